Background: an optimization exercise with open tools, aiming at small area. Do not read the settings as production practice. RTL that was checked went through simulation tests only; none was proved equivalent to the original. Runs are listed by start time; runs that overlapped did not see each other's results, and the first one shown may already differ from the original design. Not every run is shown, and edits may drop behaviour that the tests do not exercise. Function not checked in runs 1 and 3 to 8: the RTL went through the layout flow alone. The clock cells of runs 11 to 15 and 18 to 20 come from the design's own scripts or RTL, not from TritonCTS. The clock input has no modelled driver; a real chip could not lean on it and would need a root buffer or a full tree. Power and IR drop assume default switching activity.

==> flow/run.sh <==
#!/bin/bash
# synth_recipe.tcl (not shown) runs the flow's synth.tcl, then flattens the netlist and writes it again
# the make line also repeats each setting of config.mk as NAME=value (left out here)
make -C /OpenROAD-flow-scripts/flow DESIGN_CONFIG=/design/flow/config.mk WORK_HOME=/design/flow/orfs CLKGATE_MAP_FILE= SYNTH_SCRIPT=/design/flow/synth_recipe.tcl finish
==> flow/config.mk <==
export PLATFORM = sky130hd
export DESIGN_NAME = i2c_slave
export DESIGN_NICKNAME = i2c_slave
export VERILOG_FILES = /design/flow/design.v
export SDC_FILE = /design/flow/constraint.sdc
export NUM_CORES = 4
export LEC_CHECK = 0
export CAP_MARGIN = 20
export CORE_MARGIN = 2
export CORE_UTILIZATION = 40
export PLACE_DENSITY = 0.6
export SLEW_MARGIN = 20
==> flow/constraint.sdc <==
create_clock -name core_clock -period 6.0 [get_ports {i_sclk}]
set_input_delay 1.2000 -clock core_clock [delete_from_list [all_inputs] [get_ports {i_sclk}]]
set_output_delay 1.2000 -clock core_clock [all_outputs]
set_load 0.01 [all_outputs]
==> flow/design.v <==
module i2c_slave(
 input			       i_sclk
,input  		       i_rst_n
,input         [7:0]   i_device_addr
,output reg 	       o_wr_de
,output        [7:0]   o_wr_addr
,output        [7:0]   o_wr_data
,output reg            o_wr_done
,output reg    [8:0]   o_wr_length
,output        [7:0]   o_rd_addr
,input         [7:0]   i_rd_data
,output reg            o_rd_de
,input			       i_scl
,input			       i_sda
,output			       o_sda
);
localparam   S_IDLE         = 'h0;
localparam   S_START        = 'h1;
localparam   S_DEV_ADDR     = 'h2;
localparam   S_DEV_ACK      = 'h3;
localparam   S_REG_ADDR     = 'h4;
localparam   S_REG_ACK      = 'h5;
localparam   S_WR_DATA      = 'h6;
localparam   S_WR_DATA_ACK  = 'h7;
localparam   S_RD_DATA      = 'h8;
localparam   S_RD_DATA_ACK  = 'h9;
localparam   S_STOP         = 'ha;
reg  [4:0]   r_cs                ;
reg  [4:0]   r_ns                ;
reg  [3:0]   r_scl            ;
reg  [3:0]   r_sda            ;
reg          ro_sda           ;
wire         w_sda_pos        ;
wire         w_sda_neg        ;
wire         w_scl_pos        ;
wire         w_scl_neg        ;
reg  [5:0]   r_scl_pos        ;
reg  [5:0]   r_scl_neg        ;
wire         w_bus_start      ;
wire         w_bus_stop       ;
reg  [7:0]   r_device_addr    ;
reg  [7:0]   r_bit_cnt        ;
reg  [7:0]	r_wr_data_shift   ;
reg  [7:0]	r_wr_data		  ;
reg  [7:0]	r_wr_addr		  ;
reg  [7:0]	r_start_wr_addr   ;
reg  [8:0]	r_wr_length       ;
reg         r_rd_de           ;
reg  [7:0]  r_rd_addr         ;
reg  [7:0]  r_rd_data         ;
reg         r_check_ack       ;
reg         r_bus_wr_rd       ;
reg  [19:0] r_scl_low_freq_cnt;
reg  [19:0] r_scl_low_freq    ;
reg  [19:0] ro_sda_en_cnt     ;
reg         ro_sda_en         ;
reg  [19:0] r_scl_hight_freq_cnt;
reg  [19:0] r_scl_hight_freq    ;
reg  [29:0] r_scl_idle_cnt      ;
reg         r_scl_idle_en       ;
assign o_sda       = ro_sda     ;
assign o_rd_addr   = r_rd_addr  ;
assign o_wr_data   = r_wr_data  ;
assign o_wr_addr   = r_wr_addr  ;
assign w_sda_pos   = ~r_sda[3] & r_sda[2];
assign w_sda_neg   = r_sda[3] & ~r_sda[2];
assign w_scl_pos   = ~r_scl[3] & r_scl[2];
assign w_scl_neg   = r_scl[3] & ~r_scl[2];
assign w_bus_start = w_sda_neg & r_scl[3];
assign w_bus_stop  = w_sda_pos & r_scl[3];
always @(posedge i_sclk or negedge i_rst_n) begin	
	if(~i_rst_n) begin
		r_sda <= 'd0;
		r_scl <= 'd0;
	end
	else begin
		r_sda <= {r_sda[2:0],i_sda};
		r_scl <= {r_scl[2:0],i_scl};
	end
end
always @(posedge i_sclk or negedge i_rst_n) begin	
	if(~i_rst_n) begin
		r_scl_pos <= 'd0;
		r_scl_neg <= 'd0;
	end
	else begin
		r_scl_pos <= {r_scl_pos[4:0], w_scl_pos};
		r_scl_neg <= {r_scl_neg[4:0], w_scl_neg};
	end
end
always @(posedge i_sclk or negedge i_rst_n) begin	
	if(~i_rst_n)
		r_device_addr <= 'd0;
	else if(w_bus_start)
		r_device_addr <= i_device_addr;
	else ;
end
always @(posedge i_sclk or negedge i_rst_n) begin	
	if(~i_rst_n)
		r_bit_cnt <= 'd0;
	else case(r_ns)
		S_DEV_ADDR,S_REG_ADDR,S_WR_DATA,S_RD_DATA:
			if(w_scl_pos)
				r_bit_cnt <= r_bit_cnt + 'd1;
			else ;
		default:r_bit_cnt <= 'd0;
	endcase
end
always @(posedge i_sclk or negedge i_rst_n) begin	
	if(~i_rst_n)
		o_rd_de <= 'd0;
	else if((r_ns==S_DEV_ACK) && w_scl_pos && r_bus_wr_rd)
		o_rd_de <= 'd1;
	else if((r_ns==S_RD_DATA_ACK) && w_scl_pos && r_bus_wr_rd)
		o_rd_de <= 'd1;
	else
		o_rd_de <= 'd0;
end
always @(posedge i_sclk or negedge i_rst_n) begin	
	if(~i_rst_n)
		r_rd_de <= 'd0;
	else
		r_rd_de <= o_rd_de;
end
always @(posedge i_sclk or negedge i_rst_n) begin	
	if(~i_rst_n)
		o_wr_de <= 'd0;
	else if(r_cs==S_WR_DATA && r_bit_cnt=='d8 && w_scl_neg)
		o_wr_de <= 'd1;
	else
		o_wr_de <= 'd0;
end
always @(posedge i_sclk or negedge i_rst_n) begin
	if(~i_rst_n)
		r_bus_wr_rd <= 1'b0;
	else if(r_ns==S_DEV_ADDR && r_bit_cnt=='d7 && w_scl_pos)
		r_bus_wr_rd <= r_sda[3];
	else ;
end
always @(posedge i_sclk or negedge i_rst_n) begin
	if(~i_rst_n)
		r_wr_addr <= 1'b0;
	else if(r_cs==S_REG_ADDR && r_bit_cnt=='d8 && w_scl_neg)
		r_wr_addr <= r_wr_data_shift;
	else if(r_cs==S_WR_DATA_ACK && w_scl_pos)
		r_wr_addr <= r_wr_addr + 1;
	else ;
end
always @(posedge i_sclk or negedge i_rst_n) begin
	if(~i_rst_n)
		r_start_wr_addr <= 1'b0;
	else if(r_cs==S_REG_ADDR && r_bit_cnt=='d8 && w_scl_neg)
		r_start_wr_addr <= r_wr_data_shift;
	else ;
end
always @(posedge i_sclk or negedge i_rst_n) begin
	if(~i_rst_n)
		r_rd_addr <= 1'b0;
	else if(r_cs==S_REG_ADDR && r_bit_cnt=='d8 && w_scl_neg)
		r_rd_addr <= r_wr_data_shift;
	else if(r_cs==S_RD_DATA_ACK && w_scl_pos)
		r_rd_addr <= r_rd_addr + 1;
	else ;
end
always @(posedge i_sclk or negedge i_rst_n) begin
	if(~i_rst_n)
		r_wr_data <= 1'b0;
	else if(r_cs==S_WR_DATA && r_bit_cnt=='d8 && w_scl_neg)
		r_wr_data <= r_wr_data_shift;
	else ;
end
always @(posedge i_sclk or negedge i_rst_n) begin
	if(~i_rst_n)
		r_wr_length <= 'd0;
	else if(r_cs==S_WR_DATA_ACK && ~r_bus_wr_rd && w_scl_pos)
		r_wr_length <= 1 + r_wr_addr - r_start_wr_addr;
	else ;
end
always @(posedge i_sclk or negedge i_rst_n) begin
	if(~i_rst_n) begin
		o_wr_done   <= 'd0;
		o_wr_length <= 'd0;
	end
	else if(~r_bus_wr_rd && w_bus_stop) begin
		o_wr_done   <= 'd1;
		o_wr_length <= r_wr_length;
	end
	else begin
		o_wr_done   <= 'd0;
		o_wr_length <= 'd0;
	end
end
always @(posedge i_sclk or negedge i_rst_n) begin	
	if(~i_rst_n)
		r_wr_data_shift <= 'd0;
	else if(w_scl_pos)
		r_wr_data_shift <= {r_wr_data_shift[6:0],r_sda[3]};
	else;
end
always @(posedge i_sclk or negedge i_rst_n) begin	
	if(~i_rst_n)
		r_rd_data <= 'd0;
	else if(r_rd_de)
		r_rd_data <= i_rd_data;
	else if(r_ns == S_RD_DATA && w_scl_pos)
		r_rd_data <= {r_rd_data[6:0],1'b0};
	else ;
end
always @(posedge i_sclk or negedge i_rst_n) begin	
	if(~i_rst_n)
		r_check_ack <= 'd0;
	else if(r_cs == S_RD_DATA_ACK && w_scl_pos)
		if(~r_sda[3])
			r_check_ack <= 1'b1;
		else
			r_check_ack <= 1'b0;
	else if(r_cs == S_RD_DATA_ACK && w_scl_neg)
		r_check_ack <= 1'b0;
	else ;
end
always @(posedge i_sclk or negedge i_rst_n) begin	
	if(~i_rst_n)
		ro_sda <= 1'b1;
	else if(r_ns == S_IDLE)
		ro_sda <= 1'b1;
	else if(r_scl_idle_en)
		ro_sda <= 1'b1;
	else if(r_ns == S_DEV_ACK)
		if(ro_sda_en)
			ro_sda <= 1'b0;
		else
			ro_sda <= ro_sda;
	else if(r_ns == S_REG_ACK)
		if(ro_sda_en)
			ro_sda <= 1'b0;
		else
			ro_sda <= ro_sda;	
	else if(r_ns == S_RD_DATA)
		if(ro_sda_en)
			ro_sda <= r_rd_data[7];
		else
			ro_sda <= ro_sda;
	else if(r_ns == S_WR_DATA_ACK)
		if(ro_sda_en)
			ro_sda <= 1'b0;
		else
			ro_sda <= ro_sda;
	else
		if(ro_sda_en) 
			ro_sda <= 1'b1;
		else
			ro_sda <= ro_sda;
end
always @(posedge i_sclk or negedge i_rst_n) begin	
	if(~i_rst_n)
		r_scl_low_freq_cnt <= 'd0;
	else if(r_ns==S_DEV_ADDR && r_bit_cnt=='d1 && w_scl_neg)
		r_scl_low_freq_cnt <= 'd0;
	else
		r_scl_low_freq_cnt <= r_scl_low_freq_cnt + 1'd1;
end
always @(posedge i_sclk or negedge i_rst_n) begin	
	if(~i_rst_n)
		r_scl_low_freq <= 'd0;
	else if(r_ns==S_DEV_ADDR && r_bit_cnt=='d1 && w_scl_pos)
		r_scl_low_freq <= r_scl_low_freq_cnt;
	else ;
end
always @(posedge i_sclk or negedge i_rst_n) begin	
	if(~i_rst_n)
		ro_sda_en_cnt <= 'd0;
	else if(r_ns != S_IDLE && r_scl_low_freq > 0)
		if(ro_sda_en_cnt == r_scl_low_freq)
			ro_sda_en_cnt <= 0;
		else if(r_scl[3])
			ro_sda_en_cnt <= 0;
		else
			ro_sda_en_cnt <= ro_sda_en_cnt + 1'b1;
	else
		ro_sda_en_cnt <= 0;
end
always @(posedge i_sclk or negedge i_rst_n) begin	
	if(~i_rst_n)
		ro_sda_en <= 0;
	else if(|r_scl_low_freq)
		if(ro_sda_en_cnt == r_scl_low_freq[19:1])
			ro_sda_en <= 1;
		else
			ro_sda_en <= 0;
	else
		ro_sda_en <= 0;
end
always @(posedge i_sclk or negedge i_rst_n) begin	
	if(~i_rst_n)
		r_scl_hight_freq_cnt <= 'd0;
	else if(r_ns==S_DEV_ADDR && r_bit_cnt=='d1 && w_scl_pos)
		r_scl_hight_freq_cnt <= 'd0;
	else if(w_scl_pos || w_scl_neg)
		r_scl_hight_freq_cnt <= 'd0;
	else
		r_scl_hight_freq_cnt <= r_scl_hight_freq_cnt + 1'd1;
end
always @(posedge i_sclk or negedge i_rst_n) begin	
	if(~i_rst_n)
		r_scl_hight_freq <= 'd0;
	else if(r_ns == S_IDLE)
		r_scl_hight_freq <= 'd0;
	else if(r_ns==S_DEV_ADDR && r_bit_cnt=='d2 && w_scl_neg)
		r_scl_hight_freq <= r_scl_hight_freq_cnt;
	else ;
end
always @(posedge i_sclk or negedge i_rst_n) begin	
	if(~i_rst_n)
		r_scl_idle_cnt <= 'd0;
	else if(r_ns != S_IDLE && r_scl_hight_freq > 0)
		if(r_scl_idle_cnt > r_scl_hight_freq + r_scl_hight_freq[19:1]) 
			r_scl_idle_cnt <= 0;
		else if(~r_scl[3])
			r_scl_idle_cnt <= 0;
		else
			r_scl_idle_cnt <= r_scl_idle_cnt + 1'b1;
	else
		r_scl_idle_cnt <= 0;
end
always @(posedge i_sclk or negedge i_rst_n) begin	
	if(~i_rst_n)
		r_scl_idle_en <= 0;
	else if(r_scl_idle_cnt > r_scl_hight_freq + r_scl_hight_freq[19:2])
		r_scl_idle_en <= 1;
	else
		r_scl_idle_en <= 0;
end
always @(posedge i_sclk or negedge i_rst_n) begin
	if(~i_rst_n)
		r_cs <= S_IDLE;
	else if(r_scl_idle_en)
		r_cs <= S_IDLE;
	else
		r_cs <= r_ns;
end
always @(*) begin
	if(~i_rst_n)
		r_ns = S_IDLE;
	else case(r_cs)
		S_IDLE:
			if(w_bus_start)
				r_ns = S_START;
			else
				r_ns = S_IDLE;
		S_START:
			if(w_bus_start)
				r_ns = S_START;
			else if(w_bus_stop)
				r_ns = S_IDLE;
			else if(w_scl_neg)
				r_ns = S_DEV_ADDR;
			else
				r_ns = S_START;
		S_DEV_ADDR:
			if(w_bus_start)
				r_ns = S_START;
			else if(w_bus_stop)
				r_ns = S_IDLE;
			else if(r_bit_cnt == 'd8 && w_scl_neg)
				if(r_wr_data_shift[7:1] == r_device_addr[7:1])
					r_ns = S_DEV_ACK;
				else
					r_ns = S_IDLE;
			else
				r_ns = S_DEV_ADDR;
		S_DEV_ACK:
			if(w_bus_start)
				r_ns = S_START;
			else if(w_bus_stop)
				r_ns = S_IDLE;
			else if(r_bus_wr_rd && w_scl_neg)
				r_ns = S_RD_DATA;
			else if(~r_bus_wr_rd && w_scl_neg)
				r_ns = S_REG_ADDR;
			else
				r_ns = S_DEV_ACK;
		S_REG_ADDR:
			if(w_bus_start)
				r_ns = S_START;
			else if(w_bus_stop)
				r_ns = S_IDLE;
			else if(r_bit_cnt=='d8 && w_scl_neg)
				r_ns = S_REG_ACK;
			else
				r_ns = S_REG_ADDR;
		S_REG_ACK:
			if(w_bus_start)
				r_ns = S_START;
			else if(w_bus_stop)
				r_ns = S_IDLE;
			else if(w_scl_neg)
				r_ns = S_WR_DATA;
			else
				r_ns = S_REG_ACK;
		S_WR_DATA:
			if(w_bus_start)
				r_ns = S_START;
			else if(w_bus_stop)
				r_ns = S_IDLE;
			else if(r_bit_cnt=='d8 && w_scl_neg)
				r_ns = S_WR_DATA_ACK;
			else
				r_ns = S_WR_DATA;
		S_WR_DATA_ACK:
			if(w_bus_start)
				r_ns = S_START;
			else if(w_bus_stop)
				r_ns = S_IDLE;
			else if(w_scl_neg)
				r_ns = S_WR_DATA;
			else
				r_ns = S_WR_DATA_ACK;
		S_RD_DATA:
			if(w_bus_start)
				r_ns = S_START;
			else if(w_bus_stop)
				r_ns = S_IDLE;
			else if(~r_bus_wr_rd && w_scl_neg)
				r_ns = S_IDLE;
			else if(r_bit_cnt=='d8 && w_scl_neg)
				r_ns = S_RD_DATA_ACK;
			else
				r_ns = S_RD_DATA;
		S_RD_DATA_ACK:
			if(w_bus_start)
				r_ns = S_START;
			else if(w_bus_stop)
				r_ns = S_IDLE;
			else if(w_scl_neg)
				if(r_check_ack)
					r_ns = S_RD_DATA;
				else
					r_ns = S_STOP;
			else
				r_ns = S_RD_DATA_ACK;
		S_STOP:
			if(w_bus_start)
				r_ns = S_START;
			else if(w_bus_stop)
				r_ns = S_IDLE;
			else
				r_ns = S_STOP;
		default:
			if(w_bus_start)
				r_ns = S_START;
			else if(w_bus_stop)
				r_ns = S_IDLE;
			else
				r_ns = S_IDLE;
	endcase
end
endmodule
==> flow_summary.json, run 1 <==
{
  "synth_adder_area_share_pct": 11.1,
  "htreeDepth": 1,
  "power_frac_comb_pct": 4.1,
  "synth_compound_area_share_pct": 10.2,
  "globalplace.congestion": 0.826,
  "overflow": 0,
  "cp_max_fo": 5,
  "dp.cells": 1913,
  "min_path_type": "reg -> reg",
  "final_nets": 1627,
  "fin_crit_ns": 4.58,
  "grt_pass1_wl_mm": 49.5,
  "synth.largest_area_cell": "dfrtp_1",
  "finalPower_mw": 3.38,
  "netlist_instances": 1423,
  "fillers": 3310,
  "cts-resized-gates": 0,
  "outcome": "complete, no violations",
  "synth_cell_types": 73,
  "initial_core_util_pct": 40.4,
  "routed_wl_mm": 29.6,
  "fin_setup_tns_ns": 0,
  "fin_util_pct": 46.0,
  "post_layout_nonfiller_instances": 1961,
  "maxSlewViolCount": 0,
  "synth_top_family_by_area": "simple AND/OR/NAND/NOR gates",
  "drc": 0,
  "finClkSkew_ns": 0.0126,
  "cts_sinks": 232,
  "grt_usage_pct": 16.4,
  "cpMaxStageDelayCell": "dfrtp_1",
  "cts_buffer_depth": 3,
  "post-route-period-util_pct": 76.4,
  "synth_edf_count": 0,
  "pwr-share-seq_pct": 49.2,
  "slowest_delay_ns": 0.44,
  "endpoint": "r_scl_idle_en$_DFF_PN0_",
  "setup.worst_path.start": "r_scl_hight_freq[2]$_DFFE_PN0P_",
  "fp.dieArea_um2": 36200,
  "antenna_found_initial": 0,
  "drv_cap": 0,
  "postPlaceCellArea_um2": 15000,
  "io_pins": 57,
  "areaGrowthSynthToFinish_pct": 14.0,
  "r2r_slack_ns": 1.42,
  "worst_slack_ns": 1.42,
  "syn_area_um2": 13900,
  "cts_buffers": 26,
  "cp.required_ns": 6.44,
  "cp.depth": 17,
  "yosys.area_share.simple_pct": 18.6,
  "synth_mux_area_share_pct": 4.63,
  "seq_area_frac_synth_pct": 41.8,
  "firstDrtPassIters": 5,
  "synth_ff_type": "dfrtp_1",
  "hold_ws_ns": 0.349,
  "finalHoldViolCount": 0,
  "r2r_cells": 17,
  "critical_path_arrival_ns": 5.02,
  "cts-root-buf": "clkbuf_16",
  "tightest_slew_ns": 1.00,
  "r2r_start": "r_scl_hight_freq[2]$_DFFE_PN0P_",
  "first_global_vias": 10100,
  "synth_xor_xnor_area_share_pct": 10.7,
  "portBuffers": 55,
  "p_clk_share_pct": 46.6,
  "leakage_nw": 7.47,
  "diodes": 0,
  "die_x_um": 190,
  "viasPerCell": 5.17,
  "dp_hpwl_mm": 21.4,
  "timing.rr.end": "r_scl_idle_en$_DFF_PN0_",
  "vias": 10100,
  "intPower_mw": 2.58,
  "hold_buffers": 0,
  "swShare_pct": 23.7,
  "wl_per_cell_um": 15.1,
  "yosys_register_bits": 232,
  "crit_chain": "ha_1, fa_1, a211oi_1, o21ai_0, a31oi_1, a2111oi_0, a211o_1, nor2_1, xor2_1, ha_1, a21o_1, a21o_1, a21o_1, a21o_1, a211oi_1, o21ai_0, a21o_1",
  "clkLatencyLatePin_ns": 0.55,
  "synth_async_sr_flop_share_pct": 100,
  "drt_iter0_drc": 367,
  "synth_warnings": 1,
  "end_kind": "register",
  "core-area_um2": 34400,
  "cp-start-kind": "register",
  "clock.fmax_mhz": 218,
  "drive_gt1_share_pct": 7.57,
  "p_sw_uw": 802,
  "stdcell_area_um2": 15800,
  "postCtsSetupRepairBufs": 0,
  "antenna_left": 0,
  "syn_area_per_cell_um2": 9.75,
  "cp_top_family": "compound AO/OA/AOI/OAI gates",
  "grt_max_degree": 96,
  "power_density_nw_per_um2": 213,
  "ir_worst_vdd_uv": 222,
  "crit_buf_inv": 0,
  "relSlewSlack_pct": 32.4,
  "final-setup-viol-count": 0,
  "rows": 68,
  "cp_common_cell": "a21o_1",
  "rsz0062_at_grt": "false",
  "die_y_um": 190,
  "worstSetupPathType": "reg -> reg",
  "dp_slack_ns": 1.42,
  "tritoncts": "built",
  "clkTransAtPathRegs_ns": 0.06,
  "synth_top_area_share_pct": 41.7,
  "synth_area_leaders": "dfrtp_1 42%, ha_1 11%, xor2_1 6.3%"
}
## Yosys cell counts (17+ instances only)
library cell,instances
inv_1,59
mux2_2,17
a21oi_1,50
o21ai_0,53
nand2_1,132
xor2_1,100
nand3_1,80
ha_1,118
nor3_1,45
xnor2_1,69
mux2_4,20
dfrtp_1,231
nor4_1,20
nand4_1,24
nor2_1,131
clkbuf_1,29
and3_1,31
nor2b_1,19
a21o_1,26
## power groups by stage
stage               Clock (mW)  Combinational, mW  Sequential [mW]
global route              1.69              0.157             1.67
finish                    1.57              0.139             1.66
CTS                       1.62              0.144             1.66
floorplan                    0             0.0824             1.67
detailed placement           0              0.143             1.69
global placement             0              0.141             1.69
## sequential cells by signal, summed over array words and instances (netlist names), 9 cells and up
register	flops
r_wr_length	9
o_wr_length	9
r_scl_idle_cnt	30
ro_sda_en_cnt	20
r_scl_low_freq	20
r_scl_hight_freq_cnt	20
r_scl_hight_freq	20
r_scl_low_freq_cnt	20
## layer usage
layer  vias to the layer above  global-route usage (%)  wire, um
met5                         -                       0         0
met4                         0                    3.76       661
met3                        46                    1.95       882
met2                       115                    26.8     13500
met1                      4891                    23.3     14600
li1                       5094                       -         -
## worst min path at each step
stage                                  start                  to  slack, ns  cells after the start
final                     r_sda[0]$_DFF_PN0_  r_sda[1]$_DFF_PN0_       0.35                      0
after global routing      r_sda[0]$_DFF_PN0_  r_sda[1]$_DFF_PN0_       0.35                      0
after CTS                 r_sda[0]$_DFF_PN0_  r_sda[1]$_DFF_PN0_       0.35                      0
after detailed placement  r_sda[0]$_DFF_PN0_  r_sda[1]$_DFF_PN0_       0.34                      0
after global placement    r_sda[1]$_DFF_PN0_  r_sda[2]$_DFF_PN0_       0.33                      0
after floorplan           r_scl[0]$_DFF_PN0_  r_scl[1]$_DFF_PN0_       0.33                      0
## logic make-up after synthesis
family          after synthesis
buf+inv                      99
simple gates                535
flops                       232
other cells                   1
compound gates              214
fa+ha+maj                   121
mux                          52
xor+xnor                    169
## placed cells by master (no fill, tap or decap), types with 31 or more instances in the layout
cell,count
dfrtp_1,231
nand2_1,132
nor2_1,131
ha_1,118
xor2_1,100
nand3_1,80
xnor2_1,69
inv_1,59
clkdlybuf4s50_1,54
o21ai_0,53
a21oi_1,50
nor3_1,45
and3_1,31
## layout make-up
type | instances | area [um^2] | share of cell area, %
Multi-Input combinational cell | 1099 | 7720 | 48.8
Inverter | 60 | 225 | 1.42
Timing Repair Buffer | 67 | 646 | 4.08
Tap cell | 455 | 569 | 3.60
Clock inverter | 14 | 155 | 0.981
Sequential cell | 232 | 5810 | 36.7
Clock buffer | 34 | 691 | 4.37
==> inputs of run 2 (changes only) <==
==> flow/design.v (replaced) <==
module i2c_slave(
 input                 i_sclk
,input                 i_rst_n
,input         [7:0]   i_device_addr
,output reg            o_wr_de
,output        [7:0]   o_wr_addr
,output        [7:0]   o_wr_data
,output reg            o_wr_done
,output        [8:0]   o_wr_length
,output        [7:0]   o_rd_addr
,input         [7:0]   i_rd_data
,output reg            o_rd_de
,input                 i_scl
,input                 i_sda
,output                o_sda
);
localparam   S_IDLE         = 4'h0;
localparam   S_START        = 4'h1;
localparam   S_DEV_ADDR     = 4'h2;
localparam   S_DEV_ACK      = 4'h3;
localparam   S_REG_ADDR     = 4'h4;
localparam   S_REG_ACK      = 4'h5;
localparam   S_WR_DATA      = 4'h6;
localparam   S_WR_DATA_ACK  = 4'h7;
localparam   S_RD_DATA      = 4'h8;
localparam   S_RD_DATA_ACK  = 4'h9;
localparam   S_STOP         = 4'ha;
reg  [3:0]   r_cs;
reg  [3:0]   r_ns;
reg  [3:0]   r_scl;
reg  [3:0]   r_sda;
reg          ro_sda;
wire w_sda_pos   = ~r_sda[3] &  r_sda[2];
wire w_sda_neg   =  r_sda[3] & ~r_sda[2];
wire w_scl_pos   = ~r_scl[3] &  r_scl[2];
wire w_scl_neg   =  r_scl[3] & ~r_scl[2];
wire w_bus_start = w_sda_neg & r_scl[3];
wire w_bus_stop  = w_sda_pos & r_scl[3];
reg  [3:0]   r_bit_cnt;
reg  [7:0]   r_shift;
reg  [7:0]   r_rd_data;
reg  [7:0]   r_rd_addr;
reg  [8:0]   r_wr_length;
reg          r_wr_first;
reg          r_rd_de;
reg          r_bus_wr_rd;
reg  [10:0]  r_ph_cnt;
reg  [9:0]   r_scl_low;
reg  [9:0]   r_scl_high;
reg  [9:0]   r_sda_en_cnt;
reg          r_sda_en;
reg          r_idle_en;
assign o_sda       = ro_sda;
assign o_rd_addr   = r_rd_addr;
assign o_wr_data   = r_shift;
assign o_wr_length = r_wr_length;
wire [7:0] w_wr_ofs = r_wr_first ? 8'd0 : r_wr_length[7:0];
wire [8:0] w_wr_sum = {1'b0, r_rd_addr} + {1'b0, w_wr_ofs};
assign o_wr_addr = w_wr_sum[7:0];
wire w_ns_idle  = (r_ns == S_IDLE);
wire w_ns_dev   = (r_ns == S_DEV_ADDR);
wire w_cs_acked = (r_cs == S_REG_ADDR) && (r_bit_cnt == 4'd8) && w_scl_neg;
always @(posedge i_sclk or negedge i_rst_n) begin
	if(~i_rst_n) begin
		r_sda <= 4'd0;
		r_scl <= 4'd0;
	end
	else begin
		r_sda <= {r_sda[2:0], i_sda};
		r_scl <= {r_scl[2:0], i_scl};
	end
end
always @(posedge i_sclk or negedge i_rst_n) begin
	if(~i_rst_n)
		r_bit_cnt <= 4'd0;
	else if(r_ns == S_DEV_ADDR || r_ns == S_REG_ADDR || r_ns == S_WR_DATA || r_ns == S_RD_DATA) begin
		if(w_scl_pos)
			r_bit_cnt <= r_bit_cnt + 4'd1;
	end
	else
		r_bit_cnt <= 4'd0;
end
always @(posedge i_sclk or negedge i_rst_n) begin
	if(~i_rst_n)
		o_rd_de <= 1'b0;
	else
		o_rd_de <= w_scl_pos && ((r_cs == S_DEV_ACK && r_bus_wr_rd) || r_cs == S_RD_DATA_ACK);
end
always @(posedge i_sclk or negedge i_rst_n) begin
	if(~i_rst_n)
		r_rd_de <= 1'b0;
	else
		r_rd_de <= o_rd_de;
end
always @(posedge i_sclk or negedge i_rst_n) begin
	if(~i_rst_n)
		o_wr_de <= 1'b0;
	else
		o_wr_de <= (r_cs == S_WR_DATA) && (r_bit_cnt == 4'd8) && w_scl_neg;
end
always @(posedge i_sclk or negedge i_rst_n) begin
	if(~i_rst_n)
		r_bus_wr_rd <= 1'b0;
	else if(r_cs == S_DEV_ADDR && r_bit_cnt == 4'd7 && w_scl_pos)
		r_bus_wr_rd <= r_sda[3];
end
always @(posedge i_sclk) begin
	if(w_cs_acked)
		r_wr_first <= 1'b1;
	else if(r_cs == S_WR_DATA_ACK && w_scl_pos)
		r_wr_first <= 1'b0;
end
always @(posedge i_sclk or negedge i_rst_n) begin
	if(~i_rst_n)
		r_rd_addr <= 8'd0;
	else if(w_cs_acked)
		r_rd_addr <= r_shift;
	else if(r_cs == S_RD_DATA_ACK && w_scl_pos)
		r_rd_addr <= r_rd_addr + 8'd1;
end
always @(posedge i_sclk or negedge i_rst_n) begin
	if(~i_rst_n)
		r_wr_length <= 9'd0;
	else if(r_cs == S_WR_DATA_ACK && w_scl_pos)
		r_wr_length <= ({1'b0, w_wr_ofs} + 9'd1) ^ {w_wr_sum[8], 8'd0};
end
always @(posedge i_sclk or negedge i_rst_n) begin
	if(~i_rst_n)
		o_wr_done <= 1'b0;
	else
		o_wr_done <= ~r_bus_wr_rd & w_bus_stop;
end
always @(posedge i_sclk) begin
	if(w_scl_pos)
		r_shift <= {r_shift[6:0], r_sda[3]};
end
always @(posedge i_sclk) begin
	if(r_rd_de)
		r_rd_data <= i_rd_data;
	else if(r_ns == S_RD_DATA && w_scl_pos)
		r_rd_data <= {r_rd_data[6:0], 1'b0};
end
always @(posedge i_sclk or negedge i_rst_n) begin
	if(~i_rst_n)
		ro_sda <= 1'b1;
	else if(w_ns_idle || r_idle_en)
		ro_sda <= 1'b1;
	else if(r_sda_en)
		case(r_ns)
			S_DEV_ACK, S_REG_ACK, S_WR_DATA_ACK: ro_sda <= 1'b0;
			S_RD_DATA:                           ro_sda <= r_rd_data[7];
			default:                             ro_sda <= 1'b1;
		endcase
end
always @(posedge i_sclk) begin
	if(w_scl_pos || w_scl_neg)
		r_ph_cnt <= 11'd0;
	else
		r_ph_cnt <= r_ph_cnt + 11'd1;
end
always @(posedge i_sclk or negedge i_rst_n) begin
	if(~i_rst_n)
		r_scl_low <= 10'd0;
	else if(w_ns_dev && r_bit_cnt == 4'd1 && w_scl_pos)
		r_scl_low <= r_ph_cnt[9:0];
end
always @(posedge i_sclk) begin
	if(~w_ns_idle && r_scl_low != 10'd0 && r_sda_en_cnt != r_scl_low && ~r_scl[3])
		r_sda_en_cnt <= r_sda_en_cnt + 10'd1;
	else
		r_sda_en_cnt <= 10'd0;
end
always @(posedge i_sclk or negedge i_rst_n) begin
	if(~i_rst_n)
		r_sda_en <= 1'b0;
	else
		r_sda_en <= (r_scl_low != 10'd0) && (r_sda_en_cnt == r_scl_low[9:1]);
end
always @(posedge i_sclk or negedge i_rst_n) begin
	if(~i_rst_n)
		r_scl_high <= 10'd0;
	else if(w_ns_idle)
		r_scl_high <= 10'd0;
	else if(w_ns_dev && r_bit_cnt == 4'd2 && w_scl_neg)
		r_scl_high <= r_ph_cnt[9:0];
end
always @(posedge i_sclk or negedge i_rst_n) begin
	if(~i_rst_n)
		r_idle_en <= 1'b0;
	else
		r_idle_en <= r_scl[3] && (r_scl_high != 10'd0) &&
		             (r_ph_cnt > {1'b0, r_scl_high} + {3'b0, r_scl_high[9:2]});
end
always @(posedge i_sclk or negedge i_rst_n) begin
	if(~i_rst_n)
		r_cs <= S_IDLE;
	else if(r_idle_en)
		r_cs <= S_IDLE;
	else
		r_cs <= r_ns;
end
always @(*) begin
	if(w_bus_start)
		r_ns = S_START;
	else if(w_bus_stop)
		r_ns = S_IDLE;
	else case(r_cs)
		S_START:
			r_ns = w_scl_neg ? S_DEV_ADDR : S_START;
		S_DEV_ADDR:
			if(r_bit_cnt == 4'd8 && w_scl_neg)
				r_ns = (r_shift[7:1] == i_device_addr[7:1]) ? S_DEV_ACK : S_IDLE;
			else
				r_ns = S_DEV_ADDR;
		S_DEV_ACK:
			if(w_scl_neg)
				r_ns = r_bus_wr_rd ? S_RD_DATA : S_REG_ADDR;
			else
				r_ns = S_DEV_ACK;
		S_REG_ADDR:
			r_ns = (r_bit_cnt == 4'd8 && w_scl_neg) ? S_REG_ACK : S_REG_ADDR;
		S_REG_ACK:
			r_ns = w_scl_neg ? S_WR_DATA : S_REG_ACK;
		S_WR_DATA:
			r_ns = (r_bit_cnt == 4'd8 && w_scl_neg) ? S_WR_DATA_ACK : S_WR_DATA;
		S_WR_DATA_ACK:
			r_ns = w_scl_neg ? S_WR_DATA : S_WR_DATA_ACK;
		S_RD_DATA:
			r_ns = (r_bit_cnt == 4'd8 && w_scl_neg) ? S_RD_DATA_ACK : S_RD_DATA;
		S_RD_DATA_ACK:
			if(w_scl_neg)
				r_ns = r_shift[0] ? S_STOP : S_RD_DATA;
			else
				r_ns = S_RD_DATA_ACK;
		S_STOP:
			r_ns = S_STOP;
		default:
			r_ns = S_IDLE;
	endcase
end
endmodule
==> run 2 against run 1 <==
Effect of this change: worst hold slack got worse by 0.00089 ns; still clean on timing, DRC and antenna; core utilization rose by 2.1 points; largest power group unchanged; first-iteration DRC count fell by 28%; clock power fell by 65%; critical endpoint is now o_wr_addr[7]; highest routed layer unchanged; worst setup slack improved by 0.17 ns; clock skew fell by 0.0066 ns.
==> flow_summary.json, run 2 <==
{
  "portBuffers": 55,
  "finClkSkew_ns": 0.00596,
  "finalPower_mw": 1.33,
  "grt_usage_pct": 17.1,
  "final_common_cell": "dfrtp_1",
  "globalplace.congestion": 0.841,
  "synth_top_area_share_pct": 26.6,
  "relSlewSlack_pct": 47.1,
  "setup.worst_path.start": "r_wr_first$_SDFFE_PP1P_",
  "seqCellArea_um2": 2450,
  "netlist_instances": 549,
  "routed_wl_mm": 12.2,
  "synth_edf_count": 16,
  "min_to": "r_sda[2]$_DFF_PN0_",
  "areaGrowthSynthToFinish_pct": 17.7,
  "cts-resized-gates": 0,
  "fillers": 1279,
  "largest_reg_flops": 11,
  "cp_max_fo": 16,
  "min_from": "r_sda[1]$_DFF_PN0_",
  "grt_pass1_wl_mm": 20.2,
  "r2r_cells": 12,
  "critical_path_arrival_ns": 3.21,
  "timing.rr.end": "r_idle_en$_DFF_PN0_",
  "min_path_type": "reg -> reg",
  "tritoncts": "built",
  "r2r_start": "r_scl_high[2]$_DFFE_PN0P_",
  "final_nets": 659,
  "fin_setup_tns_ns": 0,
  "grt_max_degree": 62,
  "power_density_nw_per_um2": 200,
  "cts_buffers": 9,
  "min_path_cells": 0,
  "core-area_um2": 13800,
  "dp_hpwl_mm": 8.97,
  "drive_gt1_share_pct": 7.93,
  "fp.dieArea_um2": 15100,
  "yosysMostFrequentCell": "dfrtp_1",
  "viasPerCell": 5.43,
  "syn_area_per_cell_um2": 10.3,
  "crit_buf_inv": 2,
  "clkLatencyLatePin_ns": 0.34,
  "seq_area_frac_synth_pct": 43.3,
  "antenna_found_initial": 0,
  "syn_area_um2": 5650,
  "fin_crit_ns": 4.41,
  "clock.fmax_mhz": 227,
  "crit_chain": "nand2b_1, inv_1, ha_1, a21o_1, a21oi_1, nor2b_1, o21a_1, o41a_1, xor2_1, clkdlybuf4s50_1",
  "worstSetupPathType": "reg -> out",
  "cpMaxStageDelayCell": "dfxtp_1",
  "drc": 0,
  "wl_per_cell_um": 15.6,
  "first_global_vias": 4076,
  "multi_input_area_um2": 3070,
  "outcome": "complete, no violations",
  "synth_area_leaders": "dfrtp_1 27%, edfxtp_1 8.5%, ha_1 8.2%",
  "cp-start-kind": "register",
  "overflow": 0,
  "clkTransAtPathRegs_ns": 0.07,
  "initial_core_util_pct": 40.9,
  "synth_common_cells": "60 x dfrtp_1, 42 x xor2_1, 37 x ha_1, 37 x nor2_1, 34 x nand2_1",
  "hold_buffers": 0,
  "end_kind": "output pin",
  "r2r_slack_ns": 2.59,
  "drt_iter0_drc": 265,
  "io_pins": 57,
  "antenna_left": 0,
  "firstDrtPassIters": 4,
  "maxSlewViolCount": 0,
  "die_x_um": 123,
  "yosys_register_bits": 99,
  "htreeDepth": 3,
  "rows": 43,
  "diodes": 0,
  "synth.largest_area_cell": "dfrtp_1",
  "final-setup-viol-count": 0,
  "drv_cap": 0,
  "synth_async_sr_flop_share_pct": 61.6,
  "cts-root-buf": "clkbuf_16",
  "cts_buffer_depth": 2,
  "rsz0062_at_grt": "false",
  "layout_common_cells": "60 x dfrtp_1, 54 x clkdlybuf4s50_1, 42 x xor2_1, 37 x nor2_1, 37 x ha_1",
  "synth_cell_types": 66,
  "vias": 4262,
  "cp_top_family": "compound AO/OA/AOI/OAI gates",
  "post-route-period-util_pct": 73.5,
  "postCtsSetupRepairBufs": 0,
  "cts_sinks": 99,
  "tightest_slew_ns": 0.793,
  "leakage_nw": 2.89,
  "ir_worst_vdd_uv": 138,
  "synth_ff_type": "dfrtp_1",
  "finalHoldViolCount": 0,
  "synth_warnings": 1,
  "die_y_um": 123,
  "fin_util_pct": 48.1,
  "cp.required_ns": 4.80,
  "largest_register": "r_ph_cnt",
  "slowest_delay_ns": 0.63
}
run 2: cell type report:
| cell class | instances | area share, % |
|---|---|---|
| Tap cell | 180 | 3.39 |
| Clock inverter | 3 | 0.339 |
| Clock buffer | 13 | 3.93 |
| Inverter | 17 | 0.960 |
| Timing Repair Buffer | 57 | 8.43 |
| Sequential cell | 99 | 36.8 |
| Multi-Input combinational cell | 416 | 46.1 |
run 2: layer usage:
metal	share of wire [%]	GRT usage, %	vias up	wire, um
met5	0	0	-	0
met4	0.93	4.96	0	114
met3	3.4	3.95	9	417
met2	49	28.9	66	6020
met1	46	21.8	2089	5670
li1	-	-	2098	-
run 2: through the flow:
stage | setup WS, ns | hold WS (ns) | cell area (um^2) | instances
6_report | 1.59 | 0.348 | 6650 | 785
5_1_grt | 1.40 | 0.351 | 6650 | 785
4_1_cts | 1.55 | 0.349 | 6650 | 785
3_5_place_dp | 1.94 | 0.336 | 6360 | 769
3_3_place_gp | 1.95 | 0.339 | 6360 | 769
2_1_floorplan | 2.80 | 0.331 | 5650 | 549
run 2: how the worst max path moves through the flow:
stage,slack (ns),endpoint,cells past startpoint
after global placement,1.95,o_wr_addr[7],10
after detailed placement,1.94,o_wr_addr[7],10
after global routing,1.40,o_wr_addr[7],10
after floorplan,2.80,o_wr_addr[7],9
final,1.59,o_wr_addr[7],10
after CTS,1.55,o_wr_addr[7],10
run 2: cell families (layout without fill, tap and decap cells):
group	count (synthesis)	after routing	share of synthesized area [%]
AOI/OAI and AO/OA	94	94	12.2
buffers and inverters	34	90	2.37
adders and majority gates	39	39	8.90
xor gates and xnor gates	64	64	9.92
and+or+nand+nor	197	197	18.9
DFF	99	99	43.3
muxes	22	22	4.32
run 2: worst reg2reg max path, cell delays in order, from the launching register on:
cell and delay (ns):
dfrtp_1 0.41, ha_1 0.23, fa_1 0.40, a21o_1 0.17, a21oi_1 0.21, nor2b_1 0.08
o21a_1 0.19, o41a_1 0.36, xnor2_1 0.15, ha_1 0.29, and3_1 0.18, a2111oi_0 0.46
a21oi_1 0.15
run 2: where the power goes:
group	total (mW)	leakage, nW	switching, mW	internal, mW
Clock	0.548	0.139	0.241	0.308
Sequential	0.706	1.13	0.0153	0.691
Combinational	0.0744	1.62	0.0364	0.0380
==> inputs of run 3 (changes only) <==
--- a/flow/design.v
+++ b/flow/design.v
@@ -38,15 +38,14 @@
 wire w_bus_stop  = w_sda_pos & r_scl[3];
 reg  [3:0]   r_bit_cnt;
 reg  [7:0]   r_shift;
-reg  [7:0]   r_rd_data;
 reg  [7:0]   r_rd_addr;
 reg  [8:0]   r_wr_length;
 reg          r_wr_first;
-reg          r_rd_de;
 reg          r_bus_wr_rd;
 reg  [10:0]  r_ph_cnt;
 reg  [9:0]   r_scl_low;
 reg  [9:0]   r_scl_high;
+reg          r_scl_high_vld;
 reg  [9:0]   r_sda_en_cnt;
 reg          r_sda_en;
 reg          r_idle_en;
@@ -58,8 +57,9 @@
 wire [8:0] w_wr_sum = {1'b0, r_rd_addr} + {1'b0, w_wr_ofs};
 assign o_wr_addr = w_wr_sum[7:0];
 wire w_ns_idle  = (r_ns == S_IDLE);
+wire w_rd_bit   = ~r_bit_cnt[3] & i_rd_data[~r_bit_cnt[2:0]];
 wire w_ns_dev   = (r_ns == S_DEV_ADDR);
-wire w_cs_acked = (r_cs == S_REG_ADDR) && (r_bit_cnt == 4'd8) && w_scl_neg;
+wire w_cs_acked = (r_cs == S_REG_ADDR) && (r_bit_cnt[3]) && w_scl_neg;
 always @(posedge i_sclk or negedge i_rst_n) begin
 	if(~i_rst_n) begin
 		r_sda <= 4'd0;
@@ -70,10 +70,8 @@
 		r_scl <= {r_scl[2:0], i_scl};
 	end
 end
-always @(posedge i_sclk or negedge i_rst_n) begin
-	if(~i_rst_n)
-		r_bit_cnt <= 4'd0;
-	else if(r_ns == S_DEV_ADDR || r_ns == S_REG_ADDR || r_ns == S_WR_DATA || r_ns == S_RD_DATA) begin
+always @(posedge i_sclk) begin
+	if(r_ns == S_DEV_ADDR || r_ns == S_REG_ADDR || r_ns == S_WR_DATA || r_ns == S_RD_DATA) begin
 		if(w_scl_pos)
 			r_bit_cnt <= r_bit_cnt + 4'd1;
 	end
@@ -88,20 +86,14 @@
 end
 always @(posedge i_sclk or negedge i_rst_n) begin
 	if(~i_rst_n)
-		r_rd_de <= 1'b0;
-	else
-		r_rd_de <= o_rd_de;
-end
-always @(posedge i_sclk or negedge i_rst_n) begin
-	if(~i_rst_n)
 		o_wr_de <= 1'b0;
 	else
-		o_wr_de <= (r_cs == S_WR_DATA) && (r_bit_cnt == 4'd8) && w_scl_neg;
+		o_wr_de <= (r_cs == S_WR_DATA) && (r_bit_cnt[3]) && w_scl_neg;
 end
 always @(posedge i_sclk or negedge i_rst_n) begin
 	if(~i_rst_n)
 		r_bus_wr_rd <= 1'b0;
-	else if(r_cs == S_DEV_ADDR && r_bit_cnt == 4'd7 && w_scl_pos)
+	else if(r_cs == S_DEV_ADDR && r_bit_cnt[2:0] == 3'd7 && w_scl_pos)
 		r_bus_wr_rd <= r_sda[3];
 end
 always @(posedge i_sclk) begin
@@ -133,12 +125,6 @@
 always @(posedge i_sclk) begin
 	if(w_scl_pos)
 		r_shift <= {r_shift[6:0], r_sda[3]};
-end
-always @(posedge i_sclk) begin
-	if(r_rd_de)
-		r_rd_data <= i_rd_data;
-	else if(r_ns == S_RD_DATA && w_scl_pos)
-		r_rd_data <= {r_rd_data[6:0], 1'b0};
 end
 always @(posedge i_sclk or negedge i_rst_n) begin
 	if(~i_rst_n)
@@ -148,7 +134,7 @@
 	else if(r_sda_en)
 		case(r_ns)
 			S_DEV_ACK, S_REG_ACK, S_WR_DATA_ACK: ro_sda <= 1'b0;
-			S_RD_DATA:                           ro_sda <= r_rd_data[7];
+			S_RD_DATA:                           ro_sda <= w_rd_bit;
 			default:                             ro_sda <= 1'b1;
 		endcase
 end
@@ -158,37 +144,31 @@
 	else
 		r_ph_cnt <= r_ph_cnt + 11'd1;
 end
-always @(posedge i_sclk or negedge i_rst_n) begin
-	if(~i_rst_n)
-		r_scl_low <= 10'd0;
-	else if(w_ns_dev && r_bit_cnt == 4'd1 && w_scl_pos)
+always @(posedge i_sclk) begin
+	if(r_cs == S_DEV_ADDR && r_bit_cnt[2:0] == 3'd1 && w_scl_pos)
 		r_scl_low <= r_ph_cnt[9:0];
 end
 always @(posedge i_sclk) begin
-	if(~w_ns_idle && r_scl_low != 10'd0 && r_sda_en_cnt != r_scl_low && ~r_scl[3])
+	if(~w_ns_idle && r_sda_en_cnt != r_scl_low && ~r_scl[3])
 		r_sda_en_cnt <= r_sda_en_cnt + 10'd1;
 	else
 		r_sda_en_cnt <= 10'd0;
 end
-always @(posedge i_sclk or negedge i_rst_n) begin
-	if(~i_rst_n)
-		r_sda_en <= 1'b0;
-	else
-		r_sda_en <= (r_scl_low != 10'd0) && (r_sda_en_cnt == r_scl_low[9:1]);
-end
-always @(posedge i_sclk or negedge i_rst_n) begin
-	if(~i_rst_n)
-		r_scl_high <= 10'd0;
-	else if(w_ns_idle)
-		r_scl_high <= 10'd0;
-	else if(w_ns_dev && r_bit_cnt == 4'd2 && w_scl_neg)
+always @(posedge i_sclk) begin
+	r_sda_en <= (r_sda_en_cnt == r_scl_low[9:1]);
+end
+always @(posedge i_sclk) begin
+	if(w_ns_dev && r_bit_cnt[2:0] == 3'd2 && w_scl_neg)
 		r_scl_high <= r_ph_cnt[9:0];
 end
-always @(posedge i_sclk or negedge i_rst_n) begin
-	if(~i_rst_n)
-		r_idle_en <= 1'b0;
-	else
-		r_idle_en <= r_scl[3] && (r_scl_high != 10'd0) &&
+always @(posedge i_sclk) begin
+	if(w_ns_idle)
+		r_scl_high_vld <= 1'b0;
+	else if(w_ns_dev && r_bit_cnt[2:0] == 3'd2 && w_scl_neg)
+		r_scl_high_vld <= 1'b1;
+end
+always @(posedge i_sclk) begin
+	r_idle_en <= r_scl[3] && r_scl_high_vld &&
 		             (r_ph_cnt > {1'b0, r_scl_high} + {3'b0, r_scl_high[9:2]});
 end
 always @(posedge i_sclk or negedge i_rst_n) begin
@@ -208,7 +188,7 @@
 		S_START:
 			r_ns = w_scl_neg ? S_DEV_ADDR : S_START;
 		S_DEV_ADDR:
-			if(r_bit_cnt == 4'd8 && w_scl_neg)
+			if(r_bit_cnt[3] && w_scl_neg)
 				r_ns = (r_shift[7:1] == i_device_addr[7:1]) ? S_DEV_ACK : S_IDLE;
 			else
 				r_ns = S_DEV_ADDR;
@@ -218,15 +198,15 @@
 			else
 				r_ns = S_DEV_ACK;
 		S_REG_ADDR:
-			r_ns = (r_bit_cnt == 4'd8 && w_scl_neg) ? S_REG_ACK : S_REG_ADDR;
+			r_ns = (r_bit_cnt[3] && w_scl_neg) ? S_REG_ACK : S_REG_ADDR;
 		S_REG_ACK:
 			r_ns = w_scl_neg ? S_WR_DATA : S_REG_ACK;
 		S_WR_DATA:
-			r_ns = (r_bit_cnt == 4'd8 && w_scl_neg) ? S_WR_DATA_ACK : S_WR_DATA;
+			r_ns = (r_bit_cnt[3] && w_scl_neg) ? S_WR_DATA_ACK : S_WR_DATA;
 		S_WR_DATA_ACK:
 			r_ns = w_scl_neg ? S_WR_DATA : S_WR_DATA_ACK;
 		S_RD_DATA:
-			r_ns = (r_bit_cnt == 4'd8 && w_scl_neg) ? S_RD_DATA_ACK : S_RD_DATA;
+			r_ns = (r_bit_cnt[3] && w_scl_neg) ? S_RD_DATA_ACK : S_RD_DATA;
 		S_RD_DATA_ACK:
 			if(w_scl_neg)
 				r_ns = r_shift[0] ? S_STOP : S_RD_DATA;
--- a/flow/config.mk
+++ b/flow/config.mk
@@ -5,6 +5,7 @@
 export SDC_FILE = /design/flow/constraint.sdc
 export NUM_CORES = 4
 export LEC_CHECK = 0
+export ABC_AREA = 1
 export CAP_MARGIN = 20
 export CORE_MARGIN = 2
 export CORE_UTILIZATION = 40
==> run 3 against run 2 <==
Effect of this change: synthesized cell count rose by 12%; sequential power down 5.8%; maximum frequency rose by 6.7%; first-iteration DRC count up 23%; sequential share of layout area decreased by 0.46 points; clock skew up 0.0011 ns; largest power group unchanged.
==> flow_summary.json, run 3 <==
{
  "yosysMostFrequentCell": "nand2_1",
  "fin_crit_ns": 4.13,
  "routed_wl_mm": 11.6,
  "largest_reg_flops": 11,
  "wl_per_cell_um": 13.5,
  "cp_max_fo": 8,
  "synth_top_area_share_pct": 16.3,
  "worstSetupPathType": "reg -> out",
  "die_y_um": 118,
  "clkLatencyLatePin_ns": 0.35,
  "drt_iter0_drc": 325,
  "post_layout_nonfiller_instances": 856,
  "synth_cell_types": 43,
  "layout_common_cells": "126 x nand2_1, 85 x inv_1, 64 x nor2_1, 54 x clkdlybuf4s50_1, 38 x ha_1",
  "cp-start-kind": "register",
  "clock.fmax_mhz": 242,
  "cts_buffer_depth": 2,
  "die_x_um": 118,
  "core-area_um2": 12600,
  "synth_warnings": 1,
  "grt_pass1_wl_mm": 19.7,
  "yosys_register_bits": 91,
  "final_common_cell": "nand2_1",
  "fp.dieArea_um2": 13900,
  "seq_area_frac_synth_pct": 44.0,
  "end_kind": "output pin",
  "synth_edf_count": 28,
  "critical_path_arrival_ns": 2.93,
  "synth_area_leaders": "edfxtp_1 16%, dfrtp_1 16%, dfxtp_1 11%",
  "cts_sinks": 91,
  "grt_usage_pct": 17.5,
  "antenna_found_initial": 0,
  "syn_area_um2": 5170,
  "fin_setup_tns_ns": 0,
  "grt_max_degree": 35,
  "globalplace.congestion": 0.944,
  "vias": 4258,
  "viasPerCell": 4.97,
  "postCtsSetupRepairBufs": 0,
  "dp_hpwl_mm": 8.94,
  "first_global_vias": 4140,
  "firstDrtPassIters": 5,
  "portBuffers": 55,
  "maxSlewViolCount": 0,
  "diodes": 0,
  "synth_async_sr_flop_share_pct": 37.4,
  "drive_gt1_share_pct": 6.14,
  "finClkSkew_ns": 0.00709,
  "clkTransAtPathRegs_ns": 0.07,
  "overflow": 0,
  "outcome": "complete, no violations",
  "antenna_left": 0,
  "tritoncts": "built",
  "largest_register": "r_ph_cnt",
  "min_path_type": "reg -> reg",
  "r2r_cells": 18,
  "r2r_slack_ns": 3.05,
  "tightest_slew_ns": 0.832,
  "finalHoldViolCount": 0,
  "leakage_nw": 2.68,
  "drv_cap": 0,
  "post-route-period-util_pct": 68.9,
  "rsz0062_at_grt": "false",
  "initial_core_util_pct": 41.0,
  "synth.largest_area_cell": "edfxtp_1",
  "synth_ff_type": "dfrtp_1",
  "final_nets": 739,
  "final-setup-viol-count": 0,
  "power_density_nw_per_um2": 211,
  "drc": 0,
  "ir_worst_vdd_uv": 124,
  "dp.cells": 840,
  "cts-root-buf": "clkbuf_16",
  "htreeDepth": 3,
  "rows": 41,
  "cts-resized-gates": 0,
  "hold_buffers": 0,
  "netlist_instances": 613,
  "syn_area_per_cell_um2": 8.44,
  "min_path_cells": 0,
  "areaGrowthSynthToFinish_pct": 20.9,
  "io_pins": 57,
  "relSlewSlack_pct": 44.5,
  "cts_buffers": 9,
  "cp.required_ns": 4.80,
  "synth_common_cells": "126 x nand2_1, 85 x inv_1, 64 x nor2_1"
}
==> run 3: changes by cell type after synthesis, moves of 12 or more <==
cell and delta:
nor2_1 +27, xor2_1 -20, inv_1 +68, and2_1 -14, nor2b_1 -16, dfrtp_1 -27
nand2_1 +92, mux2_2 -19, edfxtp_1 +12, a21oi_1 +15
==> run 3: area by class of cell <==
class,count,area [um^2]
timing repair buffer,56,553
clock inverter,3,25.0
multi-input combinational,432,2570
clock buffer,13,283
fill,1226,6370
sequential,91,2270
inverter,89,334
tap,172,215
==> run 3: final timing paths <==
kind,startpoint,endpoint
max,r_wr_first$_SDFFE_PP1P_,o_wr_addr[7]
min,r_sda[0]$_DFF_PN0_,r_sda[1]$_DFF_PN0_
max reg2reg,r_scl_high[2]$_DFFE_PP_,r_idle_en$_DFF_P_
min reg2reg,r_sda[0]$_DFF_PN0_,r_sda[1]$_DFF_PN0_
max in group asynchronous,i_rst_n,r_wr_length[3]$_DFFE_PN0P_
min in group asynchronous,i_rst_n,r_rd_addr[7]$_DFFE_PN0P_
==> run 3: stage by stage <==
| stage | utilization, % | power (mW) | instance area [um^2] | hold slack (ns) | worst slack (ns) |
|---|---|---|---|---|---|
| finish | 49.5 | 1.32 | 6250 | 0.355 | 1.87 |
| global route | 49.5 | 1.37 | 6250 | 0.361 | 1.65 |
| CTS | 49.5 | 1.34 | 6250 | 0.357 | 1.85 |
| detailed placement | 47.1 | 0.761 | 5940 | 0.338 | 2.24 |
| global placement | 47.1 | 0.759 | 5940 | 0.335 | 2.28 |
| floorplan | - | 0.718 | 5170 | 0.331 | 2.86 |
==> run 3: cell families after synthesis <==
| group | share of synthesized area, % |
|---|---|
| XOR/XNOR | 6.10 |
| flip-flops | 44.0 |
| AND/OR/NAND/NOR | 22.9 |
| AO/OA/AOI/OAI | 10.5 |
| buffers and inverters | 6.53 |
| adder cells (fa/ha/maj) | 9.97 |
==> run 3: worst max-delay path, cell delays in order (launching register included) <==
cell	delay [ns]
dfxtp_1	0.48
inv_1	0.13
nand2_1	0.13
inv_1	0.09
ha_1	0.35
a21oi_1	0.17
nand2_1	0.10
nand2_1	0.07
nand2_1	0.05
nand2_1	0.06
nand2_1	0.07
a21oi_1	0.13
o21bai_1	0.09
xor2_1	0.13
clkdlybuf4s50_1	0.55
==> run 3: report_power, final <==
group | internal (mW) | total, mW | switching, mW
clock | 0.334 | 0.575 | 0.241
sequential | 0.650 | 0.665 | 0.0155
combinational | 0.0357 | 0.0811 | 0.0454
total | 1.02 | 1.32 | 0.302
==> run 3: routing by layer <==
metal	global-route usage, %	share of wire [%]	up-vias
li1	-	-	2169
met1	22.2	46	1925
met4	8.21	3.2	0
met2	29.0	47	130
met3	3.05	4.7	34
met5	0	0	-
==> inputs of run 4 (changes only) <==
--- a/flow/config.mk
+++ b/flow/config.mk
@@ -5,7 +5,6 @@
 export SDC_FILE = /design/flow/constraint.sdc
 export NUM_CORES = 4
 export LEC_CHECK = 0
-export ABC_AREA = 1
 export CAP_MARGIN = 20
 export CORE_MARGIN = 2
 export CORE_UTILIZATION = 40
==> run 4 against run 3 <==
Effect of this change: first-iteration DRC count shrank 3.7%; register-to-register slack lost 0.55 ns; critical path type unchanged; sequential share of layout area grew 0.39 points; total power shrank 1.1%; still clean on timing, DRC and antenna; area after synthesis grew 0.68%; maximum frequency shrank 4.5%; clock power shrank 1%; highest routed layer unchanged; synthesized cell count shrank 18%; routed wire length shrank 4.8%; flip-flop and latch count is the same; clock-buffer cell count shrank 1; core utilization shrank 0.72 points.
==> flow_summary.json, run 4 <==
{
  "outcome": "complete, no violations",
  "core-area_um2": 12700,
  "tightest_slew_ns": 1.02,
  "p_clk_share_pct": 43.5,
  "cp-start-kind": "register",
  "clock.fmax_mhz": 231,
  "antenna_left": 0,
  "timing.rr.end": "r_idle_en$_DFF_P_",
  "clkTransAtPathRegs_ns": 0.06,
  "r2r_cells": 13,
  "globalplace.congestion": 0.853,
  "leakage_nw": 2.46,
  "fin_setup_tns_ns": 0,
  "synth_area_leaders": "edfxtp_1 16%, dfrtp_1 16%, dfxtp_1 11%",
  "cts_buffers": 9,
  "rows": 41,
  "finalHoldViolCount": 0,
  "cp.required_ns": 4.80,
  "swShare_pct": 21.9,
  "fin_util_pct": 48.8,
  "power_frac_comb_pct": 5.5,
  "initial_core_util_pct": 41.1,
  "vias": 3859,
  "intPower_mw": 1.02,
  "fin_crit_ns": 4.33,
  "drt_iter0_drc": 313,
  "setup.worst_path.start": "r_wr_first$_SDFFE_PP1P_",
  "diodes": 0,
  "r2r_slack_ns": 2.50,
  "synth_cell_types": 70,
  "min_from": "r_scl[0]$_DFF_PN0_",
  "layout_common_cells": "54 x clkdlybuf4s50_1, 38 x ha_1, 37 x nand2_1, 35 x xor2_1, 33 x dfrtp_1",
  "relSlewSlack_pct": 31.3,
  "io_pins": 57,
  "syn_area_per_cell_um2": 10.4,
  "areaGrowthSynthToFinish_pct": 18.8,
  "end_kind": "output pin",
  "largest_reg_flops": 11,
  "power_density_nw_per_um2": 211,
  "final-setup-viol-count": 0,
  "yosys_register_bits": 91,
  "fp.dieArea_um2": 13900,
  "finClkSkew_ns": 0.00586,
  "cts_buffer_depth": 2,
  "largest_register": "r_ph_cnt",
  "clkLatencyLatePin_ns": 0.34,
  "drv_cap": 0,
  "synth_ff_type": "dfrtp_1",
  "min_to": "r_scl[1]$_DFF_PN0_",
  "drive_gt1_share_pct": 6.95,
  "critical_path_arrival_ns": 3.13,
  "maxSlewViolCount": 0,
  "cts-root-buf": "clkbuf_16",
  "synth_async_sr_flop_share_pct": 37.4,
  "final_common_cell": "clkdlybuf4s50_1",
  "hold_buffers": 0,
  "cp_max_fo": 16,
  "first_global_vias": 3818,
  "grt_max_degree": 35,
  "postCtsSetupRepairBufs": 0,
  "antenna_found_initial": 0,
  "netlist_instances": 502,
  "synth_top_area_share_pct": 16.1,
  "portBuffers": 55,
  "die_x_um": 118,
  "rsz0062_at_grt": "false",
  "grt_pass1_wl_mm": 18.9,
  "die_y_um": 118,
  "synth_edf_count": 28,
  "p_sw_uw": 286,
  "syn_area_um2": 5210,
  "viasPerCell": 5.26,
  "synth_warnings": 1,
  "final_nets": 616,
  "yosysMostFrequentCell": "ha_1",
  "seq_area_frac_synth_pct": 43.7,
  "ir_worst_vdd_uv": 147,
  "min_path_cells": 0,
  "fillers": 1178,
  "cts_sinks": 91,
  "synth_common_cells": "38 x ha_1, 37 x nand2_1, 35 x xor2_1",
  "synth.largest_area_cell": "edfxtp_1",
  "cts-resized-gates": 0,
  "htreeDepth": 3,
  "min_path_type": "reg -> reg",
  "tritoncts": "built",
  "dp_hpwl_mm": 8.20,
  "wl_per_cell_um": 15.0,
  "overflow": 0,
  "post-route-period-util_pct": 72.1,
  "pwr-share-seq_pct": 51.0,
  "grt_usage_pct": 16.8,
  "drc": 0,
  "routed_wl_mm": 11.0,
  "r2r_start": "r_scl_high[2]$_DFFE_PP_",
  "firstDrtPassIters": 4,
  "worstSetupPathType": "reg -> out"
}
run 4: cell count changes after synthesis, moves of 7 or more:
cell,delta
a21o_1,+7
a21oi_1,-13
inv_1,-70
nand2_1,-89
nand3_1,-9
nor2_1,-32
nor2b_1,+12
or3_1,+11
xnor2_1,+11
xor2_1,+13
run 4: worst max-delay path by stage:
stage | to | slack, ns | cells past startpoint
2_1_floorplan | r_scl_high[0]$_DFFE_PP_ | 2.83 | 6
3_3_place_gp | o_wr_addr[7] | 2.07 | 10
3_5_place_dp | o_wr_addr[7] | 2.03 | 10
4_1_cts | o_wr_addr[7] | 1.65 | 10
5_1_grt | o_wr_addr[7] | 1.40 | 10
6_report | o_wr_addr[7] | 1.67 | 10
run 4: power groups by stage:
stage / combinational (mW) / sequential, mW / clock, mW
after CTS: 0.0727 / 0.667 / 0.584
after floorplan: 0.0405 / 0.675 / 0
after global placement: 0.0705 / 0.680 / 0
final: 0.0715 / 0.667 / 0.569
after detailed placement: 0.0724 / 0.680 / 0
after global routing: 0.0789 / 0.670 / 0.615
run 4: final cells by class:
type	instances	area (um^2)	area share (%)
clock buffers	12	246	3.99
clock inverters	4	50.0	0.809
inverters	15	56.3	0.910
repair buffers	57	561	9.06
well taps	172	215	3.48
multi-input cells	382	2780	45.0
flip-flops and latches	91	2270	36.8
run 4: kinds of logic (layout without fill, tap and decap cells):
family                   count (synthesis)  count (layout)  share of synthesized area, %
buffers and inverters                   29              88                          3.03
multiplexers                            10              10                          2.55
AND/OR/NAND/NOR                        179             179                          18.5
adder cells (fa/ha/maj)                 40              40                          9.90
XOR/XNOR                                60              60                          10.1
flip-flops                              91              91                          43.7
AO/OA/AOI/OAI                           93              93                          12.3
run 4: worst max-delay path, stage by stage (launching register included):
cell,delay (ns)
dfxtp_1,0.63
nand2b_1,0.23
inv_1,0.09
ha_1,0.27
a21o_1,0.18
a21oi_1,0.20
nand2b_1,0.14
a21boi_0,0.13
o211ai_1,0.23
xnor2_1,0.14
clkdlybuf4s50_1,0.55
run 4: routing by layer:
| layer | vias to the layer above | track usage [%] | share of wire (%) |
|---|---|---|---|
| met5 | - | 0 | 0 |
| met4 | 0 | 4.59 | 0.83 |
| met3 | 6 | 4.99 | 3.6 |
| met2 | 72 | 27.1 | 48 |
| met1 | 1856 | 21.9 | 48 |
| li1 | 1925 | - | - |
run 4: metrics by stage:
step	area, um^2	cells	power (mW)	setup slack, ns	hold WS, ns
2_1_floorplan	5210	502	0.715	2.83	0.331
3_3_place_gp	5890	717	0.750	2.07	0.341
3_5_place_dp	5890	717	0.753	2.03	0.340
4_1_cts	6180	733	1.32	1.65	0.347
5_1_grt	6180	733	1.36	1.40	0.348
6_report	6180	733	1.31	1.67	0.348
==> inputs of run 5 (changes only) <==
--- a/flow/config.mk
+++ b/flow/config.mk
@@ -7,6 +7,9 @@
 export LEC_CHECK = 0
 export CAP_MARGIN = 20
 export CORE_MARGIN = 2
-export CORE_UTILIZATION = 40
-export PLACE_DENSITY = 0.6
+export CORE_UTILIZATION = 60
+export CTS_BUF_LIST = sky130_fd_sc_hd__clkbuf_8
+export CTS_CLUSTER_DIAMETER = 200
+export CTS_CLUSTER_SIZE = 50
+export PLACE_DENSITY = 0.8
 export SLEW_MARGIN = 20
==> run 5 against run 4 <==
Effect of this change: maximum frequency is 1.5% lower; flip-flop and latch count is the same; final area fell by 3.1%; via count grew 0.41%; routed wire length is 0.48% higher; clock-buffer cell count shrank 3; largest cell class unchanged; area after synthesis unchanged; largest power group unchanged; still clean on timing, DRC and antenna; sequential share of layout area grew 1.2 points.
==> flow_summary.json, run 5 <==
{
  "cts_buffers": 9,
  "hold_buffers": 0,
  "min_path_type": "reg -> reg",
  "stdcell_area_um2": 5990,
  "drv_cap": 0,
  "largest_register": "r_ph_cnt",
  "synth.largest_area_cell": "edfxtp_1",
  "vias": 3875,
  "seq_area_frac_synth_pct": 43.7,
  "cts-resized-gates": 0,
  "synth_ff_type": "dfrtp_1",
  "core-area_um2": 8300,
  "largest_reg_flops": 11,
  "finalHoldViolCount": 0,
  "finClkSkew_ns": 0.0122,
  "grt_usage_pct": 24.1,
  "grt_max_degree": 35,
  "antenna_left": 0,
  "power_density_nw_per_um2": 186,
  "synth_async_sr_flop_share_pct": 37.4,
  "htreeDepth": 3,
  "critical_path_arrival_ns": 3.19,
  "netlist_instances": 502,
  "rows": 33,
  "post-route-period-util_pct": 73.2,
  "tightest_slew_ns": 0.819,
  "multi_input_area_um2": 2800,
  "synth_mux_area_share_pct": 2.55,
  "final-setup-viol-count": 0,
  "synth_top_area_share_pct": 16.1,
  "firstDrtPassIters": 4,
  "final_nets": 616,
  "portBuffers": 55,
  "tritoncts": "built",
  "syn_area_per_cell_um2": 10.4,
  "synth_xor_xnor_area_share_pct": 10.1,
  "postCtsSetupRepairBufs": 0,
  "die_y_um": 97.2,
  "relSlewSlack_pct": 45.2,
  "areaGrowthSynthToFinish_pct": 15.1,
  "dp_hpwl_mm": 8.28,
  "dp_slack_ns": 1.81,
  "drive_gt1_share_pct": 6.95,
  "synth_cell_types": 70,
  "seqCellArea_um2": 2270,
  "cp-start-kind": "register",
  "clkTransAtPathRegs_ns": 0.08,
  "fp.dieArea_um2": 9440,
  "yosys_register_bits": 91,
  "globalplace.congestion": 0.871,
  "antenna_found_initial": 0,
  "syn_area_um2": 5210,
  "synth_common_cells": "38 x ha_1, 37 x nand2_1, 35 x xor2_1",
  "fin_setup_tns_ns": 0,
  "synth_compound_area_share_pct": 12.3,
  "fillers": 575,
  "cts_sinks": 91,
  "yosysMostFrequentCell": "ha_1",
  "clock.fmax_mhz": 228,
  "synth_area_leaders": "edfxtp_1 16%, dfrtp_1 16%, dfxtp_1 11%",
  "cts_buffer_depth": 2,
  "end_kind": "output pin",
  "die_x_um": 97.2,
  "leakage_nw": 2.40,
  "synth_adder_area_share_pct": 9.90,
  "outcome": "complete, no violations",
  "viasPerCell": 5.82,
  "maxSlewViolCount": 0,
  "cp_max_fo": 16,
  "setup.worst_path.start": "r_wr_first$_SDFFE_PP1P_",
  "synth_edf_count": 28,
  "wl_per_cell_um": 16.6,
  "routed_wl_mm": 11.1,
  "yosys.area_share.simple_pct": 18.5,
  "rsz0062_at_grt": "false",
  "synth_top_family_by_area": "simple AND/OR/NAND/NOR gates",
  "layout_common_cells": "55 x clkdlybuf4s50_1, 38 x ha_1, 37 x nand2_1, 35 x xor2_1, 33 x dfrtp_1",
  "io_pins": 57,
  "final_common_cell": "clkdlybuf4s50_1",
  "postPlaceCellArea_um2": 5810,
  "ir_worst_vdd_uv": 164,
  "cp.required_ns": 4.80,
  "worstSetupPathType": "reg -> out",
  "clkLatencyLatePin_ns": 0.38,
  "grt_pass1_wl_mm": 18.5,
  "overflow": 0,
  "initial_core_util_pct": 62.7,
  "cts-root-buf": "clkbuf_8",
  "diodes": 0,
  "min_from": "r_scl[0]$_DFF_PN0_",
  "first_global_vias": 3885,
  "fin_crit_ns": 4.39,
  "synth_warnings": 1,
  "r2r_start": "r_scl_high[2]$_DFFE_PP_",
  "drc": 0,
  "drt_iter0_drc": 90,
  "worst_slack_ns": 1.61
}
==> run 5: metal layers <==
layer  vias to the layer above  wire length (um)  track usage [%]
met5                         -                 0                0
met4                         0               264             9.32
met3                        21               482             3.60
met2                        94              5280             40.0
met1                      1837              5060             32.0
li1                       1923                 -                -
==> run 5: layout make-up <==
class | count | share of cell area [%]
well taps | 105 | 2.19
inverters | 15 | 0.939
clock buffers | 9 | 2.07
multi-input cells | 382 | 46.7
clock inverters | 7 | 0.731
repair buffers | 57 | 9.43
flip-flops and latches | 91 | 37.9
==> run 5: through the flow <==
stage | power, mW | hold WS [ns] | util, % | cells
after floorplan | 0.715 | 0.331 | - | 502
after global placement | 0.752 | 0.334 | 70.0 | 650
after detailed placement | 0.755 | 0.337 | 70.0 | 650
after CTS | 1.12 | 0.357 | 72.0 | 666
after global routing | 1.16 | 0.362 | 72.2 | 666
final | 1.11 | 0.353 | 72.2 | 666
==> run 5: worst max-delay path, stage by stage (launching register included) <==
cell and delay (ns):
dfxtp_1 0.64, nand2b_1 0.22, inv_1 0.08, ha_1 0.27
a21o_1 0.18, a21oi_1 0.23, nand2b_1 0.15, a21boi_0 0.12
o211ai_1 0.24, xnor2_1 0.14, clkdlybuf4s50_1 0.55
==> run 5: report_power, final <==
group | total (mW) | switching [mW] | internal (mW)
clock | 0.371 | 0.223 | 0.148
sequential | 0.668 | 0.0194 | 0.649
combinational | 0.0732 | 0.0353 | 0.0379
==> run 5: path summary, 6_finish.rpt <==
| path | to | slack, ns | cells past startpoint |
|---|---|---|---|
| hold reg to reg | r_scl[1]$_DFF_PN0_ | 0.35 | 0 |
| min in group asynchronous | o_wr_de$_DFF_PN0_ | 1.23 | 2 |
| max in group asynchronous | ro_sda$_DFFE_PN1P_ | 4.43 | 2 |
| setup / recovery | o_wr_addr[7] | 1.61 | 10 |
| hold / removal | r_scl[1]$_DFF_PN0_ | 0.35 | 0 |
| setup reg to reg | r_idle_en$_DFF_P_ | 2.58 | 13 |
==> run 5: logic make-up after synthesis <==
group,after synthesis
multiplexers,10
flip-flops,91
adder cells (fa/ha/maj),40
XOR/XNOR,60
AO/OA/AOI/OAI,93
AND/OR/NAND/NOR,179
buffers and inverters,29
==> inputs of run 6 (changes only) <==
==> flow/flow/run.sh (new file) <==
#!/bin/bash
# Standard ORFS layout (standard.sh, standard synthesis unchanged) with two changes:
#  * port buffers use the smallest buffer cell instead of the default pick;
#  * a lighter clock tree: larger sink clusters, clkbuf_8 only, no dummy loads.
set -euo pipefail
export BUFFER_PORTS_ARGS="-buffer_cell sky130_fd_sc_hd__buf_1"
export CTS_ARGS="-sink_clustering_enable -repair_clock_nets -sink_clustering_size 100 -sink_clustering_max_diameter 500 -buf_list sky130_fd_sc_hd__clkbuf_8 -root_buf sky130_fd_sc_hd__clkbuf_8 -dont_use_dummy_load"
bash standard.sh > orfs_flow.log 2>&1
==> flow/standard.sh (new file) <==
#!/bin/bash
# synth_recipe.tcl (not shown) runs the flow's synth.tcl, then flattens the netlist and writes it again
# the make line also repeats each setting of config.mk as NAME=value (left out here)
make -C /OpenROAD-flow-scripts/flow DESIGN_CONFIG=/design/flow/config.mk WORK_HOME=/design/flow/orfs CLKGATE_MAP_FILE= SYNTH_SCRIPT=/design/flow/synth_recipe.tcl "${@:-finish}"
--- a/flow/config.mk
+++ b/flow/config.mk
@@ -8,8 +8,5 @@
 export CAP_MARGIN = 20
 export CORE_MARGIN = 2
 export CORE_UTILIZATION = 60
-export CTS_BUF_LIST = sky130_fd_sc_hd__clkbuf_8
-export CTS_CLUSTER_DIAMETER = 200
-export CTS_CLUSTER_SIZE = 50
 export PLACE_DENSITY = 0.8
 export SLEW_MARGIN = 20
removed: flow/run.sh
==> run 6 against run 5 <==
Effect of this change: final area fell by 6.6%; routed wire length is 1.8% lower; flip-flop and latch count is the same; first-iteration DRC count is 22% higher; via count grew 1.5%; core utilization down 4.7 points; sequential share of layout area rose by 2.7 points; worst hold slack got worse by 0.0094 ns; total power is 5.4% lower; maximum frequency is 11% higher; clock-buffer cell count stayed put.
==> flow_summary.json, run 6 <==
{
  "critical_path_arrival_ns": 2.77,
  "finalHoldViolCount": 0,
  "multi_input_area_um2": 2800,
  "clock.fmax_mhz": 252,
  "min_path_cells": 0,
  "seqCellArea_um2": 2270,
  "synth_warnings": 1,
  "post-route-period-util_pct": 66.2,
  "cts-resized-gates": 0,
  "clkLatencyLatePin_ns": 0.36,
  "grt_usage_pct": 24.0,
  "tritoncts": "built",
  "core-area_um2": 8300,
  "antenna_left": 0,
  "overflow": 0,
  "diodes": 0,
  "cts_sinks": 91,
  "power_frac_comb_pct": 5.7,
  "fillers": 653,
  "netlist_instances": 502,
  "p_sw_uw": 244,
  "dp_hpwl_mm": 8.10,
  "drt_iter0_drc": 110,
  "ir_worst_vdd_uv": 123,
  "vias": 3933,
  "power_density_nw_per_um2": 188,
  "cp_max_fo": 16,
  "cp-start-kind": "register",
  "syn_area_um2": 5210,
  "cts-root-buf": "clkbuf_8",
  "wl_per_cell_um": 16.5,
  "seq_area_frac_synth_pct": 43.7,
  "r2r_cells": 13,
  "yosys_register_bits": 91,
  "final_common_cell": "buf_1",
  "maxSlewViolCount": 0,
  "hold_buffers": 0,
  "min_path_type": "reg -> reg",
  "antenna_found_initial": 0,
  "die_x_um": 97.2,
  "hold_ws_ns": 0.344,
  "die_y_um": 97.2,
  "first_global_vias": 3938,
  "intPower_uw": 809,
  "layout_common_cells": "54 x buf_1, 38 x ha_1, 37 x nand2_1, 35 x xor2_1, 33 x dfrtp_1",
  "viasPerCell": 5.98,
  "worstSetupPathType": "reg -> out",
  "routed_wl_mm": 10.9,
  "outcome": "complete, no violations",
  "globalplace.congestion": 0.995,
  "swShare_pct": 23.2,
  "relSlewSlack_pct": 42.2,
  "areaGrowthSynthToFinish_pct": 7.54,
  "io_pins": 57,
  "synth_common_cells": "38 x ha_1, 37 x nand2_1, 35 x xor2_1",
  "end_kind": "output pin",
  "clkTransAtPathRegs_ns": 0.10,
  "p_clk_share_pct": 30.8,
  "r2r_slack_ns": 2.54,
  "initial_core_util_pct": 62.7,
  "final_nets": 615,
  "cts_buffer_depth": 2,
  "firstDrtPassIters": 4,
  "postCtsSetupRepairBufs": 0,
  "cts_buffers": 9,
  "synth_async_sr_flop_share_pct": 37.4,
  "leakage_nw": 2.25,
  "synth_edf_count": 28,
  "synth.largest_area_cell": "edfxtp_1",
  "fin_crit_ns": 3.97,
  "synth_area_leaders": "edfxtp_1 16%, dfrtp_1 16%, dfxtp_1 11%",
  "largest_reg_flops": 11,
  "synth_ff_type": "dfrtp_1",
  "htreeDepth": 3,
  "finClkSkew_ns": 0.0342,
  "rsz0062_at_grt": "false",
  "grt_max_degree": 35,
  "drv_cap": 0,
  "portBuffers": 55,
  "rows": 33,
  "synth_top_area_share_pct": 16.1,
  "yosysMostFrequentCell": "ha_1",
  "fp.dieArea_um2": 9440,
  "tightest_slew_ns": 0.867,
  "syn_area_per_cell_um2": 10.4,
  "drive_gt1_share_pct": 6.15,
  "pwr-share-seq_pct": 63.5,
  "cp.required_ns": 4.80,
  "synth_cell_types": 70,
  "final-setup-viol-count": 0,
  "largest_register": "r_ph_cnt",
  "drc": 0,
  "grt_pass1_wl_mm": 18.5,
  "fin_setup_tns_ns": 0
}
## run 6: cell types whose count changed in the layout (fill, tap and decap cells not counted), sizes merged
| cell | delta |
|---|---|
| buf | +53 |
| clkdlybuf4s50 | -55 |
| clkbuf | +1 |
| inv | -1 |
| clkinv | -3 |
| clkinvlp | -3 |
## run 6: critical path, stage by stage (launching register included)
cell,delay [ns]
dfxtp_1,0.65
nand2b_1,0.22
inv_1,0.08
ha_1,0.27
a21o_1,0.18
a21oi_1,0.23
nand2b_1,0.14
a21boi_0,0.11
o211ai_1,0.23
xnor2_1,0.14
buf_1,0.16
## run 6: power groups by stage
stage,Clock [mW],Sequential (mW),Combinational (mW)
final,0.324,0.668,0.0599
after global routing,0.357,0.671,0.0680
after CTS,0.328,0.668,0.0605
after detailed placement,0,0.681,0.0600
after global placement,0,0.681,0.0575
after floorplan,0,0.675,0.0405
## run 6: final cells by class
cell class	count	area share, %
clock buffer	9	2.21
inverter	15	1.01
multi-input combinational	382	50.0
sequential	91	40.6
tap	105	2.35
timing repair buffer	56	3.84
## run 6: per-layer routing
metal / global-route usage, % / vias up / wire [um] / share of wire (%)
met2: 40.9 / 115 / 5380 / 49
met1: 31.3 / 1878 / 4800 / 44
met3: 3.02 / 24 / 459 / 4.2
met4: 9.21 / 0 / 245 / 2.3
li1: - / 1916 / - / -
met5: 0 / - / 0 / 0
## run 6: final timing paths
| kind | start | end |
|---|---|---|
| worst max-delay path | r_wr_first$_SDFFE_PP1P_ | o_wr_addr[7] |
| worst min-delay path | r_sda[0]$_DFF_PN0_ | r_sda[1]$_DFF_PN0_ |
| max in group asynchronous | i_rst_n | r_scl[1]$_DFF_PN0_ |
| min in group asynchronous | i_rst_n | r_rd_addr[3]$_DFFE_PN0P_ |
| worst max register to register | r_scl_high[2]$_DFFE_PP_ | r_idle_en$_DFF_P_ |
| worst min register to register | r_sda[0]$_DFF_PN0_ | r_sda[1]$_DFF_PN0_ |
## run 6: through the flow
stage	worst slack (ns)	instances	total power [mW]	area, um^2	utilization (%)
after floorplan	2.83	502	0.715	5210	-
after global placement	2.32	649	0.738	5460	65.8
after detailed placement	2.24	649	0.741	5460	65.8
after CTS	2.03	658	1.06	5580	67.3
after global routing	1.75	658	1.10	5600	67.5
final	2.03	658	1.05	5600	67.5
## run 6: kinds of logic after synthesis
group / synth area share, %
buf+inv: 3.03
xor+xnor: 10.1
mux: 2.55
flops: 43.7
compound gates: 12.3
fa+ha+maj: 9.90
simple gates: 18.5
==> inputs of run 7 (changes only) <==
--- a/flow/config.mk
+++ b/flow/config.mk
@@ -5,6 +5,7 @@
 export SDC_FILE = /design/flow/constraint.sdc
 export NUM_CORES = 4
 export LEC_CHECK = 0
+export ABC_CLOCK_PERIOD_IN_PS = 30000
 export CAP_MARGIN = 20
 export CORE_MARGIN = 2
 export CORE_UTILIZATION = 60
==> run 7 against run 6 <==
Effect of this change: still clean; clock power about the same; global-route usage unchanged; via count unchanged; sequential share of layout area unchanged; total power unchanged; clock skew unchanged; critical path depth unchanged; sequential power about the same.
==> flow_summary.json, run 7 <==
{
  "outcome": "complete, no violations",
  "postPlaceCellArea_um2": 5460,
  "seq_area_frac_synth_pct": 43.7,
  "finClkSkew_ns": 0.0342,
  "cts_buffer_depth": 2,
  "cts-resized-gates": 0,
  "dp_hpwl_mm": 8.10,
  "wl_per_cell_um": 16.5,
  "layout_common_cells": "54 x buf_1, 38 x ha_1, 37 x nand2_1, 35 x xor2_1, 33 x dfrtp_1",
  "drive_gt1_share_pct": 6.15,
  "stdcell_area_um2": 5600,
  "grt_usage_pct": 24.0,
  "syn_area_per_cell_um2": 10.4,
  "worst_slack_ns": 2.03,
  "post-route-period-util_pct": 66.2,
  "clock.fmax_mhz": 252,
  "yosys_register_bits": 91,
  "die_y_um": 97.2,
  "synth_area_leaders": "edfxtp_1 16%, dfrtp_1 16%, dfxtp_1 11%",
  "fp.dieArea_um2": 9440,
  "min_path_type": "reg -> reg",
  "rows": 33,
  "overflow": 0,
  "syn_area_um2": 5210,
  "end_kind": "output pin",
  "largest_register": "r_ph_cnt",
  "cp_max_fo": 16,
  "routed_wl_mm": 10.9,
  "fillers": 653,
  "final-setup-viol-count": 0,
  "grt_max_degree": 35,
  "largest_reg_flops": 11,
  "portBuffers": 55,
  "drt_iter0_drc": 110,
  "yosysMostFrequentCell": "ha_1",
  "fin_setup_tns_ns": 0,
  "globalplace.congestion": 0.995,
  "worstSetupPathType": "reg -> out",
  "htreeDepth": 3,
  "ir_worst_vdd_uv": 123,
  "die_x_um": 97.2,
  "drc": 0,
  "tightest_slew_ns": 0.867,
  "io_pins": 57,
  "maxSlewViolCount": 0,
  "synth_async_sr_flop_share_pct": 37.4,
  "grt_pass1_wl_mm": 18.5,
  "fin_crit_ns": 3.97,
  "antenna_found_initial": 0,
  "final_nets": 615,
  "clkTransAtPathRegs_ns": 0.10,
  "leakage_nw": 2.25,
  "multi_input_area_um2": 2800,
  "synth_top_area_share_pct": 16.1,
  "power_density_nw_per_um2": 188,
  "finalHoldViolCount": 0,
  "synth_cell_types": 70,
  "cts-root-buf": "clkbuf_8",
  "cp-start-kind": "register",
  "hold_buffers": 0,
  "r2r_slack_ns": 2.54,
  "synth_edf_count": 28,
  "cts_sinks": 91,
  "vias": 3933,
  "cp.required_ns": 4.80,
  "critical_path_arrival_ns": 2.77,
  "synth_common_cells": "38 x ha_1, 37 x nand2_1, 35 x xor2_1",
  "seqCellArea_um2": 2270,
  "antenna_left": 0,
  "initial_core_util_pct": 62.7,
  "netlist_instances": 502,
  "synth_ff_type": "dfrtp_1",
  "areaGrowthSynthToFinish_pct": 7.54,
  "clkLatencyLatePin_ns": 0.36,
  "drv_cap": 0,
  "diodes": 0,
  "synth.largest_area_cell": "edfxtp_1",
  "core-area_um2": 8300,
  "final_common_cell": "buf_1",
  "relSlewSlack_pct": 42.2,
  "firstDrtPassIters": 4,
  "cts_buffers": 9,
  "dp_slack_ns": 2.24,
  "viasPerCell": 5.98,
  "tritoncts": "built",
  "first_global_vias": 3938,
  "synth_warnings": 1,
  "rsz0062_at_grt": "false",
  "postCtsSetupRepairBufs": 0
}
## run 7: cell counts in the layout (fill, tap and decap cells not counted)
No cell type changed its count.
## run 7: logic make-up after synthesis
family | count (synthesis) | synth area share (%)
simple gates | 179 | 18.5
compound gates | 93 | 12.3
flops | 91 | 43.7
xor+xnor | 60 | 10.1
fa+ha+maj | 40 | 9.90
buf+inv | 29 | 3.03
mux | 10 | 2.55
## run 7: path summary, 6_finish.rpt
path	startpoint	to	cells after the start
setup / recovery	r_wr_first$_SDFFE_PP1P_	o_wr_addr[7]	10
hold / removal	r_sda[0]$_DFF_PN0_	r_sda[1]$_DFF_PN0_	0
setup reg to reg	r_scl_high[2]$_DFFE_PP_	r_idle_en$_DFF_P_	13
hold reg to reg	r_sda[0]$_DFF_PN0_	r_sda[1]$_DFF_PN0_	0
max in group asynchronous	i_rst_n	r_scl[1]$_DFF_PN0_	1
min in group asynchronous	i_rst_n	r_rd_addr[3]$_DFFE_PN0P_	1
## run 7: per-stage QoR
stage	hold WS (ns)	utilization (%)	cells	total power, mW
after floorplan	0.331	-	502	0.715
after global placement	0.335	65.8	649	0.738
after detailed placement	0.341	65.8	649	0.741
after CTS	0.348	67.3	658	1.06
after global routing	0.349	67.5	658	1.10
final	0.344	67.5	658	1.05
## run 7: final cells by class
cell class / count / area share [%]
clock buffer: 9 / 2.21
timing repair buffer: 56 / 3.84
multi-input combinational: 382 / 50.0
sequential: 91 / 40.6
tap: 105 / 2.35
inverter: 15 / 1.01
## run 7: power by group
part           internal, mW  total (mW)  switching [mW]
Sequential            0.649       0.668          0.0193
Combinational        0.0249      0.0599          0.0350
Clock                 0.135       0.324           0.189
## run 7: routing by layer
layer  vias up  wire (um)  track usage (%)
met5         -          0                0
met4         0        245             9.21
met3        24        459             3.02
met2       115       5380             40.9
met1      1878       4800             31.3
li1       1916          -                -
## run 7: critical path: stages, from the launching register on
cell and delay [ns]:
dfxtp_1 0.65, nand2b_1 0.22, inv_1 0.08, ha_1 0.27
a21o_1 0.18, a21oi_1 0.23, nand2b_1 0.14, a21boi_0 0.11
o211ai_1 0.23, xnor2_1 0.14, buf_1 0.16
==> inputs of run 8 (changes only) <==
--- a/flow/config.mk
+++ b/flow/config.mk
@@ -5,7 +5,7 @@
 export SDC_FILE = /design/flow/constraint.sdc
 export NUM_CORES = 4
 export LEC_CHECK = 0
-export ABC_CLOCK_PERIOD_IN_PS = 30000
+export ABC_AREA = 1
 export CAP_MARGIN = 20
 export CORE_MARGIN = 2
 export CORE_UTILIZATION = 60
==> run 8 against run 7 <==
Effect of this change: critical path type unchanged; flip-flop and latch count unchanged; final cell count increased by 19%; still clean on timing, DRC and antenna; sequential share of layout area down 0.27 points; synthesized cell count grew 22%.
==> flow_summary.json, run 8 <==
{
  "outcome": "complete, no violations",
  "cp-start-kind": "register",
  "grt_pass1_wl_mm": 18.7,
  "relSlewSlack_pct": 27.9,
  "drv_cap": 0,
  "min_to": "r_scl[1]$_DFF_PN0_",
  "synth_edf_count": 28,
  "grt_usage_pct": 23.9,
  "netlist_instances": 613,
  "synth_compound_area_share_pct": 10.5,
  "synth_common_cells": "126 x nand2_1, 85 x inv_1, 64 x nor2_1",
  "leakage_nw": 2.46,
  "drc": 0,
  "fp.dieArea_um2": 9380,
  "cts_buffer_depth": 2,
  "slowest_delay_ns": 0.49,
  "htreeDepth": 3,
  "synth_warnings": 1,
  "final_common_cell": "nand2_1",
  "globalplace.congestion": 0.929,
  "clock.fmax_mhz": 264,
  "synth.largest_area_cell": "edfxtp_1",
  "tightest_slew_ns": 1.07,
  "synth_top_family_by_area": "simple AND/OR/NAND/NOR gates",
  "routed_wl_mm": 11.0,
  "first_global_vias": 4218,
  "post-route-period-util_pct": 63.2,
  "grt_max_degree": 35,
  "min_path_cells": 0,
  "rsz0062_at_grt": "false",
  "r2r_slack_ns": 2.95,
  "largest_register": "r_ph_cnt",
  "areaGrowthSynthToFinish_pct": 9.00,
  "rows": 33,
  "io_pins": 57,
  "finalPower_mw": 1.05,
  "synth_adder_area_share_pct": 9.97,
  "cp_max_fo": 8,
  "timing.rr.end": "r_idle_en$_DFF_P_",
  "final_nets": 738,
  "finClkSkew_ns": 0.0213,
  "fin_setup_tns_ns": 0,
  "synth_top_area_share_pct": 16.3,
  "crit_chain": "inv_1, nand2_1, inv_1, ha_1, nand3_1, nand2_1, nand2_1, nand2_1, nand2_1, nand2_1, a21oi_1, o21bai_1, xor2_1, buf_1",
  "drive_gt1_share_pct": 5.33,
  "synth_ff_type": "dfrtp_1",
  "cp.required_ns": 4.80,
  "cpMaxStageDelayCell": "dfxtp_1",
  "r2r_start": "r_scl_high[2]$_DFFE_PP_",
  "fin_crit_ns": 3.79,
  "cts-resized-gates": 0,
  "fin_util_pct": 67.9,
  "critical_path_arrival_ns": 2.59,
  "yosysMostFrequentCell": "nand2_1",
  "finalHoldViolCount": 0,
  "vias": 4365,
  "synth_area_leaders": "edfxtp_1 16%, dfrtp_1 16%, dfxtp_1 11%",
  "clkLatencyLatePin_ns": 0.35,
  "firstDrtPassIters": 5,
  "largest_reg_flops": 11,
  "initial_core_util_pct": 62.3,
  "layout_common_cells": "126 x nand2_1, 85 x inv_1, 64 x nor2_1, 54 x buf_1, 38 x ha_1",
  "maxSlewViolCount": 0,
  "cts_buffers": 9,
  "dp_hpwl_mm": 8.54,
  "yosys.area_share.simple_pct": 22.9,
  "diodes": 0,
  "die_x_um": 96.9,
  "syn_area_per_cell_um2": 8.44,
  "portBuffers": 55,
  "tritoncts": "built",
  "synth_xor_xnor_area_share_pct": 6.10,
  "cp_common_cell": "nand2_1",
  "antenna_left": 0,
  "core-area_um2": 8300,
  "yosys_register_bits": 91,
  "hold_ws_ns": 0.369,
  "synth_mux_area_share_pct": 0,
  "seq_area_frac_synth_pct": 44.0,
  "clkTransAtPathRegs_ns": 0.09,
  "wl_per_cell_um": 14.1,
  "r2r_cells": 18,
  "synth_async_sr_flop_share_pct": 37.4,
  "min_path_type": "reg -> reg",
  "hold_buffers": 0,
  "drt_iter0_drc": 205,
  "overflow": 0,
  "end_kind": "output pin",
  "min_from": "r_scl[0]$_DFF_PN0_",
  "postCtsSetupRepairBufs": 0,
  "antenna_found_initial": 0,
  "viasPerCell": 5.59,
  "syn_area_um2": 5170,
  "final-setup-viol-count": 0,
  "ir_worst_vdd_uv": 168,
  "cts_sinks": 91,
  "cts-root-buf": "clkbuf_8",
  "die_y_um": 96.9,
  "synth_cell_types": 43,
  "power_density_nw_per_um2": 187,
  "worstSetupPathType": "reg -> out"
}
-- run 8: cell types whose count changed in the layout (fill, tap and decap cells not counted), sizes merged, moves of 13 or more --
cell and delta:
a21oi +13, inv +74, nand2 +95, nor2 +39
xor2 -13
-- run 8: report_power, final --
part | switching, mW | internal (mW)
sequential | 0.0141 | 0.649
combinational | 0.0456 | 0.0235
clock | 0.186 | 0.135
total | 0.246 | 0.807
-- run 8: stage by stage --
stage | worst slack (ns) | instances | cell area (um^2)
after floorplan | 2.86 | 613 | 5170
after global placement | 2.72 | 772 | 5510
after CTS | 2.17 | 781 | 5640
after global routing | 1.94 | 781 | 5640
final | 2.21 | 781 | 5640
after detailed placement | 2.54 | 772 | 5510
-- run 8: worst max-delay path by stage --
stage	slack (ns)	start	depth (start not counted)	to
6_report	2.21	r_wr_first$_SDFFE_PP1P_	14	o_wr_addr[7]
3_3_place_gp	2.72	r_wr_first$_SDFFE_PP1P_	14	o_wr_addr[7]
3_5_place_dp	2.54	r_wr_first$_SDFFE_PP1P_	14	o_wr_addr[7]
2_1_floorplan	2.86	r_wr_first$_SDFFE_PP1P_	14	o_wr_addr[7]
5_1_grt	1.94	r_wr_first$_SDFFE_PP1P_	14	o_wr_addr[7]
4_1_cts	2.17	r_wr_first$_SDFFE_PP1P_	14	o_wr_addr[7]
-- run 8: logic make-up (layout without fill, tap and decap cells) --
kind of cell,Yosys count,after routing
xor gates and xnor gates,36,36
adders and majority gates,40,40
buffers and inverters,90,153
AOI/OAI and AO/OA,92,92
and+or+nand+nor,264,264
DFF,91,91
-- run 8: critical path, delay by kind of cell, from the launching register on --
family / cells / cell delay (ns)
XOR/XNOR: 1 / 0.17
adder cells (fa/ha/maj): 1 / 0.37
AO/OA/AOI/OAI: 2 / 0.24
AND/OR/NAND/NOR: 7 / 0.61
flip-flops: 1 / 0.49
buffers and inverters: 3 / 0.39
-- run 8: final cells by class --
| cell class | count | area [um^2] |
|---|---|---|
| Fill cell | 667 | 2660 |
| Multi-Input combinational cell | 432 | 2570 |
| Sequential cell | 91 | 2270 |
| Inverter | 89 | 334 |
| Timing Repair Buffer | 55 | 208 |
| Tap cell | 105 | 131 |
| Clock buffer | 9 | 124 |
-- run 8: per-layer routing --
layer | wire (um) | vias up | GRT usage [%]
met1 | 4920 | 2060 | 31.1
met3 | 486 | 22 | 3.68
met5 | 0 | - | 0
met2 | 5390 | 124 | 40.6
met4 | 197 | 0 | 8.67
li1 | - | 2159 | -
==> inputs of run 9 (changes only) <==
--- a/flow/design.v
+++ b/flow/design.v
@@ -25,10 +25,73 @@
 localparam   S_RD_DATA      = 4'h8;
 localparam   S_RD_DATA_ACK  = 4'h9;
 localparam   S_STOP         = 4'ha;
+function [10:0] f_inc11(input [10:0] a);
+	integer i; reg c;
+	begin
+		c = 1'b1;
+		for(i = 0; i < 11; i = i + 1) begin
+			f_inc11[i] = a[i] ^ c;
+			c = c & a[i];
+		end
+	end
+endfunction
+function [8:0] f_inc9(input [8:0] a);
+	integer i; reg c;
+	begin
+		c = 1'b1;
+		for(i = 0; i < 9; i = i + 1) begin
+			f_inc9[i] = a[i] ^ c;
+			c = c & a[i];
+		end
+	end
+endfunction
+function [7:0] f_inc8(input [7:0] a);
+	integer i; reg c;
+	begin
+		c = 1'b1;
+		for(i = 0; i < 8; i = i + 1) begin
+			f_inc8[i] = a[i] ^ c;
+			c = c & a[i];
+		end
+	end
+endfunction
+function [8:0] f_add8(input [7:0] a, input [7:0] b);
+	integer i; reg c;
+	begin
+		c = 1'b0;
+		for(i = 0; i < 8; i = i + 1) begin
+			f_add8[i] = a[i] ^ b[i] ^ c;
+			c = (a[i] & b[i]) | (c & (a[i] ^ b[i]));
+		end
+		f_add8[8] = c;
+	end
+endfunction
+function f_ge11(input [10:0] a, input [10:0] b);
+	integer i; reg g;
+	begin
+		g = 1'b1;
+		for(i = 0; i < 11; i = i + 1)
+			g = (a[i] & ~b[i]) | ((a[i] | ~b[i]) & g);
+		f_ge11 = g;
+	end
+endfunction
+function [10:0] f_x125(input [9:0] x);
+	integer i; reg c; reg [10:0] a, b;
+	begin
+		a = {1'b0, x};
+		b = {3'b0, x[9:2]};
+		c = 1'b0;
+		for(i = 0; i < 11; i = i + 1) begin
+			f_x125[i] = a[i] ^ b[i] ^ c;
+			c = (a[i] & b[i]) | (c & (a[i] ^ b[i]));
+		end
+	end
+endfunction
 reg  [3:0]   r_cs;
 reg  [3:0]   r_ns;
 reg  [3:0]   r_scl;
 reg  [3:0]   r_sda;
+reg          r_scl_pos_d;
 reg          ro_sda;
 wire w_sda_pos   = ~r_sda[3] &  r_sda[2];
 wire w_sda_neg   =  r_sda[3] & ~r_sda[2];
@@ -36,7 +99,7 @@
 wire w_scl_neg   =  r_scl[3] & ~r_scl[2];
 wire w_bus_start = w_sda_neg & r_scl[3];
 wire w_bus_stop  = w_sda_pos & r_scl[3];
-reg  [3:0]   r_bit_cnt;
+reg  [3:0]   r_bit_cnt;           
 reg  [7:0]   r_shift;
 reg  [7:0]   r_rd_addr;
 reg  [8:0]   r_wr_length;
@@ -46,20 +109,23 @@
 reg  [9:0]   r_scl_low;
 reg  [9:0]   r_scl_high;
 reg          r_scl_high_vld;
-reg  [9:0]   r_sda_en_cnt;
 reg          r_sda_en;
+reg          r_idle_pre;
 reg          r_idle_en;
 assign o_sda       = ro_sda;
 assign o_rd_addr   = r_rd_addr;
 assign o_wr_data   = r_shift;
 assign o_wr_length = r_wr_length;
 wire [7:0] w_wr_ofs = r_wr_first ? 8'd0 : r_wr_length[7:0];
-wire [8:0] w_wr_sum = {1'b0, r_rd_addr} + {1'b0, w_wr_ofs};
+wire [8:0] w_wr_sum = f_add8(r_rd_addr, w_wr_ofs);
 assign o_wr_addr = w_wr_sum[7:0];
 wire w_ns_idle  = (r_ns == S_IDLE);
+wire w_ns_dev   = (r_ns == S_DEV_ADDR);
+wire w_cs_acked = (r_cs == S_REG_ADDR) && r_bit_cnt[3] && w_scl_neg;
 wire w_rd_bit   = ~r_bit_cnt[3] & i_rd_data[~r_bit_cnt[2:0]];
-wire w_ns_dev   = (r_ns == S_DEV_ADDR);
-wire w_cs_acked = (r_cs == S_REG_ADDR) && (r_bit_cnt[3]) && w_scl_neg;
+wire w_low_meas = (r_cs == S_DEV_ADDR) && (r_bit_cnt[2:0] == 3'd1);
+wire w_hi_meas  = w_ns_dev && (r_bit_cnt[2:0] == 3'd2) && w_scl_neg;
+wire [10:0] w_ph_inc = f_inc11(r_ph_cnt);
 always @(posedge i_sclk or negedge i_rst_n) begin
 	if(~i_rst_n) begin
 		r_sda <= 4'd0;
@@ -70,10 +136,13 @@
 		r_scl <= {r_scl[2:0], i_scl};
 	end
 end
+always @(posedge i_sclk)
+	r_scl_pos_d <= w_scl_pos;
 always @(posedge i_sclk) begin
 	if(r_ns == S_DEV_ADDR || r_ns == S_REG_ADDR || r_ns == S_WR_DATA || r_ns == S_RD_DATA) begin
 		if(w_scl_pos)
-			r_bit_cnt <= r_bit_cnt + 4'd1;
+			r_bit_cnt <= {r_bit_cnt[3] ^ (&r_bit_cnt[2:0]), r_bit_cnt[2] ^ (&r_bit_cnt[1:0]),
+			              r_bit_cnt[1] ^ r_bit_cnt[0], ~r_bit_cnt[0]};
 	end
 	else
 		r_bit_cnt <= 4'd0;
@@ -88,7 +157,7 @@
 	if(~i_rst_n)
 		o_wr_de <= 1'b0;
 	else
-		o_wr_de <= (r_cs == S_WR_DATA) && (r_bit_cnt[3]) && w_scl_neg;
+		o_wr_de <= (r_cs == S_WR_DATA) && r_bit_cnt[3] && w_scl_neg;
 end
 always @(posedge i_sclk or negedge i_rst_n) begin
 	if(~i_rst_n)
@@ -108,13 +177,13 @@
 	else if(w_cs_acked)
 		r_rd_addr <= r_shift;
 	else if(r_cs == S_RD_DATA_ACK && w_scl_pos)
-		r_rd_addr <= r_rd_addr + 8'd1;
+		r_rd_addr <= f_inc8(r_rd_addr);
 end
 always @(posedge i_sclk or negedge i_rst_n) begin
 	if(~i_rst_n)
 		r_wr_length <= 9'd0;
 	else if(r_cs == S_WR_DATA_ACK && w_scl_pos)
-		r_wr_length <= ({1'b0, w_wr_ofs} + 9'd1) ^ {w_wr_sum[8], 8'd0};
+		r_wr_length <= f_inc9({1'b0, w_wr_ofs}) ^ {w_wr_sum[8], 8'd0};
 end
 always @(posedge i_sclk or negedge i_rst_n) begin
 	if(~i_rst_n)
@@ -139,37 +208,33 @@
 		endcase
 end
 always @(posedge i_sclk) begin
-	if(w_scl_pos || w_scl_neg)
+	if(r_scl[3] ? (r_scl_pos_d || w_scl_neg)
+	            : (w_ns_idle || (r_ph_cnt[9:0] == r_scl_low && ~w_low_meas)))
 		r_ph_cnt <= 11'd0;
 	else
-		r_ph_cnt <= r_ph_cnt + 11'd1;
-end
-always @(posedge i_sclk) begin
-	if(r_cs == S_DEV_ADDR && r_bit_cnt[2:0] == 3'd1 && w_scl_pos)
+		r_ph_cnt <= w_ph_inc;
+end
+always @(posedge i_sclk) begin
+	if(w_low_meas && w_scl_pos)
 		r_scl_low <= r_ph_cnt[9:0];
 end
 always @(posedge i_sclk) begin
-	if(~w_ns_idle && r_sda_en_cnt != r_scl_low && ~r_scl[3])
-		r_sda_en_cnt <= r_sda_en_cnt + 10'd1;
-	else
-		r_sda_en_cnt <= 10'd0;
-end
-always @(posedge i_sclk) begin
-	r_sda_en <= (r_sda_en_cnt == r_scl_low[9:1]);
-end
-always @(posedge i_sclk) begin
-	if(w_ns_dev && r_bit_cnt[2:0] == 3'd2 && w_scl_neg)
-		r_scl_high <= r_ph_cnt[9:0];
+	r_sda_en <= (~r_scl[3] || r_scl_pos_d) && (r_ph_cnt == {2'b0, r_scl_low[9:1]});
+end
+always @(posedge i_sclk) begin
+	if(w_hi_meas)
+		r_scl_high <= w_ph_inc[9:0];
 end
 always @(posedge i_sclk) begin
 	if(w_ns_idle)
 		r_scl_high_vld <= 1'b0;
-	else if(w_ns_dev && r_bit_cnt[2:0] == 3'd2 && w_scl_neg)
+	else if(w_hi_meas)
 		r_scl_high_vld <= 1'b1;
 end
 always @(posedge i_sclk) begin
-	r_idle_en <= r_scl[3] && r_scl_high_vld &&
-		             (r_ph_cnt > {1'b0, r_scl_high} + {3'b0, r_scl_high[9:2]});
+	r_idle_pre <= r_scl[3] && ~r_scl_pos_d && r_scl_high_vld && ~w_ns_idle && ~w_hi_meas &&
+	              f_ge11(w_ph_inc, f_x125(r_scl_high));
+	r_idle_en  <= r_idle_pre;
 end
 always @(posedge i_sclk or negedge i_rst_n) begin
 	if(~i_rst_n)
--- a/flow/config.mk
+++ b/flow/config.mk
@@ -5,7 +5,6 @@
 export SDC_FILE = /design/flow/constraint.sdc
 export NUM_CORES = 4
 export LEC_CHECK = 0
-export ABC_AREA = 1
 export CAP_MARGIN = 20
 export CORE_MARGIN = 2
 export CORE_UTILIZATION = 60
==> run 9 against run 8 <==
Effect of this change: still clean; non-clock buffer count increased by 2; via count decreased by 31%; sequential power decreased by 9.5%; flip-flop and latch count decreased by 8; worst hold slack got worse by 0.031 ns; critical path depth decreased by 2; synthesized cell count decreased by 38%; die area decreased by 14%; clock power decreased by 6%; sequential share of layout area increased by 3.5 points; register-to-register slack got worse by 1.8 ns; critical endpoint unchanged; largest power group unchanged.
==> flow_summary.json, run 9 <==
{
  "r2r_cells": 16,
  "cts_sinks": 83,
  "final_common_cell": "buf_1",
  "vias": 3001,
  "outcome": "complete, no violations",
  "netlist_instances": 377,
  "min_to": "r_idle_en$_DFF_P_",
  "synth_cell_types": 62,
  "drv_cap": 0,
  "grt_usage_pct": 22.2,
  "rsz0062_at_grt": "false",
  "first_global_vias": 2849,
  "yosys_register_bits": 83,
  "finalPower_uw": 940,
  "dp.cells": 525,
  "critical_path_arrival_ns": 4.10,
  "yosysMostFrequentCell": "dfrtp_1",
  "cts-root-buf": "clkbuf_8",
  "cts_buffer_depth": 2,
  "synth_common_cells": "33 x dfrtp_1, 31 x nand2_1, 30 x ha_1",
  "wl_per_cell_um": 15.7,
  "final_nets": 501,
  "fin_setup_tns_ns": 0,
  "areaGrowthSynthToFinish_pct": 9.34,
  "synth_area_leaders": "edfxtp_1 19%, dfrtp_1 19%, dfxtp_1 9.5%",
  "maxSlewViolCount": 0,
  "die_x_um": 89.7,
  "synth_async_sr_flop_share_pct": 41.0,
  "fp.dieArea_um2": 8040,
  "firstDrtPassIters": 5,
  "globalplace.congestion": 0.865,
  "synth_edf_count": 28,
  "power_density_nw_per_um2": 195,
  "tritoncts": "built",
  "drc": 0,
  "rows": 31,
  "worstSetupPathType": "reg -> out",
  "min_path_type": "reg -> reg",
  "r2r_slack_ns": 1.19,
  "antenna_found_initial": 0,
  "htreeDepth": 3,
  "final-setup-viol-count": 0,
  "overflow": 0,
  "synth.largest_area_cell": "edfxtp_1",
  "min_path_cells": 0,
  "dp_hpwl_mm": 6.46,
  "clock.fmax_mhz": 189,
  "initial_core_util_pct": 61.4,
  "grt_pass1_wl_mm": 13.3,
  "diodes": 0,
  "die_y_um": 89.7,
  "antenna_left": 0,
  "finalHoldViolCount": 0,
  "post-route-period-util_pct": 88.3,
  "dp_slack_ns": 1.04,
  "post_layout_nonfiller_instances": 534,
  "end_kind": "output pin",
  "largest_reg_flops": 11,
  "routed_wl_mm": 8.36,
  "viasPerCell": 5.62,
  "syn_area_um2": 4410,
  "portBuffers": 55,
  "r2r_start": "r_scl_high[2]$_DFFE_PP_",
  "syn_area_per_cell_um2": 11.7,
  "largest_register": "r_ph_cnt",
  "hold_buffers": 0,
  "layout_common_cells": "54 x buf_1, 33 x dfrtp_1, 31 x nand2_1, 30 x ha_1",
  "fin_crit_ns": 5.30,
  "timing.rr.end": "r_idle_pre$_DFF_P_",
  "synth_warnings": 1,
  "reg_top3": "r_ph_cnt: 11 flops, r_scl_high: 10 flops, r_scl_low: 10 flops",
  "io_pins": 57,
  "drive_gt1_share_pct": 10.1,
  "cp_max_fo": 9,
  "clkLatencyLatePin_ns": 0.34,
  "tightest_slew_ns": 0.864,
  "postCtsSetupRepairBufs": 0,
  "synth_top_area_share_pct": 19.1,
  "cts_buffers": 9,
  "drt_iter0_drc": 123,
  "cp.required_ns": 4.80,
  "clkTransAtPathRegs_ns": 0.07,
  "cp-start-kind": "register",
  "grt_max_degree": 35,
  "relSlewSlack_pct": 42.4,
  "synth_ff_type": "dfrtp_1",
  "finClkSkew_ns": 0.0182,
  "ir_worst_vdd_uv": 148,
  "core-area_um2": 7180,
  "leakage_nw": 1.97,
  "seq_area_frac_synth_pct": 48.0,
  "min_from": "r_idle_pre$_DFF_P_",
  "cts-resized-gates": 0,
  "worst_slack_ns": 0.701
}
run 9: report_power, final:
part	internal, mW	switching (mW)	total (mW)
sequential	0.591	0.00969	0.600
clock	0.134	0.168	0.302
combinational	0.0152	0.0222	0.0374
total	0.740	0.200	0.940
run 9: worst max-delay path by stage:
stage | startpoint | depth (start not counted) | end | slack, ns
CTS | r_wr_first$_SDFFE_PP1P_ | 12 | o_wr_addr[7] | 0.68
finish | r_wr_first$_SDFFE_PP1P_ | 12 | o_wr_addr[7] | 0.70
global route | r_wr_first$_SDFFE_PP1P_ | 12 | o_wr_addr[7] | 0.53
floorplan | r_wr_length[0]$_DFFE_PN0P_ | 11 | o_wr_addr[7] | 1.40
global placement | r_wr_first$_SDFFE_PP1P_ | 12 | o_wr_addr[7] | 1.13
detailed placement | r_wr_first$_SDFFE_PP1P_ | 12 | o_wr_addr[7] | 1.04
run 9: cell families after synthesis:
family / Yosys count / synth area share (%)
compound gates: 52 / 8.01
xor+xnor: 33 / 6.56
fa+ha+maj: 49 / 16.0
buf+inv: 36 / 3.72
simple gates: 112 / 14.2
mux: 12 / 3.49
flops: 83 / 48.0
run 9: worst max-delay path: stages (launching register included):
cell and delay, ns:
dfxtp_1 0.53, nor2b_1 0.15, ha_1 0.21, inv_1 0.06, fa_1 0.16, inv_1 0.05
fa_1 0.40, fa_1 0.39, fa_1 0.40, fa_1 0.39, fa_1 0.39, fa_1 0.49
buf_1 0.15
run 9: through the flow:
| stage | cell area, um^2 | hold slack, ns | util, % |
|---|---|---|---|
| after CTS | 4820 | 0.335 | 67.1 |
| after detailed placement | 4690 | 0.319 | 65.4 |
| after floorplan | 4410 | 0.310 | - |
| after global placement | 4690 | 0.312 | 65.4 |
| after global routing | 4820 | 0.344 | 67.1 |
| final | 4820 | 0.337 | 67.1 |
run 9: area by class of cell:
| cell class | instances | area (um^2) |
|---|---|---|
| multi-input combinational | 258 | 2130 |
| sequential | 83 | 2110 |
| timing repair buffer | 57 | 223 |
| fill | 538 | 2360 |
| clock buffer | 9 | 124 |
| inverter | 28 | 105 |
| tap | 99 | 124 |
run 9: layer usage:
| metal | vias up | wire [um] | global-route usage (%) |
|---|---|---|---|
| li1 | 1428 | - | - |
| met1 | 1442 | 3650 | 29.0 |
| met2 | 116 | 4070 | 36.8 |
| met3 | 15 | 483 | 3.56 |
| met4 | 0 | 159 | 9.63 |
| met5 | - | 0 | 0 |
==> inputs of run 10 (changes only) <==
==> flow/flow/run.sh (replaced) <==
#!/bin/bash
# The standard layout (standard.sh's make command) with these changes:
#  * synthesis: synth_recipe.tcl with ABC's area-oriented mapping script;
#  * port buffers use the smallest buffer cell instead of the default pick;
#  * a lighter clock tree: clkbuf_8 only and no dummy loads.
set -euo pipefail
here=$(pwd)
sed "s#SYNTH_SCRIPT=[^ ]*#SYNTH_SCRIPT=$here/flow/my_synth.tcl#" standard.sh > my_standard.sh
grep -q "SYNTH_SCRIPT=$here/flow/my_synth.tcl" my_standard.sh
export FLOW_SYNTH_TCL=$here/synth_recipe.tcl
export MY_ABC_SCRIPT=$here/flow/abc_area.script
export BUFFER_PORTS_ARGS="-buffer_cell sky130_fd_sc_hd__buf_1"
export CTS_ARGS="-sink_clustering_enable -repair_clock_nets -sink_clustering_size 100 -sink_clustering_max_diameter 500 -buf_list sky130_fd_sc_hd__clkbuf_8 -root_buf sky130_fd_sc_hd__clkbuf_8 -dont_use_dummy_load"
bash my_standard.sh > orfs_flow.log 2>&1
==> flow/flow/abc_area.script (new file) <==
&get -n
&st
&dch -f
&nf -a -R 1000
&put
==> flow/flow/my_synth.tcl (new file) <==
# The standard synthesis (synth_recipe.tcl, sourced unchanged) with one
# change: ABC maps the logic with an area-oriented script (MY_ABC_SCRIPT)
# instead of the delay-oriented one.  Flip-flop mapping is untouched, so the
# registers keep their names and cell types.
proc abc {args} {
  set i [lsearch -exact $args -script]
  if {$i >= 0 && [info exists ::env(MY_ABC_SCRIPT)]} {
    lset args [expr {$i + 1}] $::env(MY_ABC_SCRIPT)
  }
  yosys abc {*}$args
}
source $::env(FLOW_SYNTH_TCL)
==> run 10 against run 9 <==
Effect of this change: still clean on timing, DRC and antenna; core utilization rose by 0.63 points; register-to-register slack got worse by 0.06 ns; final area fell by 5.5%; non-clock buffer count did not move; routed wire length fell by 11%; sequential share of layout area rose by 2.5 points; critical endpoint unchanged.
==> flow_summary.json, run 10 <==
{
  "fillers": 500,
  "drc": 0,
  "antenna_left": 0,
  "cts-root-buf": "clkbuf_8",
  "cp-start-kind": "register",
  "end_kind": "output pin",
  "viasPerCell": 5.53,
  "synth_common_cells": "33 x dfrtp_1, 30 x ha_1, 28 x edfxtp_1",
  "firstDrtPassIters": 4,
  "final_common_cell": "buf_1",
  "syn_area_per_cell_um2": 12.0,
  "synth_async_sr_flop_share_pct": 41.0,
  "endpoint": "o_wr_addr[7]",
  "seq_area_frac_synth_pct": 51.5,
  "ir_worst_vdd_uv": 159,
  "yosysMostFrequentCell": "dfrtp_1",
  "die_y_um": 86.7,
  "r2r_cells": 15,
  "worstSetupPathType": "reg -> out",
  "cts_buffer_depth": 2,
  "htreeDepth": 3,
  "first_global_vias": 2760,
  "overflow": 0,
  "drive_gt1_share_pct": 3.91,
  "tightest_slew_ns": 0.909,
  "fin_crit_ns": 5.27,
  "grt_max_degree": 35,
  "finalHoldViolCount": 0,
  "final_nets": 475,
  "dp_hpwl_mm": 5.73,
  "setup.worst_path.start": "r_wr_first$_SDFFE_PP1P_",
  "hold_buffers": 0,
  "areaGrowthSynthToFinish_pct": 11.0,
  "largest_register": "r_ph_cnt",
  "reg_top3": "r_ph_cnt: 11 flops, r_scl_high: 10 flops, r_scl_low: 10 flops",
  "min_path_type": "reg -> reg",
  "post-route-period-util_pct": 87.8,
  "clkTransAtPathRegs_ns": 0.06,
  "yosys_register_bits": 83,
  "worst_slack_ns": 0.735,
  "outcome": "complete, no violations",
  "netlist_instances": 343,
  "die_x_um": 86.7,
  "clock.fmax_mhz": 190,
  "postCtsSetupRepairBufs": 0,
  "r2r_slack_ns": 1.13,
  "synth_cell_types": 38,
  "grt_usage_pct": 22.5,
  "r2r_start": "r_scl_high[2]$_DFFE_PP_",
  "rsz0062_at_grt": "false",
  "synth_warnings": 1,
  "synth_area_leaders": "edfxtp_1 21%, dfrtp_1 20%, dfxtp_1 10%",
  "clkLatencyLatePin_ns": 0.34,
  "syn_area_um2": 4100,
  "dp_slack_ns": 1.10,
  "fin_setup_tns_ns": 0,
  "cts_buffers": 9,
  "tritoncts": "built",
  "critical_path_arrival_ns": 4.07,
  "portBuffers": 55,
  "cts-resized-gates": 0,
  "cts_sinks": 83,
  "fp.dieArea_um2": 7510,
  "initial_core_util_pct": 61.0,
  "vias": 2706,
  "largest_reg_flops": 11,
  "synth_top_area_share_pct": 20.5,
  "routed_wl_mm": 7.43,
  "diodes": 0,
  "layout_common_cells": "54 x buf_1, 33 x dfrtp_1, 30 x ha_1, 28 x edfxtp_1, 27 x nand2_1",
  "io_pins": 57,
  "drv_cap": 0,
  "grt_pass1_wl_mm": 12.9,
  "drt_iter0_drc": 129,
  "wl_per_cell_um": 15.2,
  "globalplace.congestion": 0.788,
  "cp.required_ns": 4.80,
  "finClkSkew_ns": 0.0168,
  "leakage_nw": 1.94,
  "synth_ff_type": "dfrtp_1",
  "final-setup-viol-count": 0,
  "maxSlewViolCount": 0,
  "antenna_found_initial": 0,
  "relSlewSlack_pct": 38.9,
  "core-area_um2": 6720,
  "rows": 30,
  "cp_max_fo": 8,
  "synth.largest_area_cell": "edfxtp_1",
  "timing.rr.end": "r_idle_pre$_DFF_P_",
  "power_density_nw_per_um2": 221,
  "synth_edf_count": 28
}
==> run 10: cell count changes after synthesis, moves of 5 or more <==
cell,change
and2_0,+10
clkinv_1,+23
inv_1,-28
mux2_1,+8
mux2_2,-7
nor2_2,-5
nor2b_2,-5
nor3_1,+7
==> run 10: layer usage <==
layer | track usage [%] | vias up | share of wire, %
li1 | - | 1330 | -
met1 | 28.8 | 1294 | 45
met2 | 36.6 | 72 | 49
met3 | 5.43 | 10 | 4.1
met4 | 9.80 | 0 | 1.6
met5 | 0 | - | 0
==> run 10: worst max-delay path, cell delays in order (launching register included) <==
cell and delay (ns):
dfxtp_1 0.48, nor2b_1 0.14, ha_1 0.20, clkinv_1 0.05, fa_1 0.16, clkinv_1 0.07, fa_1 0.39, fa_1 0.41
fa_1 0.41, fa_1 0.40, fa_1 0.39, fa_1 0.49, buf_1 0.14
==> run 10: layout make-up <==
class,count,area [um^2],share of cell area (%)
sequential,83,2110,46.4
timing repair buffer,57,223,4.89
multi-input combinational,237,1910,41.9
clock buffer,9,124,2.72
tap,80,100,2.20
inverter,23,86.3,1.90
==> run 10: power by group <==
part           leakage (nW)  internal, mW  switching, mW
clock network        0.0647         0.134          0.165
logic                 0.967        0.0359         0.0500
registers             0.905         0.600         0.0202
==> run 10: how the worst min path moves through the flow <==
stage / slack (ns) / from / cells after the start / to
after floorplan: 0.31 / r_idle_pre$_DFF_P_ / 0 / r_idle_en$_DFF_P_
after global placement: 0.31 / r_idle_pre$_DFF_P_ / 0 / r_idle_en$_DFF_P_
after detailed placement: 0.32 / r_idle_pre$_DFF_P_ / 0 / r_idle_en$_DFF_P_
after CTS: 0.33 / r_idle_pre$_DFF_P_ / 0 / r_idle_en$_DFF_P_
after global routing: 0.33 / r_idle_pre$_DFF_P_ / 0 / r_idle_en$_DFF_P_
final: 0.33 / r_idle_pre$_DFF_P_ / 0 / r_idle_en$_DFF_P_
==> run 10: kinds of logic after synthesis <==
kind of cell	share of synthesized area (%)
AOI/OAI and AO/OA	6.04
buffers and inverters	2.10
adders and majority gates	16.7
muxes	3.54
xor gates and xnor gates	6.62
DFF	51.5
and+or+nand+nor	13.5
==> run 10: through the flow <==
stage / instances / power, mW / hold slack, ns / cell area, um^2 / utilization [%]
floorplan: 343 / 0.685 / 0.310 / 4100 / -
global placement: 480 / 0.712 / 0.314 / 4420 / 65.8
detailed placement: 480 / 0.717 / 0.317 / 4420 / 65.8
CTS: 489 / 1.01 / 0.332 / 4550 / 67.7
global route: 489 / 1.05 / 0.334 / 4550 / 67.8
finish: 489 / 1.00 / 0.331 / 4550 / 67.8
==> inputs of run 11 (changes only) <==
--- a/flow/design.v
+++ b/flow/design.v
@@ -9,7 +9,7 @@
 ,output        [8:0]   o_wr_length
 ,output        [7:0]   o_rd_addr
 ,input         [7:0]   i_rd_data
-,output reg            o_rd_de
+,output                o_rd_de
 ,input                 i_scl
 ,input                 i_sda
 ,output                o_sda
@@ -147,12 +147,7 @@
 	else
 		r_bit_cnt <= 4'd0;
 end
-always @(posedge i_sclk or negedge i_rst_n) begin
-	if(~i_rst_n)
-		o_rd_de <= 1'b0;
-	else
-		o_rd_de <= w_scl_pos && ((r_cs == S_DEV_ACK && r_bus_wr_rd) || r_cs == S_RD_DATA_ACK);
-end
+assign o_rd_de = r_scl_pos_d && ((r_cs == S_DEV_ACK && r_bus_wr_rd) || r_cs == S_RD_DATA_ACK);
 always @(posedge i_sclk or negedge i_rst_n) begin
 	if(~i_rst_n)
 		o_wr_de <= 1'b0;
==> flow/flow/run.sh (replaced) <==
#!/bin/bash
# The standard layout (standard.sh's make command) with these changes:
#  * synthesis: synth_recipe.tcl with ABC's area-oriented mapping script;
#  * port buffers use the smallest buffer cell instead of the default pick;
#  * a lighter clock tree: the clock port drives MCTS_K buffers, each placed
#    at the centre of the cluster of flip-flops it clocks (flow/mcts_hook.tcl).
set -euo pipefail
here=$(pwd)
sed "s#SYNTH_SCRIPT=[^ ]*#SYNTH_SCRIPT=$here/flow/my_synth.tcl#" standard.sh > my_standard.sh
grep -q "SYNTH_SCRIPT=$here/flow/my_synth.tcl" my_standard.sh
export FLOW_SYNTH_TCL=$here/synth_recipe.tcl
export MY_ABC_SCRIPT=$here/flow/abc_area.script
export BUFFER_PORTS_ARGS="-buffer_cell sky130_fd_sc_hd__buf_1"
export PRE_CTS_TCL=$here/flow/mcts_hook.tcl
export MCTS_CLK=i_sclk MCTS_K=3 MCTS_BUF=sky130_fd_sc_hd__clkbuf_16
bash my_standard.sh > orfs_flow.log 2>&1
==> flow/flow/mcts.tcl (new file) <==
# Manual clock tree: the clock port drives MCTS_K buffers (MCTS_BUF), each
# placed at the centre of a cluster of the flip-flops it clocks (k-means on
# the placed flip-flop positions).
proc mcts_build {} {
  set K $::env(MCTS_K)
  set bufname $::env(MCTS_BUF)
  set block [ord::get_db_block]
  set clknet [$block findNet $::env(MCTS_CLK)]
  set master [[ord::get_db] findMaster $bufname]
  set sinks {}
  foreach it [$clknet getITerms] {
    set loc [[$it getInst] getLocation]
    lappend sinks [list $it [lindex $loc 0] [lindex $loc 1]]
  }
  set n [llength $sinks]
  # initial centres: spread along x order
  set sorted [lsort -real -index 1 $sinks]
  set cx {}; set cy {}
  for {set k 0} {$k < $K} {incr k} {
    set s [lindex $sorted [expr {int(($k + 0.5) * $n / $K)}]]
    lappend cx [lindex $s 1]; lappend cy [lindex $s 2]
  }
  for {set iter 0} {$iter < 50} {incr iter} {
    set sx [lrepeat $K 0.0]; set sy [lrepeat $K 0.0]; set cnt [lrepeat $K 0]
    set assign {}
    foreach s $sinks {
      set best 0; set bd 1e30
      for {set k 0} {$k < $K} {incr k} {
        set d [expr {abs([lindex $s 1] - [lindex $cx $k]) + abs([lindex $s 2] - [lindex $cy $k])}]
        if {$d < $bd} { set bd $d; set best $k }
      }
      lappend assign $best
      lset sx $best [expr {[lindex $sx $best] + [lindex $s 1]}]
      lset sy $best [expr {[lindex $sy $best] + [lindex $s 2]}]
      lset cnt $best [expr {[lindex $cnt $best] + 1}]
    }
    for {set k 0} {$k < $K} {incr k} {
      if {[lindex $cnt $k] > 0} {
        lset cx $k [expr {[lindex $sx $k] / [lindex $cnt $k]}]
        lset cy $k [expr {[lindex $sy $k] / [lindex $cnt $k]}]
      }
    }
  }
  puts "mcts: $n sinks, cluster sizes $cnt"
  set nets {}
  for {set k 0} {$k < $K} {incr k} {
    set inst [odb::dbInst_create $block $master "mcts_buf_$k"]
    set net [odb::dbNet_create $block "mcts_clk_$k"]
    $net setSigType CLOCK
    [$inst findITerm A] connect $clknet
    [$inst findITerm X] connect $net
    $inst setLocation [expr {int([lindex $cx $k])}] [expr {int([lindex $cy $k])}]
    $inst setPlacementStatus PLACED
    $inst setSourceType TIMING
    lappend nets $net
  }
  foreach s $sinks a $assign {
    set it [lindex $s 0]
    $it disconnect
    $it connect [lindex $nets $a]
  }
}
==> flow/flow/mcts_hook.tcl (new file) <==
# PRE_CTS hook: build a one-level clock tree by hand (see mcts.tcl) and skip
# TritonCTS, whose H-tree uses more buffers than this small design needs.
source [file join [file dirname [info script]] mcts.tcl]
mcts_build
set_propagated_clock [all_clocks]
proc clock_tree_synthesis {args} {
  puts "clock_tree_synthesis skipped: clock tree built by mcts_hook.tcl"
}
==> run 11 against run 10 <==
Effect of this change: still clean on timing, DRC and antenna; maximum frequency up 1.7%; sequential power hardly changed; core utilization down 0.16 points; largest cell class unchanged; highest routed layer unchanged.
==> flow_summary.json, run 11 <==
{
  "outcome": "complete, no violations",
  "rsz0062_at_grt": "false",
  "yosysMostFrequentCell": "nand2_1",
  "finalHoldViolCount": 0,
  "drv_cap": 0,
  "clkTransAtPathRegs_ns": 0.11,
  "die_x_um": 86.6,
  "intPower_uw": 721,
  "synth_cell_types": 38,
  "cp_max_fo": 2,
  "firstDrtPassIters": 4,
  "seqCellArea_um2": 2090,
  "grt_max_degree": 34,
  "ir_worst_vdd_uv": 200,
  "synth_common_cells": "39 x nand2_1, 32 x dfrtp_1, 30 x ha_1",
  "swShare_pct": 22.4,
  "grt_usage_pct": 20.2,
  "drc": 0,
  "synth.largest_area_cell": "edfxtp_1",
  "clock.fmax_mhz": 193,
  "fp.dieArea_um2": 7500,
  "syn_area_um2": 4100,
  "power_density_nw_per_um2": 206,
  "cp-start-kind": "register",
  "layout_common_cells": "54 x buf_1, 39 x nand2_1, 32 x dfrtp_1, 30 x ha_1, 28 x edfxtp_1",
  "synth_adder_area_share_pct": 16.7,
  "portBuffers": 55,
  "globalplace.congestion": 0.854,
  "areaGrowthSynthToFinish_pct": 10.3,
  "crit_chain": "ha_1, clkinv_1, fa_1, fa_1, fa_1, fa_1, fa_1, fa_1, clkinv_1, fa_1, clkinv_1, o22ai_1, a21oi_1, a21oi_1, maj3_1, maj3_1, maj3_1, nor4_1",
  "end_kind": "register",
  "first_global_vias": 2607,
  "reg_top3": "r_ph_cnt: 11 flops, r_scl_high: 10 flops, r_scl_low: 10 flops",
  "synth_warnings": 1,
  "rows": 30,
  "critical_path_arrival_ns": 5.26,
  "synth_mux_area_share_pct": 3.54,
  "synth_edf_count": 28,
  "synth_xor_xnor_area_share_pct": 6.63,
  "io_pins": 57,
  "power_frac_comb_pct": 9.4,
  "netlist_instances": 351,
  "yosys.area_share.simple_pct": 14.7,
  "multi_input_area_um2": 1930,
  "worst_slack_ns": 0.824,
  "dp_slack_ns": 0.849,
  "postCtsSetupRepairBufs": 0,
  "clkLatencyLatePin_ns": 0.17,
  "synth_top_family_by_area": "adder cells",
  "finClkSkew_ns": 0.0147,
  "wl_per_cell_um": 15.0,
  "overflow": 0,
  "final_common_cell": "buf_1",
  "final_nets": 477,
  "drive_gt1_share_pct": 2.68,
  "tightest_slew_ns": 0.825,
  "core-area_um2": 6680,
  "synth_area_leaders": "edfxtp_1 21%, dfrtp_1 20%, dfxtp_1 10%",
  "synth_ff_type": "dfrtp_1",
  "antenna_left": 0,
  "min_path_type": "reg -> reg",
  "routed_wl_mm": 7.37,
  "leakage_nw": 1.86,
  "cp_common_cell": "fa_1",
  "slowest_delay_ns": 0.40,
  "p_clk_share_pct": 24.2,
  "drt_iter0_drc": 133,
  "vias": 2650,
  "p_sw_uw": 208,
  "synth_top_area_share_pct": 20.5,
  "yosys_register_bits": 82,
  "grt_pass1_wl_mm": 12.4,
  "cpMaxStageDelayCell": "fa_1",
  "dp_hpwl_mm": 5.82,
  "diodes": 0,
  "relSlewSlack_pct": 45.0,
  "syn_area_per_cell_um2": 11.7,
  "viasPerCell": 5.40,
  "fillers": 520,
  "fin_crit_ns": 5.18,
  "maxSlewViolCount": 0,
  "fin_setup_tns_ns": 0,
  "synth_async_sr_flop_share_pct": 40.2,
  "worstSetupPathType": "reg -> reg",
  "die_y_um": 86.6,
  "initial_core_util_pct": 61.3,
  "cts-resized-gates": 0,
  "largest_reg_flops": 11,
  "seq_area_frac_synth_pct": 51.0,
  "hold_buffers": 0,
  "antenna_found_initial": 0,
  "synth_compound_area_share_pct": 5.07,
  "cp.required_ns": 6.09,
  "pwr-share-seq_pct": 66.4,
  "post-route-period-util_pct": 86.3,
  "final-setup-viol-count": 0,
  "largest_register": "r_ph_cnt"
}
==> run 11: changes by cell type after synthesis, sizes merged, moves of 5 or more <==
| cell | delta |
|---|---|
| nor2 | -5 |
| nand3 | +5 |
| xor2 | +8 |
| nand2 | +12 |
| a22oi | -5 |
| xnor2 | -8 |
==> run 11: layout make-up, without the clock buffers <==
type	instances	area share (%)
sequential	82	46.2
multi-input combinational	243	42.8
timing repair buffer	57	4.93
tap	80	2.22
inverter	26	2.16
==> run 11: metrics by stage <==
stage	hold WS, ns	cells	area (um^2)	util, %	total power [mW]
global route	0.362	491	4520	67.6	0.972
detailed placement	0.315	488	4430	66.2	0.713
floorplan	0.310	351	4100	-	0.680
CTS	0.352	491	4500	67.4	0.932
finish	0.352	491	4520	67.6	0.929
global placement	0.311	488	4430	66.2	0.710
==> run 11: kinds of logic (layout without fill, tap and decap cells) <==
logic type	count (synthesis)	in the layout
adders and majority gates	47	47
AOI/OAI and AO/OA	32	32
buffers and inverters	26	86
DFF	82	82
muxes	11	11
and+or+nand+nor	122	122
xor gates and xnor gates	31	31
==> run 11: final timing paths <==
path,start,end,slack (ns),depth (start not counted)
min in group asynchronous,i_rst_n,r_cs[1]$_DFF_PN0_,1.11,1
max reg2reg,r_scl_high[2]$_DFFE_PP_,r_idle_pre$_DFF_P_,0.82,18
min,r_idle_pre$_DFF_P_,r_idle_en$_DFF_P_,0.35,0
min reg2reg,r_idle_pre$_DFF_P_,r_idle_en$_DFF_P_,0.35,0
max,r_scl_high[2]$_DFFE_PP_,r_idle_pre$_DFF_P_,0.82,18
max in group asynchronous,i_rst_n,r_rd_addr[1]$_DFFE_PN0P_,4.37,1
==> run 11: power by group through the flow <==
stage	registers (mW)	logic (mW)	clock network, mW
floorplan	0.625	0.0551	0
global placement	0.627	0.0821	0
detailed placement	0.629	0.0849	0
CTS	0.616	0.0853	0.231
global route	0.620	0.0991	0.253
finish	0.617	0.0870	0.225
==> run 11: per-layer routing <==
layer	wire length, um	track usage [%]	up-vias
met1	3520	30.1	1254
met2	3580	34.5	50
met5	0	0	-
met4	51	1.56	0
li1	-	-	1340
met3	220	1.24	6
==> run 11: worst max-delay path: cells and delay by family, from the launching register on <==
kind	cells	cell delay (ns)
AO/OA/AOI/OAI	3	0.25
adder cells (fa/ha/maj)	11	4.01
buffers and inverters	3	0.21
flip-flops	1	0.37
AND/OR/NAND/NOR	1	0.25
==> inputs of run 12 (changes only) <==
==> flow/config.mk (replaced) <==
export PLATFORM = sky130hd
export DESIGN_NAME = i2c_slave
export DESIGN_NICKNAME = i2c_slave
export VERILOG_FILES = /design/flow/design.v
export SDC_FILE = /design/flow/constraint.sdc
export NUM_CORES = 4
export LEC_CHECK = 0
export CAP_MARGIN = 0
export CORE_MARGIN = 2
export CORE_UTILIZATION = 75
export PLACE_DENSITY = 0.9
export SLEW_MARGIN = 0
==> run 12 against run 11 <==
Effect of this change: worst setup slack got worse by 0.11 ns; register-to-register slack got worse by 0.11 ns; die area fell by 19%; flip-flop and latch count did not move; critical path type unchanged; largest cell class unchanged.
==> flow_summary.json, run 12 <==
{
  "synth_common_cells": "39 x nand2_1, 32 x dfrtp_1, 30 x ha_1",
  "final-setup-viol-count": 0,
  "clkTransAtPathRegs_ns": 0.10,
  "min_from": "r_idle_pre$_DFF_P_",
  "fp.dieArea_um2": 6070,
  "largest_register": "r_ph_cnt",
  "yosysMostFrequentCell": "nand2_1",
  "diodes": 0,
  "cp_max_fo": 2,
  "min_to": "r_idle_en$_DFF_P_",
  "end_kind": "register",
  "clock.fmax_mhz": 189,
  "postCtsSetupRepairBufs": 0,
  "fin_crit_ns": 5.28,
  "grt_pass1_wl_mm": 13.7,
  "final_nets": 477,
  "maxSlewViolCount": 0,
  "clkLatencyLatePin_ns": 0.16,
  "fin_setup_tns_ns": 0,
  "outcome": "complete, no violations",
  "synth_async_sr_flop_share_pct": 40.2,
  "overflow": 0,
  "hold_ws_ns": 0.336,
  "ir_worst_vdd_uv": 265,
  "yosys_register_bits": 82,
  "worstSetupPathType": "reg -> reg",
  "wl_per_cell_um": 16.7,
  "synth_edf_count": 28,
  "drt_iter0_drc": 214,
  "rsz0062_at_grt": "false",
  "synth_ff_type": "dfrtp_1",
  "worst_slack_ns": 0.715,
  "synth_warnings": 1,
  "portBuffers": 55,
  "r2r_slack_ns": 0.72,
  "min_path_type": "reg -> reg",
  "largest_reg_flops": 11,
  "met1_length_mm": 3.30,
  "cts-resized-gates": 0,
  "dp_slack_ns": 0.821,
  "post-route-period-util_pct": 88.1,
  "vias": 2845,
  "firstDrtPassIters": 4,
  "fin_util_pct": 86.2,
  "min_path_cells": 0,
  "drc": 0,
  "syn_area_um2": 4100,
  "wl_met3_um": 484,
  "grt_usage_pct": 28.4,
  "antenna_found_initial": 0,
  "leakage_nw": 1.85,
  "dp_hpwl_mm": 6.07,
  "cp-start-kind": "register",
  "finClkSkew_ns": 0.0107,
  "final_common_cell": "buf_1",
  "routed_wl_mm": 8.03,
  "top_layer": "met4",
  "hold_buffers": 0,
  "tightest_slew_ns": 1.17,
  "netlist_instances": 351,
  "synth_top_area_share_pct": 20.5,
  "initial_core_util_pct": 78.7,
  "drive_gt1_share_pct": 2.43,
  "viasPerCell": 5.91,
  "core-area_um2": 5200,
  "relSlewSlack_pct": 21.6,
  "synth_cell_types": 38,
  "antenna_left": 0,
  "finalHoldViolCount": 0,
  "globalplace.congestion": 0.882,
  "drv_cap": 0,
  "die_y_um": 77.9,
  "rows": 26,
  "r2r_start": "r_scl_high[2]$_DFFE_PP_",
  "r2r_cells": 18,
  "first_global_vias": 2913,
  "seq_area_frac_synth_pct": 51.0,
  "syn_area_per_cell_um2": 11.7,
  "cp.required_ns": 6.07,
  "reg_top3": "r_ph_cnt: 11 flops, r_scl_high: 10 flops, r_scl_low: 10 flops",
  "grt_max_degree": 34,
  "wl_met2_mm": 4.05,
  "critical_path_arrival_ns": 5.35,
  "die_x_um": 77.9,
  "io_pins": 57,
  "areaGrowthSynthToFinish_pct": 9.56,
  "layout_common_cells": "54 x buf_1, 39 x nand2_1, 32 x dfrtp_1, 30 x ha_1, 28 x edfxtp_1",
  "power_density_nw_per_um2": 206,
  "timing.rr.end": "r_idle_pre$_DFF_P_",
  "synth.largest_area_cell": "edfxtp_1",
  "synth_area_leaders": "edfxtp_1 21%, dfrtp_1 20%, dfxtp_1 10%"
}
[run 12: per-stage QoR]
step / instances / power [mW] / instance area (um^2)
final: 481 / 0.925 / 4490
after global routing: 481 / 0.958 / 4490
after CTS: 481 / 0.927 / 4490
after detailed placement: 478 / 0.714 / 4410
after global placement: 478 / 0.709 / 4410
after floorplan: 351 / 0.680 / 4100
[run 12: worst max-delay path: stages, from the launching register on]
cell and delay (ns):
edfxtp_1 0.38, ha_1 0.16, clkinv_1 0.07, fa_1 0.38, fa_1 0.39, fa_1 0.39
fa_1 0.40, fa_1 0.40, fa_1 0.37, clkinv_1 0.07, fa_1 0.41, clkinv_1 0.07
o22ai_1 0.08, a21oi_1 0.16, a21oi_1 0.06, maj3_1 0.37, maj3_1 0.37, maj3_1 0.39
nor4_1 0.26
[run 12: cell families after synthesis]
group / count (synthesis) / share of synthesized area [%]
compound gates: 32 / 5.07
xor+xnor: 31 / 6.63
fa+ha+maj: 47 / 16.7
buf+inv: 26 / 2.38
flops: 82 / 51.0
mux: 11 / 3.54
simple gates: 122 / 14.7
[run 12: area by class of cell, without the clock buffers]
cell class	count	area [um^2]
sequential	82	2090
multi-input combinational	243	1920
fill	281	717
timing repair buffer	57	223
inverter	26	97.6
tap	70	87.6
[run 12: worst max-delay path by stage]
stage	start	to	slack, ns	cells past startpoint
floorplan	r_scl_high[2]$_DFFE_PP_	r_idle_pre$_DFF_P_	1.12	18
global placement	r_scl_high[2]$_DFFE_PP_	r_idle_pre$_DFF_P_	0.97	18
detailed placement	r_scl_high[2]$_DFFE_PP_	r_idle_pre$_DFF_P_	0.82	18
CTS	r_scl_high[2]$_DFFE_PP_	r_idle_pre$_DFF_P_	0.71	18
global route	r_scl_high[2]$_DFFE_PP_	r_idle_pre$_DFF_P_	0.52	18
finish	r_scl_high[2]$_DFFE_PP_	r_idle_pre$_DFF_P_	0.72	18
[run 12: routing by layer]
metal | vias up | global-route usage (%)
met5 | - | 0
met4 | 0 | 5.96
met3 | 21 | 2.56
met2 | 101 | 51.5
met1 | 1388 | 37.8
li1 | 1335 | -
[run 12: report_power, final]
part | total, mW | internal (mW) | leakage [nW] | switching (mW)
logic | 0.0858 | 0.0331 | 0.966 | 0.0527
registers | 0.617 | 0.595 | 0.850 | 0.0229
clock network | 0.222 | 0.0922 | 0.0370 | 0.130
==> inputs of run 13 (changes only) <==
--- a/flow/config.mk
+++ b/flow/config.mk
@@ -7,6 +7,6 @@
 export LEC_CHECK = 0
 export CAP_MARGIN = 0
 export CORE_MARGIN = 2
-export CORE_UTILIZATION = 75
-export PLACE_DENSITY = 0.9
+export CORE_UTILIZATION = 60
+export PLACE_DENSITY = 0.8
 export SLEW_MARGIN = 0
==> run 13 against run 12 <==
Effect of this change: worst setup slack better by 0.097 ns; critical path depth is the same; largest cell class unchanged; critical endpoint unchanged; worst hold slack better by 0.0083 ns; sequential power about the same; sequential share of layout area decreased by 0.13 points; combinational power fell by 1%; highest routed layer unchanged; total power about the same; register-to-register slack improved by 0.097 ns; final area grew 0.28%.
==> flow_summary.json, run 13 <==
{
  "cpMaxStageDelayCell": "fa_1",
  "drive_gt1_share_pct": 2.43,
  "leakage_nw": 1.85,
  "end_kind": "register",
  "diodes": 0,
  "tightest_slew_ns": 1.13,
  "power_frac_comb_pct": 9.1,
  "grt_usage_pct": 20.2,
  "final_nets": 477,
  "fin_crit_ns": 5.19,
  "min_to": "r_idle_en$_DFF_P_",
  "relSlewSlack_pct": 23.9,
  "p_sw_uw": 205,
  "core-area_um2": 6680,
  "post-route-period-util_pct": 86.5,
  "largest_reg_flops": 11,
  "antenna_left": 0,
  "final_common_cell": "buf_1",
  "min_path_cells": 0,
  "r2r_start": "r_scl_high[2]$_DFFE_PP_",
  "grt_pass1_wl_mm": 12.4,
  "portBuffers": 55,
  "timing.rr.end": "r_idle_pre$_DFF_P_",
  "overflow": 0,
  "hold_buffers": 0,
  "synth_area_leaders": "edfxtp_1 21%, dfrtp_1 20%, dfxtp_1 10%",
  "postCtsSetupRepairBufs": 0,
  "finClkSkew_ns": 0.0128,
  "min_from": "r_idle_pre$_DFF_P_",
  "drv_cap": 0,
  "p_clk_share_pct": 24.2,
  "synth_top_area_share_pct": 20.5,
  "finalPower_uw": 925,
  "yosys_register_bits": 82,
  "firstDrtPassIters": 4,
  "cp_common_cell": "fa_1",
  "syn_area_um2": 4100,
  "clkTransAtPathRegs_ns": 0.10,
  "outcome": "complete, no violations",
  "synth_cell_types": 38,
  "seq_area_frac_synth_pct": 51.0,
  "intPower_uw": 720,
  "routed_wl_mm": 7.32,
  "grt_max_degree": 34,
  "die_y_um": 86.6,
  "clkLatencyLatePin_ns": 0.17,
  "synth_common_cells": "39 x nand2_1, 32 x dfrtp_1, 30 x ha_1",
  "power_density_nw_per_um2": 205,
  "r2r_slack_ns": 0.81,
  "crit_buf_inv": 3,
  "rows": 30,
  "synth_ff_type": "dfrtp_1",
  "rsz0062_at_grt": "false",
  "globalplace.congestion": 0.854,
  "cp_max_fo": 2,
  "cp-start-kind": "register",
  "largest_register": "r_ph_cnt",
  "antenna_found_initial": 0,
  "synth_warnings": 1,
  "first_global_vias": 2607,
  "yosysMostFrequentCell": "nand2_1",
  "io_pins": 57,
  "die_x_um": 86.6,
  "min_path_type": "reg -> reg",
  "drt_iter0_drc": 133,
  "pwr-share-seq_pct": 66.7,
  "maxSlewViolCount": 0,
  "cp.required_ns": 6.08,
  "cp_top_family": "adder cells",
  "finalHoldViolCount": 0,
  "slowest_delay_ns": 0.40,
  "worstSetupPathType": "reg -> reg",
  "ir_worst_vdd_uv": 200,
  "swShare_pct": 22.2,
  "initial_core_util_pct": 61.3,
  "vias": 2657,
  "crit_chain": "ha_1, clkinv_1, fa_1, fa_1, fa_1, fa_1, fa_1, fa_1, clkinv_1, fa_1, clkinv_1, o22ai_1, a21oi_1, a21oi_1, maj3_1, maj3_1, maj3_1, nor4_1",
  "critical_path_arrival_ns": 5.27,
  "netlist_instances": 351,
  "viasPerCell": 5.41,
  "final-setup-viol-count": 0,
  "syn_area_per_cell_um2": 11.7,
  "synth_async_sr_flop_share_pct": 40.2,
  "dp_hpwl_mm": 5.82,
  "synth_edf_count": 28,
  "wl_per_cell_um": 14.9,
  "fin_setup_tns_ns": 0,
  "cts-resized-gates": 0,
  "layout_common_cells": "54 x buf_1, 39 x nand2_1, 32 x dfrtp_1, 30 x ha_1, 28 x edfxtp_1",
  "r2r_cells": 18,
  "clock.fmax_mhz": 193,
  "reg_top3": "r_ph_cnt: 11 flops, r_scl_high: 10 flops, r_scl_low: 10 flops",
  "drc": 0,
  "areaGrowthSynthToFinish_pct": 9.87,
  "fp.dieArea_um2": 7500,
  "synth.largest_area_cell": "edfxtp_1"
}
## run 13: area by class of cell, without the clock buffers
type | count | area [um^2]
well taps | 80 | 100
fillers | 521 | 2180
multi-input cells | 243 | 1920
repair buffers | 57 | 223
inverters | 26 | 97.6
flip-flops and latches | 82 | 2090
## run 13: worst reg2reg max path: stages, from the launching register on
cell and delay, ns:
edfxtp_1 0.37, ha_1 0.15, clkinv_1 0.07, fa_1 0.38, fa_1 0.40, fa_1 0.40
fa_1 0.39, fa_1 0.40, fa_1 0.39, clkinv_1 0.07, fa_1 0.40, clkinv_1 0.07
o22ai_1 0.07, a21oi_1 0.12, a21oi_1 0.06, maj3_1 0.36, maj3_1 0.36, maj3_1 0.38
nor4_1 0.25
## run 13: metal layers
| metal | global-route usage [%] | up-vias | share of wire, % |
|---|---|---|---|
| li1 | - | 1341 | - |
| met1 | 30.1 | 1264 | 48 |
| met2 | 34.5 | 46 | 49 |
| met3 | 1.24 | 6 | 2.8 |
| met4 | 1.56 | 0 | 0.70 |
| met5 | 0 | - | 0 |
## run 13: worst max-delay path by stage
stage,end,start,depth (start not counted)
final,r_idle_pre$_DFF_P_,r_scl_high[2]$_DFFE_PP_,18
after CTS,r_idle_pre$_DFF_P_,r_scl_high[2]$_DFFE_PP_,18
after global routing,r_idle_pre$_DFF_P_,r_scl_high[2]$_DFFE_PP_,18
after detailed placement,r_idle_pre$_DFF_P_,r_scl_high[2]$_DFFE_PP_,18
after floorplan,r_idle_pre$_DFF_P_,r_scl_high[2]$_DFFE_PP_,18
after global placement,r_idle_pre$_DFF_P_,r_scl_high[2]$_DFFE_PP_,18
## run 13: logic make-up after synthesis
kind of cell / share of synthesized area (%)
AO/OA/AOI/OAI: 5.07
XOR/XNOR: 6.63
adder cells (fa/ha/maj): 16.7
buffers and inverters: 2.38
flip-flops: 51.0
multiplexers: 3.54
AND/OR/NAND/NOR: 14.7
## run 13: power by group through the flow
stage / Sequential, mW / Clock, mW / Combinational [mW]
floorplan: 0.625 / 0 / 0.0551
global placement: 0.627 / 0 / 0.0821
detailed placement: 0.629 / 0 / 0.0849
CTS: 0.616 / 0.231 / 0.0853
global route: 0.619 / 0.253 / 0.0967
finish: 0.617 / 0.224 / 0.0846
## run 13: metrics by stage
| stage | cells | area (um^2) | hold WS, ns | worst slack [ns] | util, % |
|---|---|---|---|---|---|
| after floorplan | 351 | 4100 | 0.310 | 1.12 | - |
| after global placement | 488 | 4430 | 0.311 | 0.965 | 66.2 |
| after detailed placement | 488 | 4430 | 0.315 | 0.849 | 66.2 |
| after CTS | 491 | 4500 | 0.352 | 0.808 | 67.4 |
| after global routing | 491 | 4500 | 0.362 | 0.587 | 67.4 |
| final | 491 | 4500 | 0.344 | 0.812 | 67.4 |
==> inputs of run 14 (changes only) <==
==> flow/flow/run.sh (replaced) <==
#!/bin/bash
# The standard layout (standard.sh's make command) with these changes:
#  * synthesis: synth_recipe.tcl with ABC's area-oriented mapping script, and
#    adders left to ABC instead of being mapped to full/half-adder cells;
#  * port buffers use the smallest buffer cell instead of the default pick;
#  * a lighter clock tree: the clock port drives MCTS_K buffers, each placed
#    at the centre of the cluster of flip-flops it clocks (flow/mcts_hook.tcl).
set -euo pipefail
here=$(pwd)
sed "s#SYNTH_SCRIPT=[^ ]*#SYNTH_SCRIPT=$here/flow/my_synth.tcl ADDER_MAP_FILE=#" standard.sh > my_standard.sh
grep -q "SYNTH_SCRIPT=$here/flow/my_synth.tcl" my_standard.sh
export FLOW_SYNTH_TCL=$here/synth_recipe.tcl
export MY_ABC_SCRIPT=$here/flow/abc_area.script
export BUFFER_PORTS_ARGS="-buffer_cell sky130_fd_sc_hd__buf_1"
export PRE_CTS_TCL=$here/flow/mcts_hook.tcl
export MCTS_CLK=i_sclk MCTS_K=3 MCTS_BUF=sky130_fd_sc_hd__buf_12
bash my_standard.sh > orfs_flow.log 2>&1
==> flow/flow/abc_area.script (replaced) <==
&get -n
&st
&deepsyn -T 20
&dch -f
&nf -a -R 1000
&put
==> run 14 against run 13 <==
Effect of this change: clock skew increased by 0.00089 ns; first-iteration DRC count increased by 37%; largest power group unchanged; total power decreased by 1.2%; flip-flop and latch count unchanged; final area decreased by 2.0%; routed wire length increased by 12%; worst setup slack improved by 0.18 ns; die area decreased by 1.7%; final cell count increased by 7.9%; sequential power about the same; core utilization increased by 1.3 points; clock power decreased by 4%; largest cell class unchanged.
==> flow_summary.json, run 14 <==
{
  "drc": 0,
  "vias": 3120,
  "maxSlewViolCount": 0,
  "min_path_type": "reg -> reg",
  "antenna_left": 0,
  "drive_gt1_share_pct": 2.21,
  "synth_adder_area_share_pct": 3.48,
  "rows": 29,
  "final-setup-viol-count": 0,
  "final_common_cell": "buf_1",
  "synth_async_sr_flop_share_pct": 40.2,
  "cts-resized-gates": 0,
  "worstSetupPathType": "reg -> out",
  "yosys_register_bits": 82,
  "synth_ff_type": "dfrtp_1",
  "final_nets": 475,
  "synth_xor_xnor_area_share_pct": 12.0,
  "ir_worst_vdd_uv": 193,
  "cp.required_ns": 4.80,
  "power_frac_comb_pct": 9.2,
  "synth.largest_area_cell": "edfxtp_1",
  "postPlaceCellArea_um2": 4350,
  "synth_mux_area_share_pct": 1.65,
  "synth_top_family_by_area": "simple AND/OR/NAND/NOR gates",
  "synth_common_cells": "43 x nor2_1, 37 x xnor2_1, 32 x dfrtp_1, 32 x nand2_1, 28 x edfxtp_1",
  "finalHoldViolCount": 0,
  "layout_common_cells": "54 x buf_1, 43 x nor2_1, 37 x xnor2_1, 32 x nand2_1, 32 x dfrtp_1",
  "finClkSkew_ns": 0.0137,
  "diodes": 0,
  "seq_area_frac_synth_pct": 51.9,
  "min_from": "r_idle_pre$_DFF_P_",
  "die_x_um": 85.9,
  "syn_area_um2": 4020,
  "setup.worst_path.start": "r_wr_first$_SDFFE_PP1P_",
  "drv_cap": 0,
  "swShare_pct": 22.6,
  "overflow": 0,
  "core-area_um2": 6420,
  "initial_core_util_pct": 62.7,
  "reg_top3": "r_ph_cnt: 11 flops, r_scl_high: 10 flops, r_scl_low: 10 flops",
  "netlist_instances": 393,
  "largest_reg_flops": 11,
  "grt_max_degree": 34,
  "wl_per_cell_um": 15.5,
  "yosys.area_share.simple_pct": 17.3,
  "synth_compound_area_share_pct": 11.6,
  "post-route-period-util_pct": 83.4,
  "grt_pass1_wl_mm": 13.4,
  "largest_register": "r_ph_cnt",
  "drt_iter0_drc": 182,
  "p_sw_uw": 207,
  "worst_slack_ns": 0.995,
  "fin_crit_ns": 5.01,
  "pwr-share-seq_pct": 67.2,
  "fp.dieArea_um2": 7380,
  "synth_edf_count": 28,
  "hold_ws_ns": 0.352,
  "clkTransAtPathRegs_ns": 0.10,
  "dp_hpwl_mm": 6.29,
  "die_y_um": 85.9,
  "firstDrtPassIters": 24,
  "clkLatencyLatePin_ns": 0.14,
  "first_global_vias": 2803,
  "stdcell_area_um2": 4410,
  "hold_buffers": 0,
  "portBuffers": 55,
  "outcome": "complete, no violations",
  "tightest_slew_ns": 0.948,
  "r2r_start": "r_cs[0]$_DFF_PN0_",
  "end_kind": "output pin",
  "clock.fmax_mhz": 200,
  "yosysMostFrequentCell": "nor2_1",
  "p_clk_share_pct": 23.6,
  "r2r_slack_ns": 1.95,
  "routed_wl_mm": 8.23,
  "rsz0062_at_grt": "false",
  "relSlewSlack_pct": 36.8,
  "dp_slack_ns": 1.21,
  "synth_top_area_share_pct": 20.9,
  "io_pins": 57,
  "cp_max_fo": 11,
  "critical_path_arrival_ns": 3.81,
  "grt_usage_pct": 22.0,
  "viasPerCell": 5.89,
  "power_density_nw_per_um2": 207,
  "postCtsSetupRepairBufs": 0,
  "synth_cell_types": 48,
  "synth_area_leaders": "edfxtp_1 21%, dfrtp_1 20%, dfxtp_1 10%",
  "globalplace.congestion": 0.875,
  "areaGrowthSynthToFinish_pct": 9.58,
  "cp-start-kind": "register",
  "antenna_found_initial": 0,
  "syn_area_per_cell_um2": 10.2,
  "synth_warnings": 1,
  "fillers": 506,
  "leakage_nw": 1.59,
  "intPower_uw": 707,
  "fin_setup_tns_ns": 0
}
-- run 14: cell count changes after synthesis, sizes merged, moves of 10 or more --
cell | previous run | this run
fa | 14 | 0
a21oi | 10 | 22
nor2 | 19 | 43
maj3 | 3 | 14
xnor2 | 13 | 37
ha | 30 | 0
o21ai | 5 | 15
-- run 14: layout make-up, without the clock buffers --
type | count | area (um^2) | area share [%]
Sequential cell | 82 | 2090 | 47.4
Multi-Input combinational cell | 288 | 1860 | 42.1
Timing Repair Buffer | 57 | 223 | 5.05
Tap cell | 77 | 96.3 | 2.19
Inverter | 23 | 86.3 | 1.96
-- run 14: final timing paths --
| check | depth (start not counted) | to |
|---|---|---|
| max reg2reg | 12 | r_ph_cnt[1]$_SDFF_PP0_ |
| min | 0 | r_idle_en$_DFF_P_ |
| min reg2reg | 0 | r_idle_en$_DFF_P_ |
| max in group asynchronous | 1 | r_rd_addr[3]$_DFFE_PN0P_ |
| max | 11 | o_wr_addr[7] |
| min in group asynchronous | 1 | r_scl[2]$_DFF_PN0_ |
-- run 14: cell families after synthesis --
group                      count (synthesis)
and+or+nand+nor                          143
DFF                                       82
AOI/OAI and AO/OA                         72
xor gates and xnor gates                  55
buffers and inverters                     23
adders and majority gates                 14
muxes                                      4
-- run 14: power by group through the flow --
stage               registers (mW)  logic [mW]  clock network (mW)
detailed placement           0.626      0.0844                   0
finish                       0.614      0.0844               0.216
floorplan                    0.622      0.0558                   0
global route                 0.618      0.0953               0.237
CTS                          0.614      0.0849               0.217
global placement             0.625      0.0811                   0
-- run 14: stage by stage --
stage	power [mW]	utilization, %	cells
floorplan	0.678	-	393
global placement	0.706	67.7	527
detailed placement	0.711	67.7	527
CTS	0.915	68.7	530
global route	0.950	68.7	530
finish	0.914	68.7	530
-- run 14: metal layers --
metal	vias up	GRT usage (%)	share of wire, %
li1	1512	-	-
met1	1527	32.5	46
met2	71	36.9	49
met3	10	0.962	3.3
met4	0	3.46	1.2
met5	-	0	0
-- run 14: critical path: stages (launching register included) --
cell and delay [ns]:
dfxtp_1 0.54, nor2b_1 0.17, nand2_1 0.13, o21ai_0 0.20, maj3_1 0.46, maj3_1 0.41
maj3_1 0.41, maj3_1 0.42, maj3_1 0.42, xnor2_1 0.21, xnor2_1 0.14, buf_1 0.16
==> inputs of run 15 (changes only) <==
--- a/flow/flow/run.sh
+++ b/flow/flow/run.sh
@@ -1,6 +1,6 @@
 #!/bin/bash
 # The standard layout (standard.sh's make command) with these changes:
-#  * synthesis: synth_recipe.tcl with ABC's area-oriented mapping script, and
+#  * synthesis: synth_recipe.tcl with freduce and an area-oriented ABC script, and
 #    adders left to ABC instead of being mapped to full/half-adder cells;
 #  * port buffers use the smallest buffer cell instead of the default pick;
 #  * a lighter clock tree: the clock port drives MCTS_K buffers, each placed
==> flow/flow/my_synth.tcl (replaced) <==
# The standard synthesis (synth_recipe.tcl, sourced unchanged) with one
# change at the logic-mapping step: Yosys's freduce first merges logic that
# it proves equivalent, then ABC maps the logic with an area-oriented script
# (MY_ABC_SCRIPT) instead of the delay-oriented one.  Flip-flop mapping is
# untouched, so the registers keep their names and cell types.
proc abc {args} {
  set i [lsearch -exact $args -script]
  if {$i >= 0 && [info exists ::env(MY_ABC_SCRIPT)]} {
    lset args [expr {$i + 1}] $::env(MY_ABC_SCRIPT)
  }
  yosys freduce
  yosys opt_clean
  yosys abc {*}$args
}
source $::env(FLOW_SYNTH_TCL)
==> run 15 against run 14 <==
Effect of this change: final area down 1.5%; register-to-register slack better by 0.45 ns; maximum frequency up 3.5%; sequential power grew 2%; routed wire length decreased by 1.4%; via count grew 0.96%; critical path depth up 1.
==> flow_summary.json, run 15 <==
{
  "r2r_start": "r_scl_high[3]$_DFFE_PP_",
  "routed_wl_mm": 8.11,
  "crit_chain": "and3_1, nor2_1, nor2_1, maj3_1, maj3_1, maj3_1, maj3_1, maj3_1, o21ai_0, a21oi_1, xor2_1, buf_1",
  "relSlewSlack_pct": 43.0,
  "fin_setup_tns_ns": 0,
  "top_layer": "met4",
  "overflow": 0,
  "globalplace.congestion": 0.965,
  "cpMaxStageDelayCell": "dfrtp_1",
  "netlist_instances": 397,
  "largest_register": "r_ph_cnt",
  "drc": 0,
  "drt_iter0_drc": 202,
  "dp_slack_ns": 1.35,
  "wl_met2_mm": 4.16,
  "r2r_slack_ns": 2.40,
  "vias": 3150,
  "synth_ff_type": "dfrtp_1",
  "wl_met3_um": 360,
  "post_layout_nonfiller_instances": 533,
  "diodes": 0,
  "cp_max_fo": 6,
  "final_common_cell": "buf_1",
  "critical_path_arrival_ns": 3.63,
  "io_pins": 57,
  "die_y_um": 85.4,
  "yosysMostFrequentCell": "nor2_1",
  "layout_common_cells": "54 x buf_1, 42 x nor2_1, 32 x dfrtp_1, 30 x nand2_1, 28 x edfxtp_1",
  "fillers": 497,
  "seq_area_frac_synth_pct": 52.6,
  "finalHoldViolCount": 0,
  "areaGrowthSynthToFinish_pct": 9.36,
  "core-area_um2": 6390,
  "largest_reg_flops": 11,
  "post-route-period-util_pct": 80.6,
  "clkTransAtPathRegs_ns": 0.11,
  "ir_worst_vdd_uv": 308,
  "fp.dieArea_um2": 7290,
  "dp_hpwl_mm": 6.14,
  "rows": 29,
  "firstDrtPassIters": 4,
  "drv_cap": 0,
  "synth_common_cells": "42 x nor2_1, 32 x dfrtp_1, 30 x nand2_1",
  "tightest_slew_ns": 0.856,
  "cts-resized-gates": 0,
  "timing.rr.end": "r_idle_pre$_DFF_P_",
  "antenna_left": 0,
  "postCtsSetupRepairBufs": 0,
  "dp.cells": 530,
  "synth_warnings": 1,
  "end_kind": "output pin",
  "final_nets": 478,
  "endpoint": "o_wr_addr[7]",
  "r2r_cells": 15,
  "initial_core_util_pct": 62.2,
  "drive_gt1_share_pct": 1.32,
  "rsz0062_at_grt": "false",
  "synth_area_leaders": "edfxtp_1 21%, dfrtp_1 20%, dfxtp_1 11%",
  "syn_area_per_cell_um2": 10.0,
  "finClkSkew_ns": 0.0143,
  "met1_length_mm": 3.43,
  "reg_top3": "r_ph_cnt: 11 flops, r_scl_high: 10 flops, r_scl_low: 10 flops",
  "worst_slack_ns": 1.17,
  "cp-start-kind": "register",
  "min_path_type": "reg -> reg",
  "final-setup-viol-count": 0,
  "hold_ws_ns": 0.336,
  "synth_top_area_share_pct": 21.2,
  "setup.worst_path.start": "r_rd_addr[0]$_DFFE_PN0P_",
  "hold_buffers": 0,
  "slowest_delay_ns": 0.47,
  "fin_crit_ns": 4.83,
  "power_density_nw_per_um2": 218,
  "cp.required_ns": 4.80,
  "clock.fmax_mhz": 207,
  "maxSlewViolCount": 0,
  "leakage_nw": 1.63,
  "antenna_found_initial": 0,
  "cp_common_cell": "maj3_1",
  "portBuffers": 55,
  "grt_pass1_wl_mm": 13.5,
  "yosys_register_bits": 82,
  "wl_per_cell_um": 15.2,
  "worstSetupPathType": "reg -> out",
  "viasPerCell": 5.91,
  "outcome": "complete, no violations",
  "synth_cell_types": 45,
  "synth_async_sr_flop_share_pct": 40.2,
  "grt_usage_pct": 22.1,
  "die_x_um": 85.4,
  "synth_edf_count": 28,
  "grt_max_degree": 34,
  "clkLatencyLatePin_ns": 0.14,
  "synth.largest_area_cell": "edfxtp_1",
  "syn_area_um2": 3970,
  "first_global_vias": 2951
}
-- run 15: changes by cell type after synthesis, sizes merged, moves of 5 or more --
cell,delta
or2,+5
o22ai,+5
and3,+8
nand3,-6
nor3,+15
nor2b,-10
xnor2,-13
-- run 15: cell type report, without the clock buffers --
cell class | instances | area (um^2) | share of cell area (%)
inverters | 25 | 93.8 | 2.16
multi-input cells | 290 | 1790 | 41.2
flip-flops and latches | 82 | 2090 | 48.1
well taps | 77 | 96.3 | 2.22
repair buffers | 56 | 215 | 4.96
-- run 15: routing by layer --
| metal | vias up | GRT usage (%) |
|---|---|---|
| met4 | 0 | 4.33 |
| met3 | 18 | 1.46 |
| met5 | - | 0 |
| li1 | 1543 | - |
| met2 | 87 | 40.6 |
| met1 | 1502 | 29.1 |
-- run 15: worst max-delay path: cells and delay by family, from the launching register on --
kind	cells	cell delay [ns]
AO/OA/AOI/OAI	2	0.35
adder cells (fa/ha/maj)	5	2.01
AND/OR/NAND/NOR	3	0.35
XOR/XNOR	1	0.15
flip-flops	1	0.47
buffers and inverters	1	0.16
-- run 15: worst min-delay path by stage --
stage	end	cells past startpoint	start
after floorplan	r_idle_en$_DFF_P_	0	r_idle_pre$_DFF_P_
after global placement	r_idle_en$_DFF_P_	0	r_idle_pre$_DFF_P_
after detailed placement	r_idle_en$_DFF_P_	0	r_idle_pre$_DFF_P_
after CTS	r_idle_en$_DFF_P_	0	r_idle_pre$_DFF_P_
after global routing	r_idle_en$_DFF_P_	0	r_idle_pre$_DFF_P_
final	r_idle_en$_DFF_P_	0	r_idle_pre$_DFF_P_
-- run 15: where the power goes --
group | switching (mW) | internal [mW] | total [mW]
logic | 0.0699 | 0.0413 | 0.111
clock network | 0.132 | 0.0816 | 0.214
registers | 0.0260 | 0.598 | 0.624
total | 0.228 | 0.721 | 0.949
-- run 15: per-stage QoR --
step | power (mW) | cell area, um^2 | utilization [%]
after floorplan | 0.706 | 3970 | -
after global placement | 0.742 | 4280 | 67.1
after detailed placement | 0.746 | 4280 | 67.1
after CTS | 0.953 | 4340 | 68.0
after global routing | 0.986 | 4340 | 68.0
final | 0.949 | 4340 | 68.0
-- run 15: logic make-up after synthesis --
group / count (synthesis) / share of synthesized area, %
AOI/OAI and AO/OA: 77 / 12.4
xor gates and xnor gates: 44 / 9.70
adders and majority gates: 10 / 2.52
buffers and inverters: 25 / 2.36
DFF: 82 / 52.6
muxes: 2 / 0.567
and+or+nand+nor: 157 / 19.8
==> inputs of run 16 (changes only) <==
--- a/flow/config.mk
+++ b/flow/config.mk
@@ -7,6 +7,6 @@
 export LEC_CHECK = 0
 export CAP_MARGIN = 0
 export CORE_MARGIN = 2
-export CORE_UTILIZATION = 60
-export PLACE_DENSITY = 0.8
+export CORE_UTILIZATION = 85
+export PLACE_DENSITY = 0.95
 export SLEW_MARGIN = 0
==> run 16 against run 15 <==
Effect of this change: the run now fails in global placement; area after synthesis unchanged; synthesized cell count unchanged.
==> flow_summary.json, run 16 <==
{
  "yosysMostFrequentCell": "nor2_1",
  "yosys_register_bits": 82,
  "die_x_um": 72.4,
  "portBuffers": 55,
  "initial_core_util_pct": 90.0,
  "synth_edf_count": 28,
  "syn_area_um2": 3970,
  "synth.largest_area_cell": "edfxtp_1",
  "error_line": "[ERROR GPL-0301] Utilization 103.333 % exceeds 100%.",
  "io_pins": 57,
  "die_y_um": 72.4,
  "netlist_instances": 397,
  "synth_ff_type": "dfrtp_1",
  "synth_area_leaders": "edfxtp_1 21%, dfrtp_1 20%, dfxtp_1 11%",
  "outcome": "did not finish",
  "synth_warnings": 1,
  "synth_common_cells": "42 x nor2_1, 32 x dfrtp_1, 30 x nand2_1",
  "rows": 24,
  "synth_cell_types": 45,
  "syn_area_per_cell_um2": 10.0,
  "stop_stage": "global placement",
  "seq_area_frac_synth_pct": 52.6,
  "synth_async_sr_flop_share_pct": 40.2,
  "synth_top_area_share_pct": 21.2
}
## run 16: cell counts after synthesis
No cell type changed its count.
## run 16: cells by family after synthesis
kind of cell / Yosys count / share of synthesized area [%]
simple gates: 157 / 19.8
flops: 82 / 52.6
compound gates: 77 / 12.4
xor+xnor: 44 / 9.70
buf+inv: 25 / 2.36
fa+ha+maj: 10 / 2.52
mux: 2 / 0.567
==> inputs of run 17 (changes only) <==
--- a/flow/flow/run.sh
+++ b/flow/flow/run.sh
@@ -13,5 +13,5 @@
 export MY_ABC_SCRIPT=$here/flow/abc_area.script
 export BUFFER_PORTS_ARGS="-buffer_cell sky130_fd_sc_hd__buf_1"
 export PRE_CTS_TCL=$here/flow/mcts_hook.tcl
-export MCTS_CLK=i_sclk MCTS_K=3 MCTS_BUF=sky130_fd_sc_hd__buf_12
+export MCTS_CLK=i_sclk MCTS_K=3 MCTS_BUF=sky130_fd_sc_hd__buf_8
 bash my_standard.sh > orfs_flow.log 2>&1
==> run 17 against run 16 <==
Effect of this change: the run again fails in global placement; synthesized cell count did not move; area after synthesis unchanged.
==> flow_summary.json, run 17 <==
{
  "synth_cell_types": 45,
  "io_pins": 57,
  "stop_stage": "global placement",
  "synth.largest_area_cell": "edfxtp_1",
  "error_line": "[ERROR GPL-0301] Utilization 103.333 % exceeds 100%.",
  "syn_area_um2": 3970,
  "synth_area_leaders": "edfxtp_1 21%, dfrtp_1 20%, dfxtp_1 11%",
  "yosys_register_bits": 82,
  "synth_ff_type": "dfrtp_1",
  "die_x_um": 72.4,
  "synth_async_sr_flop_share_pct": 40.2,
  "synth_edf_count": 28,
  "outcome": "did not finish",
  "yosysMostFrequentCell": "nor2_1",
  "seq_area_frac_synth_pct": 52.6,
  "synth_common_cells": "42 x nor2_1, 32 x dfrtp_1, 30 x nand2_1",
  "die_y_um": 72.4,
  "synth_top_area_share_pct": 21.2,
  "initial_core_util_pct": 90.0,
  "rows": 24,
  "syn_area_per_cell_um2": 10.0,
  "portBuffers": 55,
  "synth_warnings": 1,
  "netlist_instances": 397
}
run 17: cell counts after synthesis:
Identical to the previous run, type by type.
run 17: kinds of logic after synthesis:
| kind of cell | after synthesis | share of synthesized area, % |
|---|---|---|
| adder cells (fa/ha/maj) | 10 | 2.52 |
| XOR/XNOR | 44 | 9.70 |
| multiplexers | 2 | 0.567 |
| buffers and inverters | 25 | 2.36 |
| AO/OA/AOI/OAI | 77 | 12.4 |
| AND/OR/NAND/NOR | 157 | 19.8 |
| flip-flops | 82 | 52.6 |
==> inputs of run 18 (changes only) <==
--- a/flow/flow/run.sh
+++ b/flow/flow/run.sh
@@ -13,5 +13,5 @@
 export MY_ABC_SCRIPT=$here/flow/abc_area.script
 export BUFFER_PORTS_ARGS="-buffer_cell sky130_fd_sc_hd__buf_1"
 export PRE_CTS_TCL=$here/flow/mcts_hook.tcl
-export MCTS_CLK=i_sclk MCTS_K=3 MCTS_BUF=sky130_fd_sc_hd__buf_8
+export MCTS_CLK=i_sclk MCTS_K=3 MCTS_BUF=sky130_fd_sc_hd__buf_12
 bash my_standard.sh > orfs_flow.log 2>&1
--- a/flow/config.mk
+++ b/flow/config.mk
@@ -7,6 +7,6 @@
 export LEC_CHECK = 0
 export CAP_MARGIN = 0
 export CORE_MARGIN = 2
-export CORE_UTILIZATION = 85
-export PLACE_DENSITY = 0.95
+export CORE_UTILIZATION = 72
+export PLACE_DENSITY = 0.9
 export SLEW_MARGIN = 0
==> run 18 against run 17 <==
Effect of this change: area after synthesis is the same; the run now finishes clean; synthesized cell count is the same.
==> flow_summary.json, run 18 <==
{
  "netlist_instances": 397,
  "grt_usage_pct": 28.3,
  "cp-start-kind": "register",
  "cpMaxStageDelayCell": "dfrtp_1",
  "leakage_nw": 1.63,
  "drive_gt1_share_pct": 1.32,
  "viasPerCell": 6.18,
  "routed_wl_mm": 8.61,
  "synth_edf_count": 28,
  "crit_chain": "and3_1, nor2_1, nor2_1, maj3_1, maj3_1, maj3_1, maj3_1, maj3_1, o21ai_0, a21oi_1, xor2_1, buf_1",
  "tightest_slew_ns": 0.947,
  "yosysMostFrequentCell": "nor2_1",
  "cp_top_family": "adder cells",
  "grt_max_degree": 34,
  "clock.fmax_mhz": 203,
  "wl_per_cell_um": 16.3,
  "slowest_delay_ns": 0.44,
  "yosys_register_bits": 82,
  "dp.cells": 525,
  "final_common_cell": "buf_1",
  "synth_area_leaders": "edfxtp_1 21%, dfrtp_1 20%, dfxtp_1 11%",
  "final_nets": 478,
  "antenna_found_initial": 0,
  "synth_warnings": 1,
  "fp.dieArea_um2": 6130,
  "portBuffers": 55,
  "power_density_nw_per_um2": 220,
  "clkTransAtPathRegs_ns": 0.09,
  "post_layout_nonfiller_instances": 528,
  "globalplace.congestion": 0.918,
  "core-area_um2": 5410,
  "min_path_type": "reg -> reg",
  "synth_common_cells": "42 x nor2_1, 32 x dfrtp_1, 30 x nand2_1",
  "fin_crit_ns": 4.94,
  "cp_common_cell": "maj3_1",
  "postCtsSetupRepairBufs": 0,
  "synth_async_sr_flop_share_pct": 40.2,
  "antenna_left": 0,
  "cp.required_ns": 4.80,
  "clkLatencyLatePin_ns": 0.14,
  "seq_area_frac_synth_pct": 52.6,
  "first_global_vias": 2978,
  "end_kind": "output pin",
  "vias": 3263,
  "ir_worst_vdd_uv": 348,
  "drt_iter0_drc": 243,
  "drv_cap": 0,
  "diodes": 0,
  "relSlewSlack_pct": 36.9,
  "largest_register": "r_ph_cnt",
  "drc": 0,
  "hold_ws_ns": 0.346,
  "finalHoldViolCount": 0,
  "fin_setup_tns_ns": 0,
  "dp_hpwl_mm": 6.55,
  "hold_buffers": 0,
  "post-route-period-util_pct": 82.3,
  "io_pins": 57,
  "initial_core_util_pct": 73.5,
  "layout_common_cells": "54 x buf_1, 42 x nor2_1, 32 x dfrtp_1, 30 x nand2_1, 28 x edfxtp_1",
  "reg_top3": "r_ph_cnt: 11 flops, r_scl_high: 10 flops, r_scl_low: 10 flops",
  "critical_path_arrival_ns": 3.74,
  "areaGrowthSynthToFinish_pct": 9.20,
  "synth.largest_area_cell": "edfxtp_1",
  "die_x_um": 78.3,
  "fin_util_pct": 80.2,
  "die_y_um": 78.3,
  "syn_area_um2": 3970,
  "overflow": 0,
  "synth_top_area_share_pct": 21.2,
  "rows": 27,
  "grt_pass1_wl_mm": 14.2,
  "r2r_slack_ns": 2.47,
  "outcome": "complete, no violations",
  "synth_ff_type": "dfrtp_1",
  "largest_reg_flops": 11,
  "cp_max_fo": 7,
  "synth_cell_types": 45,
  "final-setup-viol-count": 0,
  "crit_buf_inv": 1,
  "maxSlewViolCount": 0,
  "finClkSkew_ns": 0.0190,
  "cts-resized-gates": 0,
  "syn_area_per_cell_um2": 10.0,
  "rsz0062_at_grt": "false",
  "firstDrtPassIters": 5,
  "worstSetupPathType": "reg -> out"
}
[run 18: cell counts after synthesis]
No cell type changed its count.
[run 18: worst reg2reg max path: stages (launching register included)]
cell and delay (ns):
dfrtp_1 0.44, and3_1 0.20, nor2_1 0.09, nor2_1 0.07
maj3_1 0.41, maj3_1 0.41, maj3_1 0.41, maj3_1 0.41
maj3_1 0.41, a21oi_1 0.21, xor2_1 0.09, o41ai_1 0.28
[run 18: path summary, 6_finish.rpt]
kind,cells past startpoint,end,startpoint
setup / recovery,12,o_wr_addr[7],r_wr_length[0]$_DFFE_PN0P_
hold / removal,0,r_idle_en$_DFF_P_,r_idle_pre$_DFF_P_
setup reg to reg,11,r_wr_length[8]$_DFFE_PN0P_,r_wr_length[0]$_DFFE_PN0P_
hold reg to reg,0,r_idle_en$_DFF_P_,r_idle_pre$_DFF_P_
max in group asynchronous,1,o_wr_done$_DFF_PN0_,i_rst_n
min in group asynchronous,1,r_rd_addr[1]$_DFFE_PN0P_,i_rst_n
[run 18: final cells by class, without the clock buffers]
type                       count  area, um^2
inverter                      25        93.8
tap                           72        90.1
fill                         336        1070
timing repair buffer          56         215
multi-input combinational    290        1790
sequential                    82        2090
[run 18: cell families after synthesis]
| group | synth area share (%) |
|---|---|
| simple gates | 19.8 |
| flops | 52.6 |
| compound gates | 12.4 |
| xor+xnor | 9.70 |
| buf+inv | 2.36 |
| fa+ha+maj | 2.52 |
| mux | 0.567 |
[run 18: metrics by stage]
stage	setup slack [ns]	power, mW	area [um^2]
2_1_floorplan	1.61	0.706	3970
3_5_place_dp	1.26	0.748	4280
5_1_grt	0.859	0.987	4340
4_1_cts	1.10	0.956	4340
6_report	1.06	0.956	4340
3_3_place_gp	1.45	0.742	4280
[run 18: routing by layer]
| metal | up-vias | part of all wire (%) | wire length [um] | global-route usage [%] |
|---|---|---|---|---|
| met5 | - | 0 | 0 | 0 |
| met4 | 0 | 0.96 | 83 | 4.21 |
| met3 | 9 | 6.4 | 553 | 2.30 |
| met2 | 147 | 49 | 4200 | 47.6 |
| met1 | 1559 | 44 | 3770 | 41.9 |
| li1 | 1548 | - | - | - |
[run 18: power breakdown]
part	internal (mW)	switching (mW)	total, mW
Sequential	0.598	0.0269	0.625
Combinational	0.0413	0.0731	0.114
Clock	0.0817	0.135	0.217
==> inputs of run 19 (changes only) <==
==> flow/flow/run.sh (replaced) <==
#!/bin/bash
# The standard layout (standard.sh's make command) with these changes:
#  * synthesis: synth_recipe.tcl with freduce and an area-oriented ABC script
#    (abc_area_mfs.script; should ABC fail on it, abc_area.script instead),
#    and adders left to ABC instead of being mapped to full/half-adder cells;
#  * port buffers use the smallest buffer cell instead of the default pick;
#  * a lighter clock tree: the clock port drives MCTS_K buffers, each placed
#    at the centre of the cluster of flip-flops it clocks (flow/mcts_hook.tcl).
set -euo pipefail
here=$(pwd)
sed "s#SYNTH_SCRIPT=[^ ]*#SYNTH_SCRIPT=$here/flow/my_synth.tcl ADDER_MAP_FILE=#" standard.sh > my_standard.sh
grep -q "SYNTH_SCRIPT=$here/flow/my_synth.tcl" my_standard.sh
export FLOW_SYNTH_TCL=$here/synth_recipe.tcl
export BUFFER_PORTS_ARGS="-buffer_cell sky130_fd_sc_hd__buf_1"
export PRE_CTS_TCL=$here/flow/mcts_hook.tcl
export MCTS_CLK=i_sclk MCTS_K=3 MCTS_BUF=sky130_fd_sc_hd__buf_12
if ! MY_ABC_SCRIPT=$here/flow/abc_area_mfs.script bash my_standard.sh synth > orfs_synth_try1.log 2>&1; then
  rm -rf orfs
  MY_ABC_SCRIPT=$here/flow/abc_area.script bash my_standard.sh synth > orfs_synth_try2.log 2>&1
fi
bash my_standard.sh > orfs_flow.log 2>&1
==> flow/flow/abc_area_mfs.script (new file) <==
&get -n
&st
&deepsyn -T 20
&dch -f
&nf -a -R 1000
&put
mfs3 -ae
topo
--- a/flow/config.mk
+++ b/flow/config.mk
@@ -7,6 +7,6 @@
 export LEC_CHECK = 0
 export CAP_MARGIN = 0
 export CORE_MARGIN = 2
-export CORE_UTILIZATION = 72
-export PLACE_DENSITY = 0.9
+export CORE_UTILIZATION = 60
+export PLACE_DENSITY = 0.8
 export SLEW_MARGIN = 0
==> run 19 against run 18 <==
Effect of this change: still clean; die area increased by 18%; synthesized cell count decreased by 0.76%; combinational power decreased by 4%; flip-flop and latch count unchanged; critical path type unchanged; critical endpoint unchanged; highest routed layer unchanged.
==> flow_summary.json, run 19 <==
{
  "outcome": "complete, no violations",
  "rows": 29,
  "die_y_um": 85.0,
  "synth_ff_type": "dfrtp_1",
  "setup.worst_path.start": "r_wr_length[0]$_DFFE_PN0P_",
  "seq_area_frac_synth_pct": 53.1,
  "synth_top_area_share_pct": 21.4,
  "grt_max_degree": 34,
  "io_pins": 57,
  "synth.largest_area_cell": "edfxtp_1",
  "portBuffers": 55,
  "cp-start-kind": "register",
  "fin_crit_ns": 4.78,
  "leakage_nw": 1.64,
  "cts-resized-gates": 0,
  "viasPerCell": 5.91,
  "dp_hpwl_mm": 6.09,
  "drive_gt1_share_pct": 1.11,
  "clkTransAtPathRegs_ns": 0.11,
  "min_from": "r_idle_pre$_DFF_P_",
  "swShare_pct": 23.6,
  "fin_setup_tns_ns": 0,
  "hold_buffers": 0,
  "power_density_nw_per_um2": 219,
  "min_path_type": "reg -> reg",
  "vias": 3125,
  "finClkSkew_ns": 0.0210,
  "synth_area_leaders": "edfxtp_1 21%, dfrtp_1 20%, dfxtp_1 11%",
  "relSlewSlack_pct": 37.8,
  "final-setup-viol-count": 0,
  "ir_worst_vdd_uv": 169,
  "routed_wl_mm": 8.04,
  "drt_iter0_drc": 265,
  "grt_usage_pct": 21.7,
  "firstDrtPassIters": 5,
  "syn_area_um2": 3940,
  "end_kind": "output pin",
  "postCtsSetupRepairBufs": 0,
  "first_global_vias": 2832,
  "diodes": 0,
  "largest_reg_flops": 11,
  "synth_cell_types": 47,
  "cp_max_fo": 7,
  "globalplace.congestion": 0.894,
  "reg_top3": "r_ph_cnt: 11 flops, r_scl_high: 10 flops, r_scl_low: 10 flops",
  "drv_cap": 0,
  "wl_per_cell_um": 15.2,
  "tightest_slew_ns": 0.933,
  "rsz0062_at_grt": "false",
  "critical_path_arrival_ns": 3.58,
  "synth_async_sr_flop_share_pct": 40.2,
  "overflow": 0,
  "intPower_uw": 720,
  "areaGrowthSynthToFinish_pct": 9.25,
  "yosys_register_bits": 82,
  "final_common_cell": "buf_1",
  "finalPower_uw": 942,
  "layout_common_cells": "54 x buf_1, 42 x nor2_1, 32 x dfrtp_1, 30 x nand2_1",
  "maxSlewViolCount": 0,
  "antenna_found_initial": 0,
  "final_nets": 474,
  "core-area_um2": 6350,
  "p_sw_uw": 222,
  "synth_warnings": 1,
  "synth_edf_count": 28,
  "antenna_left": 0,
  "syn_area_per_cell_um2": 9.99,
  "grt_pass1_wl_mm": 13.3,
  "drc": 0,
  "yosysMostFrequentCell": "nor2_1",
  "die_x_um": 85.0,
  "post-route-period-util_pct": 79.6,
  "fp.dieArea_um2": 7220,
  "power_frac_comb_pct": 11.5,
  "initial_core_util_pct": 62.0,
  "clock.fmax_mhz": 209,
  "pwr-share-seq_pct": 66.2,
  "cp.required_ns": 4.80,
  "clkLatencyLatePin_ns": 0.14,
  "r2r_start": "r_scl_high[3]$_DFFE_PP_",
  "finalHoldViolCount": 0,
  "p_clk_share_pct": 22.2,
  "worstSetupPathType": "reg -> out",
  "largest_register": "r_ph_cnt",
  "synth_common_cells": "42 x nor2_1, 32 x dfrtp_1, 30 x nand2_1",
  "netlist_instances": 394
}
-- run 19: layout make-up, without the clock buffers --
cell class	instances	area, um^2
Fill cell	504	2050
Inverter	25	93.8
Multi-Input combinational cell	287	1750
Sequential cell	82	2090
Tap cell	77	96.3
Timing Repair Buffer	55	208
-- run 19: routing by layer --
| layer | track usage, % | routed length, um | vias up |
|---|---|---|---|
| met5 | 0 | 0 | - |
| met4 | 4.62 | 161 | 0 |
| met3 | 1.26 | 426 | 15 |
| met2 | 34.7 | 3730 | 112 |
| met1 | 33.2 | 3710 | 1467 |
| li1 | - | - | 1531 |
-- run 19: worst paths after layout --
path,to,slack (ns),cells past startpoint
setup / recovery,o_wr_addr[7],1.22,12
hold / removal,r_idle_en$_DFF_P_,0.35,0
min in group asynchronous,r_cs[2]$_DFF_PN0_,1.12,1
hold reg to reg,r_idle_en$_DFF_P_,0.35,0
setup reg to reg,r_idle_pre$_DFF_P_,2.34,16
max in group asynchronous,r_rd_addr[3]$_DFFE_PN0P_,4.34,1
-- run 19: cells by family after synthesis --
kind of cell / count (synthesis) / share of synthesized area, %
and+or+nand+nor: 149 / 18.5
AOI/OAI and AO/OA: 86 / 14.0
muxes: 2 / 0.572
DFF: 82 / 53.1
adders and majority gates: 10 / 2.54
buffers and inverters: 25 / 2.38
xor gates and xnor gates: 40 / 8.90
-- run 19: worst max-delay path, cell delays in order, from the launching register on --
cell     delay [ns]
dfrtp_1        0.44
and3_1         0.20
nor2_1         0.09
nor2_1         0.07
maj3_1         0.41
maj3_1         0.41
maj3_1         0.41
maj3_1         0.41
maj3_1         0.41
o21ai_0        0.24
a21oi_1        0.08
xor2_1         0.13
buf_1          0.16
-- run 19: power by group through the flow --
stage | clock [mW] | sequential (mW) | combinational [mW]
detailed placement | 0 | 0.635 | 0.108
global route | 0.238 | 0.627 | 0.122
floorplan | 0 | 0.631 | 0.0724
CTS | 0.217 | 0.623 | 0.108
finish | 0.209 | 0.624 | 0.109
global placement | 0 | 0.634 | 0.106
-- run 19: through the flow --
step                instance area [um^2]  hold WS (ns)  utilization, %  setup slack, ns  cells
detailed placement                  4240         0.323            66.8             1.41    526
CTS                                 4300         0.350            67.7             1.23    529
global placement                    4240         0.312            66.8             1.46    526
global route                        4300         0.356            67.7             1.01    529
finish                              4300         0.346            67.7             1.22    529
floorplan                           3940         0.310               -             1.61    394
==> inputs of run 20 (changes only) <==
--- a/flow/design.v
+++ b/flow/design.v
@@ -108,7 +108,6 @@
 reg  [10:0]  r_ph_cnt;
 reg  [9:0]   r_scl_low;
 reg  [9:0]   r_scl_high;
-reg          r_scl_high_vld;
 reg          r_sda_en;
 reg          r_idle_pre;
 reg          r_idle_en;
@@ -217,17 +216,13 @@
 	r_sda_en <= (~r_scl[3] || r_scl_pos_d) && (r_ph_cnt == {2'b0, r_scl_low[9:1]});
 end
 always @(posedge i_sclk) begin
-	if(w_hi_meas)
+	if(w_ns_idle)
+		r_scl_high <= 10'd0;
+	else if(w_hi_meas)
 		r_scl_high <= w_ph_inc[9:0];
 end
 always @(posedge i_sclk) begin
-	if(w_ns_idle)
-		r_scl_high_vld <= 1'b0;
-	else if(w_hi_meas)
-		r_scl_high_vld <= 1'b1;
-end
-always @(posedge i_sclk) begin
-	r_idle_pre <= r_scl[3] && ~r_scl_pos_d && r_scl_high_vld && ~w_ns_idle && ~w_hi_meas &&
+	r_idle_pre <= r_scl[3] && ~r_scl_pos_d && (r_scl_high != 10'd0) && ~w_ns_idle && ~w_hi_meas &&
 	              f_ge11(w_ph_inc, f_x125(r_scl_high));
 	r_idle_en  <= r_idle_pre;
 end
==> run 20 against run 19 <==
Effect of this change: flip-flop and latch count shrank 1; critical path depth is the same; synthesized cell count up 5.3%; still clean on timing, DRC and antenna; critical path type unchanged; combinational power down 23%; global-route usage up 0.98 points; final cell count grew 4.3%; sequential share of layout area down 2.7 points; critical endpoint unchanged; clock power grew 2%; first-iteration DRC count is 18% lower.
==> flow_summary.json, run 20 <==
{
  "endpoint": "o_wr_addr[7]",
  "areaGrowthSynthToFinish_pct": 9.69,
  "postPlaceCellArea_um2": 4230,
  "drt_iter0_drc": 217,
  "met1_usage_pct": 32.8,
  "setup.worst_path.start": "r_rd_addr[0]$_DFFE_PN0P_",
  "p_clk_share_pct": 23.8,
  "final_nets": 497,
  "die_y_um": 84.7,
  "syn_area_per_cell_um2": 9.42,
  "routed_wl_mm": 8.18,
  "power_frac_comb_pct": 9.3,
  "core-area_um2": 6310,
  "fp.dieArea_um2": 7180,
  "grt.met3_usage_pct": 1.47,
  "maxSlewViolCount": 0,
  "largest_reg_flops": 11,
  "viasPerCell": 5.86,
  "layout_common_cells": "54 x buf_1, 53 x nand2_1, 53 x nor2_1, 32 x dfrtp_1, 30 x dfxtp_1",
  "cp-start-kind": "register",
  "yosys_register_bits": 81,
  "p_sw_uw": 206,
  "r2r_start": "r_rd_addr[0]$_DFFE_PN0P_",
  "synth_top_area_share_pct": 20.5,
  "pwr-share-seq_pct": 66.8,
  "min_path_type": "reg -> reg",
  "grt_max_degree": 34,
  "synth_area_leaders": "dfrtp_1 20%, dfxtp_1 15%, edfxtp_1 14%",
  "antenna_found_initial": 0,
  "firstDrtPassIters": 5,
  "drc": 0,
  "worst_slack_ns": 1.29,
  "syn_area_um2": 3910,
  "r2r_cells": 13,
  "synth_async_sr_flop_share_pct": 40.7,
  "io_pins": 57,
  "finalPower_uw": 892,
  "tightest_slew_ns": 0.920,
  "timing.rr.end": "r_wr_length[8]$_DFFE_PN0P_",
  "die_x_um": 84.7,
  "worstSetupPathType": "reg -> out",
  "fin_setup_tns_ns": 0,
  "portBuffers": 55,
  "final_common_cell": "buf_1",
  "grtUsageMet2_pct": 38.7,
  "dp_hpwl_mm": 6.17,
  "cp_max_fo": 6,
  "ir_worst_vdd_uv": 200,
  "outcome": "complete, no violations",
  "leakage_nw": 1.67,
  "clock.fmax_mhz": 212,
  "reg_top3": "r_ph_cnt: 11 flops, r_scl_high: 10 flops, r_scl_low: 10 flops",
  "intPower_uw": 686,
  "largest_register": "r_ph_cnt",
  "clkTransAtPathRegs_ns": 0.10,
  "finalHoldViolCount": 0,
  "postCtsSetupRepairBufs": 0,
  "synth_edf_count": 18,
  "rows": 29,
  "top_usage_layer": "met2",
  "grt_pass1_wl_mm": 13.8,
  "globalplace.congestion": 0.857,
  "rsz0062_at_grt": "false",
  "finClkSkew_ns": 0.0289,
  "first_global_vias": 2998,
  "initial_core_util_pct": 62.0,
  "clkLatencyLatePin_ns": 0.15,
  "netlist_instances": 415,
  "seq_area_frac_synth_pct": 50.3,
  "relSlewSlack_pct": 38.7,
  "critical_path_arrival_ns": 3.51,
  "cts-resized-gates": 0,
  "stdcell_area_um2": 4290,
  "grt_usage_pct": 22.7,
  "drv_cap": 0,
  "end_kind": "output pin",
  "synth.largest_area_cell": "dfrtp_1",
  "dp_slack_ns": 1.47,
  "wl_per_cell_um": 14.8,
  "overflow": 0,
  "antenna_left": 0,
  "hold_ws_ns": 0.338,
  "synth_warnings": 1,
  "fin_crit_ns": 4.71,
  "final-setup-viol-count": 0,
  "cp.required_ns": 4.80,
  "power_density_nw_per_um2": 208,
  "drive_gt1_share_pct": 1.47,
  "diodes": 0,
  "vias": 3237,
  "hold_buffers": 0,
  "post-route-period-util_pct": 78.5,
  "synth_cell_types": 44,
  "synth_ff_type": "dfrtp_1",
  "synth_common_cells": "53 x nand2_1, 53 x nor2_1, 32 x dfrtp_1",
  "swShare_pct": 23.1,
  "r2r_slack_ns": 2.28
}
[run 20: cell count changes in the layout (fill, tap and decap cells not counted), moves of 5 or more]
cell and change:
nor3_1 -8, o21bai_1 +5, clkinv_1 -9, nor3b_1 -5
o21ai_0 +7, nor2_1 +11, xnor2_1 +6, dfxtp_1 +9
edfxtp_1 -10, nand2_1 +23
[run 20: cells by family (layout without fill, tap and decap cells)]
| group | count (synthesis) | count (layout) | synth area share, % |
|---|---|---|---|
| AND/OR/NAND/NOR | 163 | 163 | 18.8 |
| adder cells (fa/ha/maj) | 13 | 13 | 3.33 |
| flip-flops | 81 | 81 | 50.3 |
| buffers and inverters | 16 | 76 | 1.54 |
| XOR/XNOR | 49 | 49 | 11.0 |
| AO/OA/AOI/OAI | 91 | 91 | 14.5 |
| multiplexers | 2 | 2 | 0.576 |
[run 20: critical path, cell delays in order (launching register included)]
cell and delay, ns:
dfrtp_1 0.45, and3_1 0.18, nor2_1 0.08, nor2_1 0.07
maj3_1 0.39, maj3_1 0.41, maj3_1 0.41, maj3_1 0.41
maj3_1 0.39, o21bai_1 0.18, a21oi_1 0.09, xnor2_1 0.14
buf_1 0.16
[run 20: worst min path at each step]
stage                             from                 to  cells after the start
floorplan           r_idle_pre$_DFF_P_  r_idle_en$_DFF_P_                      0
global placement    r_idle_pre$_DFF_P_  r_idle_en$_DFF_P_                      0
detailed placement  r_idle_pre$_DFF_P_  r_idle_en$_DFF_P_                      0
CTS                 r_idle_pre$_DFF_P_  r_idle_en$_DFF_P_                      0
global route        r_idle_pre$_DFF_P_  r_idle_en$_DFF_P_                      0
finish              r_idle_pre$_DFF_P_  r_idle_en$_DFF_P_                      0
[run 20: area by class of cell, without the clock buffers]
class | count | area (um^2)
fill | 501 | 2020
inverter | 16 | 60.1
multi-input combinational | 318 | 1880
sequential | 81 | 1970
tap | 77 | 96.3
timing repair buffer | 57 | 223
[run 20: power groups by stage]
stage	registers (mW)	clock network, mW	logic [mW]
floorplan	0.604	0	0.0539
global placement	0.607	0	0.0801
detailed placement	0.608	0	0.0825
CTS	0.596	0.218	0.0831
global route	0.599	0.237	0.0945
finish	0.596	0.213	0.0834
[run 20: stage by stage]
step                      std cells  utilization, %
after CTS                       552            68.0
final                           552            68.0
after global placement          549            67.0
after floorplan                 415               -
after global routing            552            68.0
after detailed placement        549            67.0
[run 20: per-layer routing]
metal / vias to the layer above / wire (um)
met4: 0 / 116
met1: 1543 / 3820
met5: - / 0
li1: 1590 / -
met3: 13 / 321
met2: 91 / 3930

==> re-timing with driven ports <==
How much do the figures lean on ideal ports? The routed layouts below were timed once more, with nothing changed but the port constraints.
Step 1 sets driving cells, clkbuf_16 on the clock port and buf_2 on the other inputs (assumed; they add their load-dependent delay and slew).
Step 2 moves the port delays by t, midway between the first and last clock arrival at a register: inputs arrive t later, outputs are due t later. That takes back most of the time a late clock gives input paths.
Three values: no drivers, after step 1, after step 2; two values: the first two.
run	shift t [ns]	setup slack, ns	latest minus earliest clock arrival (ns)	pins driven straight from the clock port
run 1	0.594	1.418 / 1.418 / 1.418	0.012 / 0.012	1
run 2	0.379	1.588 / 1.550 / 1.929	0.007 / 0.006	1
run 3	0.382	1.866 / 1.830 / 2.212	0.008 / 0.008	1
run 4	0.374	1.672 / 1.631 / 2.005	0.007 / 0.007	1
run 5	0.403	1.607 / 1.574 / 1.977	0.013 / 0.013	1
run 6	0.380	2.030 / 1.995 / 2.375	0.034 / 0.034	1
run 7	0.380	2.030 / 1.995 / 2.375	0.034 / 0.034	1
run 8	0.373	2.206 / 2.173 / 2.546	0.022 / 0.022	1
run 9	0.367	0.701 / 0.669 / 1.036	0.019 / 0.018	1
run 10	0.364	0.735 / 0.702 / 1.066	0.017 / 0.017	1
run 11	0.226	0.824 / 0.824 / 0.824	0.014 / 0.015	3
run 12	0.222	0.715 / 0.715 / 0.715	0.010 / 0.011	3
run 13	0.225	0.812 / 0.812 / 0.812	0.013 / 0.013	3
run 14	0.204	0.995 / 0.927 / 1.131	0.014 / 0.014	3
run 15	0.203	1.166 / 1.098 / 1.301	0.014 / 0.014	3
run 18	0.198	1.063 / 0.999 / 1.196	0.019 / 0.019	3
run 19	0.199	1.223 / 1.157 / 1.355	0.021 / 0.021	3
run 20	0.198	1.291 / 1.225 / 1.423	0.031 / 0.030	3
After both steps every run listed still meets setup and hold.
